This design comes from an exercise in tuning for small area and a short achievable clock period on the open sky130 flow, not from production work. Where RTL was checked, it was by simulation tests only, not by an equivalence proof against the original. Order is by start time. A run may have started before the one above it ended, and the first run may already hold edits. Some runs may be left out. An edit can pass the tests and still lose a function that they never use. Function not checked in runs 2 to 7: the RTL went through the layout flow alone. The clock cells of runs 11 to 34 come from the design's own scripts or RTL, not from TritonCTS. The clock input has no modelled driver; a real chip could not lean on it and would need a root buffer or a full tree. No activity file was given, so power comes from the tool's default toggle rates.

`design.v`:
```
`timescale 1ns / 1ps
module part3 #(
    parameter SIZE = 16
)(
    input clk,
    input [SIZE-1:0] a,
    input [SIZE-1:0] b,
    input cin,
    output [SIZE-1:0] s,
    output cout
);
    reg [SIZE:0]sum;
    always @(posedge clk) begin
        sum <= a + b + cin;
    end
    assign cout = sum[SIZE];
    assign s = sum[SIZE-1:0];
endmodule
`timescale 1ns / 1ps
module part4(
    input clk,
    input [127:0] a,
    input [127:0] b,
    input cin,
    output [127:0] s,
    output cout
);
    reg [31:0] pipe2_indelay1;
    reg [31:0] pipe3_indelay1;
    reg [31:0] pipe3_indelay2;
    reg [31:0] pipe4_indelay1;
    reg [31:0] pipe4_indelay2;
    reg [31:0] pipe4_indelay3;
    reg [31:0] pipe5_indelay1;
    reg [31:0] pipe5_indelay2;
    reg [31:0] pipe5_indelay3;
    reg [31:0] pipe5_indelay4;
    reg [31:0] pipe6_indelay1;
    reg [31:0] pipe6_indelay2;
    reg [31:0] pipe6_indelay3;
    reg [31:0] pipe6_indelay4;
    reg [31:0] pipe6_indelay5;
    reg [31:0] pipe7_indelay1;
    reg [31:0] pipe7_indelay2;
    reg [31:0] pipe7_indelay3;
    reg [31:0] pipe7_indelay4;
    reg [31:0] pipe7_indelay5;
    reg [31:0] pipe7_indelay6;
    reg [31:0] pipe8_indelay1;
    reg [31:0] pipe8_indelay2;
    reg [31:0] pipe8_indelay3;
    reg [31:0] pipe8_indelay4;
    reg [31:0] pipe8_indelay5;
    reg [31:0] pipe8_indelay6;
    reg [31:0] pipe8_indelay7;
    wire [15:0] sum_out1;
    wire [15:0] sum_out2;
    wire [15:0] sum_out3;
    wire [15:0] sum_out4;
    wire [15:0] sum_out5;
    wire [15:0] sum_out6;
    wire [15:0] sum_out7;
    wire [15:0] sum_out8;  
    reg [15:0] pipe1_outdelay1;
    reg [15:0] pipe1_outdelay2;
    reg [15:0] pipe1_outdelay3;
    reg [15:0] pipe1_outdelay4;
    reg [15:0] pipe1_outdelay5;
    reg [15:0] pipe1_outdelay6;
    reg [15:0] pipe1_outdelay7;
    reg [15:0] pipe2_outdelay1;
    reg [15:0] pipe2_outdelay2;
    reg [15:0] pipe2_outdelay3;
    reg [15:0] pipe2_outdelay4;
    reg [15:0] pipe2_outdelay5;
    reg [15:0] pipe2_outdelay6;
    reg [15:0] pipe3_outdelay1;
    reg [15:0] pipe3_outdelay2;
    reg [15:0] pipe3_outdelay3;
    reg [15:0] pipe3_outdelay4;
    reg [15:0] pipe3_outdelay5;
    reg [15:0] pipe4_outdelay1;
    reg [15:0] pipe4_outdelay2;
    reg [15:0] pipe4_outdelay3;
    reg [15:0] pipe4_outdelay4;
    reg [15:0] pipe5_outdelay1;
    reg [15:0] pipe5_outdelay2;
    reg [15:0] pipe5_outdelay3;
    reg [15:0] pipe6_outdelay1;
    reg [15:0] pipe6_outdelay2;
    reg [15:0] pipe7_outdelay1;
    wire pipe1_carry;
    wire pipe2_carry;
    wire pipe3_carry;
    wire pipe4_carry;
    wire pipe5_carry;
    wire pipe6_carry;
    wire pipe7_carry; 
    wire pipe8_carry;
    part3 #(.SIZE(16)) full_adder_one(.clk(clk), .a(a[15:0]), .b(b[15:0]), .cin(cin), .s(sum_out1), .cout(pipe1_carry));
    part3 #(.SIZE(16)) full_adder_two(.clk(clk), .a(pipe2_indelay1[31:16]), .b(pipe2_indelay1[15:0]), .cin(pipe1_carry), .s(sum_out2), .cout(pipe2_carry));
    part3 #(.SIZE(16)) full_adder_three(.clk(clk), .a(pipe3_indelay2[31:16]), .b(pipe3_indelay2[15:0]), .cin(pipe2_carry), .s(sum_out3), .cout(pipe3_carry));
    part3 #(.SIZE(16)) full_adder_four(.clk(clk), .a(pipe4_indelay3[31:16]), .b(pipe4_indelay3[15:0]), .cin(pipe3_carry), .s(sum_out4), .cout(pipe4_carry));
    part3 #(.SIZE(16)) full_adder_five(.clk(clk), .a(pipe5_indelay4[31:16]), .b(pipe5_indelay4[15:0]), .cin(pipe4_carry), .s(sum_out5), .cout(pipe5_carry));
    part3 #(.SIZE(16)) full_adder_six(.clk(clk), .a(pipe6_indelay5[31:16]), .b(pipe6_indelay5[15:0]), .cin(pipe5_carry), .s(sum_out6), .cout(pipe6_carry));
    part3 #(.SIZE(16)) full_adder_seven(.clk(clk), .a(pipe7_indelay6[31:16]), .b(pipe7_indelay6[15:0]), .cin(pipe6_carry), .s(sum_out7), .cout(pipe7_carry));
    part3 #(.SIZE(16)) full_adder_eight(.clk(clk), .a(pipe8_indelay7[31:16]), .b(pipe8_indelay7[15:0]), .cin(pipe7_carry), .s(sum_out8), .cout(pipe8_carry));
    assign cout = pipe8_carry;
    assign s = {sum_out8, pipe7_outdelay1, pipe6_outdelay2, pipe5_outdelay3, pipe4_outdelay4, pipe3_outdelay5, pipe2_outdelay6, pipe1_outdelay7};
    always @(posedge clk) begin
        pipe2_indelay1 <= {a[31:16], b[31:16]};
        pipe3_indelay1 <= {a[47:32], b[47:32]};
        pipe3_indelay2 <= pipe3_indelay1;
        pipe4_indelay1 <= {a[63:48], b[63:48]};
        pipe4_indelay2 <= pipe4_indelay1;
        pipe4_indelay3 <= pipe4_indelay2;
        pipe5_indelay1 <= {a[79:64], b[79:64]};
        pipe5_indelay2 <= pipe5_indelay1;
        pipe5_indelay3 <= pipe5_indelay2;
        pipe5_indelay4 <= pipe5_indelay3;
        pipe6_indelay1 <= {a[95:80], b[95:80]};
        pipe6_indelay2 <= pipe6_indelay1;
        pipe6_indelay3 <= pipe6_indelay2;
        pipe6_indelay4 <= pipe6_indelay3;
        pipe6_indelay5 <= pipe6_indelay4;
        pipe7_indelay1 <= {a[111:96], b[111:96]};
        pipe7_indelay2 <= pipe7_indelay1;
        pipe7_indelay3 <= pipe7_indelay2;
        pipe7_indelay4 <= pipe7_indelay3;
        pipe7_indelay5 <= pipe7_indelay4;
        pipe7_indelay6 <= pipe7_indelay5;
        pipe8_indelay1 <= {a[127:112], b[127:112]};
        pipe8_indelay2 <= pipe8_indelay1;
        pipe8_indelay3 <= pipe8_indelay2;
        pipe8_indelay4 <= pipe8_indelay3;
        pipe8_indelay5 <= pipe8_indelay4;
        pipe8_indelay6 <= pipe8_indelay5;
        pipe8_indelay7 <= pipe8_indelay6;
        pipe1_outdelay1 <= sum_out1;
        pipe1_outdelay2 <= pipe1_outdelay1;
        pipe1_outdelay3 <= pipe1_outdelay2;
        pipe1_outdelay4 <= pipe1_outdelay3;
        pipe1_outdelay5 <= pipe1_outdelay4;
        pipe1_outdelay6 <= pipe1_outdelay5;
        pipe1_outdelay7 <= pipe1_outdelay6;
        pipe2_outdelay1 <= sum_out2;
        pipe2_outdelay2 <= pipe2_outdelay1;
        pipe2_outdelay3 <= pipe2_outdelay2;
        pipe2_outdelay4 <= pipe2_outdelay3;
        pipe2_outdelay5 <= pipe2_outdelay4;
        pipe2_outdelay6 <= pipe2_outdelay5;
        pipe3_outdelay1 <= sum_out3;
        pipe3_outdelay2 <= pipe3_outdelay1;
        pipe3_outdelay3 <= pipe3_outdelay2;
        pipe3_outdelay4 <= pipe3_outdelay3;
        pipe3_outdelay5 <= pipe3_outdelay4;
        pipe4_outdelay1 <= sum_out4;
        pipe4_outdelay2 <= pipe4_outdelay1;
        pipe4_outdelay3 <= pipe4_outdelay2;
        pipe4_outdelay4 <= pipe4_outdelay3;
        pipe5_outdelay1 <= sum_out5;
        pipe5_outdelay2 <= pipe5_outdelay1;
        pipe5_outdelay3 <= pipe5_outdelay2;
        pipe6_outdelay1 <= sum_out6;
        pipe6_outdelay2 <= pipe6_outdelay1;
        pipe7_outdelay1 <= sum_out7;
    end
endmodule
```
`run.sh`:
```
#!/bin/bash
# synth_recipe.tcl (not shown) runs the flow's synth.tcl, then flattens the netlist and writes it again
# the make line also repeats each setting of config.mk as NAME=value (left out here)
make -C /OpenROAD-flow-scripts/flow DESIGN_CONFIG=/design/flow/config.mk WORK_HOME=/design/flow/orfs CLKGATE_MAP_FILE= SYNTH_SCRIPT=/design/flow/synth_recipe.tcl finish
```
`config.mk`:
```
export PLATFORM = sky130hd
export DESIGN_NAME = part4
export DESIGN_NICKNAME = part4
export VERILOG_FILES = /design/flow/design.v
export SDC_FILE = /design/flow/constraint.sdc
export NUM_CORES = 4
export LEC_CHECK = 0
export CAP_MARGIN = 20
export CORE_MARGIN = 2
export CORE_UTILIZATION = 40
export SLEW_MARGIN = 20
```
`constraint.sdc`:
```
create_clock -name core_clock -period 3.2 [get_ports {clk}]
set_input_delay 0.6400 -clock core_clock [delete_from_list [all_inputs] [get_ports {clk}]]
set_output_delay 0.6400 -clock core_clock [all_outputs]
set_load 0.01 [all_outputs]
```
==> results of run 1 <==
-- per-stage QoR --
stage | hold WS, ns | setup WS (ns)
after floorplan | 0.310 | 0.316
final | 0.301 | 0.228
after CTS | 0.287 | 0.227
after global routing | 0.299 | 0.0715
after global placement | 0.310 | -0.270
after detailed placement | 0.312 | -0.294
-- worst max-delay path: stages (launching register included) --
cell	delay, ns
dfxtp_1	0.32
fa_1	0.47
fa_1	0.48
a21oi_2	0.16
o21bai_2	0.10
a2111oi_2	0.60
o31ai_2	0.17
a21o_1	0.22
a211oi_1	0.24
a21oi_1	0.07
-- final cells by class --
type | instances | area share (%)
Sequential cell | 1480 | 65.6
Multi-Input combinational cell | 667 | 11.9
Clock buffer | 197 | 8.99
Timing Repair Buffer | 389 | 8.60
Tap cell | 1155 | 3.20
Clock inverter | 56 | 1.54
Inverter | 28 | 0.233
Antenna cell | 2 | 0.0111
-- final timing paths --
kind / cells after the start / slack, ns / from / endpoint
max: 9 / 0.23 / full_adder_three.sum[16] / full_adder_four.sum[12]
min: 0 / 0.30 / pipe5_indelay2[2] / pipe5_indelay3[2]
max reg2reg: 9 / 0.23 / full_adder_three.sum[16] / full_adder_four.sum[12]
min reg2reg: 0 / 0.30 / pipe5_indelay2[2] / pipe5_indelay3[2]
-- logic make-up after synthesis --
group                      Yosys count
DFF                               1480
xor gates and xnor gates            94
adders and majority gates          136
and+or+nand+nor                    179
buffers and inverters               30
AOI/OAI and AO/OA                  258
-- power by group through the flow --
stage / logic (mW) / clock network [mW] / registers, mW
after CTS: 2.53 / 17.0 / 21.3
after detailed placement: 2.51 / 0 / 21.7
after floorplan: 0.954 / 0 / 21.6
final: 2.50 / 16.4 / 21.3
after global routing: 2.70 / 17.7 / 21.5
after global placement: 2.48 / 0 / 21.7
-- layout by cell type (no fill, tap or decap), types with 25 or more instances in the layout --
cell	Yosys	final
a21o_1	36	36
ha_1	120	120
xor2_1	36	36
clkbuf_1	2	28
clkdlybuf4s50_1	0	386
dfxtp_1	1480	1480
inv_1	28	28
xnor2_1	58	58
nor3_1	32	32
a21oi_1	68	68
nor2_1	56	56
nand2_1	25	25
o21ai_0	36	36
clkbuf_16	0	145
-- metal layers --
layer | global-route usage, % | up-vias | wire, um
li1 | - | 8286 | -
met1 | 13.4 | 7322 | 22800
met2 | 20.9 | 365 | 27000
met3 | 3.80 | 133 | 2890
met4 | 5.76 | 14 | 1500
met5 | 0 | - | 92
==> impl_metrics.tcl, run 1 <==
set metrics [dict create \
    status "complete, no violations" \
    std_cell_rows 108 \
    fin_worst_skew_ns 0.0232 \
    grt-ovfl-total 0 \
    synth-xor-area-share_pct 2.35 \
    multiInputGateArea_sq_um 5360 \
    hold_class "flip-flop to flip-flop" \
    crit_path_end_kind "flip-flop" \
    grt_pass1_wl_mm 84.7 \
    wl_mm 54.3 \
    dpl-instance-area_sq_um 40400 \
    grt_pass1_vias 16976 \
    gp_congestion 0.798 \
    register_area_sq_um 29600 \
    cts_root_buf "clkbuf_16" \
    async_reset_ff_share_pct 0 \
    fin_setup_tns_ns 0 \
    final_cells 3974 \
    synth_warnings 2 \
    finalHoldViolations 0 \
    leakage_nw 18.9 \
    synth_area_leaders "dfxtp_1, ha_1, xnor2_1, a21oi_1, fa_1" \
    ys_types 65 \
    synthSimpleGateAreaFrac_pct 2.56 \
    tightest_slew_ns 0.558 \
    dr.pass1.iters 5 \
    drt_iter0_markers 543 \
    rsz0062_at_grt "no" \
    syn_inst 2177 \
    synth_top_family_by_area "adder cells" \
    holdBufCountCts 0 \
    worst-path-max-fanout 3 \
    pwr-share-comb_pct 6.2 \
    fp.dieH_um 300 \
    ys_seq_elements 1480 \
    drc_errors 0 \
    port_buffers 386 \
    final_cell_area_sq_um 45200 \
    swShare_pct 20.6 \
    syn_area_sq_um 35100 \
    cts.sinks 1480 \
    finalNetCount 3102 \
    clk_latency_ns 0.72 \
    yosys.area.top_type "dfxtp_1" \
    crit_required_ns 3.79 \
    start_kind "flip-flop" \
    wl_per_cell_um 13.7 \
    fillers 7054 \
    ys_top_cells_by_count "dfxtp_1, ha_1, a21oi_1, xnor2_1, nor2_1" \
    ant_nets 0 \
    synth_nets 2571 \
    ir_drop_mv 0.525 \
    track_usage_pct 12.0 \
    post-route-period-util_pct 92.9 \
    synth_edf_count 0 \
    die_area_sq_um 90100 \
    worstSetupPathType "flip-flop to flip-flop" \
    dp.cells 3719 \
    avgSynthCellArea_sq_um 16.1 \
    drive_gt1_share_pct 9.02 \
    ys.flop_type "dfxtp_1" \
    syn_to_final_growth_pct 28.7 \
    clkTransAtPathRegs_ns 0.06 \
    synth.most_common_cell "dfxtp_1" \
    post_cts_buffers 0 \
    clockBufferDepth 3 \
    antenna_found_initial 9 \
    die_width_um 300 \
    synth_compound_area_share_pct 5.18 \
    pwr_density_cell_nw_per_um2 890 \
    setup_viol 0 \
    fin_crit_ns 2.97 \
    synth-adder-area-share_pct 5.19 \
    power.internal_mw 31.9 \
    cts-resized-gates 0 \
    synth_top_area_share_pct 84.4 \
    hpwl_mm 37.7 \
    p_clk_share_pct 40.9 \
    initial_core_util_pct 40.4 \
    pwr-share-seq_pct 52.9 \
    fmax_mhz 337 \
    p_switching_mw 8.29 \
    muxShareOfSynthArea_pct 0 \
    vias 16120 \
    arrival_ns 3.56 \
    core_sq_um 86900 \
    p_total_mw 40.2 \
    seq_area_frac_synth_pct 84.4 \
    finish.utilization_pct 52.0 \
    vias_per_cell 4.06 \
    cts_buffers 142 \
    drv_slew 0 \
    top_level_ports 387 \
    grt_max_degree 17 \
    max-cap-violations 0 \
    relSlewSlack_pct 62.7 \
    htreeDepth 4 \
    tritoncts "yes" \
]
==> run 2, diff against run 1 <==
==> design.v (replaced) <==
`timescale 1ns / 1ps
module part3 #(
    parameter W = 4
)(
    input  [W-1:0] a,
    input  [W-1:0] b,
    input          cin,
    output [W:0]   s
);
    assign s = a + b + cin;
endmodule
module pmerge #(
    parameter W = 4,
    parameter M = 4
)(
    input  [M*(W+1)-1:0] x,
    output [M*W:0]       y
);
    wire [M:0] c;
    assign c[0] = 1'b0;
    genvar j;
    generate
        for (j = 0; j < M; j = j + 1) begin : sl
            wire [W-1:0] sm = x[j*(W+1) +: W];
            wire         g  = x[j*(W+1) + W];
            assign c[j+1] = g | (&sm & c[j]);
            assign y[j*W +: W] = sm + c[j];
        end
    endgenerate
    assign y[M*W] = c[M];
endmodule
`timescale 1ns / 1ps
module part4(
    input clk,
    input [127:0] a,
    input [127:0] b,
    input cin,
    output [127:0] s,
    output cout
);
    localparam W0 = 4;
    localparam N0 = 128 / W0;
    localparam M1 = 4;
    localparam W1 = W0 * M1;
    localparam N1 = N0 / M1;
    wire [N0*(W0+1)-1:0] d0;
    genvar k;
    generate
        for (k = 0; k < N0; k = k + 1) begin : in_sl
            part3 #(.W(W0)) add (.a(a[k*W0 +: W0]), .b(b[k*W0 +: W0]),
                                 .cin(k == 0 ? cin : 1'b0), .s(d0[k*(W0+1) +: W0+1]));
        end
    endgenerate
    reg [N0*(W0+1)-1:0] r0;
    always @(posedge clk) r0 <= d0;
    wire [N1*(W1+1)-1:0] d1;
    generate
        for (k = 0; k < N1; k = k + 1) begin : m1
            pmerge #(.W(W0), .M(M1)) mg (.x(r0[k*M1*(W0+1) +: M1*(W0+1)]), .y(d1[k*(W1+1) +: W1+1]));
        end
    endgenerate
    reg [N1*(W1+1)-1:0] r1;
    always @(posedge clk) r1 <= d1;
    wire [128:0] d2;
    pmerge #(.W(W1), .M(N1)) m2 (.x(r1), .y(d2));
    reg [128:0] r2, r3, r4, r5, r6, r7;
    always @(posedge clk) begin
        r2 <= d2;
        r3 <= r2;
        r4 <= r3;
        r5 <= r4;
        r6 <= r5;
        r7 <= r6;
    end
    assign {cout, s} = r7;
endmodule
==> run 2 against run 1 <==
Net effect:
- worst hold slack improved by 0.00076 ns
- utilization is 0.21 points higher
- synthesized cell count down 5.5%
- die area shrank 16%
==> impl_metrics.tcl, run 2 <==
set metrics [dict create \
    wl_mm 49.3 \
    status "complete, no violations" \
    ant_nets 0 \
    cpPeakStageDelay_ns 0.38 \
    pwr-share-seq_pct 53.6 \
    largest_reg_flops 160 \
    drv_slew 0 \
    clockBufferDepth 3 \
    fin_setup_tns_ns 0 \
    synth_nets 2537 \
    fin_worst_skew_ns 0.0295 \
    cp_slowest_cell "dfxtp_1" \
    path_delay_family "simple AND/OR/NAND/NOR gates" \
    grt_pass1_vias 15702 \
    crit_chain "nand3_1 > nor4_1 > a21o_4 > a31o_4 > a21o_1 > ha_1 > ha_1 > inv_1 > or2_1 > nor2_1 > nand3_1 > xnor2_1" \
    drive_gt1_share_pct 7.05 \
    core_sq_um 72800 \
    finalNetCount 3020 \
    grt-ovfl-total 0 \
    htreeDepth 3 \
    vias_per_cell 4.19 \
    tritoncts "yes" \
    ys.flop_type "dfxtp_1" \
    post_cts_buffers 0 \
    tightest_slew_ns 0.473 \
    hold_class "flip-flop to flip-flop" \
    final_cells 3587 \
    fillers 6159 \
    ys_top_cells_by_count "dfxtp_1, ha_1, xnor2_1, inv_1, nand3_1" \
    antenna_found_initial 6 \
    cts.sinks 1070 \
    ys_types 45 \
    dpl-instance-area_sq_um 34400 \
    synth_edf_count 0 \
    pwr_density_cell_nw_per_um2 872 \
    holdBufCountCts 0 \
    synth_top_area_share_pct 72.9 \
    seq_area_frac_synth_pct 72.9 \
    syn_to_final_growth_pct 29.4 \
    leakage_nw 16.4 \
    dp.cells 3398 \
    ir_drop_mv 0.500 \
    gp_congestion 0.796 \
    cts_buffers 99 \
    worstSetupPathType "flip-flop to flip-flop" \
    pwr-share-comb_pct 9.0 \
    ys_seq_elements 1070 \
    post-route-period-util_pct 90.3 \
    drt_iter0_markers 424 \
    cts-resized-gates 0 \
    synth_warnings 1 \
    track_usage_pct 12.8 \
    die_area_sq_um 75700 \
    top_level_ports 387 \
    vias 15022 \
    cp.buffers_inverters 1 \
    wl_per_cell_um 13.7 \
    syn_inst 2057 \
    crit_required_ns 3.72 \
    port_buffers 386 \
    synth_area_leaders "dfxtp_1, ha_1, xnor2_1, fa_1, inv_1" \
    fmax_mhz 346 \
    top_register "r0" \
    worst-path-max-fanout 4 \
    yosys.area.top_type "dfxtp_1" \
    die_width_um 275 \
    hpwl_mm 37.3 \
    synth.most_common_cell "dfxtp_1" \
    initial_core_util_pct 40.4 \
    swShare_pct 21.8 \
    clkTransAtPathRegs_ns 0.06 \
    grt_pass1_wl_mm 76.1 \
    fp.dieH_um 275 \
    setup_viol 0 \
    std_cell_rows 99 \
    rsz0062_at_grt "no" \
    avgSynthCellArea_sq_um 14.3 \
    p_clk_share_pct 37.4 \
    drc_errors 0 \
    final_cell_mix "dfxtp_1, clkdlybuf4s50_1, ha_1" \
    syn_area_sq_um 29400 \
    dr.pass1.iters 4 \
    fin_crit_ns 2.89 \
    final_cell_area_sq_um 38000 \
    async_reset_ff_share_pct 0 \
    arrival_ns 3.41 \
    start_kind "flip-flop" \
    reg_top3 "r0 (160), r1 (136)" \
    grt_max_degree 17 \
    final_common_cell "dfxtp_1" \
    clk_latency_ns 0.64 \
    relSlewSlack_pct 68.2 \
    finalHoldViolations 0 \
    power.internal_mw 26.0 \
    max-cap-violations 0 \
    cts_root_buf "clkbuf_16" \
    crit_path_end_kind "flip-flop" \
    p_switching_mw 7.22 \
]
-- run 2: final cells by class --
| cell class | count | area (sq um) | share of cell area (%) |
|---|---|---|---|
| Antenna cell | 4 | 10.0 | 0.0263 |
| Inverter | 136 | 510 | 1.34 |
| Timing Repair Buffer | 386 | 3860 | 10.2 |
| Clock buffer | 127 | 2700 | 7.11 |
| Sequential cell | 1070 | 21400 | 56.3 |
| Tap cell | 959 | 1200 | 3.16 |
| Multi-Input combinational cell | 847 | 7440 | 19.6 |
| Clock inverter | 58 | 887 | 2.33 |
-- run 2: final timing paths --
check | slack, ns | from | end | depth (start not counted)
min | 0.30 | r2[123] | r3[123] | 0
max | 0.31 | r1[21] | r2[76] | 12
max reg2reg | 0.31 | r1[21] | r2[76] | 12
min reg2reg | 0.30 | r2[123] | r3[123] | 0
-- run 2: power by group through the flow --
stage	clock, mW	sequential, mW	combinational, mW
finish	12.4	17.8	3.00
CTS	12.8	17.8	3.08
floorplan	0	17.9	1.15
global placement	0	18.0	3.05
detailed placement	0	18.1	3.05
global route	13.3	18.1	3.30
-- run 2: kinds of logic after synthesis --
kind of cell / count (synthesis) / synth area share, %
flops: 1070 / 72.9
buf+inv: 140 / 1.82
simple gates: 283 / 5.67
compound gates: 131 / 3.05
xor+xnor: 211 / 6.29
fa+ha+maj: 222 / 10.3
-- run 2: per-layer routing --
| metal | vias up | GRT usage, % | wire (um) |
|---|---|---|---|
| li1 | 7678 | - | - |
| met1 | 6907 | 14.1 | 19800 |
| met2 | 336 | 22.8 | 24700 |
| met3 | 99 | 3.52 | 3260 |
| met4 | 2 | 6.23 | 1570 |
| met5 | - | 0 | 16 |
-- run 2: stage by stage --
| step | util (%) | setup slack, ns | total power [mW] | hold slack (ns) |
|---|---|---|---|---|
| 3_5_place_dp | 47.3 | 0.327 | 21.2 | 0.312 |
| 4_1_cts | 52.2 | 0.281 | 33.7 | 0.300 |
| 2_1_floorplan | - | 0.677 | 19.0 | 0.310 |
| 3_3_place_gp | 47.3 | 0.358 | 21.1 | 0.310 |
| 5_1_grt | 52.2 | 0.0564 | 34.8 | 0.305 |
| 6_report | 52.2 | 0.311 | 33.2 | 0.302 |
==> run 3, diff against run 2 <==
==> design.v (replaced) <==
`timescale 1ns / 1ps
module part3 #(
    parameter W = 8
)(
    input  [W-1:0] a,
    input  [W-1:0] b,
    input          cin,
    output [W:0]   s
);
    assign s = a + b + cin;
endmodule
module plook #(
    parameter N = 16
)(
    input  [N-1:0] g,
    input  [N-1:0] p,
    output [N:0]   c
);
    localparam L = $clog2(N);
    wire [N-1:0] gg [0:L];
    wire [N-1:0] pp [0:L];
    assign gg[0] = g;
    assign pp[0] = p;
    genvar l, j;
    generate
        for (l = 0; l < L; l = l + 1) begin : lv
            for (j = 0; j < N; j = j + 1) begin : nd
                if (j >= (1 << l)) begin : mg
                    assign gg[l+1][j] = gg[l][j] | (pp[l][j] & gg[l][j-(1<<l)]);
                    assign pp[l+1][j] = pp[l][j] & pp[l][j-(1<<l)];
                end else begin : cp
                    assign gg[l+1][j] = gg[l][j];
                    assign pp[l+1][j] = pp[l][j];
                end
            end
        end
    endgenerate
    assign c = {gg[L], 1'b0};
endmodule
module pinc #(
    parameter W = 8
)(
    input  [W-1:0] x,
    input          c,
    output [W-1:0] y
);
    genvar i;
    generate
        for (i = 0; i < W; i = i + 1) begin : bt
            if (i == 0) begin : b0
                assign y[i] = x[i] ^ c;
            end else begin : bn
                assign y[i] = x[i] ^ (c & (&x[i-1:0]));
            end
        end
    endgenerate
endmodule
`timescale 1ns / 1ps
module part4(
    input clk,
    input [127:0] a,
    input [127:0] b,
    input cin,
    output [127:0] s,
    output cout
);
    localparam W = 8;
    localparam N = 128 / W;
    wire [127:0] d0s;
    wire [N-1:0] d0g;
    genvar k;
    generate
        for (k = 0; k < N; k = k + 1) begin : in_sl
            part3 #(.W(W)) add (.a(a[k*W +: W]), .b(b[k*W +: W]),
                                .cin(k == 0 ? cin : 1'b0), .s({d0g[k], d0s[k*W +: W]}));
        end
    endgenerate
    reg [127:0] r0s;
    reg [N-1:0] r0g;
    always @(posedge clk) begin
        r0s <= d0s;
        r0g <= d0g;
    end
    wire [N-1:0] p0;
    generate
        for (k = 0; k < N; k = k + 1) begin : pr
            assign p0[k] = &r0s[k*W +: W];
        end
    endgenerate
    wire [N:0] c1;
    plook #(.N(N)) look (.g(r0g), .p(p0), .c(c1));
    reg [127:0] r1s;
    reg [N:1] r1c;
    always @(posedge clk) begin
        r1s <= r0s;
        r1c <= c1[N:1];
    end
    wire [127:0] d2;
    assign d2[W-1:0] = r1s[W-1:0];
    generate
        for (k = 1; k < N; k = k + 1) begin : ic
            pinc #(.W(W)) inc (.x(r1s[k*W +: W]), .c(r1c[k]), .y(d2[k*W +: W]));
        end
    endgenerate
    reg [128:0] r2, r3, r4, r5, r6, r7;
    always @(posedge clk) begin
        r2 <= {r1c[N], d2};
        r3 <= r2;
        r4 <= r3;
        r5 <= r4;
        r6 <= r5;
        r7 <= r6;
    end
    assign {cout, s} = r7;
endmodule
==> run 3 against run 2 <==
Net effect:
- still clean on timing, DRC and antenna
- synthesized cell count fell by 5.8%
- global-route usage fell by 0.19 points
- register-to-register slack improved by 0.55 ns
- first-iteration DRC count fell by 8.5%
- largest power group unchanged
==> impl_metrics.tcl, run 3 <==
set metrics [dict create \
    ys_types 43 \
    synth_top_area_share_pct 76.2 \
    cts_root_buf "clkbuf_16" \
    crit_required_ns 3.66 \
    wl_mm 46.0 \
    leakage_nw 15.2 \
    post-route-period-util_pct 73.2 \
    drt_iter0_markers 388 \
    async_reset_ff_share_pct 0 \
    vias 14408 \
    htreeDepth 3 \
    finalHoldViolations 0 \
    fillers 5717 \
    post_cts_buffers 0 \
    tritoncts "yes" \
    grt_pass1_wl_mm 71.2 \
    syn_inst 1938 \
    setup_viol 0 \
    cts_buffers 99 \
    relSlewSlack_pct 50.6 \
    worst-path-max-fanout 2 \
    clk_latency_ns 0.63 \
    hold_class "flip-flop to flip-flop" \
    hpwl_mm 34.2 \
    syn_to_final_growth_pct 30.6 \
    syn_area_sq_um 27900 \
    fin_worst_skew_ns 0.0180 \
    clkTransAtPathRegs_ns 0.07 \
    fp.dieH_um 268 \
    grt-ovfl-total 0 \
    cts-resized-gates 0 \
    dr.pass1.iters 4 \
    grt_pass1_vias 14457 \
    gp_congestion 0.817 \
    register_area_sq_um 21300 \
    avgSynthCellArea_sq_um 14.4 \
    initial_core_util_pct 40.5 \
    finalNetCount 2844 \
    wl_per_cell_um 13.4 \
    synth_nets 2355 \
    final_common_cell "dfxtp_1" \
    ys.flop_type "dfxtp_1" \
    cts.sinks 1062 \
    drive_gt1_share_pct 7.25 \
    antenna_found_initial 1 \
    fin_crit_ns 2.34 \
    fin_setup_tns_ns 0 \
    fmax_mhz 427 \
    core_sq_um 68800 \
    clockBufferDepth 3 \
    drv_slew 0 \
    grt_max_degree 17 \
    die_area_sq_um 71900 \
    worstSetupPathType "flip-flop to flip-flop" \
    final_cell_mix "dfxtp_1, clkdlybuf4s50_1, xnor2_1" \
    crit_path_end_kind "flip-flop" \
    r2r_slack_ns 0.86 \
    start_kind "flip-flop" \
    tightest_slew_ns 0.738 \
    seq_area_frac_synth_pct 76.2 \
    holdBufCountCts 0 \
    vias_per_cell 4.18 \
    ant_nets 0 \
    final_cell_area_sq_um 36400 \
    max-cap-violations 0 \
    die_width_um 268 \
    ys_top_cells_by_count "dfxtp_1, xnor2_1, ha_1, a21oi_1, nor2_1" \
    synth_warnings 2 \
    ys_seq_elements 1062 \
    rsz0062_at_grt "no" \
    track_usage_pct 12.6 \
    status "complete, no violations" \
    yosys.area.top_type "dfxtp_1" \
    synth.most_common_cell "dfxtp_1" \
    dpl-instance-area_sq_um 32900 \
    top_level_ports 387 \
    port_buffers 386 \
    multiInputGateArea_sq_um 6460 \
    drc_errors 0 \
    ir_drop_mv 0.412 \
    synth_edf_count 0 \
    arrival_ns 2.80 \
    synth_area_leaders "dfxtp_1, ha_1, xnor2_1, xor2_1, a21oi_1" \
    std_cell_rows 96 \
    pwr_density_cell_nw_per_um2 883 \
]
## run 3: path summary, 6_finish.rpt
path | end | cells past startpoint | start
setup / recovery | r1c[15] | 6 | r0g[0]
setup reg to reg | r1c[15] | 6 | r0g[0]
hold reg to reg | r6[15] | 0 | r5[15]
hold / removal | r6[15] | 0 | r5[15]
## run 3: metrics by stage
step                worst slack, ns  std cells  util (%)  total power, mW  hold slack, ns
global route                  0.806       3442      52.9             33.7           0.322
CTS                           0.858       3442      52.9             32.7           0.308
floorplan                      1.07       1938         -             18.7           0.310
detailed placement            0.413       3257      47.9             20.6           0.312
finish                        0.857       3444      52.9             32.2           0.317
global placement              0.484       3257      47.9             20.4           0.310
## run 3: area by class of cell
cell class	count	share of cell area, %
sequential	1062	58.3
clock inverter	40	1.62
timing repair buffer	388	10.6
antenna	2	0.0137
inverter	48	0.494
tap	931	3.20
clock buffer	145	7.96
multi-input combinational	828	17.7
## run 3: report_power, final
group / switching (mW) / total, mW / internal [mW] / leakage, nW
sequential: 0.976 / 17.4 / 16.4 / 8.96
clock: 4.77 / 12.0 / 7.24 / 1.71
combinational: 1.18 / 2.80 / 1.62 / 4.50
## run 3: kinds of logic (layout without fill, tap and decap cells)
family | Yosys count | in the layout | synth area share (%)
and+or+nand+nor | 274 | 274 | 4.80
AOI/OAI and AO/OA | 194 | 194 | 4.46
other | 0 | 2 | 0
adders and majority gates | 159 | 159 | 7.59
xor gates and xnor gates | 201 | 201 | 6.31
buffers and inverters | 48 | 621 | 0.646
DFF | 1062 | 1062 | 76.2
## run 3: worst max-delay path, stage by stage (launching register included)
cell and delay, ns:
dfxtp_1 0.32, nand4_1 0.13, o31ai_1 0.16, a311oi_2 0.63
a211oi_1 0.18, nor3_1 0.57, a31oi_1 0.18
## run 3: per-layer routing
metal  global-route usage, %  share of wire [%]
met3                    3.15                6.3
met4                    5.80                3.1
met1                    14.7                 42
met2                    21.9                 49
met5                       0                  0
==> run 4, diff against run 3 <==
--- a/config.mk
+++ b/config.mk
@@ -5,6 +5,7 @@
 export SDC_FILE = /design/flow/constraint.sdc
 export NUM_CORES = 4
 export LEC_CHECK = 0
+export ABC_AREA = 1
 export CAP_MARGIN = 20
 export CORE_MARGIN = 2
 export CORE_UTILIZATION = 40
==> run 4 against run 3 <==
Net effect:
- still clean on timing, DRC and antenna
- count of clock-buffer cells in the layout down 6
- combinational power increased by 6%
- worst hold slack got worse by 0.00088 ns
- setup slack improved by 0.058 ns
- first-iteration DRC count grew 41%
- final cell count is 9.6% higher
- die area is 4.2% higher
- clock power is essentially flat
- critical path depth decreased by 5
- flip-flop and latch count unchanged
- critical endpoint is now s[86]
==> impl_metrics.tcl, run 4 <==
set metrics [dict create \
    cpPeakStageDelay_ns 0.58 \
    vias_per_cell 4.14 \
    clockBufferDepth 3 \
    holdBufCountCts 0 \
    tightest_slew_ns 0.487 \
    fmax_mhz 438 \
    synth_warnings 2 \
    synth_top_area_share_pct 73.1 \
    power.internal_mw 25.3 \
    die_width_um 274 \
    swShare_pct 21.8 \
    vias 15608 \
    final_cell_mix "dfxtp_1, clkdlybuf4s50_1, nand2_1" \
    die_area_sq_um 74900 \
    cts_buffers 100 \
    synth_area_leaders "dfxtp_1, ha_1, xor2_1, nand2_1, a21oi_1" \
    crit_path_end_kind "output port" \
    seq_area_frac_synth_pct 73.1 \
    pwr_density_cell_nw_per_um2 858 \
    synth-xor-area-share_pct 5.53 \
    initial_core_util_pct 40.6 \
    gp_congestion 0.842 \
    start_kind "flip-flop" \
    worst-path-max-fanout 1 \
    post-route-period-util_pct 71.4 \
    drive_gt1_share_pct 9.77 \
    track_usage_pct 13.1 \
    path_delay_family "buffers and inverters" \
    grt_pass1_vias 15645 \
    grt-ovfl-total 0 \
    avgSynthCellArea_sq_um 12.9 \
    groute.layer.met3.usage_pct 3.63 \
    p_switching_mw 7.04 \
    worstSetupPathType "flip-flop to output port" \
    ys_types 25 \
    tritoncts "yes" \
    clkTransAtPathRegs_ns 0.06 \
    drt_iter0_markers 549 \
    status "complete, no violations" \
    fin_crit_ns 2.29 \
    std_cell_rows 98 \
    hold_class "flip-flop to flip-flop" \
    dr.pass1.iters 5 \
    wl_per_cell_um 13.0 \
    wl_mm 49.2 \
    crit_required_ns 2.56 \
    ant_nets 0 \
    leakage_nw 16.6 \
    cts.sinks 1062 \
    crit_chain "clkdlybuf4s50_1" \
    fin_setup_tns_ns 0 \
    htreeDepth 3 \
    ys_seq_elements 1062 \
    core_sq_um 71700 \
    grt_use_met1_pct 15.5 \
    finalNetCount 3158 \
    final_common_cell "dfxtp_1" \
    fin_hold_ws_ns 0.316 \
    grtUsageMet2_pct 22.0 \
    synth.most_common_cell "dfxtp_1" \
    cp_slowest_cell "clkdlybuf4s50_1" \
    ys.flop_type "dfxtp_1" \
    synthSimpleGateAreaFrac_pct 9.43 \
    grt_max_degree 16 \
    hpwl_mm 37.1 \
    dp.cells 3589 \
    ys_top_cells_by_count "dfxtp_1, nand2_1, inv_1, ha_1, xor2_1" \
    synth-adder-area-share_pct 7.28 \
    cts_root_buf "clkbuf_16" \
    max-cap-violations 0 \
    pwr-share-comb_pct 9.1 \
    antenna_found_initial 3 \
    relSlewSlack_pct 67.4 \
    rsz0062_at_grt "no" \
    syn_to_final_growth_pct 29.5 \
    fin_worst_skew_ns 0.0156 \
    grt_pass1_wl_mm 76.8 \
    synth_top_family_by_area "simple AND/OR/NAND/NOR gates" \
    drc_errors 0 \
    post_cts_buffers 0 \
    drv_slew 0 \
    synth_compound_area_share_pct 2.84 \
    synth_edf_count 0 \
    setup_viol 0 \
    syn_inst 2253 \
    n_antenna_cell 0 \
    muxShareOfSynthArea_pct 0 \
    cp.buffers_inverters 1 \
    syn_area_sq_um 29100 \
    top_usage_layer "met2" \
    fp.dieH_um 274 \
    ir_drop_mv 0.459 \
    final_cells 3774 \
    clk_latency_ns 0.63 \
    synth_nets 2670 \
    port_buffers 386 \
    async_reset_ff_share_pct 0 \
    cts-resized-gates 0 \
    yosys.area.top_type "dfxtp_1" \
    p_clk_share_pct 37.6 \
    finalHoldViolations 0 \
    top_level_ports 387 \
    pwr-share-seq_pct 53.3 \
    arrival_ns 1.65 \
]
run 4: cell types whose count changed after synthesis, moves of 19 or more:
cell | previous run | this run
nor2_4 | 2 | 30
a21o_1 | 34 | 2
nand3_1 | 35 | 94
xor2_1 | 47 | 142
nand2_1 | 67 | 285
a21oi_1 | 74 | 126
nand4_1 | 58 | 15
o21ai_1 | 32 | 1
nand2_2 | 0 | 32
inv_1 | 47 | 143
nor3_1 | 21 | 2
xnor2_1 | 154 | 14
run 4: final cells by class:
| cell class | count | area (sq um) |
|---|---|---|
| clock buffer | 139 | 2880 |
| clock inverter | 46 | 639 |
| fill | 6021 | 34100 |
| inverter | 143 | 537 |
| multi-input combinational | 1048 | 7300 |
| sequential | 1062 | 21300 |
| tap | 950 | 1190 |
| timing repair buffer | 386 | 3860 |
run 4: final timing paths:
check / startpoint / to / slack [ns] / depth (start not counted)
max: r7[86] / s[86] / 0.91 / 1
min: r3[80] / r4[80] / 0.32 / 0
min reg2reg: r3[80] / r4[80] / 0.32 / 0
max reg2reg: r0s[40] / r1c[15] / 1.32 / 9
run 4: cell families after synthesis:
group	after synthesis
compound gates	153
xor+xnor	171
fa+ha+maj	159
buf+inv	143
flops	1062
simple gates	565
run 4: per-stage QoR:
| step | setup WS (ns) | power (mW) | area (sq um) | utilization [%] |
|---|---|---|---|---|
| CTS | 0.880 | 32.8 | 37700 | 52.5 |
| finish | 0.915 | 32.3 | 37700 | 52.5 |
| detailed placement | 0.626 | 20.6 | 34100 | 47.6 |
| floorplan | 1.23 | 18.6 | 29100 | - |
| global route | 0.849 | 33.9 | 37700 | 52.5 |
| global placement | 0.611 | 20.4 | 34100 | 47.6 |
run 4: routing by layer:
| metal | part of all wire [%] | up-vias |
|---|---|---|
| li1 | - | 8175 |
| met2 | 48 | 321 |
| met4 | 2.9 | 4 |
| met3 | 6.1 | 89 |
| met1 | 43 | 7019 |
| met5 | 0.055 | - |
run 4: power by group through the flow:
stage / Sequential (mW) / Clock [mW] / Combinational [mW]
2_1_floorplan: 17.4 / 0 / 1.20
3_3_place_gp: 17.5 / 0 / 2.97
3_5_place_dp: 17.6 / 0 / 2.99
4_1_cts: 17.3 / 12.5 / 3.01
5_1_grt: 17.5 / 13.1 / 3.25
6_report: 17.2 / 12.2 / 2.96
==> run 5, diff against run 4 <==
--- a/config.mk
+++ b/config.mk
@@ -5,8 +5,8 @@
 export SDC_FILE = /design/flow/constraint.sdc
 export NUM_CORES = 4
 export LEC_CHECK = 0
-export ABC_AREA = 1
 export CAP_MARGIN = 20
 export CORE_MARGIN = 2
 export CORE_UTILIZATION = 40
+export SETUP_SLACK_MARGIN = 1.6
 export SLEW_MARGIN = 20
==> run 5 against run 4 <==
Net effect:
- critical path depth increased by 6
- still clean on timing, DRC and antenna
- combinational power increased by 5%
- setup slack improved by 0.49 ns
==> impl_metrics.tcl, run 5 <==
set metrics [dict create \
    arrival_ns 2.32 \
    finish.utilization_pct 55.3 \
    drt_iter0_markers 482 \
    top_level_ports 387 \
    syn_inst 1938 \
    wl_per_cell_um 14.3 \
    std_cell_rows 96 \
    port_buffers 386 \
    tritoncts "yes" \
    status "complete, no violations" \
    post-place-ws_ns 0.546 \
    syn_area_sq_um 27900 \
    dr.pass1.iters 4 \
    tightest_slew_ns 0.511 \
    drc_errors 0 \
    setup_ws_ns 1.41 \
    seq_area_frac_synth_pct 76.2 \
    drv_slew 0 \
    timing.rr.end "r1c[10]" \
    dp.cells 3256 \
    vias_per_cell 4.22 \
    final_cell_mix "dfxtp_1, clkdlybuf4s50_1, xnor2_1" \
    track_usage_pct 13.6 \
    hold_class "primary input to flip-flop" \
    r2r_slack_ns 1.41 \
    crit_required_ns 3.73 \
    grt_pass1_wl_mm 76.1 \
    ir_drop_mv 0.427 \
    cp.depth 7 \
    ys_top_cells_by_count "dfxtp_1, xnor2_1, ha_1, a21oi_1, nor2_1" \
    drive_gt1_share_pct 25.5 \
    grt-ovfl-total 0 \
    synth_nets 2355 \
    synth.most_common_cell "dfxtp_1" \
    max-cap-violations 0 \
    avgSynthCellArea_sq_um 14.4 \
    cp-startpoint "r0s[34]" \
    setup_viol 0 \
    vias 14729 \
    fin_hold_ws_ns 0.246 \
    hold_path.startpoint "b[96]" \
    path_delay_family "compound AO/OA/AOI/OAI gates" \
    fp.dieH_um 268 \
    synth_top_area_share_pct 76.2 \
    fin_setup_tns_ns 0 \
    pwr_density_cell_nw_per_um2 859 \
    finalNetCount 2897 \
    htreeDepth 3 \
    clockBufferDepth 3 \
    hpwl_mm 36.6 \
    rsz0062_at_grt "yes" \
    grt_pass1_vias 15005 \
    core_sq_um 68800 \
    ys.flop_type "dfxtp_1" \
    wl_mm 49.8 \
    worst-path-max-fanout 3 \
    final_common_cell "dfxtp_1" \
    ant_nets 0 \
    yosys.area.top_type "dfxtp_1" \
    finalHoldViolations 0 \
    cts_root_buf "clkbuf_16" \
    syn_to_final_growth_pct 36.4 \
    async_reset_ff_share_pct 0 \
    cp.buffers_inverters 2 \
    regToRegStartpoint "r0s[34]" \
    die_area_sq_um 71900 \
    gp_congestion 0.824 \
    cpPeakStageDelay_ns 0.34 \
    crit_chain "nand4_1 > buf_6 > nor4_4 > a311oi_4 > buf_12 > o221ai_4 > a21o_1" \
    start_kind "flip-flop" \
    initial_core_util_pct 40.5 \
    synth_edf_count 0 \
    grt_max_degree 17 \
    relSlewSlack_pct 65.9 \
    critical_path.endpoint "r1c[10]" \
    leakage_nw 15.9 \
    holdBufCountCts 0 \
    fmax_mhz 557 \
    cp_slowest_cell "nor4_4" \
    ys_seq_elements 1062 \
    die_width_um 268 \
    ys_types 43 \
    fin_worst_skew_ns 0.0179 \
    clk_latency_ns 0.62 \
    cts_buffers 99 \
    crit_path_end_kind "flip-flop" \
    worstSetupPathType "flip-flop to flip-flop" \
    antenna_found_initial 7 \
    cts.sinks 1062 \
    fin_crit_ns 1.79 \
    post-route-period-util_pct 56.1 \
    synth_area_leaders "dfxtp_1, ha_1, xnor2_1, xor2_1, a21oi_1" \
    final_cells 3492 \
    clkTransAtPathRegs_ns 0.06 \
    synth_warnings 2 \
    timing.reg2reg.worst_path_depth 7 \
]
[run 5: cell types whose count changed after synthesis, sizes merged, moves of 44 or more]
cell and change:
nand2 -265, xnor2 +125, inv -95, xor2 -95
nand3 -59, a21oi -52, nand4 +47, nor2 -44
[run 5: worst min-delay path by stage]
stage,slack [ns],end,depth (start not counted)
after detailed placement,0.31,r3[103],0
after global routing,0.22,r0s[96],2
after floorplan,0.31,r1s[0],0
after CTS,0.25,r0s[96],2
final,0.25,r0s[96],2
after global placement,0.31,r4[87],0
[run 5: power breakdown]
| group | switching [mW] | internal [mW] |
|---|---|---|
| Combinational | 1.36 | 1.76 |
| Sequential | 1.04 | 16.5 |
| Clock | 4.72 | 7.33 |
[run 5: repair_timing]
action | CTS | global route
gates resized for setup | 856 | 121
pin swaps | 94 | 116
endpoints found under the setup margin | 203 | 190
buffers inserted | 40 | 14
cloned | 0 | 0
[run 5: logic make-up (layout without fill, tap and decap cells)]
group	Yosys count	after routing	synth area share (%)
xor gates and xnor gates	201	201	6.31
AOI/OAI and AO/OA	194	194	4.46
adders and majority gates	159	159	7.59
and+or+nand+nor	274	274	4.80
buffers and inverters	48	670	0.646
DFF	1062	1062	76.2
other	0	1	0
[run 5: final cells by class]
type                       count  area [sq um]
antenna                        1          2.50
clock buffer                 132          2800
sequential                  1062         21400
multi-input combinational    828          7640
timing repair buffer         441          4160
fill                        5604         30800
clock inverter                49           692
tap                          931          1160
inverter                      48           198
[run 5: stage by stage]
stage / total power [mW] / area (sq um)
finish: 32.7 / 38000
global route: 34.2 / 38000
CTS: 33.0 / 37700
detailed placement: 20.7 / 33700
global placement: 20.6 / 33700
floorplan: 18.8 / 28700
[run 5: layer usage]
metal  vias up  track usage [%]  routed length, um
met1      6740             15.6              20500
met5         -                0                 76
li1       7568                -                  -
met4        12             6.07               1770
met2       299             23.8              24400
met3       110             3.81               3050
[run 5: worst register-to-register path: stages (launching register included)]
cell	delay, ns
dfxtp_2	0.32
nand4_1	0.11
buf_6	0.15
nor4_4	0.34
a311oi_4	0.14
buf_12	0.18
o221ai_4	0.21
a21o_1	0.25
==> run 6, diff against run 5 <==
--- a/design.v
+++ b/design.v
@@ -1,16 +1,25 @@
 `timescale 1ns / 1ps
 module part3 #(
-    parameter W = 8
+    parameter W = 4
 )(
     input  [W-1:0] a,
     input  [W-1:0] b,
     input          cin,
     output [W:0]   s
 );
-    assign s = a + b + cin;
+    wire [W:0] c;
+    assign c[0] = cin;
+    genvar i;
+    generate
+        for (i = 0; i < W; i = i + 1) begin : fa
+            assign s[i] = a[i] ^ b[i] ^ c[i];
+            assign c[i+1] = (a[i] & b[i]) | (a[i] & c[i]) | (b[i] & c[i]);
+        end
+    endgenerate
+    assign s[W] = c[W];
 endmodule
 module plook #(
-    parameter N = 16
+    parameter N = 32
 )(
     input  [N-1:0] g,
     input  [N-1:0] p,
@@ -38,7 +47,7 @@
     assign c = {gg[L], 1'b0};
 endmodule
 module pinc #(
-    parameter W = 8
+    parameter W = 4
 )(
     input  [W-1:0] x,
     input          c,
@@ -64,7 +73,7 @@
     output [127:0] s,
     output cout
 );
-    localparam W = 8;
+    localparam W = 4;
     localparam N = 128 / W;
     wire [127:0] d0s;
     wire [N-1:0] d0g;
@@ -79,7 +88,7 @@
     reg [N-1:0] r0g;
     always @(posedge clk) begin
         r0s <= d0s;
-        r0g <= d0g;
+        r0g <= ~d0g;
     end
     wire [N-1:0] p0;
     generate
@@ -88,7 +97,7 @@
         end
     endgenerate
     wire [N:0] c1;
-    plook #(.N(N)) look (.g(r0g), .p(p0), .c(c1));
+    plook #(.N(N)) look (.g(~r0g), .p(p0), .c(c1));
     reg [127:0] r1s;
     reg [N:1] r1c;
     always @(posedge clk) begin
--- a/config.mk
+++ b/config.mk
@@ -7,6 +7,10 @@
 export LEC_CHECK = 0
 export CAP_MARGIN = 20
 export CORE_MARGIN = 2
-export CORE_UTILIZATION = 40
-export SETUP_SLACK_MARGIN = 1.6
+export CORE_UTILIZATION = 60
+export CTS_BUF_LIST = sky130_fd_sc_hd__clkbuf_8 sky130_fd_sc_hd__clkbuf_16
+export CTS_CLUSTER_DIAMETER = 60
+export CTS_CLUSTER_SIZE = 20
+export PLACE_DENSITY = 0.75
+export SETUP_SLACK_MARGIN = 1.4
 export SLEW_MARGIN = 20
==> run 6 against run 5 <==
Net effect:
- still clean on timing, DRC and antenna
- global-route usage increased by 4.4 points
- first-iteration DRC count decreased by 1.7%
- count of clock-buffer cells in the layout decreased by 69
- via count decreased by 17%
- sequential share of layout area increased by 9.3 points
- largest power group unchanged
- clock power decreased by 38%
- worst hold slack improved by 0.066 ns
- setup slack got worse by 0.44 ns
- die area decreased by 35%
- fmax decreased by 20%
- sequential power about the same
- non-clock buffer count decreased by 37
==> impl_metrics.tcl, run 6 <==
set metrics [dict create \
    fmax_mhz 448 \
    hold_class "flip-flop to flip-flop" \
    crit_path_end_kind "flip-flop" \
    setup_ws_ns 0.970 \
    crit_required_ns 3.74 \
    syn_inst 1607 \
    status "complete, no violations" \
    timing.reg2reg.worst_path_depth 8 \
    wl_per_cell_um 15.7 \
    worstSetupPathType "flip-flop to flip-flop" \
    register_area_sq_um 21900 \
    clk_latency_ns 0.61 \
    die_area_sq_um 46500 \
    relSlewSlack_pct 70.1 \
    cp_slowest_cell "nor4_4" \
    tritoncts "yes" \
    crit_chain "nand4_1 > nor4_4 > o211ai_1 > buf_4 > a41o_4 > a41o_4 > o21a_4 > o31ai_2" \
    syn_to_final_growth_pct 24.4 \
    ys.flop_type "dfxtp_1" \
    whs_path_depth 0 \
    port_buffers 386 \
    timing.rr.end "r1c[32]" \
    fin_hold_ws_ns 0.313 \
    holdBufCountCts 0 \
    synth.most_common_cell "dfxtp_1" \
    worst-path-max-fanout 5 \
    syn_area_sq_um 26900 \
    post-place-ws_ns 0.260 \
    leakage_nw 13.9 \
    vias_per_cell 4.57 \
    antenna_found_initial 3 \
    wl_mm 42.0 \
    start_kind "flip-flop" \
    finalNetCount 2491 \
    synth_warnings 2 \
    fin_setup_tns_ns 0 \
    hold-path-endpoint "r7[51]" \
    hpwl_mm 30.8 \
    final_cells 2672 \
    synth_edf_count 0 \
    setup_viol 0 \
    drc_errors 0 \
    yosys.area.top_type "dfxtp_1" \
    hold_path.startpoint "r6[51]" \
    multiInputGateArea_sq_um 5600 \
    arrival_ns 2.77 \
    cts.sinks 1094 \
    rsz0062_at_grt "yes" \
    drv_slew 0 \
    pwr_density_cell_nw_per_um2 817 \
    clkTransAtPathRegs_ns 0.08 \
    clockBufferDepth 3 \
    std_cell_rows 77 \
    ys_seq_elements 1094 \
    fillers 2684 \
    post-route-period-util_pct 69.7 \
    grt_pass1_vias 12779 \
    synth_area_leaders "dfxtp_1, fa_1, ha_1, xnor2_1, nand4_1" \
    final_common_cell "dfxtp_1" \
    drive_gt1_share_pct 18.8 \
    r2r_slack_ns 0.97 \
    async_reset_ff_share_pct 0 \
    top_level_ports 387 \
    core_sq_um 44200 \
    cpMostUsedCell "a41o_4" \
    fin_worst_skew_ns 0.0178 \
    ir_drop_mv 0.510 \
    ant_nets 0 \
    ys_top_cells_by_count "dfxtp_1, fa_1, ha_1, xnor2_1, nand4_1" \
    grt_max_degree 21 \
    p_total_mw 27.3 \
    die_width_um 216 \
    grt-ovfl-total 0 \
    htreeDepth 2 \
    synth_top_area_share_pct 81.4 \
    avgSynthCellArea_sq_um 16.7 \
    tightest_slew_ns 0.448 \
    fin_crit_ns 2.23 \
    cpPeakStageDelay_ns 0.39 \
    initial_core_util_pct 60.8 \
    fp.dieH_um 216 \
    synth_nets 2024 \
    finalHoldViolations 0 \
    ys_types 41 \
    grt_pass1_wl_mm 64.5 \
    drt_iter0_markers 474 \
    dp.cells 2586 \
    track_usage_pct 18.0 \
    dr.pass1.iters 6 \
    seq_area_frac_synth_pct 81.4 \
    regToRegStartpoint "r0s[14]" \
    cts_buffers 61 \
    vias 12207 \
    max-cap-violations 0 \
    final_cell_mix "dfxtp_1, clkdlybuf4s50_1, buf_2" \
    cts_root_buf "clkbuf_16" \
    gp_congestion 0.820 \
]
[run 6: power breakdown]
| part | switching [mW] | total, mW | internal (mW) | leakage (nW) |
|---|---|---|---|---|
| clock | 3.86 | 7.44 | 3.58 | 0.813 |
| sequential | 0.942 | 17.7 | 16.8 | 9.23 |
| combinational | 1.06 | 2.16 | 1.11 | 3.84 |
[run 6: cell families (layout without fill, tap and decap cells)]
| family | count (synthesis) | after routing | synth area share [%] |
|---|---|---|---|
| flip-flops | 1094 | 1094 | 81.4 |
| AO/OA/AOI/OAI | 69 | 69 | 1.77 |
| adder cells (fa/ha/maj) | 159 | 159 | 10.1 |
| other | 0 | 1 | 0 |
| AND/OR/NAND/NOR | 137 | 137 | 2.92 |
| XOR/XNOR | 93 | 93 | 3.03 |
| buffers and inverters | 55 | 527 | 0.767 |
[run 6: worst max path at each step]
stage | slack, ns | end | startpoint | cells past startpoint
after floorplan | 1.09 | r0s[3] | cin | 6
after global placement | 0.25 | r1c[32] | r0s[23] | 7
after detailed placement | 0.26 | r1c[32] | r0s[20] | 7
after CTS | 0.98 | r1c[32] | r0s[14] | 8
after global routing | 0.88 | r1c[32] | r0s[14] | 8
final | 0.97 | r1c[32] | r0s[14] | 8
[run 6: stage by stage]
step	util (%)	instance area, sq um
floorplan	-	27500
global placement	72.7	32100
detailed placement	72.7	32100
CTS	75.4	33300
global route	75.7	33500
finish	75.7	33500
[run 6: final cells by class]
type / instances / share of cell area (%)
clock buffer: 63 / 4.71
clock inverter: 5 / 0.209
antenna: 1 / 0.00748
multi-input combinational: 458 / 16.7
sequential: 1094 / 65.5
inverter: 55 / 0.624
tap: 592 / 2.21
timing repair buffer: 404 / 9.98
[run 6: worst max-delay path: cells and delay by family (launching register included)]
family,cells,cell delay [ns]
buffers and inverters,1,0.18
AOI/OAI and AO/OA,5,1.04
DFF,1,0.33
and+or+nand+nor,2,0.59
[run 6: what timing repair did]
item | 4_1_cts | 5_1_grt
resized for setup | 636 | 24
pin swaps | 36 | 30
endpoints found under the setup margin | 213 | 54
cloned | 0 | 0
buffers inserted | 12 | 5
[run 6: metal layers]
| layer | track usage (%) | vias to the layer above | wire [um] |
|---|---|---|---|
| li1 | - | 6101 | - |
| met1 | 21.2 | 5761 | 17000 |
| met2 | 31.9 | 270 | 21400 |
| met3 | 4.65 | 71 | 2490 |
| met4 | 6.44 | 4 | 1090 |
| met5 | 0 | - | 20 |
==> run 7, diff against run 6 <==
==> config.mk (replaced) <==
export PLATFORM = sky130hd
export DESIGN_NAME = part4
export DESIGN_NICKNAME = part4
export VERILOG_FILES = /design/flow/design.v
export SDC_FILE = /design/flow/constraint.sdc
export NUM_CORES = 4
export LEC_CHECK = 0
export CAP_MARGIN = 20
export CORE_MARGIN = 2
export CORE_UTILIZATION = 40
export SETUP_SLACK_MARGIN = 1.4
export SLEW_MARGIN = 20
==> run 7 against run 6 <==
Net effect:
- worst hold slack got worse by 0.029 ns
- wire length is 7.9% higher
- final cell count grew 15%
- synthesized cell count unchanged
- critical endpoint unchanged
- count of clock-buffer cells in the layout increased by 68
==> impl_metrics.tcl, run 7 <==
set metrics [dict create \
    final_common_cell "dfxtp_1" \
    hpwl_mm 33.4 \
    antenna_found_initial 0 \
    grt_max_degree 17 \
    wl_per_cell_um 14.7 \
    vias_per_cell 4.08 \
    fp.dieH_um 263 \
    cts_buffers 101 \
    relSlewSlack_pct 63.6 \
    register_area_sq_um 21900 \
    cts.sinks 1094 \
    ys_types 41 \
    worstSetupPathType "flip-flop to flip-flop" \
    track_usage_pct 13.1 \
    ir_drop_mv 0.420 \
    final_cell_mix "dfxtp_1, clkdlybuf4s50_1, buf_2" \
    port_buffers 386 \
    synth_warnings 2 \
    ys.flop_type "dfxtp_1" \
    max-cap-violations 0 \
    crit_path_end_kind "flip-flop" \
    fillers 5447 \
    synth_edf_count 0 \
    die_width_um 263 \
    synth_top_area_share_pct 81.4 \
    fmax_mhz 439 \
    syn_inst 1607 \
    cp.buffers_inverters 0 \
    drt_iter0_markers 320 \
    dr.pass1.iters 4 \
    async_reset_ff_share_pct 0 \
    path_delay_family "simple AND/OR/NAND/NOR gates" \
    dp.cells 2868 \
    fin_setup_tns_ns 0 \
    final_cells 3073 \
    avgSynthCellArea_sq_um 16.7 \
    ys_top_cells_by_count "dfxtp_1, fa_1, ha_1, xnor2_1, nand4_1" \
    arrival_ns 2.83 \
    multiInputGateArea_sq_um 5580 \
    htreeDepth 3 \
    syn_area_sq_um 26900 \
    swShare_pct 21.0 \
    synth.most_common_cell "dfxtp_1" \
    drc_errors 0 \
    clockBufferDepth 3 \
    pwr-share-seq_pct 54.0 \
    core_sq_um 66900 \
    top_level_ports 387 \
    tritoncts "yes" \
    cts_root_buf "clkbuf_16" \
    syn_to_final_growth_pct 33.4 \
    finish.utilization_pct 53.6 \
    initial_core_util_pct 40.2 \
    post-place-ws_ns 0.548 \
    synth_area_leaders "dfxtp_1, fa_1, ha_1, xnor2_1, nand4_1" \
    hold_class "primary input to flip-flop" \
    finalHoldViolations 0 \
    ant_nets 0 \
    crit_chain "nand4_1 > or4_1 > o22ai_2 > nor2_1 > a41o_1 > o21a_1 > o31ai_2" \
    pwr-share-comb_pct 6.6 \
    n_antenna_cell 0 \
    clk_latency_ns 0.63 \
    setup_viol 0 \
    start_kind "flip-flop" \
    pwr_density_cell_nw_per_um2 915 \
    crit_required_ns 3.75 \
    rsz0062_at_grt "yes" \
    fin_worst_skew_ns 0.0189 \
    grt_pass1_vias 13301 \
    seq_area_frac_synth_pct 81.4 \
    vias 12538 \
    fin_crit_ns 2.28 \
    wl_mm 45.3 \
    p_switching_mw 6.88 \
    gp_congestion 0.780 \
    cp_slowest_cell "or4_1" \
    leakage_nw 14.9 \
    post-route-period-util_pct 71.2 \
    drv_slew 0 \
    power.internal_mw 26.0 \
    ys_seq_elements 1094 \
    die_area_sq_um 69300 \
    yosys.area.top_type "dfxtp_1" \
    worst-path-max-fanout 3 \
    grt-ovfl-total 0 \
    clkTransAtPathRegs_ns 0.06 \
    p_total_mw 32.9 \
    std_cell_rows 95 \
    status "complete, no violations" \
    grt_pass1_wl_mm 70.3 \
    drive_gt1_share_pct 23.4 \
    tightest_slew_ns 0.546 \
    p_clk_share_pct 39.4 \
    synth_nets 2024 \
    holdBufCountCts 0 \
    finalNetCount 2534 \
    cpPeakStageDelay_ns 0.63 \
    setup_ws_ns 0.920 \
]
run 7: path summary, 6_finish.rpt:
| check | endpoint | depth (start not counted) | start | slack [ns] |
|---|---|---|---|---|
| hold reg to reg | r7[21] | 0 | r6[21] | 0.31 |
| hold / removal | r0s[72] | 2 | b[72] | 0.28 |
| setup / recovery | r1c[32] | 7 | r0s[51] | 0.92 |
| setup reg to reg | r1c[32] | 7 | r0s[51] | 0.92 |
run 7: timing repair:
| action | 4_1_cts | 5_1_grt |
|---|---|---|
| buffers inserted | 14 | 5 |
| endpoints found under the setup margin | 201 | 45 |
| gates cloned | 0 | 0 |
| resized for setup | 647 | 27 |
| pin swaps | 46 | 30 |
run 7: cells by family (layout without fill, tap and decap cells):
family,after synthesis,after routing,synth area share [%]
AO/OA/AOI/OAI,69,69,1.77
XOR/XNOR,93,93,3.03
adder cells (fa/ha/maj),159,159,10.1
buffers and inverters,55,648,0.767
flip-flops,1094,1094,81.4
AND/OR/NAND/NOR,137,137,2.92
run 7: metal layers:
metal / vias up / wire (um) / global-route usage (%)
met3: 96 / 1970 / 2.84
li1: 6261 / - / -
met5: - / 0 / 0
met2: 289 / 22400 / 22.4
met4: 0 / 1470 / 6.22
met1: 5892 / 19500 / 15.8
run 7: final cells by class:
class,instances,area share [%]
inverters,55,0.582
flip-flops and latches,1094,61.1
repair buffers,407,9.27
well taps,873,3.04
multi-input cells,458,15.6
clock buffers,131,7.89
clock inverters,55,2.57
run 7: power by group through the flow:
stage               sequential, mW  combinational (mW)  clock [mW]
finish                        17.8                2.16        12.9
global route                  18.1                2.39        13.9
global placement              18.0                2.56           0
floorplan                     17.9               0.656           0
CTS                           17.8                2.23        13.3
detailed placement            18.1                2.58           0
run 7: metrics by stage:
step	area, sq um	hold WS (ns)
after CTS	35800	0.317
after global routing	35900	0.245
after detailed placement	32500	0.312
final	35900	0.284
after floorplan	27500	0.310
after global placement	32500	0.310
run 7: worst register-to-register path: stages (launching register included):
cell	delay, ns
dfxtp_1	0.37
nand4_1	0.20
or4_1	0.63
o22ai_2	0.24
nor2_1	0.08
a41o_1	0.27
o21a_1	0.25
o31ai_2	0.17
==> run 8, diff against run 7 <==
==> design.v (replaced) <==
`timescale 1ns / 1ps
module gpo (
    input  gn_hi, pn_hi, gn_lo, pn_lo,
    output g, p
);
    assign g = ~(gn_hi & (pn_hi | gn_lo));
    assign p = ~(pn_hi | pn_lo);
endmodule
module gpa (
    input  g_hi, p_hi, g_lo, p_lo,
    output gn, pn
);
    assign gn = ~(g_hi | (p_hi & g_lo));
    assign pn = ~(p_hi & p_lo);
endmodule
module go (
    input  gn_hi, pn_hi, gn_lo,
    output g
);
    assign g = ~(gn_hi & (pn_hi | gn_lo));
endmodule
module ga (
    input  g_hi, p_hi, g_lo,
    output gn
);
    assign gn = ~(g_hi | (p_hi & g_lo));
endmodule
module ginv (
    input  x,
    output y
);
    assign y = ~x;
endmodule
module part3 #(
    parameter L = 5
)(
    input  [(1<<L)-1:0] gn,
    input  [(1<<L)-1:0] pn,
    output [(1<<L)-1:0] c
);
    localparam N = 1 << L;
    wire [N-1:0] gg [0:L];
    wire [N-1:0] pp [0:L];
    assign gg[0] = gn;
    assign pp[0] = pn;
    genvar l, j;
    generate
        for (l = 0; l < L; l = l + 1) begin : lv
            for (j = 0; j < N; j = j + 1) begin : nd
                if (j < (1 << l)) begin : pass
                    ginv u (.x(gg[l][j]), .y(gg[l+1][j]));
                    assign pp[l+1][j] = 1'b0;
                end else if (j < (2 << l)) begin : fin
                    if (l % 2 == 0) begin : o
                        go u (.gn_hi(gg[l][j]), .pn_hi(pp[l][j]), .gn_lo(gg[l][j-(1<<l)]), .g(gg[l+1][j]));
                    end else begin : a
                        ga u (.g_hi(gg[l][j]), .p_hi(pp[l][j]), .g_lo(gg[l][j-(1<<l)]), .gn(gg[l+1][j]));
                    end
                    assign pp[l+1][j] = 1'b0;
                end else begin : mid
                    if (l % 2 == 0) begin : o
                        gpo u (.gn_hi(gg[l][j]), .pn_hi(pp[l][j]), .gn_lo(gg[l][j-(1<<l)]), .pn_lo(pp[l][j-(1<<l)]),
                               .g(gg[l+1][j]), .p(pp[l+1][j]));
                    end else begin : a
                        gpa u (.g_hi(gg[l][j]), .p_hi(pp[l][j]), .g_lo(gg[l][j-(1<<l)]), .p_lo(pp[l][j-(1<<l)]),
                               .gn(gg[l+1][j]), .pn(pp[l+1][j]));
                    end
                end
            end
        end
    endgenerate
    assign c = gg[L];
endmodule
`timescale 1ns / 1ps
module part4(
    input clk,
    input [127:0] a,
    input [127:0] b,
    input cin,
    output [127:0] s,
    output cout
);
    localparam W = 4;
    localparam N = 128 / W;
    wire [128:0] c0;
    wire [127:0] d0s;
    wire [N-1:0] d0g;
    genvar k, i;
    generate
        for (k = 0; k < N; k = k + 1) begin : in_sl
            for (i = 0; i < W; i = i + 1) begin : fa
                localparam n = k*W + i;
                wire ci = (i == 0) ? ((k == 0) ? cin : 1'b0) : c0[n];
                assign d0s[n] = a[n] ^ b[n] ^ ci;
                assign c0[n+1] = (a[n] & b[n]) | (a[n] & ci) | (b[n] & ci);
            end
            assign d0g[k] = c0[k*W+W];
        end
    endgenerate
    reg [127:0] r0s;
    reg [N-1:0] r0gn;    
    always @(posedge clk) begin
        r0s <= d0s;
        r0gn <= ~d0g;
    end
    wire [N-1:0] pn;
    generate
        for (k = 0; k < N; k = k + 1) begin : pr
            assign pn[k] = ~&r0s[k*W +: W];
        end
    endgenerate
    wire [N-1:0] c1;
    part3 #(.L(5)) look (.gn(r0gn), .pn(pn), .c(c1));
    reg [127:0] r1s;
    reg [N:1] r1c;
    always @(posedge clk) begin
        r1s <= r0s;
        r1c <= c1;
    end
    wire [127:0] d2;
    assign d2[W-1:0] = r1s[W-1:0];
    generate
        for (k = 1; k < N; k = k + 1) begin : ic
            for (i = 0; i < W; i = i + 1) begin : bt
                if (i == 0) begin : b0
                    assign d2[k*W] = r1s[k*W] ^ r1c[k];
                end else begin : bn
                    assign d2[k*W+i] = r1s[k*W+i] ^ (r1c[k] & (&r1s[k*W +: i]));
                end
            end
        end
    endgenerate
    reg [128:0] r2, r3, r4, r5, r6, r7;
    always @(posedge clk) begin
        r2 <= {r1c[N], d2};
        r3 <= r2;
        r4 <= r3;
        r5 <= r4;
        r6 <= r5;
        r7 <= r6;
    end
    assign {cout, s} = r7;
endmodule
--- a/config.mk
+++ b/config.mk
@@ -7,6 +7,12 @@
 export LEC_CHECK = 0
 export CAP_MARGIN = 20
 export CORE_MARGIN = 2
-export CORE_UTILIZATION = 40
+export CORE_UTILIZATION = 60
+export CTS_BUF_LIST = sky130_fd_sc_hd__clkbuf_8 sky130_fd_sc_hd__clkbuf_16
+export CTS_CLUSTER_DIAMETER = 60
+export CTS_CLUSTER_SIZE = 20
+export PLACE_DENSITY = 0.75
 export SETUP_SLACK_MARGIN = 1.4
 export SLEW_MARGIN = 20
+export SYNTH_HIERARCHICAL = 1
+export SYNTH_MINIMUM_KEEP_SIZE = 0
==> run 8 against run 7 <==
Net effect:
- worst hold slack improved by 0.033 ns
- sequential share of layout area rose by 3.5 points
- count of clock-buffer cells in the layout fell by 68
- critical path depth fell by 3
- fmax rose by 26%
- total power fell by 17%
- largest cell class unchanged
- largest power group unchanged
- highest routed layer unchanged
==> impl_metrics.tcl, run 8 <==
set metrics [dict create \
    status "complete, no violations" \
    grt-ovfl-total 0 \
    port_buffers 386 \
    dr.pass1.iters 4 \
    final_common_cell "dfxtp_1" \
    drv_slew 0 \
    gp_congestion 0.824 \
    cts_root_buf "clkbuf_16" \
    timing.reg2reg.worst_path_depth 6 \
    p_total_mw 27.2 \
    wl_mm 46.0 \
    syn_to_final_growth_pct 22.7 \
    final_cell_mix "dfxtp_1, clkdlybuf4s50_1, buf_2" \
    fp.dieH_um 219 \
    final_cell_area_sq_um 33900 \
    post-route-period-util_pct 56.8 \
    relSlewSlack_pct 76.6 \
    drt_iter0_markers 413 \
    top_level_ports 387 \
    std_cell_rows 78 \
    grt_pass1_wl_mm 69.6 \
    ir_drop_mv 0.601 \
    arrival_ns 2.37 \
    die_width_um 219 \
    dpl-instance-area_sq_um 32900 \
    cp.depth 4 \
    die_area_sq_um 47800 \
    path_delay_family "adder cells" \
    clockBufferDepth 3 \
    cpMostUsedCell "fa_2" \
    setup_viol 0 \
    cp.buffers_inverters 1 \
    fin_crit_ns 1.82 \
    vias 13099 \
    hpwl_mm 34.9 \
    max-cap-violations 0 \
    track_usage_pct 19.4 \
    pwr_density_cell_nw_per_um2 802 \
    holdBufCountCts 0 \
    drive_gt1_share_pct 21.9 \
    hold_class "flip-flop to flip-flop" \
    crit_chain "clkdlybuf4s50_1 > fa_2 > fa_2 > fa_2" \
    crit_required_ns 3.75 \
    worstSetupPathType "primary input to flip-flop" \
    post-place-ws_ns 0.548 \
    r2r_slack_ns 1.40 \
    leakage_nw 13.9 \
    drc_errors 0 \
    synth_warnings 8 \
    worst-path-max-fanout 1 \
    setup_ws_ns 1.38 \
    synth_nets 2151 \
    ant_nets 0 \
    fin_worst_skew_ns 0.0260 \
    rsz0062_at_grt "yes" \
    whs_path_depth 0 \
    core_sq_um 45500 \
    avgSynthCellArea_sq_um 15.9 \
    cpPeakStageDelay_ns 0.52 \
    cts.sinks 1094 \
    finalNetCount 2612 \
    antenna_found_initial 0 \
    start_kind "primary input" \
    grt_max_degree 21 \
    tightest_slew_ns 0.350 \
    fmax_mhz 551 \
    clk_latency_ns 0.62 \
    initial_core_util_pct 60.8 \
    tritoncts "yes" \
    syn_inst 1734 \
    cts_buffers 60 \
    crit_path_end_kind "flip-flop" \
    grt_pass1_vias 13725 \
    cp_slowest_cell "fa_2" \
    clkTransAtPathRegs_ns 0.08 \
    htreeDepth 2 \
    n_antenna_cell 0 \
    vias_per_cell 4.68 \
    syn_area_sq_um 27700 \
    finalHoldViolations 0 \
    fin_setup_tns_ns 0 \
    wl_per_cell_um 16.4 \
]
run 8: changes by cell type in the layout (fill, tap and decap cells not counted), sizes merged, moves of 20 or more:
| cell | before | now |
|---|---|---|
| clkbuf | 135 | 63 |
| o21ai | 17 | 75 |
| a21oi | 6 | 54 |
| nor2 | 7 | 54 |
| nand2 | 11 | 44 |
| bufinv | 22 | 0 |
| clkinv | 21 | 1 |
run 8: worst paths after layout:
kind,startpoint,to
max,a[33],r0s[35]
min,r3[91],r4[91]
max reg2reg,r0s[59],r1c[20]
min reg2reg,r3[91],r4[91]
run 8: stage by stage:
stage | hold slack [ns] | std cells | utilization [%]
finish | 0.316 | 2798 | 74.6
global route | 0.322 | 2798 | 74.6
CTS | 0.317 | 2786 | 74.3
detailed placement | 0.312 | 2720 | 72.3
global placement | 0.310 | 2720 | 72.3
floorplan | 0.310 | 1734 | -
run 8: worst reg2reg max path, cell delays in order (launching register included):
cell and delay (ns):
dfxtp_1 0.38, nand4_1 0.29, nor2_2 0.27, nand2_1 0.15
nor2_2 0.21, nand2_1 0.10, o21ai_2 0.28
run 8: area by class of cell:
type,count,area [sq um]
flip-flops and latches,1094,21900
fillers,2914,11500
multi-input cells,572,6190
repair buffers,399,3250
clock buffers,63,1540
well taps,600,751
inverters,68,258
clock inverters,2,25.0
run 8: what timing repair did:
item	in CTS	in global routing
endpoints found under the setup margin	202	35
pin swaps	14	30
setup buffers	1	12
resized for setup	617	14
run 8: power breakdown:
group	switching, mW	total [mW]	internal, mW
clock	3.81	7.21	3.40
combinational	1.15	2.24	1.10
sequential	0.976	17.8	16.8
total	5.93	27.2	21.3
run 8: metal layers:
| layer | wire length (um) | GRT usage [%] | part of all wire (%) | vias to the layer above |
|---|---|---|---|---|
| met3 | 2520 | 4.13 | 5.5 | 80 |
| met2 | 23900 | 35.5 | 52 | 295 |
| li1 | - | - | - | 6469 |
| met5 | 0 | 0 | 0 | - |
| met4 | 1210 | 6.51 | 2.6 | 0 |
| met1 | 18300 | 22.4 | 40 | 6255 |
==> run 9, diff against run 8 <==
==> flow/run.sh (new file) <==
#!/bin/bash
# The standard layout, with the smallest buffer on the ports in place of
# the default port buffer; the resizer still upsizes port buffers that
# limit timing. make's full output goes to make.log in this folder.
set -euo pipefail
export BUFFER_PORTS_ARGS="-buffer_cell sky130_fd_sc_hd__buf_1"
bash standard.sh > make.log 2>&1
==> standard.sh (new file) <==
#!/bin/bash
# synth_recipe.tcl (not shown) runs the flow's synth.tcl, then flattens the netlist and writes it again
# the make line also repeats each setting of config.mk as NAME=value (left out here)
make -C /OpenROAD-flow-scripts/flow DESIGN_CONFIG=/design/flow/config.mk WORK_HOME=/design/flow/orfs CLKGATE_MAP_FILE= SYNTH_SCRIPT=/design/flow/synth_recipe.tcl "${@:-finish}"
removed: run.sh
==> run 9 against run 8 <==
Net effect:
- register-to-register slack better by 0.02 ns
- largest cell class unchanged
- count of clock-buffer cells in the layout up 1
- synthesized area unchanged
- flip-flop and latch count unchanged
- first-iteration DRC count up 24%
- utilization down 3.4 points
==> impl_metrics.tcl, run 9 <==
set metrics [dict create \
    status "complete, no violations" \
    hold_path.startpoint "b[40]" \
    core_sq_um 45500 \
    fillers 2997 \
    synth_warnings 8 \
    power.internal_mw 21.1 \
    cts_root_buf "clkbuf_16" \
    worstSetupPathType "flip-flop to flip-flop" \
    top_layer "met4" \
    p_switching_mw 5.98 \
    fp.dieH_um 219 \
    tightest_slew_ns 0.385 \
    crit_path_end_kind "flip-flop" \
    ant_nets 0 \
    track_usage_pct 18.8 \
    grt_pass1_wl_mm 67.5 \
    drt_iter0_markers 511 \
    syn_area_sq_um 27700 \
    final_cell_mix "dfxtp_1, buf_1, fa_2" \
    top_level_ports 387 \
    post-place-ws_ns 0.917 \
    pwr-share-comb_pct 7.2 \
    final_cells 2804 \
    ir_drop_mv 0.514 \
    antenna_found_initial 0 \
    cts.sinks 1094 \
    holdBufCountCts 0 \
    dpl-instance-area_sq_um 30500 \
    tritoncts "yes" \
    finalNetCount 2614 \
    pwr_density_cell_nw_per_um2 837 \
    setup_ws_ns 1.42 \
    setup_viol 0 \
    wl_met2_mm 23.8 \
    finalHoldViolations 0 \
    wl_per_cell_um 16.1 \
    grt-ovfl-total 0 \
    fmax_mhz 560 \
    relSlewSlack_pct 74.3 \
    fin_crit_ns 1.78 \
    p_clk_share_pct 27.0 \
    syn_to_final_growth_pct 17.1 \
    pwr-share-seq_pct 65.8 \
    clkTransAtPathRegs_ns 0.08 \
    dr.pass1.iters 4 \
    hpwl_mm 34.3 \
    cp-startpoint "r0s[54]" \
    final_cell_area_sq_um 32400 \
    cts_buffers 61 \
    max-cap-violations 0 \
    multiInputGateArea_sq_um 6220 \
    wl_mm 45.3 \
    start_kind "flip-flop" \
    clockBufferDepth 3 \
    crit_required_ns 3.70 \
    std_cell_rows 78 \
    leakage_nw 12.9 \
    avgSynthCellArea_sq_um 15.9 \
    n_antenna_cell 0 \
    vias 13002 \
    worst-path-max-fanout 3 \
    gp_congestion 0.821 \
    port_buffers 386 \
    die_width_um 219 \
    register_area_sq_um 21900 \
    drv_slew 0 \
    htreeDepth 2 \
    rsz0062_at_grt "yes" \
    wl_met3_mm 1.84 \
    fin_setup_tns_ns 0 \
    vias_per_cell 4.64 \
    finish.utilization_pct 71.2 \
    arrival_ns 2.28 \
    swShare_pct 22.1 \
    grt_pass1_vias 13375 \
    synth_nets 2151 \
    post-route-period-util_pct 55.8 \
    syn_inst 1734 \
    dp.cells 2720 \
    clk_latency_ns 0.62 \
    wl_met1_mm 18.5 \
    regToRegStartpoint "r0s[54]" \
    final_common_cell "dfxtp_1" \
    drc_errors 0 \
    drive_gt1_share_pct 18.9 \
    initial_core_util_pct 60.8 \
    hold_class "primary input to flip-flop" \
    fin_worst_skew_ns 0.0192 \
    grt_max_degree 21 \
    die_area_sq_um 47800 \
]
==> run 9: worst paths after layout <==
path	to	slack, ns	depth (start not counted)
worst max-delay path	r1c[20]	1.42	6
worst min-delay path	r0s[40]	0.29	2
worst max register to register	r1c[20]	1.42	6
worst min register to register	r6[24]	0.32	0
==> run 9: metrics by stage <==
stage	hold WS (ns)	total power, mW
after floorplan	0.310	18.7
after global placement	0.310	19.8
after detailed placement	0.312	20.0
after CTS	0.238	27.4
after global routing	0.259	28.3
final	0.287	27.1
==> run 9: what timing repair did <==
item | 4_1_cts | 5_1_grt
endpoints found under the hold margin | 0 | 0
buffers inserted | 2 | 12
gates resized for setup | 74 | 24
pin swaps | 2 | 13
endpoints found under the setup margin | 57 | 23
==> run 9: routing by layer <==
| metal | up-vias | track usage, % |
|---|---|---|
| met5 | - | 0 |
| met4 | 0 | 6.55 |
| met3 | 66 | 2.84 |
| met2 | 289 | 34.4 |
| met1 | 6177 | 22.5 |
| li1 | 6470 | - |
==> run 9: worst max-delay path, cell delays in order (launching register included) <==
cell,delay (ns)
dfxtp_1,0.33
nand4_1,0.29
nor2_2,0.27
nand2_1,0.14
nor2_1,0.24
nand2_1,0.10
o21ai_2,0.29
==> run 9: cell type report <==
class                   instances  area share [%]
repair buffers                400            5.00
flip-flops and latches       1094            67.7
well taps                     600            2.32
clock buffers                  64            4.84
multi-input cells             572            19.2
clock inverters                 6           0.147
inverters                      68           0.796
==> run 9: power groups by stage <==
stage / clock [mW] / combinational, mW / sequential [mW]
after floorplan: 0 / 0.767 / 17.9
after CTS: 7.57 / 1.96 / 17.9
after global placement: 0 / 1.82 / 18.0
after global routing: 8.04 / 2.16 / 18.1
after detailed placement: 0 / 1.89 / 18.2
final: 7.32 / 1.94 / 17.8
==> run 10, diff against run 9 <==
==> flow/run.sh (replaced) <==
#!/bin/bash
# The standard layout with two changes: the smallest buffer on the ports
# (the resizer still upsizes those that limit timing), and a shallow
# two-level clock tree (flow/cts_tree.tcl) in place of TritonCTS's.
# make's full output goes to make.log in this folder.
set -euo pipefail
export BUFFER_PORTS_ARGS="-buffer_cell sky130_fd_sc_hd__buf_1"
export PRE_CTS_TCL="$(pwd)/flow/cts_tree.tcl"
bash standard.sh > make.log 2>&1
==> flow/cts_tree.tcl (new file) <==
# Sourced by ORFS's cts.tcl as PRE_CTS_TCL. Replaces clock_tree_synthesis
# with a two-level tree: the flip-flops are split by recursive bisection of
# their placement into clusters of at most CTS_TREE_CAP sinks, each driven
# by a leaf buffer at its centre; the leaves are split the same way into
# CTS_TREE_ROOTS groups, each driven by a root buffer that the clock port
# drives. Every flip-flop sees the same two buffers, so the tree is
# balanced; it is just shallower than TritonCTS's.

proc cts_tree_bisect { pts cap } {
  # pts: list of {item x y}; returns a list of clusters (lists of pts)
  if { [llength $pts] <= $cap } { return [list $pts] }
  set xs [lsort -real [lmap p $pts { lindex $p 1 }]]
  set ys [lsort -real [lmap p $pts { lindex $p 2 }]]
  set dx [expr { [lindex $xs end] - [lindex $xs 0] }]
  set dy [expr { [lindex $ys end] - [lindex $ys 0] }]
  set idx [expr { $dx >= $dy ? 1 : 2 }]
  set s [lsort -real -index $idx $pts]
  set h [expr { [llength $s] / 2 }]
  return [concat [cts_tree_bisect [lrange $s 0 [expr { $h - 1 }]] $cap] \
                 [cts_tree_bisect [lrange $s $h end] $cap]]
}

proc cts_tree_centre { pts } {
  set sx 0.0; set sy 0.0
  foreach p $pts { set sx [expr { $sx + [lindex $p 1] }]; set sy [expr { $sy + [lindex $p 2] }] }
  set n [llength $pts]
  return [list [expr { int($sx / $n) }] [expr { int($sy / $n) }]]
}

proc cts_tree_buffer { block master name x y innet } {
  set inst [odb::dbInst_create $block $master $name]
  $inst setLocation $x $y
  $inst setPlacementStatus PLACED
  set net [odb::dbNet_create $block "${name}_net"]
  $net setSigType CLOCK
  [$inst findITerm X] connect $net
  if { $innet ne "" } { [$inst findITerm A] connect $innet }
  return [list $inst $net]
}

rename clock_tree_synthesis cts_tree_tritoncts
proc clock_tree_synthesis { args } {
  set cap [expr { [info exists ::env(CTS_TREE_CAP)] ? $::env(CTS_TREE_CAP) : 35 }]
  set nroots [expr { [info exists ::env(CTS_TREE_ROOTS)] ? $::env(CTS_TREE_ROOTS) : 4 }]
  set leafbuf [expr { [info exists ::env(CTS_TREE_LEAF)] ? $::env(CTS_TREE_LEAF) : "sky130_fd_sc_hd__clkbuf_16" }]
  set rootbuf [expr { [info exists ::env(CTS_TREE_ROOT)] ? $::env(CTS_TREE_ROOT) : "sky130_fd_sc_hd__clkbuf_16" }]
  set db [ord::get_db]
  set block [ord::get_db_block]
  set clk [get_ports [get_property [lindex [all_clocks] 0] sources]]
  set clknet [$block findNet [get_name [get_nets -of_objects $clk]]]
  set sinks {}
  foreach it [$clknet getITerms] {
    set bb [[$it getInst] getBBox]
    lappend sinks [list $it [expr { ([$bb xMin] + [$bb xMax]) / 2 }] [expr { ([$bb yMin] + [$bb yMax]) / 2 }]]
  }
  set clusters [cts_tree_bisect $sinks $cap]
  set leaves {}
  set i 0
  foreach c $clusters {
    lassign [cts_tree_centre $c] x y
    lappend leaves [list $i $x $y]
    set leafnet($i) $c
    incr i
  }
  set groups [cts_tree_bisect $leaves [expr { int(ceil([llength $leaves] / double($nroots))) }]]
  set lm [$db findMaster $leafbuf]
  set rm [$db findMaster $rootbuf]
  set r 0
  foreach g $groups {
    lassign [cts_tree_centre $g] x y
    lassign [cts_tree_buffer $block $rm "ctree_root_$r" $x $y $clknet] rinst rnet
    foreach l $g {
      lassign $l li lx ly
      lassign [cts_tree_buffer $block $lm "ctree_leaf_$li" $lx $ly $rnet] linst lnet
      foreach s $leafnet($li) {
        set it [lindex $s 0]
        $it disconnect
        $it connect $lnet
      }
    }
    incr r
  }
  puts "cts_tree: [llength $sinks] sinks, [llength $clusters] leaf buffers, [llength $groups] root buffers"
  set_propagated_clock [all_clocks]
}
==> run 10 against run 9 <==
Net effect:
- the run now fails in clock tree synthesis
- synthesized area is the same
- synthesized cell count is the same
==> impl_metrics.tcl, run 10 <==
set metrics [dict create \
    fp.dieH_um 219 \
    dp.cells 2720 \
    die_width_um 219 \
    avgSynthCellArea_sq_um 15.9 \
    std_cell_rows 78 \
    stop_error "[ERROR STA-0333] object '_f27193de6e7f0000_p_Pin' is not a port." \
    lastStage "clock tree synthesis" \
    hpwl_mm 34.3 \
    status "stopped before the end" \
    initial_core_util_pct 60.8 \
    syn_inst 1734 \
    post-place-ws_ns 0.917 \
    port_buffers 386 \
    dpl-instance-area_sq_um 30500 \
    syn_area_sq_um 27700 \
    top_level_ports 387 \
    gp_congestion 0.821 \
    synth_warnings 8 \
    synth_nets 2151 \
]
==> run 10: how the worst min path moves through the flow <==
stage | endpoint | startpoint | slack [ns]
detailed placement | r6[5] | r5[5] | 0.31
global placement | r6[87] | r5[87] | 0.31
floorplan | r1s[0] | r0s[0] | 0.31
==> run 10: power by group through the flow <==
stage          sequential, mW  combinational, mW  clock, mW
2_1_floorplan            17.9              0.767          0
3_5_place_dp             18.2               1.89          0
3_3_place_gp             18.0               1.82          0
==> run 11, diff against run 10 <==
--- a/flow/cts_tree.tcl
+++ b/flow/cts_tree.tcl
@@ -46,8 +46,8 @@
   set rootbuf [expr { [info exists ::env(CTS_TREE_ROOT)] ? $::env(CTS_TREE_ROOT) : "sky130_fd_sc_hd__clkbuf_16" }]
   set db [ord::get_db]
   set block [ord::get_db_block]
-  set clk [get_ports [get_property [lindex [all_clocks] 0] sources]]
-  set clknet [$block findNet [get_name [get_nets -of_objects $clk]]]
+  set src [lindex [get_property [lindex [all_clocks] 0] sources] 0]
+  set clknet [[$block findBTerm [get_full_name $src]] getNet]
   set sinks {}
   foreach it [$clknet getITerms] {
     set bb [[$it getInst] getBBox]
==> run 11 against run 10 <==
Net effect:
- now clean on timing, DRC and antenna
- synthesized area unchanged
- synthesized cell count unchanged
==> impl_metrics.tcl, run 11 <==
set metrics [dict create \
    critical_path.endpoint "r0s[55]" \
    std_cell_rows 78 \
    max-cap-violations 0 \
    die_area_sq_um 47800 \
    vias 12696 \
    syn_area_sq_um 27700 \
    avgSynthCellArea_sq_um 15.9 \
    status "complete, no violations" \
    timing.rr.end "r1c[20]" \
    worstSetupPathType "primary input to flip-flop" \
    wl_per_cell_um 16.0 \
    pwr_density_cell_nw_per_um2 795 \
    fin_setup_tns_ns 0 \
    post-place-ws_ns 0.917 \
    antenna_found_initial 0 \
    finalNetCount 2589 \
    fin_crit_ns 1.84 \
    grt-ovfl-total 0 \
    final_common_cell "dfxtp_1" \
    grt_pass1_vias 12908 \
    grt_pass1_wl_mm 65.3 \
    drc_errors 0 \
    setup_ws_ns 1.36 \
    finalHoldViolations 0 \
    clk_latency_ns 0.39 \
    vias_per_cell 4.58 \
    hold_class "flip-flop to flip-flop" \
    fin_worst_skew_ns 0.0178 \
    port_buffers 386 \
    clkTransAtPathRegs_ns 0.12 \
    wl_mm 44.2 \
    final_cell_mix "dfxtp_1, buf_1, fa_2" \
    multiInputGateArea_sq_um 6230 \
    gp_congestion 0.821 \
    post-route-period-util_pct 57.5 \
    leakage_nw 12.4 \
    hpwl_mm 34.3 \
    drt_iter0_markers 541 \
    tightest_slew_ns 0.383 \
    initial_core_util_pct 60.8 \
    syn_to_final_growth_pct 14.6 \
    cpPeakStageDelay_ns 0.51 \
    top_level_ports 387 \
    register_area_sq_um 21900 \
    fmax_mhz 544 \
    regToRegStartpoint "r0s[54]" \
    crit_path_end_kind "flip-flop" \
    synth_nets 2151 \
    relSlewSlack_pct 74.4 \
    whs_path_depth 0 \
    syn_inst 1734 \
    timing.reg2reg.worst_path_depth 6 \
    holdBufCountCts 0 \
    r2r_slack_ns 1.43 \
    worst-path-max-fanout 1 \
    grt_max_degree 36 \
    cpMostUsedCell "fa_2" \
    synth_warnings 8 \
    drv_slew 0 \
    crit_required_ns 3.54 \
    fillers 3078 \
    ir_drop_mv 0.520 \
    drive_gt1_share_pct 15.5 \
    die_width_um 219 \
    track_usage_pct 17.8 \
    start_kind "primary input" \
    rsz0062_at_grt "yes" \
    fp.dieH_um 219 \
    dr.pass1.iters 4 \
    cp_slowest_cell "fa_2" \
    ant_nets 0 \
    n_antenna_cell 0 \
    setup_viol 0 \
    arrival_ns 2.18 \
    core_sq_um 45500 \
    crit_chain "buf_1 > ha_4 > fa_2 > fa_2 > fa_2" \
    p_total_mw 25.2 \
    cp-startpoint "a[52]" \
]
-- run 11: cell type report --
type	instances	share of cell area (%)
Tap cell	600	2.37
Sequential cell	1094	69.1
Buffer	36	2.84
Inverter	68	0.813
Multi-Input combinational cell	572	19.7
Timing Repair Buffer	400	5.20
-- run 11: worst min path at each step --
| stage | start | end |
|---|---|---|
| floorplan | r0s[0] | r1s[0] |
| global placement | r5[87] | r6[87] |
| detailed placement | r5[5] | r6[5] |
| CTS | r3[79] | r4[79] |
| global route | r5[94] | r6[94] |
| finish | r4[110] | r5[110] |
-- run 11: power by group --
group | internal, mW | switching [mW] | total [mW]
Sequential | 16.8 | 1.04 | 17.8
Clock | 2.06 | 3.43 | 5.49
Combinational | 0.819 | 1.08 | 1.90
-- run 11: what timing repair did --
item | in CTS | in global routing
setup endpoints to repair | 41 | 35
gates resized for setup | 23 | 50
pin swaps | 41 | 37
setup buffers | 2 | 12
-- run 11: critical path, delay by kind of cell --
kind	cells	cell delay [ns]
adders and majority gates	4	1.43
buffers and inverters	1	0.11
-- run 11: per-layer routing --
| metal | track usage (%) | up-vias | share of wire (%) |
|---|---|---|---|
| met5 | 0 | - | 0 |
| met4 | 3.45 | 0 | 1.9 |
| met3 | 1.56 | 41 | 3.8 |
| met2 | 33.2 | 244 | 52 |
| met1 | 22.5 | 6008 | 42 |
| li1 | - | 6403 | - |
-- run 11: per-stage QoR --
stage	cells	utilization [%]	hold slack (ns)	instance area, sq um
2_1_floorplan	1734	-	0.310	28300
3_3_place_gp	2720	67.0	0.310	30500
3_5_place_dp	2720	67.0	0.312	30500
4_1_cts	2758	69.2	0.333	31500
5_1_grt	2770	69.7	0.332	31700
6_report	2770	69.7	0.324	31700
==> run 12, diff against run 11 <==
==> design.v (replaced) <==
`timescale 1ns / 1ps
module gpo (
    input  gn_hi, pn_hi, gn_lo, pn_lo,
    output g, p
);
    assign g = ~(gn_hi & (pn_hi | gn_lo));
    assign p = ~(pn_hi | pn_lo);
endmodule
module gpa (
    input  g_hi, p_hi, g_lo, p_lo,
    output gn, pn
);
    assign gn = ~(g_hi | (p_hi & g_lo));
    assign pn = ~(p_hi & p_lo);
endmodule
module go (
    input  gn_hi, pn_hi, gn_lo,
    output g
);
    assign g = ~(gn_hi & (pn_hi | gn_lo));
endmodule
module ga (
    input  g_hi, p_hi, g_lo,
    output gn
);
    assign gn = ~(g_hi | (p_hi & g_lo));
endmodule
module ginv (
    input  x,
    output y
);
    assign y = ~x;
endmodule
module part3 #(
    parameter N = 43,
    parameter L = 4
)(
    input  [N-1:0]          gn,
    input  [N-1:0]          pn,
    output [(1<<L)-1:0]     c,
    output [(N-1)/2-1:1<<L] g,
    output [(N-1)/2-1:1<<L] p
);
    localparam M = (N - 1) / 2;
    wire [M-1:0] gg [0:L];
    wire [M-1:0] pp [0:L];
    genvar l, m;
    generate
        for (m = 0; m < M; m = m + 1) begin : pr
            if (m == 0) begin : fin
                go u (.gn_hi(gn[1]), .pn_hi(pn[1]), .gn_lo(gn[0]), .g(gg[0][0]));
                assign pp[0][0] = 1'b0;
            end else begin : mid
                gpo u (.gn_hi(gn[2*m+1]), .pn_hi(pn[2*m+1]), .gn_lo(gn[2*m]), .pn_lo(pn[2*m]),
                       .g(gg[0][m]), .p(pp[0][m]));
            end
        end
        for (l = 0; l < L; l = l + 1) begin : lv
            for (m = 0; m < M; m = m + 1) begin : nd
                if (m < (1 << l)) begin : pass
                    ginv u (.x(gg[l][m]), .y(gg[l+1][m]));
                    assign pp[l+1][m] = 1'b0;
                end else if (m < (2 << l)) begin : fin
                    if (l % 2 == 0) begin : a
                        ga u (.g_hi(gg[l][m]), .p_hi(pp[l][m]), .g_lo(gg[l][m-(1<<l)]), .gn(gg[l+1][m]));
                    end else begin : o
                        go u (.gn_hi(gg[l][m]), .pn_hi(pp[l][m]), .gn_lo(gg[l][m-(1<<l)]), .g(gg[l+1][m]));
                    end
                    assign pp[l+1][m] = 1'b0;
                end else begin : mid
                    if (l % 2 == 0) begin : a
                        gpa u (.g_hi(gg[l][m]), .p_hi(pp[l][m]), .g_lo(gg[l][m-(1<<l)]), .p_lo(pp[l][m-(1<<l)]),
                               .gn(gg[l+1][m]), .pn(pp[l+1][m]));
                    end else begin : o
                        gpo u (.gn_hi(gg[l][m]), .pn_hi(pp[l][m]), .gn_lo(gg[l][m-(1<<l)]), .pn_lo(pp[l][m-(1<<l)]),
                               .g(gg[l+1][m]), .p(pp[l+1][m]));
                    end
                end
            end
        end
    endgenerate
    assign c = gg[L][(1<<L)-1:0];
    assign g = gg[L][M-1:1<<L];
    assign p = pp[L][M-1:1<<L];
endmodule
`timescale 1ns / 1ps
module part4(
    input clk,
    input [127:0] a,
    input [127:0] b,
    input cin,
    output [127:0] s,
    output cout
);
    localparam N = 43;
    localparam M = (N - 1) / 2;    
    localparam L = 4;              
    localparam F = 1 << L;         
    wire [128:0] c0;
    wire [127:0] d0s;
    wire [N-1:0] d0g;
    genvar j, i;
    generate
        for (i = 0; i < 128; i = i + 1) begin : fa
            wire ci = (i == 0) ? cin : (i % 3 == 2) ? 1'b0 : c0[i];
            assign d0s[i] = a[i] ^ b[i] ^ ci;
            assign c0[i+1] = (a[i] & b[i]) | (a[i] & ci) | (b[i] & ci);
        end
        for (j = 0; j < N; j = j + 1) begin : sg
            assign d0g[j] = c0[3*j+2];
        end
    endgenerate
    reg [127:0] r0s;
    reg [N-1:0] r0gn;    
    always @(posedge clk) begin
        r0s <= d0s;
        r0gn <= ~d0g;
    end
    wire [N-1:0] pn0;
    assign pn0[0] = ~&r0s[1:0];
    generate
        for (j = 1; j < N; j = j + 1) begin : p0
            assign pn0[j] = ~&r0s[3*j-1 +: 3];
        end
    endgenerate
    wire [F-1:0] c1;
    wire [M-1:F] g1, p1;
    part3 #(.N(N), .L(L)) look (.gn(r0gn), .pn(pn0), .c(c1), .g(g1), .p(p1));
    reg [127:0] r1s;
    reg [F-1:0] r1c;         
    reg [M-1:F] r1g, r1p;    
    reg [M:0]   r1gn;        
    wire [M:0]  gn_even;
    generate
        for (j = 0; j <= M; j = j + 1) begin : ev
            assign gn_even[j] = r0gn[2*j];
        end
    endgenerate
    always @(posedge clk) begin
        r1s <= r0s;
        r1c <= c1;
        r1g <= g1;
        r1p <= p1;
        r1gn <= gn_even;
    end
    wire [N-1:0] co;         
    generate
        for (j = 0; j < N; j = j + 1) begin : fc
            if (j == 0) begin : s0
                assign co[0] = ~r1gn[0];
            end else if (j % 2 == 1 && (j - 1) / 2 < F) begin : odd_done
                assign co[j] = r1c[(j-1)/2];
            end else if (j % 2 == 1) begin : odd
                assign co[j] = r1g[(j-1)/2] | (r1p[(j-1)/2] & r1c[(j-1)/2 - F]);
            end else begin : even
                assign co[j] = ~r1gn[j/2] | ((&r1s[3*j-1 +: 3]) & co[j-1]);
            end
        end
    endgenerate
    wire [127:0] d2;
    assign d2[1:0] = r1s[1:0];
    generate
        for (j = 1; j < N; j = j + 1) begin : ic
            for (i = 0; i < 3; i = i + 1) begin : bt
                if (i == 0) begin : b0
                    assign d2[3*j-1] = r1s[3*j-1] ^ co[j-1];
                end else begin : bn
                    assign d2[3*j-1+i] = r1s[3*j-1+i] ^ (co[j-1] & (&r1s[3*j-1 +: i]));
                end
            end
        end
    endgenerate
    reg [128:0] r2, r3, r4, r5, r6, r7;
    always @(posedge clk) begin
        r2 <= {co[N-1], d2};
        r3 <= r2;
        r4 <= r3;
        r5 <= r4;
        r6 <= r5;
        r7 <= r6;
    end
    assign {cout, s} = r7;
endmodule
==> config.mk (replaced) <==
export PLATFORM = sky130hd
export DESIGN_NAME = part4
export DESIGN_NICKNAME = part4
export VERILOG_FILES = /design/flow/design.v
export SDC_FILE = /design/flow/constraint.sdc
export NUM_CORES = 4
export LEC_CHECK = 0
export CAP_MARGIN = 20
export CORE_MARGIN = 2
export CORE_UTILIZATION = 60
export PLACE_DENSITY = 0.75
export SETUP_SLACK_MARGIN = 1.5
export SLEW_MARGIN = 20
export SYNTH_HIERARCHICAL = 1
export SYNTH_MINIMUM_KEEP_SIZE = 0
==> run 12 against run 11 <==
Net effect:
- worst hold slack worse by 0.023 ns
- wire length down 4.7%
- first-iteration DRC count down 3.0%
- via count about the same
- synthesized area up 1.5%
- clock skew up 0.020 ns
- die area up 1.5%
- total power up 1.0%
- largest cell class unchanged
- largest power group unchanged
- highest routed layer unchanged
==> impl_metrics.tcl, run 12 <==
set metrics [dict create \
    status "complete, no violations" \
    crit_chain "buf_1" \
    port_buffers 386 \
    post_cts_buffers 0 \
    top_level_ports 387 \
    grt_pass1_wl_mm 62.5 \
    cpPeakStageDelay_ns 0.40 \
    std_cell_rows 79 \
    dp.cells 2762 \
    n_antenna_cell 0 \
    synth_nets 2197 \
    setup_viol 0 \
    post-place-ws_ns 1.26 \
    fin_crit_ns 1.61 \
    syn_area_sq_um 28100 \
    final_cell_area_sq_um 31600 \
    arrival_ns 0.97 \
    fin_hold_ws_ns 0.301 \
    cp_slowest_cell "dfxtp_1" \
    avgSynthCellArea_sq_um 15.9 \
    finalHoldViolations 0 \
    cp-startpoint "r7[6]" \
    core_sq_um 46400 \
    clkTransAtPathRegs_ns 0.12 \
    clk_latency_ns 0.40 \
    antenna_found_initial 0 \
    finish.utilization_pct 68.2 \
    crit_required_ns 2.56 \
    leakage_nw 12.8 \
    fillers 3208 \
    final_cells 2799 \
    ir_drop_mv 0.600 \
    hold_path.startpoint "r6[110]" \
    gp_congestion 0.801 \
    final_cell_mix "dfxtp_1, buf_1, nand2_1" \
    crit_path_end_kind "output port" \
    drc_errors 0 \
    wl_mm 42.1 \
    hpwl_mm 32.8 \
    worst-path-max-fanout 1 \
    grt_pass1_vias 12719 \
    ant_nets 0 \
    vias_per_cell 4.54 \
    grt-ovfl-total 0 \
    drv_slew 0 \
    fmax_mhz 622 \
    grt_max_degree 36 \
    vias 12699 \
    fin_setup_tns_ns 0 \
    wl_per_cell_um 15.1 \
    fin_worst_skew_ns 0.0374 \
    syn_inst 1769 \
    post-route-period-util_pct 50.3 \
    die_width_um 220 \
    final_common_cell "dfxtp_1" \
    synth_warnings 8 \
    worstSetupPathType "flip-flop to output port" \
    p_total_mw 25.5 \
    track_usage_pct 16.6 \
    start_kind "flip-flop" \
    drt_iter0_markers 525 \
    hold_class "flip-flop to flip-flop" \
    rsz0062_at_grt "no" \
    tightest_slew_ns 0.451 \
    max-cap-violations 0 \
    regToRegStartpoint "r0s[74]" \
    dpl-instance-area_sq_um 30600 \
    r2r_slack_ns 1.67 \
    setup_ws_ns 1.59 \
    finalNetCount 2622 \
    drive_gt1_share_pct 10.3 \
    fp.dieH_um 220 \
    pwr_density_cell_nw_per_um2 805 \
    initial_core_util_pct 60.6 \
    cp.buffers_inverters 1 \
    syn_to_final_growth_pct 12.6 \
    die_area_sq_um 48500 \
    relSlewSlack_pct 69.9 \
    dr.pass1.iters 4 \
    path_delay_family "flip-flops" \
]
[run 12: cell count changes in the layout (fill, tap and decap cells not counted), moves of 28 or more]
cell	before	now
fa_1	1	44
fa_2	96	42
nand2_1	44	72
nand3_1	31	62
nand4_1	62	16
xnor2_1	62	17
xor2_1	31	63
[run 12: power by group]
part           switching (mW)  internal (mW)  total, mW
Combinational            1.05          0.728       1.78
Sequential              0.965           17.1       18.0
Clock                    3.53           2.11       5.64
Total                    5.54           19.9       25.5
[run 12: repair_timing]
action                                  in CTS  in global routing
pin swaps                                    0                  0
hold buffers                                 0                  0
endpoints found under the hold margin        0                  0
gates resized for setup                      1                 13
endpoints found under the setup margin       1                 18
[run 12: layer usage]
layer	global-route usage, %	up-vias	part of all wire [%]
met3	1.87	69	4.4
li1	-	6450	-
met4	3.96	0	2.7
met1	21.0	5914	43
met2	30.3	266	50
met5	0	-	0
[run 12: worst paths after layout]
kind         endpoint  cells past startpoint
min           r7[110]                      0
max              s[6]                      1
min reg2reg   r7[110]                      0
max reg2reg   r1c[13]                      6
[run 12: cell type report]
class                   instances  area (sq um)  share of cell area (%)
plain buffers                  37           926                    2.93
flip-flops and latches       1121         22400                    71.0
well taps                     607           759                    2.40
inverters                      69           259                   0.819
multi-input cells             579          5770                    18.3
repair buffers                386          1450                    4.58
==> run 13, diff against run 12 <==
--- a/flow/cts_tree.tcl
+++ b/flow/cts_tree.tcl
@@ -1,23 +1,25 @@
 # Sourced by ORFS's cts.tcl as PRE_CTS_TCL. Replaces clock_tree_synthesis
 # with a two-level tree: the flip-flops are split by recursive bisection of
-# their placement into clusters of at most CTS_TREE_CAP sinks, each driven
+# their placement into equal clusters of at most CTS_TREE_CAP sinks, each driven
 # by a leaf buffer at its centre; the leaves are split the same way into
 # CTS_TREE_ROOTS groups, each driven by a root buffer that the clock port
 # drives. Every flip-flop sees the same two buffers, so the tree is
 # balanced; it is just shallower than TritonCTS's.
 
-proc cts_tree_bisect { pts cap } {
-  # pts: list of {item x y}; returns a list of clusters (lists of pts)
-  if { [llength $pts] <= $cap } { return [list $pts] }
+proc cts_tree_bisect { pts k } {
+  # pts: list of {item x y}; splits them into k clusters of near-equal size
+  # by recursive bisection across the longer side of their bounding box
+  if { $k <= 1 } { return [list $pts] }
   set xs [lsort -real [lmap p $pts { lindex $p 1 }]]
   set ys [lsort -real [lmap p $pts { lindex $p 2 }]]
   set dx [expr { [lindex $xs end] - [lindex $xs 0] }]
   set dy [expr { [lindex $ys end] - [lindex $ys 0] }]
   set idx [expr { $dx >= $dy ? 1 : 2 }]
   set s [lsort -real -index $idx $pts]
-  set h [expr { [llength $s] / 2 }]
-  return [concat [cts_tree_bisect [lrange $s 0 [expr { $h - 1 }]] $cap] \
-                 [cts_tree_bisect [lrange $s $h end] $cap]]
+  set k1 [expr { $k / 2 }]
+  set h [expr { int(round([llength $s] * double($k1) / $k)) }]
+  return [concat [cts_tree_bisect [lrange $s 0 [expr { $h - 1 }]] $k1] \
+                 [cts_tree_bisect [lrange $s $h end] [expr { $k - $k1 }]]]
 }
 
 proc cts_tree_centre { pts } {
@@ -40,7 +42,7 @@
 
 rename clock_tree_synthesis cts_tree_tritoncts
 proc clock_tree_synthesis { args } {
-  set cap [expr { [info exists ::env(CTS_TREE_CAP)] ? $::env(CTS_TREE_CAP) : 35 }]
+  set cap [expr { [info exists ::env(CTS_TREE_CAP)] ? $::env(CTS_TREE_CAP) : 30 }]
   set nroots [expr { [info exists ::env(CTS_TREE_ROOTS)] ? $::env(CTS_TREE_ROOTS) : 4 }]
   set leafbuf [expr { [info exists ::env(CTS_TREE_LEAF)] ? $::env(CTS_TREE_LEAF) : "sky130_fd_sc_hd__clkbuf_16" }]
   set rootbuf [expr { [info exists ::env(CTS_TREE_ROOT)] ? $::env(CTS_TREE_ROOT) : "sky130_fd_sc_hd__clkbuf_16" }]
@@ -53,7 +55,7 @@
     set bb [[$it getInst] getBBox]
     lappend sinks [list $it [expr { ([$bb xMin] + [$bb xMax]) / 2 }] [expr { ([$bb yMin] + [$bb yMax]) / 2 }]]
   }
-  set clusters [cts_tree_bisect $sinks $cap]
+  set clusters [cts_tree_bisect $sinks [expr { int(ceil([llength $sinks] / double($cap))) }]]
   set leaves {}
   set i 0
   foreach c $clusters {
@@ -62,7 +64,7 @@
     set leafnet($i) $c
     incr i
   }
-  set groups [cts_tree_bisect $leaves [expr { int(ceil([llength $leaves] / double($nroots))) }]]
+  set groups [cts_tree_bisect $leaves [expr { min($nroots, [llength $leaves]) }]]
   set lm [$db findMaster $leafbuf]
   set rm [$db findMaster $rootbuf]
   set r 0
==> run 13 against run 12 <==
Net effect:
- sequential share of layout area shrank 0.27 points
- critical path depth did not move
- synthesized area stayed put
- setup slack lost 0.0066 ns
- via count hardly changed
- worst hold slack better by 0.024 ns
- first-iteration DRC count decreased by 12%
- final area up 0.39%
- clock skew down 0.017 ns
==> impl_metrics.tcl, run 13 <==
set metrics [dict create \
    status "complete, no violations" \
    start_kind "flip-flop" \
    fin_setup_tns_ns 0 \
    track_usage_pct 16.6 \
    synth_nets 2197 \
    final_cell_mix "dfxtp_1, buf_1, nand2_1" \
    crit_chain "buf_1" \
    final_common_cell "dfxtp_1" \
    fp.dieH_um 220 \
    n_antenna_cell 0 \
    final_cells 2804 \
    worstSetupPathType "flip-flop to output port" \
    syn_to_final_growth_pct 13.0 \
    clk_latency_ns 0.40 \
    finish.utilization_pct 68.4 \
    grt_pass1_wl_mm 62.5 \
    grt_max_degree 31 \
    port_buffers 386 \
    arrival_ns 0.98 \
    finalNetCount 2627 \
    holdBufCountCts 0 \
    vias_per_cell 4.53 \
    dr.pass1.iters 4 \
    rsz0062_at_grt "no" \
    ir_drop_mv 0.628 \
    fin_hold_ws_ns 0.325 \
    drv_slew 0 \
    cp.buffers_inverters 1 \
    drc_errors 0 \
    antenna_found_initial 0 \
    hold_class "flip-flop to flip-flop" \
    syn_area_sq_um 28100 \
    setup_viol 0 \
    core_sq_um 46400 \
    wl_mm 42.2 \
    cpPeakStageDelay_ns 0.39 \
    avgSynthCellArea_sq_um 15.9 \
    gp_congestion 0.801 \
    synth_warnings 8 \
    syn_inst 1769 \
    fin_crit_ns 1.62 \
    drt_iter0_markers 461 \
    die_area_sq_um 48500 \
    cp_slowest_cell "dfxtp_1" \
    pwr_density_cell_nw_per_um2 812 \
    hpwl_mm 32.8 \
    path_delay_family "flip-flops" \
    max-cap-violations 0 \
    initial_core_util_pct 60.6 \
    crit_required_ns 2.56 \
    clkTransAtPathRegs_ns 0.10 \
    post-route-period-util_pct 50.5 \
    ant_nets 0 \
    grt-ovfl-total 0 \
    finalHoldViolations 0 \
    fmax_mhz 619 \
    worst-path-max-fanout 1 \
    relSlewSlack_pct 71.2 \
    fin_worst_skew_ns 0.0208 \
    leakage_nw 12.9 \
    wl_per_cell_um 15.0 \
    dp.cells 2762 \
    die_width_um 220 \
    vias 12696 \
    drive_gt1_share_pct 10.5 \
    top_level_ports 387 \
    tightest_slew_ns 0.429 \
    std_cell_rows 79 \
    crit_path_end_kind "output port" \
    grt_pass1_vias 12745 \
]
[run 13: per-layer routing]
metal,part of all wire (%),GRT usage [%],vias up
met5,0,0,-
met4,2.7,4.12,0
met3,3.8,1.58,64
met2,50,30.2,256
met1,44,21.2,5917
li1,-,-,6459
[run 13: layout make-up]
type | instances | area, sq um
tap | 607 | 759
buffer | 42 | 1050
fill | 3157 | 14600
timing repair buffer | 386 | 1450
sequential | 1121 | 22400
multi-input combinational | 579 | 5770
inverter | 69 | 259
[run 13: where the power goes]
group	total, mW	switching (mW)	leakage [nW]	internal, mW
sequential	18.0	0.963	9.46	17.1
combinational	1.78	1.05	2.90	0.728
clock	5.96	3.58	0.518	2.38
[run 13: final timing paths]
| check | start | end | slack, ns | cells after the start |
|---|---|---|---|---|
| max | r7[6] | s[6] | 1.58 | 1 |
| min | r5[32] | r6[32] | 0.32 | 0 |
| max reg2reg | r0s[26] | r1c[15] | 1.66 | 6 |
| min reg2reg | r5[32] | r6[32] | 0.32 | 0 |
[run 13: timing repair]
| item | 4_1_cts | 5_1_grt |
|---|---|---|
| resized for setup | 1 | 12 |
| endpoints found under the setup margin | 1 | 18 |
| hold endpoints to repair | 0 | 0 |
| setup buffers | 0 | 0 |
[run 13: through the flow]
step / instance area, sq um / worst slack, ns / power, mW
6_report: 31700 / 1.58 / 25.8
5_1_grt: 31700 / 1.50 / 26.9
4_1_cts: 31700 / 1.51 / 26.0
3_5_place_dp: 30600 / 1.26 / 20.2
3_3_place_gp: 30600 / 1.29 / 20.0
2_1_floorplan: 28400 / 1.50 / 18.9
==> run 14, diff against run 13 <==
--- a/config.mk
+++ b/config.mk
@@ -9,7 +9,7 @@
 export CORE_MARGIN = 2
 export CORE_UTILIZATION = 60
 export PLACE_DENSITY = 0.75
-export SETUP_SLACK_MARGIN = 1.5
+export SETUP_SLACK_MARGIN = 1.75
 export SLEW_MARGIN = 20
 export SYNTH_HIERARCHICAL = 1
 export SYNTH_MINIMUM_KEEP_SIZE = 0
==> run 14 against run 13 <==
Net effect:
- first-iteration DRC count up 3.3%
- sequential share of layout area shrank 3.7 points
- final cell count increased by 0.25%
- flip-flop and latch count unchanged
- worst hold slack worse by 0.00060 ns
- wire length grew 3.8%
- final area rose by 6.2%
- via count is 0.86% higher
- critical endpoint is now s[10]
==> impl_metrics.tcl, run 14 <==
set metrics [dict create \
    status "complete, no violations" \
    syn_inst 1769 \
    crit_path_end_kind "output port" \
    synth_nets 2197 \
    relSlewSlack_pct 77.3 \
    ir_drop_mv 0.747 \
    fin_hold_ws_ns 0.324 \
    regToRegStartpoint "r0s[16]" \
    fmax_mhz 656 \
    drive_gt1_share_pct 27.2 \
    fin_crit_ns 1.52 \
    wl_per_cell_um 15.6 \
    path_delay_family "flip-flops" \
    drt_iter0_markers 476 \
    rsz0062_at_grt "yes" \
    hold-path-endpoint "r7[126]" \
    final_cell_area_sq_um 33700 \
    finalNetCount 2634 \
    cp.buffers_inverters 1 \
    dr.pass1.iters 4 \
    dpl-instance-area_sq_um 31000 \
    r2r_slack_ns 1.71 \
    n_antenna_cell 0 \
    ant_nets 0 \
    track_usage_pct 17.2 \
    fin_setup_tns_ns 0 \
    top_level_ports 387 \
    grtUsageMet2_pct 32.4 \
    grt_pass1_wl_mm 64.8 \
    worstSetupPathType "flip-flop to output port" \
    groute.layer.met3.usage_pct 2.03 \
    fillers 2827 \
    syn_to_final_growth_pct 20.0 \
    grt-ovfl-total 0 \
    die_width_um 220 \
    syn_area_sq_um 28100 \
    crit_chain "buf_6" \
    timing.rr.end "r1c[14]" \
    final_cell_mix "dfxtp_1, buf_1, dfxtp_2" \
    vias_per_cell 4.56 \
    core_sq_um 46400 \
    power.internal_mw 20.8 \
    port_buffers 386 \
    pwr-share-comb_pct 8.9 \
    setup_viol 0 \
    final_common_cell "dfxtp_1" \
    max-cap-violations 0 \
    hold_class "flip-flop to flip-flop" \
    arrival_ns 0.88 \
    grt_use_met1_pct 21.4 \
    die_area_sq_um 48500 \
    p_switching_mw 5.80 \
    p_clk_share_pct 22.5 \
    top_usage_layer "met2" \
    vias 12805 \
    clkTransAtPathRegs_ns 0.10 \
    fp.dieH_um 220 \
    cp_slowest_cell "dfxtp_2" \
    std_cell_rows 79 \
    gp_congestion 0.777 \
    avgSynthCellArea_sq_um 15.9 \
    synth_warnings 8 \
    initial_core_util_pct 60.6 \
    grt_max_degree 31 \
    pwr-share-seq_pct 68.6 \
    drv_slew 0 \
    holdBufCountCts 0 \
    tightest_slew_ns 0.340 \
    start_kind "flip-flop" \
    leakage_nw 13.7 \
    crit_required_ns 2.56 \
    grt_pass1_vias 12922 \
    post-route-period-util_pct 47.6 \
    whs_path_depth 0 \
    timing.reg2reg.worst_path_depth 6 \
    antenna_found_initial 0 \
    swShare_pct 21.8 \
    hold_path.startpoint "r6[126]" \
    cpPeakStageDelay_ns 0.38 \
    pwr_density_cell_nw_per_um2 789 \
    fin_worst_skew_ns 0.0169 \
    p_total_mw 26.6 \
    clk_latency_ns 0.40 \
    wl_mm 43.8 \
    worst-path-max-fanout 1 \
    hpwl_mm 32.3 \
    finalHoldViolations 0 \
    drc_errors 0 \
]
run 14: cell count changes in the layout (fill, tap and decap cells not counted), moves of 14 or more:
cell,before,now
dfxtp_1,1121,1010
ha_4,15,41
nor2_1,38,13
nand3_1,62,47
buf_6,0,110
nor2_4,1,26
buf_2,0,36
ha_2,27,1
fa_1,44,2
dfxtp_2,0,111
o21ai_4,0,14
fa_2,42,84
buf_1,386,236
run 14: metal layers:
layer | vias to the layer above | routed length [um]
met3 | 54 | 1860
li1 | 6465 | -
met5 | - | 0
met1 | 6035 | 18300
met2 | 251 | 22900
met4 | 0 | 796
run 14: power by group through the flow:
stage	Clock (mW)	Sequential [mW]	Combinational, mW
4_1_cts	6.13	18.2	2.27
3_5_place_dp	0	18.4	1.84
2_1_floorplan	0	18.2	0.736
6_report	5.98	18.2	2.38
5_1_grt	6.62	18.5	2.62
3_3_place_gp	0	18.3	1.78
run 14: worst max path at each step:
stage / slack, ns / depth (start not counted) / end / from
4_1_cts: 1.64 / 6 / r1c[14] / r0s[40]
3_3_place_gp: 1.32 / 4 / r0s[76] / a[74]
6_report: 1.68 / 1 / s[10] / r7[10]
2_1_floorplan: 1.50 / 3 / r0s[100] / a[98]
5_1_grt: 1.62 / 1 / s[7] / r7[7]
3_5_place_dp: 1.31 / 4 / r0s[73] / a[71]
run 14: per-stage QoR:
step,std cells,setup WS [ns],util [%]
after global routing,2811,1.62,72.7
after detailed placement,2762,1.31,66.9
after CTS,2804,1.64,71.3
after global placement,2762,1.32,66.9
final,2811,1.68,72.7
after floorplan,1769,1.50,-
run 14: worst reg2reg max path: stages, from the launching register on:
cell and delay, ns:
dfxtp_2 0.37, nand3_4 0.11, nor2_4 0.19, nand2_1 0.14
o21ai_2 0.22, a21oi_2 0.12, o21ai_1 0.24
run 14: what timing repair did:
item / 4_1_cts / 5_1_grt
setup endpoints to repair: 161 / 162
pin swaps: 20 / 53
setup buffers: 0 / 7
resized for setup: 350 / 167
run 14: area by class of cell:
| type | instances | area [sq um] | area share, % |
|---|---|---|---|
| multi-input combinational | 579 | 6670 | 19.8 |
| timing repair buffer | 393 | 2380 | 7.05 |
| buffer | 42 | 1050 | 3.12 |
| sequential | 1121 | 22600 | 67.0 |
| inverter | 69 | 267 | 0.791 |
| tap | 607 | 759 | 2.25 |
==> run 15, diff against run 14 <==
--- a/config.mk
+++ b/config.mk
@@ -7,9 +7,9 @@
 export LEC_CHECK = 0
 export CAP_MARGIN = 20
 export CORE_MARGIN = 2
-export CORE_UTILIZATION = 60
-export PLACE_DENSITY = 0.75
-export SETUP_SLACK_MARGIN = 1.75
+export CORE_UTILIZATION = 70
+export PLACE_DENSITY = 0.85
+export SETUP_SLACK_MARGIN = 1.5
 export SLEW_MARGIN = 20
 export SYNTH_HIERARCHICAL = 1
 export SYNTH_MINIMUM_KEEP_SIZE = 0
==> run 15 against run 14 <==
Net effect:
- still clean
- synthesized area is the same
- global-route usage rose by 5.2 points
- worst hold slack worse by 0.00079 ns
- sequential share of layout area increased by 3.9 points
- wire length is 9.2% higher
- flip-flop and latch count is the same
- via count up 2.3%
- setup slack worse by 0.15 ns
- clock skew rose by 0.010 ns
- die area decreased by 14%
- final area down 6.1%
- largest cell class unchanged
==> impl_metrics.tcl, run 15 <==
set metrics [dict create \
    setup_ws_ns 1.52 \
    avgSynthCellArea_sq_um 15.9 \
    syn_to_final_growth_pct 12.7 \
    tightest_slew_ns 0.412 \
    hold_path.startpoint "r2[43]" \
    hpwl_mm 34.3 \
    cpPeakStageDelay_ns 0.35 \
    core_sq_um 39600 \
    die_area_sq_um 41700 \
    wl_mm 47.8 \
    synth_warnings 8 \
    syn_inst 1769 \
    path_delay_family "simple AND/OR/NAND/NOR gates" \
    arrival_ns 1.96 \
    fin_crit_ns 1.68 \
    final_common_cell "dfxtp_1" \
    vias_per_cell 4.81 \
    crit_chain "nand3_1 > nor2_4 > nand2_1 > nor2_1 > nand2_1 > o21ai_1" \
    grt-ovfl-total 0 \
    grt_pass1_vias 13868 \
    grt_max_degree 31 \
    dr.pass1.iters 4 \
    r2r_slack_ns 1.52 \
    regToRegStartpoint "r0s[38]" \
    cp_slowest_cell "dfxtp_1" \
    ant_nets 0 \
    worstSetupPathType "flip-flop to flip-flop" \
    max-cap-violations 0 \
    drt_iter0_markers 572 \
    final_cells 2722 \
    fmax_mhz 596 \
    post_cts_buffers 0 \
    cp.buffers_inverters 0 \
    drive_gt1_share_pct 10.7 \
    syn_area_sq_um 28100 \
    pwr_density_cell_nw_per_um2 824 \
    vias 13097 \
    gp_congestion 0.800 \
    std_cell_rows 73 \
    finish.utilization_pct 79.8 \
    timing.reg2reg.worst_path_depth 6 \
    relSlewSlack_pct 72.5 \
    p_total_mw 26.1 \
    cts-resized-gates 8 \
    dp.cells 2680 \
    fp.dieH_um 204 \
    hold_class "flip-flop to flip-flop" \
    setup_viol 0 \
    start_kind "flip-flop" \
    cpMostUsedCell "nand2_1" \
    crit_path_end_kind "flip-flop" \
    hold-path-endpoint "r3[43]" \
    leakage_nw 12.9 \
    track_usage_pct 22.4 \
    drc_errors 0 \
    post-route-period-util_pct 52.4 \
    worst-path-max-fanout 3 \
    crit_required_ns 3.48 \
    status "complete, no violations" \
    drv_slew 0 \
    fin_setup_tns_ns 0 \
    final_cell_mix "dfxtp_1, buf_1, nand2_1" \
    holdBufCountCts 0 \
    fin_worst_skew_ns 0.0272 \
    rsz0062_at_grt "yes" \
    whs_path_depth 0 \
    initial_core_util_pct 70.8 \
    n_antenna_cell 0 \
    die_width_um 204 \
    timing.rr.end "r1c[11]" \
    clkTransAtPathRegs_ns 0.11 \
    antenna_found_initial 2 \
    wl_per_cell_um 17.6 \
    clk_latency_ns 0.41 \
    finalHoldViolations 0 \
    grt_pass1_wl_mm 71.0 \
    finalNetCount 2627 \
    post-place-ws_ns 1.27 \
    ir_drop_mv 0.530 \
    synth_nets 2197 \
    top_level_ports 387 \
    cp.depth 6 \
    port_buffers 386 \
]
-- run 15: area by class of cell --
| class | instances | area, sq um |
|---|---|---|
| flip-flops and latches | 1121 | 22400 |
| fillers | 2088 | 8000 |
| multi-input cells | 579 | 5790 |
| repair buffers | 386 | 1450 |
| plain buffers | 42 | 1050 |
| well taps | 525 | 657 |
| inverters | 69 | 259 |
-- run 15: how the worst max path moves through the flow --
stage / from / to / slack (ns)
2_1_floorplan: a[98] / r0s[100] / 1.50
3_3_place_gp: a[74] / r0s[76] / 1.32
3_5_place_dp: a[74] / r0s[76] / 1.27
4_1_cts: r0s[28] / r1c[11] / 1.51
5_1_grt: r0s[16] / r1c[11] / 1.47
6_report: r0s[38] / r1c[11] / 1.52
-- run 15: report_power, final --
| part | internal [mW] | total (mW) | switching (mW) |
|---|---|---|---|
| logic | 0.730 | 1.83 | 1.10 |
| registers | 17.1 | 18.2 | 1.09 |
| clock network | 2.38 | 6.06 | 3.68 |
-- run 15: per-stage QoR --
stage / hold WS (ns) / instance area (sq um)
final: 0.324 / 31600
after global routing: 0.336 / 31600
after CTS: 0.330 / 31600
after detailed placement: 0.312 / 30500
after global placement: 0.310 / 30500
after floorplan: 0.310 / 28400
-- run 15: routing by layer --
metal  vias up  global-route usage (%)  share of wire [%]
li1       6453                       -                  -
met1      6195                    25.6                 39
met2       335                    42.7                 52
met3       110                    2.73                4.3
met4         4                    8.13                4.3
met5         -                       0              0.042
==> run 16, diff against run 15 <==
--- a/flow/cts_tree.tcl
+++ b/flow/cts_tree.tcl
@@ -4,7 +4,9 @@
 # by a leaf buffer at its centre; the leaves are split the same way into
 # CTS_TREE_ROOTS groups, each driven by a root buffer that the clock port
 # drives. Every flip-flop sees the same two buffers, so the tree is
-# balanced; it is just shallower than TritonCTS's.
+# balanced; it is just shallower than TritonCTS's. Leaves and roots are
+# inverters by default (two inversions per path, so the flip-flops see the
+# true clock): an inverter is faster than a buffer.
 
 proc cts_tree_bisect { pts k } {
   # pts: list of {item x y}; splits them into k clusters of near-equal size
@@ -35,17 +37,17 @@
   $inst setPlacementStatus PLACED
   set net [odb::dbNet_create $block "${name}_net"]
   $net setSigType CLOCK
-  [$inst findITerm X] connect $net
+  foreach it [$inst getITerms] { if { [$it isOutputSignal] } { $it connect $net } }
   if { $innet ne "" } { [$inst findITerm A] connect $innet }
   return [list $inst $net]
 }
 
 rename clock_tree_synthesis cts_tree_tritoncts
 proc clock_tree_synthesis { args } {
-  set cap [expr { [info exists ::env(CTS_TREE_CAP)] ? $::env(CTS_TREE_CAP) : 30 }]
+  set cap [expr { [info exists ::env(CTS_TREE_CAP)] ? $::env(CTS_TREE_CAP) : 40 }]
   set nroots [expr { [info exists ::env(CTS_TREE_ROOTS)] ? $::env(CTS_TREE_ROOTS) : 4 }]
-  set leafbuf [expr { [info exists ::env(CTS_TREE_LEAF)] ? $::env(CTS_TREE_LEAF) : "sky130_fd_sc_hd__clkbuf_16" }]
-  set rootbuf [expr { [info exists ::env(CTS_TREE_ROOT)] ? $::env(CTS_TREE_ROOT) : "sky130_fd_sc_hd__clkbuf_16" }]
+  set leafbuf [expr { [info exists ::env(CTS_TREE_LEAF)] ? $::env(CTS_TREE_LEAF) : "sky130_fd_sc_hd__clkinv_16" }]
+  set rootbuf [expr { [info exists ::env(CTS_TREE_ROOT)] ? $::env(CTS_TREE_ROOT) : "sky130_fd_sc_hd__clkinv_16" }]
   set db [ord::get_db]
   set block [ord::get_db_block]
   set src [lindex [get_property [lindex [all_clocks] 0] sources] 0]
--- a/config.mk
+++ b/config.mk
@@ -7,8 +7,8 @@
 export LEC_CHECK = 0
 export CAP_MARGIN = 20
 export CORE_MARGIN = 2
-export CORE_UTILIZATION = 70
-export PLACE_DENSITY = 0.85
+export CORE_UTILIZATION = 60
+export PLACE_DENSITY = 0.75
 export SETUP_SLACK_MARGIN = 1.5
 export SLEW_MARGIN = 20
 export SYNTH_HIERARCHICAL = 1
==> run 16 against run 15 <==
Net effect:
- register-to-register slack better by 0.11 ns
- worst hold slack worse by 0.019 ns
- sequential power about the same
- wire length down 13%
- final cell count up 2.7%
- critical path depth down 2
- flip-flop and latch count unchanged
- via count down 3.7%
- highest routed layer is now met4
- still clean
- final area about the same
- largest power group unchanged
- critical path type is now primary input to flip-flop
- critical endpoint is now r0s[79]
==> impl_metrics.tcl, run 16 <==
set metrics [dict create \
    crit_path_end_kind "flip-flop" \
    top_level_ports 387 \
    dp.cells 2762 \
    drv_slew 0 \
    drt_iter0_markers 396 \
    start_kind "primary input" \
    relSlewSlack_pct 71.4 \
    worstSetupPathType "primary input to flip-flop" \
    hold_class "flip-flop to flip-flop" \
    rsz0062_at_grt "no" \
    final_cells 2795 \
    synth_warnings 8 \
    finalHoldViolations 0 \
    synth_nets 2197 \
    grt_max_degree 40 \
    finish.utilization_pct 68.3 \
    die_area_sq_um 48500 \
    cp_slowest_cell "fa_1" \
    fin_hold_ws_ns 0.304 \
    std_cell_rows 79 \
    post-route-period-util_pct 51.1 \
    fmax_mhz 611 \
    syn_inst 1769 \
    avgSynthCellArea_sq_um 15.9 \
    core_sq_um 46400 \
    post-place-ws_ns 1.26 \
    final_cell_mix "dfxtp_1, buf_1, nand2_1" \
    wl_per_cell_um 15.0 \
    p_clk_share_pct 20.7 \
    setup_ws_ns 1.56 \
    cp-startpoint "a[77]" \
    ir_drop_mv 0.650 \
    grt_pass1_vias 12582 \
    fp.dieH_um 220 \
    clk_latency_ns 0.34 \
    leakage_nw 12.7 \
    vias_per_cell 4.51 \
    fin_worst_skew_ns 0.0458 \
    finalNetCount 2618 \
    gp_congestion 0.801 \
    tightest_slew_ns 0.427 \
    p_total_mw 25.0 \
    ant_nets 0 \
    worst-path-max-fanout 1 \
    final_cell_area_sq_um 31700 \
    pwr-share-seq_pct 72.2 \
    track_usage_pct 16.5 \
    crit_required_ns 3.36 \
    max-cap-violations 0 \
    vias 12610 \
    wl_mm 41.8 \
    dr.pass1.iters 4 \
    status "complete, no violations" \
    die_width_um 220 \
    syn_area_sq_um 28100 \
    clkTransAtPathRegs_ns 0.10 \
    pwr-share-comb_pct 7.1 \
    power.internal_mw 18.6 \
    setup_viol 0 \
    hold_path.startpoint "r4[55]" \
    hpwl_mm 32.8 \
    final_common_cell "dfxtp_1" \
    drc_errors 0 \
    dpl-instance-area_sq_um 30600 \
    post_cts_buffers 0 \
    port_buffers 386 \
    syn_to_final_growth_pct 12.8 \
    arrival_ns 1.80 \
    drive_gt1_share_pct 10.1 \
    holdBufCountCts 0 \
    n_antenna_cell 0 \
    grt-ovfl-total 0 \
    initial_core_util_pct 60.6 \
    antenna_found_initial 0 \
    fin_crit_ns 1.64 \
    p_switching_mw 6.43 \
    regToRegStartpoint "r0s[52]" \
    cpPeakStageDelay_ns 0.53 \
    grt_pass1_wl_mm 62.2 \
    crit_chain "buf_1 > ha_4 > fa_2 > fa_1" \
    fin_setup_tns_ns 0 \
    swShare_pct 25.7 \
    pwr_density_cell_nw_per_um2 789 \
]
run 16: area by class of cell:
cell class,instances,area (sq um)
Fill cell,3198,14700
Inverter,102,1250
Multi-Input combinational cell,579,5770
Sequential cell,1121,22400
Tap cell,607,759
Timing Repair Buffer,386,1450
run 16: timing repair:
action	4_1_cts	5_1_grt
gates resized for setup	1	13
endpoints found under the setup margin	2	18
gates cloned	0	0
run 16: path summary, 6_finish.rpt:
check | end | slack [ns] | depth (start not counted)
max reg2reg | r1c[8] | 1.63 | 6
max | r0s[79] | 1.56 | 4
min reg2reg | r5[55] | 0.30 | 0
min | r5[55] | 0.30 | 0
run 16: worst max-delay path: cells and delay by family:
| family | cells | cell delay, ns |
|---|---|---|
| adder cells (fa/ha/maj) | 3 | 1.05 |
| buffers and inverters | 1 | 0.10 |
run 16: power groups by stage:
stage	registers, mW	clock network, mW	logic, mW
6_report	18.0	5.18	1.78
5_1_grt	18.3	5.86	2.00
4_1_cts	18.1	5.35	1.82
3_5_place_dp	18.4	0	1.81
3_3_place_gp	18.3	0	1.75
2_1_floorplan	18.2	0	0.711
run 16: routing by layer:
metal / GRT usage, % / share of wire, % / up-vias / routed length, um
met5: 0 / 0 / - / 0
met4: 3.71 / 2.5 / 0 / 1030
met3: 1.80 / 3.8 / 57 / 1600
met2: 30.1 / 50 / 248 / 20900
met1: 21.2 / 44 / 5892 / 18300
li1: - / - / 6413 / -
==> run 17, diff against run 16 <==
--- a/design.v
+++ b/design.v
@@ -24,6 +24,32 @@
     output gn
 );
     assign gn = ~(g_hi | (p_hi & g_lo));
+endmodule
+module hadd (
+    input  a, b,
+    output s, c
+);
+    assign s = a ^ b;
+    assign c = a & b;
+endmodule
+module fadd (
+    input  a, b, ci,
+    output s, co
+);
+    assign s = a ^ b ^ ci;
+    assign co = (a & b) | (a & ci) | (b & ci);
+endmodule
+module pxor (
+    input  a, b,
+    output y
+);
+    assign y = a ^ b;
+endmodule
+module cout_n (
+    input  g, p, ci,
+    output con
+);
+    assign con = ~(g | (p & ci));
 endmodule
 module ginv (
     input  x,
@@ -37,9 +63,8 @@
 )(
     input  [N-1:0]          gn,
     input  [N-1:0]          pn,
-    output [(1<<L)-1:0]     c,
-    output [(N-1)/2-1:1<<L] g,
-    output [(N-1)/2-1:1<<L] p
+    output [(N-1)/2-1:0]    g,
+    output [(N-1)/2-1:0]    p
 );
     localparam M = (N - 1) / 2;
     wire [M-1:0] gg [0:L];
@@ -79,9 +104,8 @@
             end
         end
     endgenerate
-    assign c = gg[L][(1<<L)-1:0];
-    assign g = gg[L][M-1:1<<L];
-    assign p = pp[L][M-1:1<<L];
+    assign g = gg[L];
+    assign p = pp[L];
 endmodule
 `timescale 1ns / 1ps
 module part4(
@@ -94,27 +118,32 @@
 );
     localparam N = 43;
     localparam M = (N - 1) / 2;    
-    localparam L = 4;              
-    localparam F = 1 << L;         
-    wire [128:0] c0;
+    localparam L1 = 3;             
     wire [127:0] d0s;
-    wire [N-1:0] d0g;
+    wire [N-1:0] d0gn;
     genvar j, i;
     generate
-        for (i = 0; i < 128; i = i + 1) begin : fa
-            wire ci = (i == 0) ? cin : (i % 3 == 2) ? 1'b0 : c0[i];
-            assign d0s[i] = a[i] ^ b[i] ^ ci;
-            assign c0[i+1] = (a[i] & b[i]) | (a[i] & ci) | (b[i] & ci);
-        end
-        for (j = 0; j < N; j = j + 1) begin : sg
-            assign d0g[j] = c0[3*j+2];
+        for (j = 0; j < N; j = j + 1) begin : sl
+            localparam LO = (j == 0) ? 0 : 3 * j - 1;    
+            localparam HI = 3 * j + 1;                   
+            wire [HI:LO] c;                              
+            if (j == 0) begin : b0
+                fadd u (.a(a[0]), .b(b[0]), .ci(cin), .s(d0s[0]), .co(c[1]));
+            end else begin : bn
+                hadd u0 (.a(a[LO]), .b(b[LO]), .s(d0s[LO]), .c(c[LO+1]));
+                fadd u1 (.a(a[LO+1]), .b(b[LO+1]), .ci(c[LO+1]), .s(d0s[LO+1]), .co(c[LO+2]));
+            end
+            wire p, g;
+            hadd ut (.a(a[HI]), .b(b[HI]), .s(p), .c(g));
+            pxor us (.a(p), .b(c[HI]), .y(d0s[HI]));
+            cout_n uc (.g(g), .p(p), .ci(c[HI]), .con(d0gn[j]));
         end
     endgenerate
     reg [127:0] r0s;
     reg [N-1:0] r0gn;    
     always @(posedge clk) begin
         r0s <= d0s;
-        r0gn <= ~d0g;
+        r0gn <= d0gn;
     end
     wire [N-1:0] pn0;
     assign pn0[0] = ~&r0s[1:0];
@@ -123,13 +152,11 @@
             assign pn0[j] = ~&r0s[3*j-1 +: 3];
         end
     endgenerate
-    wire [F-1:0] c1;
-    wire [M-1:F] g1, p1;
-    part3 #(.N(N), .L(L)) look (.gn(r0gn), .pn(pn0), .c(c1), .g(g1), .p(p1));
+    wire [M-1:0] g1n, p1n;    
+    part3 #(.N(N), .L(L1)) look (.gn(r0gn), .pn(pn0), .g(g1n), .p(p1n));
     reg [127:0] r1s;
-    reg [F-1:0] r1c;         
-    reg [M-1:F] r1g, r1p;    
-    reg [M:0]   r1gn;        
+    reg [M-1:0] r1gn, r1pn;    
+    reg [M:0]   r1en;          
     wire [M:0]  gn_even;
     generate
         for (j = 0; j <= M; j = j + 1) begin : ev
@@ -138,22 +165,41 @@
     endgenerate
     always @(posedge clk) begin
         r1s <= r0s;
-        r1c <= c1;
-        r1g <= g1;
-        r1p <= p1;
-        r1gn <= gn_even;
+        r1gn <= g1n;
+        r1pn <= p1n;
+        r1en <= gn_even;
     end
+    wire [M-1:0] g3, p3, g4n, p4n;
+    generate
+        for (j = 0; j < M; j = j + 1) begin : l3
+            if (j < 8) begin : pass
+                ginv u (.x(r1gn[j]), .y(g3[j]));
+                assign p3[j] = 1'b0;
+            end else if (j < 16) begin : fin
+                go u (.gn_hi(r1gn[j]), .pn_hi(r1pn[j]), .gn_lo(r1gn[j-8]), .g(g3[j]));
+                assign p3[j] = 1'b0;
+            end else begin : mid
+                gpo u (.gn_hi(r1gn[j]), .pn_hi(r1pn[j]), .gn_lo(r1gn[j-8]), .pn_lo(r1pn[j-8]),
+                       .g(g3[j]), .p(p3[j]));
+            end
+        end
+        for (j = 0; j < M; j = j + 1) begin : l4
+            if (j < 16) begin : pass
+                ginv u (.x(g3[j]), .y(g4n[j]));
+            end else begin : fin
+                ga u (.g_hi(g3[j]), .p_hi(p3[j]), .g_lo(g3[j-16]), .gn(g4n[j]));
+            end
+        end
+    endgenerate
     wire [N-1:0] co;         
     generate
         for (j = 0; j < N; j = j + 1) begin : fc
             if (j == 0) begin : s0
-                assign co[0] = ~r1gn[0];
-            end else if (j % 2 == 1 && (j - 1) / 2 < F) begin : odd_done
-                assign co[j] = r1c[(j-1)/2];
+                assign co[0] = ~r1en[0];
             end else if (j % 2 == 1) begin : odd
-                assign co[j] = r1g[(j-1)/2] | (r1p[(j-1)/2] & r1c[(j-1)/2 - F]);
+                assign co[j] = ~g4n[(j-1)/2];
             end else begin : even
-                assign co[j] = ~r1gn[j/2] | ((&r1s[3*j-1 +: 3]) & co[j-1]);
+                assign co[j] = ~r1en[j/2] | ((&r1s[3*j-1 +: 3]) & co[j-1]);
             end
         end
     endgenerate
==> flow/run.sh (replaced) <==
#!/bin/bash
# The standard layout with three changes: the smallest buffer on the ports,
# a shallow two-level clock tree (flow/cts_tree.tcl) in place of
# TritonCTS's, and stronger cells on the paths to the outputs (set when the
# tree is built; the resizer still sizes everything as usual afterwards).
# make's full output goes to make.log in this folder.
set -euo pipefail
export BUFFER_PORTS_ARGS="-buffer_cell sky130_fd_sc_hd__buf_1"
export PRE_CTS_TCL="$(pwd)/flow/cts_tree.tcl"
export CTS_TREE_OUT_BUF=sky130_fd_sc_hd__buf_4
export CTS_TREE_OUT_FF=sky130_fd_sc_hd__dfxtp_2
bash standard.sh > make.log 2>&1
--- a/flow/cts_tree.tcl
+++ b/flow/cts_tree.tcl
@@ -40,6 +40,35 @@
   foreach it [$inst getITerms] { if { [$it isOutputSignal] } { $it connect $net } }
   if { $innet ne "" } { [$inst findITerm A] connect $innet }
   return [list $inst $net]
+}
+
+# Gives each output port's buffer, and the flip-flop that drives it, the
+# drive strengths CTS_TREE_OUT_BUF and CTS_TREE_OUT_FF (when set): the
+# paths to the outputs carry the fixed output delay, so they are the ones
+# that need the drive.
+proc cts_tree_size_outputs { block } {
+  set obuf [expr { [info exists ::env(CTS_TREE_OUT_BUF)] ? $::env(CTS_TREE_OUT_BUF) : "" }]
+  set off [expr { [info exists ::env(CTS_TREE_OUT_FF)] ? $::env(CTS_TREE_OUT_FF) : "" }]
+  set nb 0; set nf 0
+  foreach bt [$block getBTerms] {
+    if { [$bt getIoType] ne "OUTPUT" } { continue }
+    set net [$bt getNet]
+    if { $net eq "NULL" } { continue }
+    foreach it [$net getITerms] {
+      if { ![$it isOutputSignal] } { continue }
+      set buf [$it getInst]
+      if { ![string match "*__buf_*" [[$buf getMaster] getName]] } { continue }
+      set in [$buf findITerm A]
+      if { $in eq "NULL" || [$in getNet] eq "NULL" } { continue }
+      foreach dit [[$in getNet] getITerms] {
+        if { [$dit isOutputSignal] && [string match "*__dfxtp_*" [[[$dit getInst] getMaster] getName]] } {
+          if { $off ne "" } { replace_cell [[$dit getInst] getName] $off; incr nf }
+        }
+      }
+      if { $obuf ne "" } { replace_cell [$buf getName] $obuf; incr nb }
+    }
+  }
+  puts "cts_tree: resized $nb output buffers and $nf flip-flops"
 }
 
 rename clock_tree_synthesis cts_tree_tritoncts
@@ -85,5 +114,6 @@
     incr r
   }
   puts "cts_tree: [llength $sinks] sinks, [llength $clusters] leaf buffers, [llength $groups] root buffers"
+  cts_tree_size_outputs $block
   set_propagated_clock [all_clocks]
 }
--- a/config.mk
+++ b/config.mk
@@ -9,7 +9,7 @@
 export CORE_MARGIN = 2
 export CORE_UTILIZATION = 60
 export PLACE_DENSITY = 0.75
-export SETUP_SLACK_MARGIN = 1.5
+export SETUP_SLACK_MARGIN = 1.6
 export SLEW_MARGIN = 20
 export SYNTH_HIERARCHICAL = 1
 export SYNTH_MINIMUM_KEEP_SIZE = 0
==> run 17 against run 16 <==
Net effect:
- flip-flop and latch count rose by 8
- register-to-register slack better by 0.05 ns
- via count rose by 4.1%
- first-iteration DRC count grew 28%
- die area grew 2.3%
- clock skew down 0.0029 ns
==> impl_metrics.tcl, run 17 <==
set metrics [dict create \
    r2r_slack_ns 1.68 \
    antenna_found_initial 1 \
    die_width_um 223 \
    synth_warnings 8 \
    final_cell_area_sq_um 32600 \
    grt_max_degree 40 \
    drive_gt1_share_pct 20.5 \
    start_kind "flip-flop" \
    fp.dieH_um 223 \
    ant_nets 0 \
    fmax_mhz 660 \
    post-route-period-util_pct 47.4 \
    ir_drop_mv 0.615 \
    dpl-instance-area_sq_um 31000 \
    clk_latency_ns 0.34 \
    std_cell_rows 80 \
    dp.cells 2837 \
    tightest_slew_ns 0.431 \
    clkTransAtPathRegs_ns 0.10 \
    relSlewSlack_pct 71.2 \
    avgSynthCellArea_sq_um 15.7 \
    status "complete, no violations" \
    pwr_density_cell_nw_per_um2 790 \
    finalHoldViolations 0 \
    crit_required_ns 3.42 \
    cts-resized-gates 2 \
    arrival_ns 1.73 \
    drt_iter0_markers 508 \
    cp_slowest_cell "nor2_1" \
    crit_chain "nand3_1 > nor2_1 > nand2_1 > o21ai_1 > a21oi_2" \
    syn_area_sq_um 28700 \
    fin_setup_tns_ns 0 \
    vias_per_cell 4.57 \
    hold_class "flip-flop to flip-flop" \
    hpwl_mm 33.3 \
    fillers 3224 \
    fin_worst_skew_ns 0.0429 \
    rsz0062_at_grt "no" \
    n_antenna_cell 0 \
    grt-ovfl-total 0 \
    final_cell_mix "dfxtp_1, buf_1, buf_4, dfxtp_2, ha_1" \
    wl_mm 43.4 \
    wl_per_cell_um 15.1 \
    worst-path-max-fanout 3 \
    drv_slew 0 \
    vias 13122 \
    crit_path_end_kind "flip-flop" \
    holdBufCountCts 0 \
    grt_pass1_vias 13340 \
    worstSetupPathType "flip-flop to flip-flop" \
    syn_to_final_growth_pct 13.5 \
    dr.pass1.iters 4 \
    gp_congestion 0.864 \
    port_buffers 386 \
    track_usage_pct 17.0 \
    syn_inst 1836 \
    die_area_sq_um 49700 \
    post_cts_buffers 0 \
    leakage_nw 13.7 \
    setup_viol 0 \
    cpPeakStageDelay_ns 0.37 \
    core_sq_um 47500 \
    drc_errors 0 \
    grt_pass1_wl_mm 66.5 \
    fin_crit_ns 1.52 \
    top_level_ports 387 \
    finalNetCount 2685 \
    synth_nets 2264 \
    finish.utilization_pct 68.6 \
    max-cap-violations 0 \
    final_common_cell "dfxtp_1" \
    initial_core_util_pct 60.4 \
    final_cells 2870 \
]
run 17: area by class of cell:
class                      instances  area, sq um  area share (%)
sequential                      1129        22800            69.8
multi-input combinational        653         5960            18.3
inverter                          87         1190            3.66
tap                              615          769            2.36
timing repair buffer             386         1930            5.93
run 17: power by group:
| part | internal, mW | switching, mW | leakage (nW) |
|---|---|---|---|
| Sequential | 17.3 | 1.02 | 9.52 |
| Combinational | 1.11 | 1.13 | 3.82 |
| Clock | 0.760 | 4.45 | 0.377 |
run 17: routing by layer:
metal,vias to the layer above,share of wire [%],track usage (%)
li1,6707,-,-
met3,70,3.9,2.16
met4,2,2.8,4.03
met2,258,50,31.3
met5,-,0.016,0
met1,6085,44,21.1
run 17: path summary, 6_finish.rpt:
check / from / end / cells past startpoint
worst max-delay path: r0s[14] / r1gn[7] / 5
worst min register to register: r6[4] / r7[4] / 0
worst min-delay path: r6[4] / r7[4] / 0
worst max register to register: r0s[14] / r1gn[7] / 5
run 17: critical path: cells and delay by family (launching register included):
family,cells,cell delay (ns)
compound gates,2,0.40
flops,1,0.35
simple gates,3,0.65
run 17: per-stage QoR:
| step | total power [mW] | hold WS, ns | setup slack [ns] |
|---|---|---|---|
| 2_1_floorplan | 19.3 | 0.310 | 1.69 |
| 3_3_place_gp | 20.3 | 0.310 | 1.56 |
| 3_5_place_dp | 20.5 | 0.312 | 1.52 |
| 4_1_cts | 26.1 | 0.298 | 1.62 |
| 5_1_grt | 27.0 | 0.303 | 1.61 |
| 6_report | 25.8 | 0.295 | 1.68 |
==> run 18, diff against run 17 <==
--- a/config.mk
+++ b/config.mk
@@ -9,7 +9,7 @@
 export CORE_MARGIN = 2
 export CORE_UTILIZATION = 60
 export PLACE_DENSITY = 0.75
-export SETUP_SLACK_MARGIN = 1.6
+export SETUP_SLACK_MARGIN = 1.8
 export SLEW_MARGIN = 20
 export SYNTH_HIERARCHICAL = 1
 export SYNTH_MINIMUM_KEEP_SIZE = 0
==> run 18 against run 17 <==
Net effect:
- clock skew increased by 0.0043 ns
- final cell count up 0.17%
- largest power group unchanged
- die area did not move
- utilization grew 3.1 points
- critical endpoint is now s[7]
- sequential power about the same
- final area increased by 4.6%
- first-iteration DRC count is 2.2% higher
- combinational power grew 19%
==> impl_metrics.tcl, run 18 <==
set metrics [dict create \
    whs_path_depth 0 \
    track_usage_pct 17.3 \
    arrival_ns 0.81 \
    std_cell_rows 80 \
    grt_max_degree 40 \
    post-route-period-util_pct 45.5 \
    max-cap-violations 0 \
    timing.reg2reg.worst_path_depth 5 \
    dr.pass1.iters 4 \
    syn_inst 1836 \
    clkTransAtPathRegs_ns 0.10 \
    top_level_ports 387 \
    grt_pass1_wl_mm 68.3 \
    fmax_mhz 687 \
    hpwl_mm 33.2 \
    crit_chain "buf_6" \
    syn_area_sq_um 28700 \
    die_width_um 223 \
    drc_errors 0 \
    clk_latency_ns 0.34 \
    synth_warnings 8 \
    status "complete, no violations" \
    crit_required_ns 2.56 \
    finalNetCount 2690 \
    antenna_found_initial 0 \
    register_area_sq_um 22800 \
    hold_class "flip-flop to flip-flop" \
    port_buffers 386 \
    synth_nets 2264 \
    setup_ws_ns 1.75 \
    cpPeakStageDelay_ns 0.37 \
    cp.buffers_inverters 1 \
    worst-path-max-fanout 1 \
    fillers 3031 \
    finalHoldViolations 0 \
    ir_drop_mv 0.698 \
    grt-ovfl-total 0 \
    drv_slew 0 \
    wl_mm 44.6 \
    die_area_sq_um 49700 \
    setup_viol 0 \
    syn_to_final_growth_pct 18.7 \
    final_common_cell "dfxtp_1" \
    cp_slowest_cell "dfxtp_2" \
    pwr_density_cell_nw_per_um2 771 \
    path_delay_family "flip-flops" \
    vias_per_cell 4.60 \
    crit_path_end_kind "output port" \
    tightest_slew_ns 0.346 \
    vias 13225 \
    cp.depth 1 \
    wl_per_cell_um 15.5 \
    drive_gt1_share_pct 27.1 \
    fin_setup_tns_ns 0 \
    multiInputGateArea_sq_um 6910 \
    final_cell_mix "dfxtp_1, buf_1, dfxtp_2" \
    grt_pass1_vias 13602 \
    drt_iter0_markers 519 \
    fin_crit_ns 1.45 \
    relSlewSlack_pct 77.0 \
    gp_congestion 0.845 \
    leakage_nw 13.9 \
    fp.dieH_um 223 \
    avgSynthCellArea_sq_um 15.7 \
    start_kind "flip-flop" \
    initial_core_util_pct 60.4 \
    rsz0062_at_grt "yes" \
    fin_worst_skew_ns 0.0472 \
    ant_nets 0 \
    n_antenna_cell 0 \
    post-place-ws_ns 1.59 \
    core_sq_um 47500 \
    worstSetupPathType "flip-flop to output port" \
]
-- run 18: power by group --
part           internal [mW]  total (mW)  switching (mW)
logic                   1.45        2.66            1.21
clock network          0.761        5.23            4.47
registers               17.3        18.4            1.11
-- run 18: per-layer routing --
metal  track usage [%]  routed length (um)
met1              21.9               19400
met2              31.8               22600
met4              4.37                1210
met5                 0                   0
met3              1.75                1370
-- run 18: final timing paths --
check / endpoint / from / slack (ns)
min: r7[8] / r6[8] / 0.30
max reg2reg: r1gn[14] / r0s[88] / 1.85
max: s[7] / r7[7] / 1.75
min reg2reg: r7[8] / r6[8] / 0.30
-- run 18: final cells by class --
cell class,instances,area share [%]
inverters,87,3.50
multi-input cells,653,20.3
flip-flops and latches,1129,66.8
well taps,615,2.26
repair buffers,391,7.20
-- run 18: per-stage QoR --
step | std cells | hold slack [ns] | area, sq um | total power [mW] | util [%]
global route | 2875 | 0.304 | 34100 | 27.5 | 71.8
floorplan | 1836 | 0.310 | 29400 | 19.3 | -
CTS | 2873 | 0.305 | 33800 | 26.5 | 71.1
detailed placement | 2837 | 0.312 | 31600 | 20.6 | 66.4
finish | 2875 | 0.300 | 34100 | 26.3 | 71.8
global placement | 2837 | 0.310 | 31600 | 20.4 | 66.4
-- run 18: repair_timing --
item                                    4_1_cts  5_1_grt
hold buffers                                  0        0
endpoints found under the setup margin      168      176
setup buffers                                 3        2
pin swaps                                     4       17
gates cloned                                  0        0
gates resized for setup                     159       76
==> run 19, diff against run 18 <==
==> flow/run.sh (replaced) <==
#!/bin/bash
# The standard layout with four changes: the smallest drive for every
# combinational cell of the synthesised netlist (flow/downsize.tcl; the
# resizer sizes up where timing needs it), the smallest buffer on the
# ports, a shallow two-level clock tree (flow/cts_tree.tcl) in place of
# TritonCTS's, and stronger cells on the paths to the outputs (set when the
# tree is built; the resizer still sizes everything as usual afterwards).
# make's full output goes to make.log in this folder.
set -euo pipefail
export BUFFER_PORTS_ARGS="-buffer_cell sky130_fd_sc_hd__buf_1"
export PRE_FLOORPLAN_TCL="$(pwd)/flow/downsize.tcl"
export PRE_CTS_TCL="$(pwd)/flow/cts_tree.tcl"
export CTS_TREE_OUT_BUF=sky130_fd_sc_hd__buf_4
export CTS_TREE_OUT_FF=sky130_fd_sc_hd__dfxtp_2
bash standard.sh > make.log 2>&1
==> flow/downsize.tcl (new file) <==
# Sourced by ORFS's floorplan.tcl as PRE_FLOORPLAN_TCL, on the synthesised
# netlist. Yosys's ABC maps the small lookahead modules with drive strength
# 2 gates, sized for a load they do not have; this gives every
# combinational cell the smallest drive of its kind. The floorplan's setup
# repair, and the resizer in the later steps, size up again where timing
# needs it.
set cts_ds_n 0
set cts_ds_area 0.0
foreach inst [[ord::get_db_block] getInsts] {
  set m [[$inst getMaster] getName]
  if { ![regexp {^(sky130_fd_sc_hd__[a-z0-9]+)_([0-9]+)$} $m -> base drive] } { continue }
  if { $drive <= 1 || [string match "*df*" $base] || [string match "*buf*" $base] } { continue }
  set small [[ord::get_db] findMaster "${base}_1"]
  if { $small eq "NULL" } { continue }
  set cts_ds_area [expr { $cts_ds_area + [[$inst getMaster] getWidth] - [$small getWidth] }]
  replace_cell [$inst getName] "${base}_1"
  incr cts_ds_n
}
puts "downsize: $cts_ds_n cells to drive 1"
--- a/config.mk
+++ b/config.mk
@@ -9,7 +9,7 @@
 export CORE_MARGIN = 2
 export CORE_UTILIZATION = 60
 export PLACE_DENSITY = 0.75
-export SETUP_SLACK_MARGIN = 1.8
+export SETUP_SLACK_MARGIN = 1.7
 export SLEW_MARGIN = 20
 export SYNTH_HIERARCHICAL = 1
 export SYNTH_MINIMUM_KEEP_SIZE = 0
==> run 19 against run 18 <==
Net effect:
- sequential share of layout area increased by 4.2 points
- utilization fell by 2.6 points
- fmax is 1.9% lower
- combinational power down 21%
- wire length down 5.0%
- via count down 0.97%
- critical path type is now flip-flop to flip-flop
==> impl_metrics.tcl, run 19 <==
set metrics [dict create \
    clk_latency_ns 0.34 \
    ant_nets 0 \
    dr.pass1.iters 5 \
    cpPeakStageDelay_ns 0.38 \
    pwr_density_cell_nw_per_um2 798 \
    tightest_slew_ns 0.376 \
    holdBufCountCts 0 \
    start_kind "flip-flop" \
    worst-path-max-fanout 2 \
    rsz0062_at_grt "yes" \
    synth_warnings 8 \
    register_area_sq_um 22800 \
    fin_setup_tns_ns 0 \
    track_usage_pct 16.5 \
    drc_errors 0 \
    grt-ovfl-total 0 \
    final_cells 2865 \
    max-cap-violations 0 \
    final_cell_mix "dfxtp_1, buf_1, dfxtp_2" \
    grt_max_degree 40 \
    syn_to_final_growth_pct 14.2 \
    dpl-instance-area_sq_um 30300 \
    wl_mm 42.4 \
    port_buffers 386 \
    ir_drop_mv 0.648 \
    cp.buffers_inverters 0 \
    fp.dieH_um 220 \
    dp.cells 2829 \
    final_common_cell "dfxtp_1" \
    syn_area_sq_um 28100 \
    worstSetupPathType "flip-flop to flip-flop" \
    arrival_ns 1.68 \
    power.internal_mw 19.1 \
    hold_class "flip-flop to flip-flop" \
    vias 13097 \
    fin_worst_skew_ns 0.0383 \
    grt_pass1_vias 12520 \
    setup_viol 0 \
    status "complete, no violations" \
    grt_pass1_wl_mm 62.2 \
    finalHoldViolations 0 \
    hpwl_mm 32.0 \
    crit_path_end_kind "flip-flop" \
    p_total_mw 25.6 \
    clkTransAtPathRegs_ns 0.10 \
    relSlewSlack_pct 74.7 \
    crit_chain "nand3_1 > o21ai_1 > a21oi_1 > o21ai_1 > a21oi_1" \
    post-route-period-util_pct 46.3 \
    gp_congestion 0.785 \
    cp_slowest_cell "dfxtp_1" \
    drive_gt1_share_pct 14.3 \
    final_cell_area_sq_um 32100 \
    die_area_sq_um 48500 \
    vias_per_cell 4.57 \
    multiInputGateArea_sq_um 5400 \
    path_delay_family "compound AO/OA/AOI/OAI gates" \
    drv_slew 0 \
    syn_inst 1836 \
    fmax_mhz 675 \
    leakage_nw 13.6 \
    pwr-share-seq_pct 71.4 \
    die_width_um 220 \
    p_switching_mw 6.48 \
    avgSynthCellArea_sq_um 15.3 \
    initial_core_util_pct 60.6 \
    core_sq_um 46400 \
    finalNetCount 2687 \
    top_level_ports 387 \
    std_cell_rows 79 \
    crit_required_ns 3.40 \
    p_clk_share_pct 20.4 \
    wl_per_cell_um 14.8 \
    pwr-share-comb_pct 8.2 \
    fin_crit_ns 1.48 \
    fillers 3133 \
    drt_iter0_markers 591 \
    antenna_found_initial 1 \
    synth_nets 2264 \
    swShare_pct 25.3 \
]
[run 19: power by group through the flow]
stage	Sequential [mW]	Clock, mW	Combinational [mW]
after floorplan	18.4	0	0.730
after global placement	18.4	0	1.70
after detailed placement	18.5	0	1.77
after CTS	18.3	5.36	2.13
after global routing	18.6	5.89	2.34
final	18.3	5.22	2.11
[run 19: final timing paths]
| path | depth (start not counted) | end | slack [ns] | start |
|---|---|---|---|---|
| max | 5 | r1gn[19] | 1.72 | r0s[74] |
| min | 0 | r7[32] | 0.31 | r6[32] |
| max reg2reg | 5 | r1gn[19] | 1.72 | r0s[74] |
| min reg2reg | 0 | r7[32] | 0.31 | r6[32] |
[run 19: per-layer routing]
layer | up-vias | GRT usage, % | wire, um | part of all wire (%)
met5 | - | 0 | 0 | 0
met4 | 0 | 3.76 | 893 | 2.1
met3 | 50 | 1.91 | 1590 | 3.8
met2 | 289 | 29.7 | 20800 | 49
met1 | 6063 | 21.5 | 19100 | 45
li1 | 6695 | - | - | -
[run 19: stage by stage]
| step | utilization (%) | worst slack [ns] | hold slack (ns) |
|---|---|---|---|
| 6_report | 69.2 | 1.72 | 0.306 |
| 5_1_grt | 69.2 | 1.69 | 0.311 |
| 2_1_floorplan | - | 1.71 | 0.310 |
| 4_1_cts | 68.9 | 1.68 | 0.309 |
| 3_3_place_gp | 65.3 | 1.46 | 0.310 |
| 3_5_place_dp | 65.3 | 1.45 | 0.312 |
[run 19: final cells by class]
class	instances	share of cell area, %
tap	607	2.37
timing repair buffer	388	6.10
sequential	1129	71.0
inverter	87	3.72
antenna	1	0.00780
multi-input combinational	653	16.8
[run 19: what timing repair did]
item / in CTS / in global routing
setup endpoints to repair: 13 / 35
pin swaps: 0 / 2
setup buffers: 0 / 2
resized for setup: 7 / 29
==> run 20, diff against run 19 <==
==> flow/run.sh (replaced) <==
#!/bin/bash
# The standard layout with three changes: the smallest buffer on the ports,
# a shallow two-level clock tree (flow/cts_tree.tcl) in place of
# TritonCTS's, and stronger cells on the paths to the outputs (set when the
# tree is built; the resizer still sizes everything as usual afterwards).
# make's full output goes to make.log in this folder.
set -euo pipefail
export BUFFER_PORTS_ARGS="-buffer_cell sky130_fd_sc_hd__buf_1"
export PRE_CTS_TCL="$(pwd)/flow/cts_tree.tcl"
export CTS_TREE_OUT_BUF=sky130_fd_sc_hd__buf_4
export CTS_TREE_OUT_FF=sky130_fd_sc_hd__dfxtp_2
bash standard.sh > make.log 2>&1
removed: flow/downsize.tcl
==> run 20 against run 19 <==
Net effect:
- still clean
- sequential power is essentially flat
- combinational power increased by 9%
- clock skew grew 0.0099 ns
- highest routed layer is now met5
==> impl_metrics.tcl, run 20 <==
set metrics [dict create \
    p_switching_mw 6.60 \
    register_area_sq_um 22800 \
    final_cell_area_sq_um 32800 \
    worstSetupPathType "flip-flop to output port" \
    top_usage_layer "met2" \
    hold-path-endpoint "r3[3]" \
    synth_warnings 8 \
    setup_viol 0 \
    std_cell_rows 80 \
    fmax_mhz 684 \
    grt_pass1_wl_mm 66.7 \
    final_common_cell "dfxtp_1" \
    max-cap-violations 0 \
    clkTransAtPathRegs_ns 0.11 \
    crit_path_end_kind "output port" \
    hold_class "flip-flop to flip-flop" \
    syn_area_sq_um 28700 \
    drv_slew 0 \
    multiInputGateArea_sq_um 6140 \
    grt_use_met1_pct 19.7 \
    vias 13155 \
    wl_per_cell_um 15.1 \
    top_level_ports 387 \
    post-place-ws_ns 1.55 \
    grt_pass1_vias 13471 \
    fin_crit_ns 1.46 \
    regToRegStartpoint "r1gn[0]" \
    avgSynthCellArea_sq_um 15.7 \
    fp.dieH_um 223 \
    gp_congestion 0.796 \
    drt_iter0_markers 379 \
    groute.layer.met3.usage_pct 3.02 \
    rsz0062_at_grt "yes" \
    cp.buffers_inverters 1 \
    p_clk_share_pct 20.2 \
    cp_slowest_cell "dfxtp_2" \
    syn_inst 1836 \
    holdBufCountCts 0 \
    timing.rr.end "r2[105]" \
    finish.utilization_pct 69.0 \
    grt_max_degree 40 \
    crit_chain "buf_4" \
    wl_mm 43.4 \
    final_cells 2874 \
    vias_per_cell 4.58 \
    status "complete, no violations" \
    r2r_slack_ns 1.78 \
    dpl-instance-area_sq_um 31100 \
    hpwl_mm 33.6 \
    fin_worst_skew_ns 0.0482 \
    die_area_sq_um 49700 \
    fin_setup_tns_ns 0 \
    synth_nets 2264 \
    antenna_found_initial 2 \
    clk_latency_ns 0.34 \
    pwr-share-seq_pct 70.9 \
    grt-ovfl-total 0 \
    dr.pass1.iters 4 \
    arrival_ns 0.82 \
    worst-path-max-fanout 1 \
    fin_hold_ws_ns 0.308 \
    setup_ws_ns 1.74 \
    leakage_nw 13.7 \
    cpPeakStageDelay_ns 0.34 \
    drc_errors 0 \
    start_kind "flip-flop" \
    relSlewSlack_pct 76.0 \
    tightest_slew_ns 0.359 \
    path_delay_family "flip-flops" \
    fillers 3216 \
    timing.reg2reg.worst_path_depth 6 \
    syn_to_final_growth_pct 14.2 \
    ant_nets 0 \
    power.internal_mw 19.2 \
    track_usage_pct 17.0 \
    whs_path_depth 0 \
    pwr-share-comb_pct 8.9 \
    finalNetCount 2688 \
    p_total_mw 25.8 \
    grtUsageMet2_pct 32.0 \
    swShare_pct 25.6 \
    pwr_density_cell_nw_per_um2 786 \
    finalHoldViolations 0 \
    port_buffers 386 \
    drive_gt1_share_pct 23.2 \
    die_width_um 223 \
    ir_drop_mv 0.611 \
    final_cell_mix "dfxtp_1, buf_1, buf_4" \
    post-route-period-util_pct 45.7 \
    initial_core_util_pct 60.4 \
    crit_required_ns 2.56 \
    hold_path.startpoint "r2[3]" \
    dp.cells 2837 \
    core_sq_um 47500 \
]
run 20: per-layer routing:
metal / wire length [um] / part of all wire, % / up-vias
met2: 22100 / 51 / 263
met4: 1390 / 3.2 / 4
met1: 17700 / 41 / 6106
met3: 2140 / 4.9 / 76
met5: 22 / 0.051 / -
li1: - / - / 6706
run 20: worst max-delay path by stage:
| stage | end | startpoint | slack (ns) | cells after the start |
|---|---|---|---|---|
| final | s[40] | r7[40] | 1.74 | 1 |
| after global routing | r2[105] | r1gn[0] | 1.67 | 6 |
| after CTS | r1pn[9] | r0s[26] | 1.71 | 5 |
| after detailed placement | r1gn[16] | r0s[100] | 1.55 | 5 |
| after global placement | r1pn[20] | r0s[100] | 1.57 | 5 |
| after floorplan | r0s[100] | a[98] | 1.74 | 3 |
run 20: power by group through the flow:
stage	logic (mW)	registers (mW)	clock network (mW)
2_1_floorplan	0.883	18.4	0
3_3_place_gp	1.91	18.4	0
3_5_place_dp	1.97	18.6	0
4_1_cts	2.33	18.4	5.38
5_1_grt	2.52	18.6	5.91
6_report	2.30	18.3	5.21
run 20: area by class of cell:
cell class	instances	share of cell area (%)
inverters	87	3.64
repair buffers	389	5.96
well taps	615	2.34
diodes	1	0.00762
multi-input cells	653	18.7
flip-flops and latches	1129	69.4
run 20: what timing repair did:
item	in CTS	in global routing
buffers inserted	0	3
gates resized for setup	9	23
pin swaps	1	4
setup endpoints to repair	26	35
==> run 21, diff against run 20 <==
==> flow/run.sh (replaced) <==
#!/bin/bash
# The standard layout with four changes: the smallest drive for every
# combinational cell of the synthesised netlist (flow/downsize.tcl; the
# resizer sizes up where timing needs it), the smallest buffer on the
# ports, a shallow two-level clock tree (flow/cts_tree.tcl) in place of
# TritonCTS's, and stronger cells on the paths to the outputs (set when the
# tree is built; the resizer still sizes everything as usual afterwards).
# make's full output goes to make.log in this folder.
set -euo pipefail
export BUFFER_PORTS_ARGS="-buffer_cell sky130_fd_sc_hd__buf_1"
export PRE_FLOORPLAN_TCL="$(pwd)/flow/downsize.tcl"
export PRE_CTS_TCL="$(pwd)/flow/cts_tree.tcl"
export CTS_TREE_OUT_BUF=sky130_fd_sc_hd__buf_4
export CTS_TREE_OUT_FF=sky130_fd_sc_hd__dfxtp_2
bash standard.sh > make.log 2>&1
==> flow/downsize.tcl (new file) <==
# Sourced by ORFS's floorplan.tcl as PRE_FLOORPLAN_TCL, on the synthesised
# netlist. Yosys's ABC maps the small lookahead modules with drive strength
# 2 gates, sized for a load they do not have; this gives every
# combinational cell the smallest drive of its kind. The floorplan's setup
# repair, and the resizer in the later steps, size up again where timing
# needs it.
set cts_ds_n 0
set cts_ds_area 0.0
foreach inst [[ord::get_db_block] getInsts] {
  set m [[$inst getMaster] getName]
  if { ![regexp {^(sky130_fd_sc_hd__[a-z0-9]+)_([0-9]+)$} $m -> base drive] } { continue }
  if { $drive <= 1 || [string match "*df*" $base] || [string match "*buf*" $base] } { continue }
  set small [[ord::get_db] findMaster "${base}_1"]
  if { $small eq "NULL" } { continue }
  set cts_ds_area [expr { $cts_ds_area + [[$inst getMaster] getWidth] - [$small getWidth] }]
  replace_cell [$inst getName] "${base}_1"
  incr cts_ds_n
}
puts "downsize: $cts_ds_n cells to drive 1"
--- a/config.mk
+++ b/config.mk
@@ -9,7 +9,7 @@
 export CORE_MARGIN = 2
 export CORE_UTILIZATION = 60
 export PLACE_DENSITY = 0.75
-export SETUP_SLACK_MARGIN = 1.7
+export SETUP_SLACK_MARGIN = 1.75
 export SLEW_MARGIN = 20
 export SYNTH_HIERARCHICAL = 1
 export SYNTH_MINIMUM_KEEP_SIZE = 0
==> run 21 against run 20 <==
Net effect:
- still clean on timing, DRC and antenna
- combinational power decreased by 3%
- fmax increased by 0.66%
- flip-flop and latch count unchanged
- worst hold slack got worse by 0.0088 ns
- via count increased by 0.83%
- clock skew decreased by 0.0065 ns
- total power about the same
- clock power about the same
- wire length decreased by 0.30%
- register-to-register slack improved by 0.03 ns
- largest cell class unchanged
==> impl_metrics.tcl, run 21 <==
set metrics [dict create \
    setup_ws_ns 1.75 \
    vias_per_cell 4.63 \
    worstSetupPathType "flip-flop to output port" \
    post-route-period-util_pct 45.4 \
    syn_to_final_growth_pct 15.8 \
    ir_drop_mv 0.725 \
    cp.buffers_inverters 1 \
    crit_required_ns 2.56 \
    top_level_ports 387 \
    critical_path.endpoint "s[9]" \
    fillers 3070 \
    setup_viol 0 \
    max-cap-violations 0 \
    grt_pass1_wl_mm 64.3 \
    final_common_cell "dfxtp_1" \
    fin_setup_tns_ns 0 \
    synth_nets 2264 \
    initial_core_util_pct 60.6 \
    pwr_density_cell_nw_per_um2 794 \
    worst-path-max-fanout 1 \
    fin_hold_ws_ns 0.299 \
    finalHoldViolations 0 \
    crit_chain "buf_6" \
    grt_max_degree 40 \
    cp.depth 1 \
    cp_slowest_cell "dfxtp_2" \
    die_width_um 220 \
    start_kind "flip-flop" \
    fin_crit_ns 1.45 \
    crit_path_end_kind "output port" \
    port_buffers 386 \
    final_cell_mix "dfxtp_1, buf_1, dfxtp_2" \
    die_area_sq_um 48500 \
    cp-startpoint "r7[9]" \
    finalNetCount 2685 \
    relSlewSlack_pct 74.9 \
    timing.rr.end "r2[117]" \
    wl_per_cell_um 15.1 \
    antenna_found_initial 1 \
    post_cts_buffers 0 \
    clk_latency_ns 0.34 \
    syn_area_sq_um 28100 \
    track_usage_pct 17.0 \
    arrival_ns 0.81 \
    std_cell_rows 79 \
    core_sq_um 46400 \
    holdBufCountCts 0 \
    ant_nets 0 \
    r2r_slack_ns 1.81 \
    drv_slew 0 \
    syn_inst 1836 \
    wl_mm 43.3 \
    timing.reg2reg.worst_path_depth 6 \
    vias 13264 \
    tightest_slew_ns 0.374 \
    dr.pass1.iters 7 \
    status "complete, no violations" \
    post-place-ws_ns 1.50 \
    clkTransAtPathRegs_ns 0.10 \
    synth_warnings 8 \
    gp_congestion 0.783 \
    avgSynthCellArea_sq_um 15.3 \
    regToRegStartpoint "r1pn[10]" \
    fin_worst_skew_ns 0.0416 \
    hpwl_mm 32.4 \
    leakage_nw 13.6 \
    p_total_mw 25.8 \
    fp.dieH_um 220 \
    grt-ovfl-total 0 \
    drc_errors 0 \
    rsz0062_at_grt "yes" \
    drt_iter0_markers 537 \
    cpPeakStageDelay_ns 0.37 \
    grt_pass1_vias 13034 \
    fmax_mhz 688 \
    path_delay_family "flip-flops" \
    drive_gt1_share_pct 17.2 \
    hold_class "flip-flop to flip-flop" \
]
run 21: changes by cell type in the layout (fill, tap and decap cells not counted), sizes merged:
cell	change
buf	-3
run 21: stage by stage:
stage / cell area, sq um / cells / utilization (%)
after floorplan: 28200 / 1836 / -
after global placement: 30400 / 2829 / 65.6
after detailed placement: 30400 / 2829 / 65.6
final: 32500 / 2863 / 70.2
after global routing: 32500 / 2863 / 70.2
after CTS: 32200 / 2862 / 69.5
run 21: layer usage:
layer / global-route usage, % / vias to the layer above / share of wire (%)
li1: - / 6703 / -
met1: 21.9 / 6210 / 44
met2: 30.6 / 289 / 50
met3: 1.81 / 62 / 4.0
met4: 4.16 / 0 / 2.6
met5: 0 / - / 0
run 21: cell type report:
cell class | instances | area, sq um | area share [%]
well taps | 607 | 759 | 2.34
inverters | 87 | 1190 | 3.67
flip-flops and latches | 1129 | 22800 | 70.0
multi-input cells | 653 | 5640 | 17.3
diodes | 1 | 2.50 | 0.00769
repair buffers | 386 | 2160 | 6.65
run 21: timing repair:
| action | CTS | global route |
|---|---|---|
| gates resized for setup | 48 | 82 |
| pin swaps | 0 | 8 |
| endpoints found under the setup margin | 57 | 104 |
| endpoints found under the hold margin | 0 | 0 |
run 21: worst min path at each step:
stage	cells past startpoint	slack, ns	from	to
finish	0	0.30	r3[6]	r4[6]
global route	0	0.30	r6[102]	r7[102]
CTS	0	0.30	r6[102]	r7[102]
detailed placement	0	0.31	r2[104]	r3[104]
global placement	0	0.31	r3[82]	r4[82]
floorplan	0	0.31	r0gn[42]	r1en[21]
run 21: report_power, final:
group          total (mW)  internal [mW]  switching, mW
Clock                5.21          0.759           4.45
Sequential           18.4           17.3           1.05
Combinational        2.24           1.19           1.06
Total                25.8           19.3           6.56
==> run 22, diff against run 21 <==
--- a/config.mk
+++ b/config.mk
@@ -9,7 +9,7 @@
 export CORE_MARGIN = 2
 export CORE_UTILIZATION = 60
 export PLACE_DENSITY = 0.75
-export SETUP_SLACK_MARGIN = 1.75
+export SETUP_SLACK_MARGIN = 1.8
 export SLEW_MARGIN = 20
 export SYNTH_HIERARCHICAL = 1
 export SYNTH_MINIMUM_KEEP_SIZE = 0
==> run 22 against run 21 <==
Net effect:
- clock skew up 0.0012 ns
- first-iteration DRC count increased by 2.8%
- synthesized area did not move
- die area is the same
- synthesized cell count stayed put
- combinational power up about 10%
- wire length up 3.1%
- critical path depth unchanged
- sequential power about the same
- largest cell class unchanged
==> impl_metrics.tcl, run 22 <==
set metrics [dict create \
    hold_class "flip-flop to flip-flop" \
    wl_per_cell_um 15.6 \
    wl_met1_mm 20.1 \
    crit_required_ns 2.56 \
    std_cell_rows 79 \
    synth_nets 2264 \
    die_area_sq_um 48500 \
    finalNetCount 2686 \
    p_switching_mw 6.69 \
    leakage_nw 13.6 \
    finish.utilization_pct 71.5 \
    avgSynthCellArea_sq_um 15.3 \
    path_delay_family "flip-flops" \
    p_clk_share_pct 20.0 \
    antenna_found_initial 0 \
    p_total_mw 26.1 \
    cp_slowest_cell "dfxtp_2" \
    grt_pass1_vias 13189 \
    setup_viol 0 \
    drive_gt1_share_pct 20.7 \
    vias_per_cell 4.60 \
    synth_warnings 8 \
    drt_iter0_markers 552 \
    worstSetupPathType "flip-flop to output port" \
    fin_crit_ns 1.46 \
    syn_area_sq_um 28100 \
    fp.dieH_um 220 \
    die_width_um 220 \
    top_level_ports 387 \
    status "complete, no violations" \
    grt_max_degree 40 \
    track_usage_pct 17.6 \
    wl_met3_mm 1.53 \
    port_buffers 386 \
    initial_core_util_pct 60.6 \
    gp_congestion 0.781 \
    tightest_slew_ns 0.338 \
    ir_drop_mv 0.602 \
    arrival_ns 0.82 \
    relSlewSlack_pct 77.3 \
    final_cell_mix "dfxtp_1, buf_1, dfxtp_2" \
    dr.pass1.iters 4 \
    core_sq_um 46400 \
    syn_inst 1836 \
    final_cell_area_sq_um 33200 \
    vias 13174 \
    n_antenna_cell 0 \
    ant_nets 0 \
    cpPeakStageDelay_ns 0.37 \
    clk_latency_ns 0.34 \
    cp.buffers_inverters 1 \
    start_kind "flip-flop" \
    hold_path.startpoint "r2[102]" \
    syn_to_final_growth_pct 18.0 \
    fillers 2940 \
    max-cap-violations 0 \
    swShare_pct 25.6 \
    drc_errors 0 \
    rsz0062_at_grt "yes" \
    pwr-share-comb_pct 9.4 \
    power.internal_mw 19.4 \
    dpl-instance-area_sq_um 30700 \
    finalHoldViolations 0 \
    final_common_cell "dfxtp_1" \
    post-route-period-util_pct 45.5 \
    pwr_density_cell_nw_per_um2 788 \
    regToRegStartpoint "r1gn[2]" \
    worst-path-max-fanout 1 \
    holdBufCountCts 0 \
    clkTransAtPathRegs_ns 0.10 \
    cp-startpoint "r7[102]" \
    crit_chain "buf_6" \
    top_layer "met4" \
    fin_setup_tns_ns 0 \
    wl_met2_mm 22.0 \
    grt-ovfl-total 0 \
    wl_mm 44.6 \
    fin_worst_skew_ns 0.0428 \
    pwr-share-seq_pct 70.5 \
    drv_slew 0 \
    fmax_mhz 687 \
    hpwl_mm 33.0 \
    grt_pass1_wl_mm 66.1 \
    crit_path_end_kind "output port" \
]
## run 22: through the flow
step	setup slack [ns]	cells	hold slack, ns
2_1_floorplan	1.76	1836	0.310
3_3_place_gp	1.41	2829	0.310
3_5_place_dp	1.44	2829	0.312
4_1_cts	1.73	2862	0.295
5_1_grt	1.68	2863	0.301
6_report	1.74	2863	0.293
## run 22: worst paths after layout
check	endpoint	slack, ns	depth (start not counted)
worst min-delay path	r3[102]	0.29	0
worst max register to register	r2[117]	1.81	6
worst max-delay path	s[102]	1.74	1
worst min register to register	r3[102]	0.29	0
## run 22: cell type report
cell class | instances | area (sq um) | area share (%)
Tap cell | 607 | 759 | 2.29
Timing Repair Buffer | 387 | 2420 | 7.31
Sequential cell | 1129 | 22800 | 68.7
Multi-Input combinational cell | 653 | 5990 | 18.1
Inverter | 87 | 1200 | 3.61
## run 22: metal layers
| metal | GRT usage (%) | vias to the layer above |
|---|---|---|
| met5 | 0 | - |
| li1 | - | 6699 |
| met2 | 31.4 | 267 |
| met3 | 1.59 | 55 |
| met1 | 23.4 | 6153 |
| met4 | 3.67 | 0 |
## run 22: timing repair
action,4_1_cts,5_1_grt
pin swaps,3,22
gates resized for setup,161,76
buffers inserted,0,1
setup endpoints to repair,178,181
## run 22: power by group through the flow
stage | combinational (mW) | clock [mW] | sequential [mW]
after floorplan | 0.752 | 0 | 18.4
after global placement | 1.76 | 0 | 18.4
after detailed placement | 1.82 | 0 | 18.6
after CTS | 2.46 | 5.37 | 18.4
after global routing | 2.70 | 5.93 | 18.7
final | 2.47 | 5.24 | 18.4
==> run 23, diff against run 22 <==
==> flow/run.sh (replaced) <==
#!/bin/bash
# The standard layout with four changes: the smallest drive for every
# combinational cell of the synthesised netlist (flow/downsize.tcl; the
# resizer sizes up where timing needs it), the smallest buffer on the
# ports, a shallow two-level clock tree (flow/cts_tree.tcl) in place of
# TritonCTS's, and shorter, stronger paths to the outputs: when the tree is
# built, the flip-flops that drive the output buffers move next to them,
# and they and the buffers get a stronger drive (the resizer still sizes
# everything as usual afterwards).
# make's full output goes to make.log in this folder.
set -euo pipefail
export BUFFER_PORTS_ARGS="-buffer_cell sky130_fd_sc_hd__buf_1"
export PRE_FLOORPLAN_TCL="$(pwd)/flow/downsize.tcl"
export PRE_CTS_TCL="$(pwd)/flow/cts_tree.tcl"
export CTS_TREE_PULL_OUTPUTS=1
export CTS_TREE_OUT_BUF=sky130_fd_sc_hd__buf_4
export CTS_TREE_OUT_FF=sky130_fd_sc_hd__dfxtp_2
bash standard.sh > make.log 2>&1
--- a/flow/cts_tree.tcl
+++ b/flow/cts_tree.tcl
@@ -71,6 +71,47 @@
   puts "cts_tree: resized $nb output buffers and $nf flip-flops"
 }
 
+# Moves the flip-flop that drives each output port's buffer next to that
+# buffer (which sits by the port), on the side towards the core's centre:
+# the path to the output carries the fixed output delay, so its wire
+# should be the short one, and the wire from the flip-flop before it the
+# long one. Detailed placement legalises the moved cells afterwards.
+proc cts_tree_pull_outputs { block } {
+  set core [$block getCoreArea]
+  set cx [expr { ([$core xMin] + [$core xMax]) / 2.0 }]
+  set cy [expr { ([$core yMin] + [$core yMax]) / 2.0 }]
+  set step 4000
+  set n 0
+  foreach bt [$block getBTerms] {
+    if { [$bt getIoType] ne "OUTPUT" } { continue }
+    set net [$bt getNet]
+    if { $net eq "NULL" } { continue }
+    foreach it [$net getITerms] {
+      if { ![$it isOutputSignal] } { continue }
+      set buf [$it getInst]
+      set in [$buf findITerm A]
+      if { $in eq "NULL" || [$in getNet] eq "NULL" } { continue }
+      set bb [$buf getBBox]
+      set bx [expr { ([$bb xMin] + [$bb xMax]) / 2.0 }]
+      set by [expr { ([$bb yMin] + [$bb yMax]) / 2.0 }]
+      foreach dit [[$in getNet] getITerms] {
+        set ff [$dit getInst]
+        if { ![$dit isOutputSignal] || ![string match "*__dfxtp_*" [[$ff getMaster] getName]] } { continue }
+        set dx [expr { $cx - $bx }]; set dy [expr { $cy - $by }]
+        if { abs($dx) >= abs($dy) } {
+          set x [expr { $bx + ($dx > 0 ? $step : -$step) }]; set y $by
+        } else {
+          set x $bx; set y [expr { $by + ($dy > 0 ? $step : -$step) }]
+        }
+        set fb [$ff getBBox]
+        $ff setLocation [expr { int($x - ([$fb xMax] - [$fb xMin]) / 2) }] [expr { int($y - ([$fb yMax] - [$fb yMin]) / 2) }]
+        incr n
+      }
+    }
+  }
+  puts "cts_tree: moved $n output flip-flops next to their buffers"
+}
+
 rename clock_tree_synthesis cts_tree_tritoncts
 proc clock_tree_synthesis { args } {
   set cap [expr { [info exists ::env(CTS_TREE_CAP)] ? $::env(CTS_TREE_CAP) : 40 }]
@@ -79,6 +120,9 @@
   set rootbuf [expr { [info exists ::env(CTS_TREE_ROOT)] ? $::env(CTS_TREE_ROOT) : "sky130_fd_sc_hd__clkinv_16" }]
   set db [ord::get_db]
   set block [ord::get_db_block]
+  if { [info exists ::env(CTS_TREE_PULL_OUTPUTS)] && $::env(CTS_TREE_PULL_OUTPUTS) } {
+    cts_tree_pull_outputs $block
+  }
   set src [lindex [get_property [lindex [all_clocks] 0] sources] 0]
   set clknet [[$block findBTerm [get_full_name $src]] getNet]
   set sinks {}
--- a/config.mk
+++ b/config.mk
@@ -9,7 +9,7 @@
 export CORE_MARGIN = 2
 export CORE_UTILIZATION = 60
 export PLACE_DENSITY = 0.75
-export SETUP_SLACK_MARGIN = 1.8
+export SETUP_SLACK_MARGIN = 1.85
 export SLEW_MARGIN = 20
 export SYNTH_HIERARCHICAL = 1
 export SYNTH_MINIMUM_KEEP_SIZE = 0
==> run 23 against run 22 <==
Net effect:
- still clean on timing, DRC and antenna
- final cell count about the same
- setup slack better by 0.018 ns
- synthesized cell count unchanged
- utilization up 1.2 points
- clock skew up 0.0027 ns
- critical endpoint unchanged
==> impl_metrics.tcl, run 23 <==
set metrics [dict create \
    status "complete, no violations" \
    dpl-instance-area_sq_um 30900 \
    cp_slowest_cell "dfxtp_2" \
    path_delay_family "flip-flops" \
    fin_worst_skew_ns 0.0455 \
    crit_required_ns 2.56 \
    setup_ws_ns 1.76 \
    start_kind "flip-flop" \
    finalNetCount 2687 \
    std_cell_rows 79 \
    ant_nets 0 \
    syn_to_final_growth_pct 20.1 \
    top_level_ports 387 \
    wl_per_cell_um 17.1 \
    post-route-period-util_pct 44.9 \
    synth_warnings 8 \
    hold_class "flip-flop to flip-flop" \
    fin_setup_tns_ns 0 \
    finalHoldViolations 0 \
    vias_per_cell 4.73 \
    final_cell_mix "dfxtp_1, buf_1, dfxtp_2" \
    swShare_pct 26.0 \
    cpPeakStageDelay_ns 0.35 \
    crit_chain "buf_6" \
    power.internal_mw 19.5 \
    grt_max_degree 40 \
    dp.cells 2829 \
    grt-ovfl-total 0 \
    final_cells 2865 \
    die_area_sq_um 48500 \
    ir_drop_mv 0.752 \
    final_cell_area_sq_um 33700 \
    clkTransAtPathRegs_ns 0.10 \
    tightest_slew_ns 0.337 \
    cp.buffers_inverters 1 \
    worstSetupPathType "flip-flop to output port" \
    relSlewSlack_pct 77.4 \
    wl_mm 48.9 \
    fin_hold_ws_ns 0.306 \
    p_total_mw 26.4 \
    die_width_um 220 \
    final_common_cell "dfxtp_1" \
    avgSynthCellArea_sq_um 15.3 \
    gp_congestion 0.803 \
    fp.dieH_um 220 \
    drive_gt1_share_pct 23.0 \
    track_usage_pct 19.4 \
    finish.utilization_pct 72.7 \
    p_switching_mw 6.87 \
    drv_slew 0 \
    pwr-share-comb_pct 9.8 \
    arrival_ns 0.80 \
    leakage_nw 13.7 \
    antenna_found_initial 0 \
    fmax_mhz 696 \
    hpwl_mm 32.5 \
    core_sq_um 46400 \
    max-cap-violations 0 \
    dr.pass1.iters 5 \
    syn_area_sq_um 28100 \
    fin_crit_ns 1.44 \
    fillers 2805 \
    synth_nets 2264 \
    post-place-ws_ns 1.56 \
    grt_pass1_wl_mm 72.7 \
    grt_pass1_vias 14186 \
    p_clk_share_pct 20.0 \
    setup_viol 0 \
    worst-path-max-fanout 1 \
    clk_latency_ns 0.34 \
    drt_iter0_markers 609 \
    drc_errors 0 \
    pwr-share-seq_pct 70.3 \
    rsz0062_at_grt "yes" \
    port_buffers 386 \
    vias 13553 \
    initial_core_util_pct 60.6 \
    pwr_density_cell_nw_per_um2 782 \
    syn_inst 1836 \
    crit_path_end_kind "output port" \
]
[run 23: timing repair]
action	4_1_cts	5_1_grt
buffers inserted	0	2
resized for setup	182	130
hold buffers	0	0
pin swaps	7	45
endpoints found under the setup margin	188	197
[run 23: cell type report]
| class | count | area (sq um) | area share, % |
|---|---|---|---|
| antenna | 1 | 2.50 | 0.00742 |
| inverter | 87 | 1190 | 3.54 |
| multi-input combinational | 653 | 6530 | 19.4 |
| sequential | 1129 | 22800 | 67.6 |
| tap | 607 | 759 | 2.25 |
| timing repair buffer | 388 | 2430 | 7.21 |
[run 23: worst paths after layout]
kind | startpoint | endpoint | slack (ns) | depth (start not counted)
worst min register to register | r4[103] | r5[103] | 0.31 | 0
worst max-delay path | r7[102] | s[102] | 1.76 | 1
worst max register to register | r1gn[2] | r2[117] | 1.80 | 6
worst min-delay path | r4[103] | r5[103] | 0.31 | 0
[run 23: per-layer routing]
| metal | track usage [%] | share of wire [%] |
|---|---|---|
| met1 | 23.4 | 41 |
| met4 | 5.46 | 2.9 |
| met2 | 36.5 | 52 |
| met5 | 0 | 0 |
| met3 | 2.27 | 3.8 |
[run 23: power by group through the flow]
stage               sequential (mW)  combinational, mW  clock, mW
finish                         18.5               2.58       5.26
global route                   18.8               2.81       5.94
global placement               18.4               1.76          0
detailed placement             18.6               1.82          0
CTS                            18.5               2.50       5.42
floorplan                      18.4              0.762          0
[run 23: worst reg2reg max path: cells and delay by family (launching register included)]
family | cells | cell delay, ns
compound gates | 1 | 0.19
xor+xnor | 1 | 0.16
fa+ha+maj | 1 | 0.19
buf+inv | 1 | 0.06
flops | 1 | 0.40
simple gates | 2 | 0.26
==> run 24, diff against run 23 <==
--- a/config.mk
+++ b/config.mk
@@ -9,7 +9,7 @@
 export CORE_MARGIN = 2
 export CORE_UTILIZATION = 60
 export PLACE_DENSITY = 0.75
-export SETUP_SLACK_MARGIN = 1.85
+export SETUP_SLACK_MARGIN = 1.75
 export SLEW_MARGIN = 20
 export SYNTH_HIERARCHICAL = 1
 export SYNTH_MINIMUM_KEEP_SIZE = 0
==> run 24 against run 23 <==
Net effect:
- synthesized cell count did not move
- die area unchanged
- final cell count about the same
- flip-flop and latch count unchanged
- synthesized area stayed put
- register-to-register slack hardly changed
- worst hold slack got worse by 0.0040 ns
- clock skew decreased by 0.0016 ns
- critical path type unchanged
- largest power group unchanged
==> impl_metrics.tcl, run 24 <==
set metrics [dict create \
    status "complete, no violations" \
    setup_ws_ns 1.77 \
    grt_pass1_vias 13558 \
    core_sq_um 46400 \
    post-route-period-util_pct 44.7 \
    post-place-ws_ns 1.50 \
    track_usage_pct 18.3 \
    fp.dieH_um 220 \
    final_common_cell "dfxtp_1" \
    initial_core_util_pct 60.6 \
    dpl-instance-area_sq_um 30400 \
    tightest_slew_ns 0.424 \
    drc_errors 0 \
    ant_nets 0 \
    finalNetCount 2685 \
    gp_congestion 0.783 \
    worst-path-max-fanout 1 \
    dp.cells 2829 \
    syn_area_sq_um 28100 \
    critical_path.endpoint "s[18]" \
    wl_per_cell_um 16.1 \
    crit_required_ns 2.56 \
    std_cell_rows 79 \
    cp.depth 1 \
    syn_inst 1836 \
    arrival_ns 0.79 \
    final_cell_area_sq_um 32500 \
    die_width_um 220 \
    drt_iter0_markers 630 \
    grt_max_degree 40 \
    relSlewSlack_pct 71.6 \
    setup_viol 0 \
    wl_mm 46.2 \
    fin_setup_tns_ns 0 \
    grtUsageMet2_pct 33.4 \
    clk_latency_ns 0.34 \
    grt_use_met1_pct 23.0 \
    post_cts_buffers 0 \
    hold_path.startpoint "r3[6]" \
    final_cells 2863 \
    cp-startpoint "r7[18]" \
    fmax_mhz 698 \
    antenna_found_initial 1 \
    max-cap-violations 0 \
    r2r_slack_ns 1.81 \
    vias 13390 \
    pwr-share-seq_pct 71.1 \
    crit_path_end_kind "output port" \
    p_switching_mw 6.66 \
    rsz0062_at_grt "yes" \
    leakage_nw 13.6 \
    ir_drop_mv 0.624 \
    synth_warnings 8 \
    vias_per_cell 4.68 \
    fin_worst_skew_ns 0.0440 \
    finalHoldViolations 0 \
    grt-ovfl-total 0 \
    cp.buffers_inverters 1 \
    avgSynthCellArea_sq_um 15.3 \
    die_area_sq_um 48500 \
    crit_chain "buf_6" \
    top_level_ports 387 \
    top_usage_layer "met2" \
    timing.rr.end "r2[117]" \
    fin_hold_ws_ns 0.302 \
    final_cell_mix "dfxtp_1, buf_1, dfxtp_2" \
    swShare_pct 25.7 \
    start_kind "flip-flop" \
    dr.pass1.iters 5 \
    p_clk_share_pct 20.3 \
    synth_nets 2264 \
    power.internal_mw 19.2 \
    path_delay_family "flip-flops" \
    pwr_density_cell_nw_per_um2 798 \
    timing.reg2reg.worst_path_depth 6 \
    regToRegStartpoint "r1pn[10]" \
    fin_crit_ns 1.43 \
    drv_slew 0 \
    port_buffers 386 \
    worstSetupPathType "flip-flop to output port" \
    syn_to_final_growth_pct 15.6 \
    drive_gt1_share_pct 17.0 \
    cpPeakStageDelay_ns 0.34 \
    grt_pass1_wl_mm 68.7 \
    groute.layer.met3.usage_pct 1.68 \
    hold_class "flip-flop to flip-flop" \
    pwr-share-comb_pct 8.6 \
    cp_slowest_cell "dfxtp_2" \
    clkTransAtPathRegs_ns 0.10 \
    holdBufCountCts 0 \
    hpwl_mm 32.4 \
]
run 24: metrics by stage:
stage                     util [%]  power, mW
after floorplan                  -       19.1
after global placement        65.6       20.1
after detailed placement      65.6       20.3
after CTS                     69.3       26.0
after global routing          70.0       27.2
final                         70.0       25.9
run 24: cell type report:
class,count,area [sq um]
antenna,1,2.50
fill,3023,13900
inverter,87,1190
multi-input combinational,653,5630
sequential,1129,22800
tap,607,759
timing repair buffer,386,2100
run 24: layer usage:
metal  share of wire [%]  wire (um)  vias up
li1                    -          -     6714
met3                 3.4       1580       83
met2                  51      23600      291
met1                  42      19500     6302
met5                   0          0        -
met4                 3.3       1510        0
run 24: power groups by stage:
stage               clock, mW  combinational (mW)  sequential, mW
global route             5.96                2.47            18.7
finish                   5.25                2.24            18.4
CTS                      5.42                2.17            18.4
floorplan                   0               0.738            18.4
detailed placement          0                1.76            18.6
global placement            0                1.70            18.4
run 24: how the worst min path moves through the flow:
stage | to | slack, ns | cells past startpoint
global placement | r4[82] | 0.31 | 0
floorplan | r1en[21] | 0.31 | 0
CTS | r4[6] | 0.31 | 0
global route | r4[6] | 0.32 | 0
detailed placement | r3[104] | 0.31 | 0
finish | r4[6] | 0.30 | 0
run 24: repair_timing:
item / 4_1_cts / 5_1_grt
pin swaps: 0 / 9
setup endpoints to repair: 39 / 86
resized for setup: 30 / 80
gates cloned: 0 / 0
==> run 25, diff against run 24 <==
--- a/flow/run.sh
+++ b/flow/run.sh
@@ -15,4 +15,5 @@
 export CTS_TREE_PULL_OUTPUTS=1
 export CTS_TREE_OUT_BUF=sky130_fd_sc_hd__buf_4
 export CTS_TREE_OUT_FF=sky130_fd_sc_hd__dfxtp_2
+export CTS_TREE_OUT_FIX=1
 bash standard.sh > make.log 2>&1
--- a/flow/cts_tree.tcl
+++ b/flow/cts_tree.tcl
@@ -45,7 +45,8 @@
 # Gives each output port's buffer, and the flip-flop that drives it, the
 # drive strengths CTS_TREE_OUT_BUF and CTS_TREE_OUT_FF (when set): the
 # paths to the outputs carry the fixed output delay, so they are the ones
-# that need the drive.
+# that need the drive. With CTS_TREE_OUT_FIX set, the resizer may not change
+# the output buffers afterwards: a larger one gains next to nothing there.
 proc cts_tree_size_outputs { block } {
   set obuf [expr { [info exists ::env(CTS_TREE_OUT_BUF)] ? $::env(CTS_TREE_OUT_BUF) : "" }]
   set off [expr { [info exists ::env(CTS_TREE_OUT_FF)] ? $::env(CTS_TREE_OUT_FF) : "" }]
@@ -66,6 +67,7 @@
         }
       }
       if { $obuf ne "" } { replace_cell [$buf getName] $obuf; incr nb }
+      if { [info exists ::env(CTS_TREE_OUT_FIX)] && $::env(CTS_TREE_OUT_FIX) } { $buf setDoNotTouch 1 }
     }
   }
   puts "cts_tree: resized $nb output buffers and $nf flip-flops"
@@ -114,7 +116,7 @@
 
 rename clock_tree_synthesis cts_tree_tritoncts
 proc clock_tree_synthesis { args } {
-  set cap [expr { [info exists ::env(CTS_TREE_CAP)] ? $::env(CTS_TREE_CAP) : 40 }]
+  set cap [expr { [info exists ::env(CTS_TREE_CAP)] ? $::env(CTS_TREE_CAP) : 50 }]
   set nroots [expr { [info exists ::env(CTS_TREE_ROOTS)] ? $::env(CTS_TREE_ROOTS) : 4 }]
   set leafbuf [expr { [info exists ::env(CTS_TREE_LEAF)] ? $::env(CTS_TREE_LEAF) : "sky130_fd_sc_hd__clkinv_16" }]
   set rootbuf [expr { [info exists ::env(CTS_TREE_ROOT)] ? $::env(CTS_TREE_ROOT) : "sky130_fd_sc_hd__clkinv_16" }]
==> run 25 against run 24 <==
Net effect:
- clock power down 7.2%
- fmax up 1.1%
- clock skew down 0.0036 ns
- combinational power down 4%
- worst hold slack better by 0.013 ns
- first-iteration DRC count down 10%
- synthesized area unchanged
- final area down 1.2%
- synthesized cell count unchanged
- total power down 2.0%
- wire length down 1.7%
==> impl_metrics.tcl, run 25 <==
set metrics [dict create \
    avgSynthCellArea_sq_um 15.3 \
    hpwl_mm 32.4 \
    clk_latency_ns 0.30 \
    crit_path_end_kind "output port" \
    dr.pass1.iters 5 \
    arrival_ns 0.78 \
    final_cell_area_sq_um 32100 \
    ant_nets 0 \
    synth_warnings 8 \
    path_delay_family "flip-flops" \
    drive_gt1_share_pct 16.7 \
    drc_errors 0 \
    wl_mm 45.5 \
    timing.reg2reg.worst_path_depth 6 \
    fp.dieH_um 220 \
    r2r_slack_ns 1.81 \
    setup_viol 0 \
    crit_chain "buf_4" \
    gp_congestion 0.783 \
    wl_per_cell_um 15.9 \
    grt_pass1_wl_mm 68.0 \
    fin_worst_skew_ns 0.0404 \
    final_cell_mix "dfxtp_1, buf_1, dfxtp_2" \
    fin_setup_tns_ns 0 \
    port_buffers 386 \
    syn_area_sq_um 28100 \
    worstSetupPathType "flip-flop to output port" \
    die_width_um 220 \
    cpPeakStageDelay_ns 0.34 \
    pwr-share-comb_pct 8.4 \
    rsz0062_at_grt "yes" \
    std_cell_rows 79 \
    fin_hold_ws_ns 0.315 \
    pwr_density_cell_nw_per_um2 791 \
    final_common_cell "dfxtp_1" \
    pwr-share-seq_pct 72.4 \
    timing.rr.end "r2[111]" \
    finalHoldViolations 0 \
    hold_class "flip-flop to flip-flop" \
    cp.buffers_inverters 1 \
    fmax_mhz 706 \
    grt-ovfl-total 0 \
    crit_required_ns 2.56 \
    fin_crit_ns 1.42 \
    cp_slowest_cell "dfxtp_2" \
    p_clk_share_pct 19.2 \
    antenna_found_initial 3 \
    p_switching_mw 6.35 \
    relSlewSlack_pct 73.4 \
    vias 13270 \
    core_sq_um 46400 \
    top_level_ports 387 \
    worst-path-max-fanout 1 \
    swShare_pct 25.0 \
    max-cap-violations 0 \
    drt_iter0_markers 564 \
    grt_pass1_vias 13465 \
    start_kind "flip-flop" \
    status "complete, no violations" \
    initial_core_util_pct 60.6 \
    power.internal_mw 19.0 \
    leakage_nw 13.4 \
    synth_nets 2264 \
    ir_drop_mv 0.618 \
    post-route-period-util_pct 44.3 \
    drv_slew 0 \
    grt_max_degree 51 \
    cp-startpoint "r7[41]" \
    cp.depth 1 \
    syn_inst 1836 \
    finalNetCount 2680 \
    syn_to_final_growth_pct 14.2 \
    dpl-instance-area_sq_um 30400 \
    die_area_sq_um 48500 \
    vias_per_cell 4.64 \
    critical_path.endpoint "s[41]" \
    clkTransAtPathRegs_ns 0.11 \
    tightest_slew_ns 0.396 \
    regToRegStartpoint "r1gn[1]" \
    track_usage_pct 18.0 \
]
run 25: cell count changes in the layout (fill, tap and decap cells not counted), sizes merged:
cell	previous run	this run
buf	386	387
clkinv	33	27
run 25: how the worst min path moves through the flow:
stage          cells after the start       end  slack, ns      from
2_1_floorplan                      0  r1en[21]       0.31  r0gn[42]
3_3_place_gp                       0    r4[82]       0.31    r3[82]
3_5_place_dp                       0   r3[104]       0.31   r2[104]
4_1_cts                            0    r7[65]       0.30    r6[65]
5_1_grt                            0    r7[65]       0.32    r6[65]
6_report                           0    r7[65]       0.31    r6[65]
run 25: power by group through the flow:
stage	Clock (mW)	Sequential (mW)	Combinational (mW)
after global placement	0	18.4	1.70
after CTS	5.01	18.4	2.15
after floorplan	0	18.4	0.738
final	4.87	18.4	2.14
after detailed placement	0	18.6	1.76
after global routing	5.53	18.7	2.38
run 25: metrics by stage:
step                worst slack, ns  std cells  util (%)  power, mW
finish                         1.78       2858      69.2       25.4
global route                   1.72       2858      69.2       26.6
CTS                            1.72       2856      68.8       25.6
detailed placement             1.50       2829      65.6       20.3
global placement               1.53       2829      65.6       20.1
floorplan                      1.76       1836         -       19.1
run 25: timing repair:
action / 4_1_cts / 5_1_grt
pin swaps: 0 / 7
setup buffers: 0 / 1
resized for setup: 15 / 42
setup endpoints to repair: 27 / 42
hold buffers: 0 / 0
endpoints found under the hold margin: 0 / 0
run 25: layer usage:
metal / GRT usage (%) / wire length (um) / vias up
met2: 33.1 / 22900 / 284
met1: 23.0 / 19700 / 6211
li1: - / - / 6699
met4: 4.81 / 1340 / 2
met3: 1.39 / 1510 / 74
met5: 0 / 13 / -
run 25: final cells by class:
cell class	count	area, sq um
sequential	1129	22800
fill	3051	14300
multi-input combinational	653	5590
timing repair buffer	387	1940
inverter	81	1010
tap	607	759
antenna	1	2.50
==> run 26, diff against run 25 <==
==> flow/run.sh (replaced) <==
#!/bin/bash
# The standard layout with five changes: the smallest drive for every
# combinational cell of the synthesised netlist (flow/downsize.tcl; the
# resizer sizes up where timing needs it), the smallest buffer on the
# ports, a shallow two-level clock tree (flow/cts_tree.tcl) in place of
# TritonCTS's, and shorter, stronger paths to the outputs: when the tree is
# built, the flip-flops that drive the output buffers move next to them,
# and they and the buffers get a stronger drive (the resizer still sizes
# everything as usual afterwards), and an area recovery after the repairs
# on global-route parasitics that keeps the worst slack (flow/area_recover.tcl).
# make's full output goes to make.log in this folder.
set -euo pipefail
export BUFFER_PORTS_ARGS="-buffer_cell sky130_fd_sc_hd__buf_1"
export PRE_FLOORPLAN_TCL="$(pwd)/flow/downsize.tcl"
export PRE_CTS_TCL="$(pwd)/flow/cts_tree.tcl"
export PRE_GLOBAL_ROUTE_TCL="$(pwd)/flow/area_recover.tcl"
export CTS_TREE_PULL_OUTPUTS=1
export CTS_TREE_OUT_BUF=sky130_fd_sc_hd__buf_4
export CTS_TREE_OUT_FF=sky130_fd_sc_hd__dfxtp_2
export CTS_TREE_OUT_FIX=1
bash standard.sh > make.log 2>&1
==> flow/area_recover.tcl (new file) <==
# Sourced by ORFS's global_route.tcl as PRE_GLOBAL_ROUTE_TCL. Replaces the
# flow's power recovery step (which runs after the repairs on global-route
# parasitics) with an area recovery that keeps timing: each combinational
# cell above the smallest drive of its kind is tried at smaller drives, and
# a smaller drive is kept only if the worst setup slack stays at least what
# it was before this step, hold slack stays positive, and no max-slew or
# max-capacitance violation appears. A smaller drive of the same cell is
# never wider, so placement stays legal.
proc recover_power_helper { } {
  set db [ord::get_db]
  estimate_parasitics -global_routing
  set target [worst_slack -max]
  set slew0 [sta::max_slew_violation_count]
  set cap0 [sta::max_capacitance_violation_count]
  set area0 [rsz::design_area]
  set n 0
  foreach inst [[ord::get_db_block] getInsts] {
    if { [$inst isDoNotTouch] } { continue }
    set m [[$inst getMaster] getName]
    if { ![regexp {^(sky130_fd_sc_hd__[a-z0-9]+)_([0-9]+)$} $m -> base drive] } { continue }
    if { $drive <= 1 || [regexp {df|dl|clk|tap|fill|decap|diode|conb} $base] } { continue }
    foreach d {1 2 4 6 8} {
      if { $d >= $drive } { break }
      if { [$db findMaster "${base}_$d"] eq "NULL" } { continue }
      replace_cell [$inst getName] "${base}_$d"
      estimate_parasitics -global_routing
      if { [worst_slack -max] >= $target && [worst_slack -min] >= 0
           && [sta::max_slew_violation_count] <= $slew0
           && [sta::max_capacitance_violation_count] <= $cap0 } {
        incr n
        break
      }
      replace_cell [$inst getName] $m
      estimate_parasitics -global_routing
    }
  }
  puts "area_recover: $n cells smaller, area [sta::format_area $area0 0] -> [sta::format_area [rsz::design_area] 0] um2, worst slack [worst_slack -max] (was $target)"
}
==> run 26 against run 25 <==
Net effect:
- total power is 0.15% lower
- clock power hardly changed
- clock skew is 0.00052 ns lower
- die area stayed put
- fmax is 3.7% lower
- wire length hardly changed
- synthesized cell count stayed put
- flip-flop and latch count stayed put
- setup slack worse by 0.054 ns
- final area is 0.53% lower
- worst hold slack worse by 0.0081 ns
==> impl_metrics.tcl, run 26 <==
set metrics [dict create \
    status "complete, no violations" \
    holdBufCountCts 0 \
    port_buffers 386 \
    wl_mm 45.5 \
    grt_max_degree 51 \
    final_cell_mix "dfxtp_1, buf_1, dfxtp_2" \
    crit_chain "buf_1 > ha_1 > fa_1 > xor2_1" \
    synth_warnings 8 \
    dpl-instance-area_sq_um 30400 \
    synth_nets 2264 \
    top_level_ports 387 \
    clkTransAtPathRegs_ns 0.11 \
    max-cap-violations 0 \
    grt-ovfl-total 0 \
    hold_class "flip-flop to flip-flop" \
    cp_slowest_cell "fa_1" \
    cp.buffers_inverters 1 \
    core_sq_um 46400 \
    fillers 3099 \
    wl_per_cell_um 15.9 \
    finish.utilization_pct 68.8 \
    finalNetCount 2680 \
    track_usage_pct 18.0 \
    final_common_cell "dfxtp_1" \
    start_kind "primary input" \
    fin_setup_tns_ns 0 \
    path_delay_family "adder cells" \
    drc_errors 0 \
    post-route-period-util_pct 46.0 \
    vias_per_cell 4.67 \
    worst-path-max-fanout 2 \
    clk_latency_ns 0.30 \
    gp_congestion 0.783 \
    pwr_density_cell_nw_per_um2 794 \
    setup_ws_ns 1.73 \
    crit_required_ns 3.36 \
    fp.dieH_um 220 \
    finalHoldViolations 0 \
    die_width_um 220 \
    syn_inst 1836 \
    vias 13333 \
    antenna_found_initial 3 \
    cpPeakStageDelay_ns 0.41 \
    initial_core_util_pct 60.6 \
    post-place-ws_ns 1.50 \
    dr.pass1.iters 5 \
    avgSynthCellArea_sq_um 15.3 \
    grt_pass1_vias 13465 \
    worstSetupPathType "primary input to flip-flop" \
    drt_iter0_markers 600 \
    syn_to_final_growth_pct 13.6 \
    syn_area_sq_um 28100 \
    leakage_nw 13.5 \
    tightest_slew_ns 0.399 \
    final_cell_area_sq_um 31900 \
    ir_drop_mv 0.621 \
    crit_path_end_kind "flip-flop" \
    hpwl_mm 32.4 \
    fmax_mhz 680 \
    grt_pass1_wl_mm 68.0 \
    fin_worst_skew_ns 0.0399 \
    setup_viol 0 \
    relSlewSlack_pct 73.2 \
    die_area_sq_um 48500 \
    std_cell_rows 79 \
    arrival_ns 1.63 \
    drive_gt1_share_pct 14.2 \
    fin_crit_ns 1.47 \
    drv_slew 0 \
    rsz0062_at_grt "yes" \
    ant_nets 0 \
]
-- run 26: path summary, 6_finish.rpt --
| path | slack (ns) | to | from | cells past startpoint |
|---|---|---|---|---|
| min | 0.31 | r7[65] | r6[65] | 0 |
| min reg2reg | 0.31 | r7[65] | r6[65] | 0 |
| max reg2reg | 1.78 | r1gn[13] | r0s[52] | 5 |
| max | 1.73 | r0s[70] | a[68] | 4 |
-- run 26: final cells by class --
type	instances	area [sq um]	area share [%]
diodes	1	2.50	0.00784
inverters	81	1010	3.18
flip-flops and latches	1129	22800	71.4
repair buffers	387	1940	6.08
well taps	607	759	2.38
multi-input cells	653	5420	17.0
-- run 26: power by group --
part	internal, mW	switching [mW]
combinational	1.05	1.06
sequential	17.3	1.05
clock	0.655	4.22
-- run 26: per-layer routing --
layer	GRT usage, %	vias up	part of all wire [%]
met5	0	-	0.029
met3	1.39	75	3.3
met2	33.1	281	51
li1	-	6694	-
met4	4.81	2	3.0
met1	23.0	6281	43
-- run 26: through the flow --
step	hold slack, ns	std cells	power [mW]
6_report	0.307	2858	25.3
3_5_place_dp	0.312	2829	20.3
3_3_place_gp	0.310	2829	20.1
2_1_floorplan	0.310	1836	19.1
4_1_cts	0.305	2856	25.6
5_1_grt	0.316	2858	26.6
-- run 26: timing repair --
action                                  CTS  global route
setup buffers                             0             1
gates resized for setup                  15            42
cloned                                    0             0
endpoints found under the setup margin   27            42
pin swaps                                 0             7
-- run 26: worst register-to-register path, delay by kind of cell, from the launching register on --
| family | cells | cell delay [ns] |
|---|---|---|
| and+or+nand+nor | 3 | 0.50 |
| DFF | 1 | 0.41 |
| AOI/OAI and AO/OA | 2 | 0.37 |
==> run 27, diff against run 26 <==
==> flow/run.sh (replaced) <==
#!/bin/bash
# The standard layout with four changes: the smallest drive for every
# combinational cell of the synthesised netlist (flow/downsize.tcl; the
# resizer sizes up where timing needs it), the smallest buffer on the
# ports, a shallow two-level clock tree (flow/cts_tree.tcl) in place of
# TritonCTS's, and shorter, stronger paths to the outputs: when the tree is
# built, the flip-flops that drive the output buffers move next to them,
# and they and the buffers get a stronger drive (the resizer still sizes
# everything as usual afterwards).
# make's full output goes to make.log in this folder.
set -euo pipefail
export BUFFER_PORTS_ARGS="-buffer_cell sky130_fd_sc_hd__buf_1"
export PRE_FLOORPLAN_TCL="$(pwd)/flow/downsize.tcl"
export PRE_CTS_TCL="$(pwd)/flow/cts_tree.tcl"
export CTS_TREE_PULL_OUTPUTS=1
export CTS_TREE_OUT_BUF=sky130_fd_sc_hd__buf_4
export CTS_TREE_OUT_FF=sky130_fd_sc_hd__dfxtp_2
bash standard.sh > make.log 2>&1
--- a/flow/cts_tree.tcl
+++ b/flow/cts_tree.tcl
@@ -45,8 +45,7 @@
 # Gives each output port's buffer, and the flip-flop that drives it, the
 # drive strengths CTS_TREE_OUT_BUF and CTS_TREE_OUT_FF (when set): the
 # paths to the outputs carry the fixed output delay, so they are the ones
-# that need the drive. With CTS_TREE_OUT_FIX set, the resizer may not change
-# the output buffers afterwards: a larger one gains next to nothing there.
+# that need the drive.
 proc cts_tree_size_outputs { block } {
   set obuf [expr { [info exists ::env(CTS_TREE_OUT_BUF)] ? $::env(CTS_TREE_OUT_BUF) : "" }]
   set off [expr { [info exists ::env(CTS_TREE_OUT_FF)] ? $::env(CTS_TREE_OUT_FF) : "" }]
@@ -67,7 +66,6 @@
         }
       }
       if { $obuf ne "" } { replace_cell [$buf getName] $obuf; incr nb }
-      if { [info exists ::env(CTS_TREE_OUT_FIX)] && $::env(CTS_TREE_OUT_FIX) } { $buf setDoNotTouch 1 }
     }
   }
   puts "cts_tree: resized $nb output buffers and $nf flip-flops"
removed: flow/area_recover.tcl
==> run 27 against run 26 <==
Net effect:
- via count down 0.30%
- still clean
- sequential power about the same
- total power up 0.12%
- worst hold slack better by 0.0061 ns
- clock skew up 0.00060 ns
- flip-flop and latch count unchanged
==> impl_metrics.tcl, run 27 <==
set metrics [dict create \
    status "complete, no violations" \
    ant_nets 0 \
    finalNetCount 2680 \
    worstSetupPathType "flip-flop to output port" \
    register_area_sq_um 22800 \
    wl_mm 45.4 \
    drt_iter0_markers 567 \
    cp-startpoint "r7[40]" \
    post-route-period-util_pct 44.3 \
    fin_worst_skew_ns 0.0405 \
    top_level_ports 387 \
    p_clk_share_pct 19.2 \
    dr.pass1.iters 5 \
    track_usage_pct 18.0 \
    path_delay_family "flip-flops" \
    vias_per_cell 4.65 \
    pwr-share-comb_pct 8.4 \
    vias 13293 \
    fp.dieH_um 220 \
    fmax_mhz 705 \
    timing.reg2reg.worst_path_depth 6 \
    final_cell_area_sq_um 32100 \
    final_cells 2858 \
    ir_drop_mv 0.665 \
    cp_slowest_cell "dfxtp_2" \
    hpwl_mm 32.4 \
    wl_per_cell_um 15.9 \
    tightest_slew_ns 0.418 \
    arrival_ns 0.78 \
    std_cell_rows 79 \
    rsz0062_at_grt "yes" \
    die_width_um 220 \
    r2r_slack_ns 1.81 \
    worst-path-max-fanout 1 \
    port_buffers 386 \
    clk_latency_ns 0.30 \
    crit_required_ns 2.56 \
    timing.rr.end "r2[111]" \
    setup_ws_ns 1.78 \
    grt_max_degree 51 \
    pwr-share-seq_pct 72.4 \
    final_cell_mix "dfxtp_1, buf_1, dfxtp_2" \
    drv_slew 0 \
    dp.cells 2829 \
    crit_chain "buf_4" \
    antenna_found_initial 3 \
    final_common_cell "dfxtp_1" \
    start_kind "flip-flop" \
    regToRegStartpoint "r1gn[1]" \
    grt_pass1_vias 13465 \
    finalHoldViolations 0 \
    setup_viol 0 \
    grt-ovfl-total 0 \
    drive_gt1_share_pct 16.7 \
    cp.depth 1 \
    core_sq_um 46400 \
    gp_congestion 0.783 \
    synth_nets 2264 \
    power.internal_mw 19.0 \
    cpPeakStageDelay_ns 0.34 \
    leakage_nw 13.4 \
    hold_class "flip-flop to flip-flop" \
    avgSynthCellArea_sq_um 15.3 \
    dpl-instance-area_sq_um 30400 \
    critical_path.endpoint "s[40]" \
    syn_to_final_growth_pct 14.2 \
    synth_warnings 8 \
    holdBufCountCts 0 \
    swShare_pct 25.0 \
    post-place-ws_ns 1.50 \
    fillers 3050 \
    cp.buffers_inverters 1 \
    p_switching_mw 6.34 \
    fin_setup_tns_ns 0 \
    clkTransAtPathRegs_ns 0.11 \
    drc_errors 0 \
    max-cap-violations 0 \
    syn_area_sq_um 28100 \
    multiInputGateArea_sq_um 5590 \
    die_area_sq_um 48500 \
    syn_inst 1836 \
    fin_crit_ns 1.42 \
    pwr_density_cell_nw_per_um2 791 \
    initial_core_util_pct 60.6 \
    relSlewSlack_pct 71.9 \
    grt_pass1_wl_mm 68.0 \
    crit_path_end_kind "output port" \
]
## run 27: power by group through the flow
stage / registers [mW] / clock network [mW] / logic [mW]
after floorplan: 18.4 / 0 / 0.738
final: 18.4 / 4.87 / 2.14
after detailed placement: 18.6 / 0 / 1.76
after CTS: 18.4 / 5.01 / 2.15
after global placement: 18.4 / 0 / 1.70
after global routing: 18.7 / 5.53 / 2.38
## run 27: final cells by class
type / count / share of cell area (%)
antenna: 1 / 0.00780
inverter: 81 / 3.16
multi-input combinational: 653 / 17.4
sequential: 1129 / 71.0
tap: 607 / 2.37
timing repair buffer: 387 / 6.06
## run 27: worst min path at each step
stage,startpoint,endpoint,slack [ns],cells past startpoint
2_1_floorplan,r0gn[42],r1en[21],0.31,0
3_3_place_gp,r3[82],r4[82],0.31,0
3_5_place_dp,r2[104],r3[104],0.31,0
4_1_cts,r6[65],r7[65],0.30,0
5_1_grt,r6[65],r7[65],0.32,0
6_report,r6[65],r7[65],0.31,0
## run 27: metrics by stage
stage / total power [mW] / hold slack [ns] / utilization, %
5_1_grt: 26.6 / 0.316 / 69.2
4_1_cts: 25.6 / 0.305 / 68.8
6_report: 25.4 / 0.313 / 69.2
3_3_place_gp: 20.1 / 0.310 / 65.6
2_1_floorplan: 19.1 / 0.310 / -
3_5_place_dp: 20.3 / 0.312 / 65.6
## run 27: timing repair
action / 4_1_cts / 5_1_grt
setup endpoints to repair: 27 / 42
setup buffers: 0 / 1
gates resized for setup: 15 / 43
pin swaps: 0 / 7
## run 27: per-layer routing
layer  wire [um]  global-route usage, %
met5          13                      0
met4        1340                   4.81
met3        1490                   1.39
met2       23000                   33.1
met1       19600                   23.0
==> run 28, diff against run 27 <==
--- a/config.mk
+++ b/config.mk
@@ -7,7 +7,7 @@
 export LEC_CHECK = 0
 export CAP_MARGIN = 20
 export CORE_MARGIN = 2
-export CORE_UTILIZATION = 60
+export CORE_UTILIZATION = 52
 export PLACE_DENSITY = 0.75
 export SETUP_SLACK_MARGIN = 1.75
 export SLEW_MARGIN = 20
==> run 28 against run 27 <==
Net effect:
- utilization shrank 9.0 points
- die area up 15%
- fmax shrank 3.5%
- critical endpoint is now r2[105]
- first-iteration DRC count grew 3.0%
- largest power group unchanged
- highest routed layer is now met4
- wire length is 2.8% higher
==> impl_metrics.tcl, run 28 <==
set metrics [dict create \
    status "complete, no violations" \
    grt_pass1_vias 13823 \
    critical_path.endpoint "r2[105]" \
    grt_pass1_wl_mm 70.4 \
    fin_worst_skew_ns 0.0501 \
    die_area_sq_um 55900 \
    ant_nets 0 \
    wl_met2_mm 24.3 \
    post-place-ws_ns 1.52 \
    post-route-period-util_pct 45.9 \
    syn_to_final_growth_pct 14.9 \
    antenna_found_initial 0 \
    worst-path-max-fanout 2 \
    hpwl_mm 33.6 \
    p_clk_share_pct 19.3 \
    power.internal_mw 19.1 \
    relSlewSlack_pct 74.2 \
    timing.reg2reg.worst_path_depth 6 \
    std_cell_rows 85 \
    syn_inst 1836 \
    core_sq_um 53600 \
    regToRegStartpoint "r1gn[0]" \
    clkTransAtPathRegs_ns 0.11 \
    p_switching_mw 6.40 \
    leakage_nw 13.5 \
    cp.depth 6 \
    pwr_density_cell_nw_per_um2 790 \
    drive_gt1_share_pct 17.1 \
    drt_iter0_markers 584 \
    path_delay_family "flip-flops" \
    cpPeakStageDelay_ns 0.37 \
    initial_core_util_pct 52.4 \
    setup_ws_ns 1.73 \
    r2r_slack_ns 1.73 \
    top_level_ports 387 \
    wl_per_cell_um 15.8 \
    fp.dieH_um 236 \
    pwr-share-seq_pct 72.0 \
    die_width_um 236 \
    syn_area_sq_um 28100 \
    n_antenna_cell 0 \
    port_buffers 386 \
    wl_mm 46.6 \
    ir_drop_mv 0.625 \
    vias_per_cell 4.51 \
    arrival_ns 1.66 \
    synth_nets 2264 \
    dr.pass1.iters 4 \
    grt_max_degree 51 \
    top_layer "met4" \
    crit_required_ns 3.39 \
    holdBufCountCts 0 \
    fmax_mhz 680 \
    fillers 3942 \
    drv_slew 0 \
    rsz0062_at_grt "yes" \
    drc_errors 0 \
    max-cap-violations 0 \
    finalNetCount 2681 \
    final_common_cell "dfxtp_1" \
    avgSynthCellArea_sq_um 15.3 \
    clk_latency_ns 0.30 \
    track_usage_pct 15.9 \
    fin_setup_tns_ns 0 \
    tightest_slew_ns 0.384 \
    crit_chain "inv_1 > a21oi_4 > nand4b_1 > nand2_1 > ha_1 > xor2_1" \
    cp-startpoint "r1gn[0]" \
    p_total_mw 25.5 \
    crit_path_end_kind "flip-flop" \
    grt-ovfl-total 0 \
    cp.buffers_inverters 1 \
    swShare_pct 25.1 \
    start_kind "flip-flop" \
    vias 13279 \
    synth_warnings 8 \
    cp_slowest_cell "dfxtp_2" \
    fin_crit_ns 1.47 \
    final_cell_mix "dfxtp_1, buf_1, dfxtp_2" \
    gp_congestion 0.827 \
    wl_met1_mm 19.6 \
    timing.rr.end "r2[105]" \
    pwr-share-comb_pct 8.7 \
    finalHoldViolations 0 \
    setup_viol 0 \
    wl_met3_mm 1.36 \
    hold_class "flip-flop to flip-flop" \
    worstSetupPathType "flip-flop to flip-flop" \
]
run 28: cell type report:
class / count / area (sq um) / share of cell area [%]
inverters: 81 / 1010 / 3.14
multi-input cells: 653 / 5610 / 17.4
flip-flops and latches: 1129 / 22800 / 70.6
well taps: 696 / 871 / 2.70
repair buffers: 388 / 1980 / 6.15
run 28: worst min path at each step:
stage               startpoint        to  slack [ns]  cells past startpoint
finish                  r6[96]    r7[96]        0.30                      0
global route            r4[57]    r5[57]        0.32                      0
CTS                     r4[57]    r5[57]        0.31                      0
detailed placement      r1s[1]     r2[1]        0.31                      0
global placement        r5[69]    r6[69]        0.31                      0
floorplan             r0gn[42]  r1en[21]        0.31                      0
run 28: stage by stage:
stage	cells	utilization, %	cell area (sq um)	hold slack (ns)
finish	2947	60.2	32300	0.302
global route	2947	60.2	32300	0.323
CTS	2945	59.8	32000	0.310
detailed placement	2918	56.9	30500	0.312
global placement	2918	56.9	30500	0.310
floorplan	1836	-	28200	0.310
run 28: routing by layer:
layer  vias up  global-route usage, %
li1       6693                      -
met2       259                   30.6
met3        73                   1.52
met1      6254                   19.0
met4         0                   3.89
met5         -                      0
run 28: power by group through the flow:
stage               logic (mW)  registers (mW)  clock network, mW
global route              2.42            18.7               5.55
CTS                       2.21            18.4               5.04
detailed placement        1.81            18.6                  0
finish                    2.21            18.3               4.91
floorplan                0.738            18.4                  0
global placement          1.75            18.4                  0
run 28: timing repair:
action	in CTS	in global routing
setup buffers	0	2
resized for setup	20	57
setup endpoints to repair	40	54
pin swaps	0	8
==> run 29, diff against run 28 <==
--- a/config.mk
+++ b/config.mk
@@ -7,7 +7,7 @@
 export LEC_CHECK = 0
 export CAP_MARGIN = 20
 export CORE_MARGIN = 2
-export CORE_UTILIZATION = 52
+export CORE_UTILIZATION = 68
 export PLACE_DENSITY = 0.75
 export SETUP_SLACK_MARGIN = 1.75
 export SLEW_MARGIN = 20
==> run 29 against run 28 <==
Net effect:
- synthesized area did not move
- synthesized cell count did not move
- die area fell by 23%
- critical path type unchanged
- largest power group unchanged
- clock power barely moved
- combinational power fell by 4%
- sequential share of layout area rose by 0.71 points
- worst hold slack got worse by 0.0085 ns
- largest cell class unchanged
- critical path depth fell by 1
- setup slack improved by 0.041 ns
- utilization rose by 18 points
==> impl_metrics.tcl, run 29 <==
set metrics [dict create \
    die_width_um 207 \
    setup_ws_ns 1.77 \
    std_cell_rows 74 \
    initial_core_util_pct 68.8 \
    drv_slew 0 \
    relSlewSlack_pct 72.9 \
    drive_gt1_share_pct 16.2 \
    crit_chain "nand3_1 > o21ai_2 > a21oi_1 > o21ai_1 > a21oi_1" \
    synth_warnings 8 \
    crit_path_end_kind "flip-flop" \
    core_sq_um 40800 \
    setup_viol 0 \
    leakage_nw 13.4 \
    final_common_cell "dfxtp_1" \
    finalHoldViolations 0 \
    finalNetCount 2679 \
    post-route-period-util_pct 44.6 \
    arrival_ns 1.60 \
    p_total_mw 25.3 \
    cp_slowest_cell "dfxtp_1" \
    post_cts_buffers 0 \
    fin_worst_skew_ns 0.0451 \
    status "complete, no violations" \
    tightest_slew_ns 0.405 \
    gp_congestion 0.780 \
    syn_inst 1836 \
    die_area_sq_um 42900 \
    wl_per_cell_um 15.8 \
    fillers 2394 \
    vias 13290 \
    cp-startpoint "r0s[57]" \
    clkTransAtPathRegs_ns 0.11 \
    fp.dieH_um 207 \
    top_level_ports 387 \
    critical_path.endpoint "r1gn[16]" \
    fin_setup_tns_ns 0 \
    syn_area_sq_um 28100 \
    regToRegStartpoint "r0s[57]" \
    vias_per_cell 4.78 \
    grt_max_degree 51 \
    drt_iter0_markers 588 \
    ir_drop_mv 0.563 \
    port_buffers 386 \
    wl_mm 44.0 \
    syn_to_final_growth_pct 13.7 \
    holdBufCountCts 0 \
    start_kind "flip-flop" \
    rsz0062_at_grt "yes" \
    track_usage_pct 19.9 \
    avgSynthCellArea_sq_um 15.3 \
    max-cap-violations 0 \
    synth_nets 2264 \
    worstSetupPathType "flip-flop to flip-flop" \
    grt-ovfl-total 0 \
    pwr_density_cell_nw_per_um2 794 \
    fmax_mhz 700 \
    clk_latency_ns 0.30 \
    post-place-ws_ns 1.54 \
    grt_pass1_vias 13652 \
    grt_pass1_wl_mm 68.0 \
    hold_class "flip-flop to flip-flop" \
    drc_errors 0 \
    worst-path-max-fanout 2 \
    cpMostUsedCell "a21oi_1" \
    final_cell_mix "dfxtp_1, buf_1, dfxtp_2" \
    finish.utilization_pct 78.2 \
    dr.pass1.iters 4 \
    crit_required_ns 3.37 \
    cpPeakStageDelay_ns 0.43 \
    fin_crit_ns 1.43 \
    hpwl_mm 31.2 \
    timing.reg2reg.worst_path_depth 5 \
    timing.rr.end "r1gn[16]" \
    ant_nets 0 \
    r2r_slack_ns 1.77 \
    antenna_found_initial 1 \
]
-- run 29: where the power goes --
part	leakage, nW	total [mW]	switching, mW	internal (mW)
logic	3.60	2.13	1.06	1.07
registers	9.52	18.3	1.03	17.3
clock network	0.308	4.88	4.22	0.654
total	13.4	25.3	6.31	19.0
-- run 29: critical path, delay by kind of cell (launching register included) --
kind,cells,cell delay (ns)
simple gates,1,0.15
flops,1,0.43
compound gates,4,0.72
-- run 29: through the flow --
stage | area (sq um) | hold WS, ns | cells
after floorplan | 28200 | 0.310 | 1836
after global routing | 31900 | 0.323 | 2782
after CTS | 31800 | 0.310 | 2781
final | 31900 | 0.294 | 2782
after detailed placement | 30300 | 0.312 | 2754
after global placement | 30300 | 0.310 | 2754
-- run 29: what timing repair did --
action | in CTS | in global routing
setup endpoints to repair | 16 | 38
pin swaps | 0 | 6
gates resized for setup | 10 | 37
-- run 29: cell type report --
class / instances / area (sq um) / area share, %
multi-input combinational: 653 / 5530 / 17.3
timing repair buffer: 386 / 1940 / 6.08
tap: 532 / 666 / 2.09
inverter: 81 / 1010 / 3.17
sequential: 1129 / 22800 / 71.3
antenna: 1 / 2.50 / 0.00784
-- run 29: worst min-delay path by stage --
stage                        start  endpoint  depth (start not counted)
after global routing        r6[59]    r7[59]                          0
final                       r4[68]    r5[68]                          0
after floorplan           r0gn[42]  r1en[21]                          0
after global placement      r4[62]    r5[62]                          0
after CTS                   r4[68]    r5[68]                          0
after detailed placement    r2[10]    r3[10]                          0
-- run 29: per-layer routing --
layer	vias up	GRT usage [%]	share of wire, %	routed length, um
li1	6696	-	-	-
met5	-	0	0	0
met3	74	2.42	3.9	1730
met2	313	37.1	51	22400
met1	6207	24.3	42	18400
met4	0	5.76	3.3	1460
==> run 30, diff against run 29 <==
--- a/config.mk
+++ b/config.mk
@@ -7,9 +7,9 @@
 export LEC_CHECK = 0
 export CAP_MARGIN = 20
 export CORE_MARGIN = 2
-export CORE_UTILIZATION = 68
+export CORE_UTILIZATION = 60
 export PLACE_DENSITY = 0.75
-export SETUP_SLACK_MARGIN = 1.75
+export SETUP_SLACK_MARGIN = 1.72
 export SLEW_MARGIN = 20
 export SYNTH_HIERARCHICAL = 1
 export SYNTH_MINIMUM_KEEP_SIZE = 0
==> run 30 against run 29 <==
Net effect:
- still clean on timing, DRC and antenna
- critical path depth stayed put
- clock power hardly changed
- final cell count rose by 2.7%
- largest cell class unchanged
- highest routed layer is now met5
==> impl_metrics.tcl, run 30 <==
set metrics [dict create \
    status "complete, no violations" \
    crit_required_ns 3.35 \
    grt-ovfl-total 0 \
    synth_warnings 8 \
    fmax_mhz 684 \
    drv_slew 0 \
    leakage_nw 13.4 \
    gp_congestion 0.783 \
    synth_nets 2264 \
    fin_worst_skew_ns 0.0412 \
    finalHoldViolations 0 \
    hold_class "flip-flop to flip-flop" \
    finish.utilization_pct 69.0 \
    finalNetCount 2680 \
    syn_to_final_growth_pct 13.9 \
    ir_drop_mv 0.661 \
    start_kind "flip-flop" \
    worstSetupPathType "flip-flop to flip-flop" \
    worst-path-max-fanout 2 \
    track_usage_pct 18.0 \
    tightest_slew_ns 0.396 \
    drive_gt1_share_pct 16.0 \
    avgSynthCellArea_sq_um 15.3 \
    final_cell_mix "dfxtp_1, buf_1, buf_4, dfxtp_2, ha_1" \
    final_common_cell "dfxtp_1" \
    grt_pass1_vias 13460 \
    grt_pass1_wl_mm 68.0 \
    rsz0062_at_grt "yes" \
    ant_nets 0 \
    wl_mm 45.5 \
    clkTransAtPathRegs_ns 0.11 \
    fin_crit_ns 1.46 \
    clk_latency_ns 0.30 \
    syn_area_sq_um 28100 \
    syn_inst 1836 \
    wl_per_cell_um 15.9 \
    crit_path_end_kind "flip-flop" \
    top_level_ports 387 \
    core_sq_um 46400 \
    drt_iter0_markers 591 \
    die_area_sq_um 48500 \
    max-cap-violations 0 \
    pwr_density_cell_nw_per_um2 793 \
    arrival_ns 1.61 \
    grt_max_degree 51 \
    hpwl_mm 32.4 \
    vias 13256 \
    die_width_um 220 \
    fin_hold_ws_ns 0.311 \
    antenna_found_initial 3 \
    drc_errors 0 \
    dr.pass1.iters 4 \
    fin_setup_tns_ns 0 \
    std_cell_rows 79 \
    port_buffers 386 \
    initial_core_util_pct 60.6 \
    setup_viol 0 \
    p_total_mw 25.4 \
    vias_per_cell 4.64 \
    relSlewSlack_pct 73.4 \
    fp.dieH_um 220 \
    post-route-period-util_pct 45.7 \
]
-- run 30: critical path: stages (launching register included) --
cell and delay, ns:
dfxtp_1 0.35, nand3_1 0.13, o21ai_1 0.31, a21oi_1 0.15, o21ai_1 0.26, a21oi_1 0.10
-- run 30: area by class of cell --
type                    instances  area [sq um]
diodes                          1          2.50
fillers                      3072         14400
inverters                      81          1010
multi-input cells             653          5500
flip-flops and latches       1129         22800
well taps                     607           759
repair buffers                387          1940
-- run 30: report_power, final --
group	switching (mW)	total (mW)	internal, mW
sequential	1.05	18.4	17.3
combinational	1.06	2.12	1.06
clock	4.23	4.88	0.655
-- run 30: worst paths after layout --
kind / start / end / slack (ns) / depth (start not counted)
setup / recovery: r0s[40] / r1gn[13] / 1.74 / 5
hold / removal: r6[65] / r7[65] / 0.31 / 0
setup reg to reg: r0s[40] / r1gn[13] / 1.74 / 5
hold reg to reg: r6[65] / r7[65] / 0.31 / 0
-- run 30: routing by layer --
metal / wire (um) / GRT usage [%]
met1: 19800 / 23.0
met2: 22800 / 33.1
met3: 1510 / 1.39
met4: 1360 / 4.81
met5: 13 / 0
-- run 30: timing repair --
item,CTS,global route
endpoints found under the setup margin,20,36
cloned,0,0
pin swaps,0,3
resized for setup,10,25
hold buffers,0,0
buffers inserted,0,1
-- run 30: through the flow --
step | cells | instance area, sq um | worst slack, ns
after CTS | 2856 | 31900 | 1.72
after global placement | 2829 | 30400 | 1.53
after global routing | 2858 | 32000 | 1.69
after detailed placement | 2829 | 30400 | 1.50
after floorplan | 1836 | 28200 | 1.76
final | 2858 | 32000 | 1.74
==> run 31, diff against run 30 <==
==> flow/downsize.tcl (replaced) <==
# Sourced by ORFS's floorplan.tcl as PRE_FLOORPLAN_TCL, on the synthesised
# netlist. Yosys's ABC maps the small lookahead modules with drive strength
# 2 gates, sized for a load they do not have; this gives every
# combinational cell the smallest drive of its kind, except the cells
# that feed the stage-1 registers (r1*), whose lookahead is the deepest
# logic between registers. The floorplan's setup repair, and the resizer
# in the later steps, size up again where timing needs it.
set ds_keep {}
foreach c [get_fanin -to [get_pins -of_objects [get_cells r1*] -filter "direction==input"] -flat -only_cells] {
  dict set ds_keep [get_full_name $c] 1
}
set ds_n 0
foreach inst [[ord::get_db_block] getInsts] {
  set m [[$inst getMaster] getName]
  if { ![regexp {^(sky130_fd_sc_hd__[a-z0-9]+)_([0-9]+)$} $m -> base drive] } { continue }
  if { $drive <= 1 || [string match "*df*" $base] || [string match "*buf*" $base] } { continue }
  if { [dict exists $ds_keep [$inst getName]] } { continue }
  if { [[ord::get_db] findMaster "${base}_1"] eq "NULL" } { continue }
  replace_cell [$inst getName] "${base}_1"
  incr ds_n
}
puts "downsize: $ds_n cells to drive 1, [dict size $ds_keep] cells feeding stage 1 kept"
--- a/config.mk
+++ b/config.mk
@@ -9,7 +9,7 @@
 export CORE_MARGIN = 2
 export CORE_UTILIZATION = 60
 export PLACE_DENSITY = 0.75
-export SETUP_SLACK_MARGIN = 1.72
+export SETUP_SLACK_MARGIN = 1.75
 export SLEW_MARGIN = 20
 export SYNTH_HIERARCHICAL = 1
 export SYNTH_MINIMUM_KEEP_SIZE = 0
==> run 31 against run 30 <==
Net effect:
- sequential share of layout area fell by 0.78 points
- combinational power up 5%
- register-to-register slack improved by 0.04 ns
- via count increased by 0.55%
- flip-flop and latch count did not move
- total power rose by 0.41%
- critical path depth shrank 4
- final area increased by 1.1%
- global-route usage is 0.16 points lower
- critical endpoint is now s[27]
==> impl_metrics.tcl, run 31 <==
set metrics [dict create \
    wl_per_cell_um 15.9 \
    syn_to_final_growth_pct 14.0 \
    dp.cells 2829 \
    grt_max_degree 51 \
    p_clk_share_pct 19.2 \
    dr.pass1.iters 4 \
    n_antenna_cell 0 \
    clkTransAtPathRegs_ns 0.11 \
    finalHoldViolations 0 \
    start_kind "flip-flop" \
    track_usage_pct 17.9 \
    p_switching_mw 6.41 \
    fin_worst_skew_ns 0.0506 \
    antenna_found_initial 0 \
    tightest_slew_ns 0.318 \
    initial_core_util_pct 60.9 \
    cp.depth 1 \
    grt_pass1_vias 13866 \
    gp_congestion 0.807 \
    final_cells 2857 \
    post-route-period-util_pct 44.4 \
    hold_path.startpoint "r6[78]" \
    final_cell_mix "dfxtp_1, buf_1, dfxtp_2" \
    setup_viol 0 \
    vias_per_cell 4.67 \
    pwr-share-seq_pct 72.1 \
    finish.utilization_pct 69.5 \
    arrival_ns 0.78 \
    crit_chain "buf_4" \
    pwr_density_cell_nw_per_um2 788 \
    vias 13329 \
    final_common_cell "dfxtp_1" \
    syn_area_sq_um 28400 \
    synth_warnings 8 \
    drc_errors 0 \
    avgSynthCellArea_sq_um 15.4 \
    fmax_mhz 704 \
    ir_drop_mv 0.734 \
    whs_path_depth 0 \
    cpPeakStageDelay_ns 0.33 \
    path_delay_family "flip-flops" \
    power.internal_mw 19.1 \
    crit_required_ns 2.56 \
    drive_gt1_share_pct 19.7 \
    timing.rr.end "r1gn[15]" \
    regToRegStartpoint "r0s[76]" \
    drv_slew 0 \
    std_cell_rows 79 \
    fin_crit_ns 1.42 \
    hpwl_mm 32.0 \
    leakage_nw 13.5 \
    worstSetupPathType "flip-flop to output port" \
    crit_path_end_kind "output port" \
    core_sq_um 46600 \
    setup_ws_ns 1.78 \
    ant_nets 0 \
    fin_hold_ws_ns 0.293 \
    syn_inst 1836 \
    hold_class "flip-flop to flip-flop" \
    grt-ovfl-total 0 \
    status "complete, no violations" \
    synth_nets 2264 \
    rsz0062_at_grt "yes" \
    swShare_pct 25.2 \
    grt_pass1_wl_mm 69.9 \
    finalNetCount 2680 \
    die_width_um 221 \
    wl_mm 45.4 \
    fin_setup_tns_ns 0 \
    max-cap-violations 0 \
    fp.dieH_um 221 \
    relSlewSlack_pct 78.8 \
    clk_latency_ns 0.31 \
    timing.reg2reg.worst_path_depth 5 \
    top_level_ports 387 \
    hold-path-endpoint "r7[78]" \
    worst-path-max-fanout 1 \
    cp_slowest_cell "dfxtp_2" \
    r2r_slack_ns 1.78 \
    pwr-share-comb_pct 8.7 \
    port_buffers 386 \
    cp.buffers_inverters 1 \
    drt_iter0_markers 495 \
    post-place-ws_ns 1.56 \
    die_area_sq_um 49000 \
]
run 31: cell count changes in the layout (fill, tap and decap cells not counted), sizes merged:
cell	previous run	this run
diode	1	0
run 31: layer usage:
metal	global-route usage, %	share of wire (%)	up-vias	wire [um]
li1	-	-	6701	-
met1	21.4	41	6267	18600
met2	33.7	52	278	23400
met3	1.95	3.8	83	1730
met4	5.15	3.6	0	1620
met5	0	0	-	0
run 31: final cells by class:
type                       instances  area, sq um
fill                            3046        14200
sequential                      1129        22800
multi-input combinational        653         5840
tap                              607          759
timing repair buffer             387         1960
inverter                          81         1010
run 31: how the worst max path moves through the flow:
stage	start	slack, ns	end
after floorplan	a[98]	1.76	r0s[100]
after global placement	r0s[52]	1.56	r1pn[12]
after detailed placement	r0s[52]	1.56	r1pn[8]
after CTS	r1gn[2]	1.75	r2[117]
after global routing	r1pn[19]	1.71	r2[124]
final	r7[27]	1.78	s[27]
run 31: power groups by stage:
stage                     Sequential [mW]  Clock (mW)  Combinational [mW]
after floorplan                      18.4           0               0.803
after global placement               18.4           0                1.77
after detailed placement             18.6           0                1.83
after CTS                            18.4        5.05                2.23
after global routing                 18.7        5.57                2.43
final                                18.4        4.89                2.22
run 31: through the flow:
stage	power, mW	area (sq um)
floorplan	19.2	28500
global placement	20.2	30700
detailed placement	20.4	30700
CTS	25.7	32200
global route	26.7	32300
finish	25.5	32300
run 31: timing repair:
item / in CTS / in global routing
resized for setup: 21 / 37
setup endpoints to repair: 34 / 46
hold buffers: 0 / 0
endpoints found under the hold margin: 0 / 0
buffers inserted: 0 / 1
pin swaps: 1 / 4
==> run 32, diff against run 31 <==
==> flow/downsize.tcl (replaced) <==
# Sourced by ORFS's floorplan.tcl as PRE_FLOORPLAN_TCL, on the synthesised
# netlist. Yosys's ABC maps the small lookahead modules with drive strength
# 2 gates, sized for a load they do not have; this gives every
# combinational cell the smallest drive of its kind. The floorplan's setup
# repair, and the resizer in the later steps, size up again where timing
# needs it.
set cts_ds_n 0
set cts_ds_area 0.0
foreach inst [[ord::get_db_block] getInsts] {
  set m [[$inst getMaster] getName]
  if { ![regexp {^(sky130_fd_sc_hd__[a-z0-9]+)_([0-9]+)$} $m -> base drive] } { continue }
  if { $drive <= 1 || [string match "*df*" $base] || [string match "*buf*" $base] } { continue }
  set small [[ord::get_db] findMaster "${base}_1"]
  if { $small eq "NULL" } { continue }
  set cts_ds_area [expr { $cts_ds_area + [[$inst getMaster] getWidth] - [$small getWidth] }]
  replace_cell [$inst getName] "${base}_1"
  incr cts_ds_n
}
puts "downsize: $cts_ds_n cells to drive 1"
--- a/config.mk
+++ b/config.mk
@@ -9,7 +9,7 @@
 export CORE_MARGIN = 2
 export CORE_UTILIZATION = 60
 export PLACE_DENSITY = 0.75
-export SETUP_SLACK_MARGIN = 1.75
+export SETUP_SLACK_MARGIN = 1.78
 export SLEW_MARGIN = 20
 export SYNTH_HIERARCHICAL = 1
 export SYNTH_MINIMUM_KEEP_SIZE = 0
==> run 32 against run 31 <==
Net effect:
- still clean on timing, DRC and antenna
- sequential share of layout area decreased by 0.82 points
- first-iteration DRC count grew 16%
- sequential power hardly changed
- register-to-register slack gained 0.02 ns
- critical endpoint is now s[4]
- largest power group unchanged
==> impl_metrics.tcl, run 32 <==
set metrics [dict create \
    core_sq_um 46400 \
    fillers 2953 \
    die_area_sq_um 48500 \
    post-route-period-util_pct 44.0 \
    vias 13260 \
    fmax_mhz 710 \
    gp_congestion 0.781 \
    cp_slowest_cell "dfxtp_2" \
    relSlewSlack_pct 71.4 \
    drv_slew 0 \
    die_width_um 220 \
    track_usage_pct 18.1 \
    grt_pass1_wl_mm 67.9 \
    start_kind "flip-flop" \
    fin_worst_skew_ns 0.0444 \
    max-cap-violations 0 \
    crit_required_ns 2.56 \
    std_cell_rows 79 \
    pwr_density_cell_nw_per_um2 785 \
    cpPeakStageDelay_ns 0.36 \
    fin_crit_ns 1.41 \
    drc_errors 0 \
    port_buffers 386 \
    drive_gt1_share_pct 19.2 \
    clkTransAtPathRegs_ns 0.11 \
    antenna_found_initial 1 \
    path_delay_family "flip-flops" \
    grt_max_degree 51 \
    syn_area_sq_um 28100 \
    register_area_sq_um 22800 \
    syn_inst 1836 \
    final_common_cell "dfxtp_1" \
    worstSetupPathType "flip-flop to output port" \
    final_cell_mix "dfxtp_1, buf_1, dfxtp_2" \
    ir_drop_mv 0.689 \
    wl_mm 46.5 \
    setup_viol 0 \
    grt_pass1_vias 13435 \
    setup_ws_ns 1.79 \
    hpwl_mm 33.0 \
    top_level_ports 387 \
    fin_setup_tns_ns 0 \
    rsz0062_at_grt "yes" \
    status "complete, no violations" \
    vias_per_cell 4.64 \
    syn_to_final_growth_pct 16.6 \
    fp.dieH_um 220 \
    holdBufCountCts 0 \
    tightest_slew_ns 0.427 \
    grt-ovfl-total 0 \
    crit_chain "buf_6" \
    synth_nets 2264 \
    cp.buffers_inverters 1 \
    dr.pass1.iters 5 \
    wl_per_cell_um 16.3 \
    ant_nets 0 \
    arrival_ns 0.77 \
    hold_class "flip-flop to flip-flop" \
    multiInputGateArea_sq_um 5890 \
    leakage_nw 13.5 \
    worst-path-max-fanout 1 \
    avgSynthCellArea_sq_um 15.3 \
    finalHoldViolations 0 \
    finalNetCount 2681 \
    synth_warnings 8 \
    clk_latency_ns 0.30 \
    initial_core_util_pct 60.6 \
    post-place-ws_ns 1.44 \
    crit_path_end_kind "output port" \
    drt_iter0_markers 574 \
]
[run 32: changes by cell type in the layout (fill, tap and decap cells not counted), moves of 28 or more]
cell	delta
ha_2	+28
buf_4	-84
a21oi_1	+36
buf_6	+85
ha_1	-43
a21oi_2	-37
[run 32: power breakdown]
group	switching, mW	internal (mW)
Clock	4.23	0.655
Combinational	1.12	1.28
Sequential	1.11	17.3
[run 32: worst paths after layout]
kind | start | endpoint | slack [ns] | cells after the start
worst max-delay path | r7[4] | s[4] | 1.79 | 1
worst min-delay path | r5[63] | r6[63] | 0.31 | 0
worst max register to register | r0s[21] | r1gn[10] | 1.80 | 5
worst min register to register | r5[63] | r6[63] | 0.31 | 0
[run 32: per-stage QoR]
stage               utilization, %  hold slack, ns  cell area [sq um]  power [mW]  cells
detailed placement            66.1           0.312              30700        20.4   2829
global route                  70.6           0.318              32700        26.9   2859
global placement              66.1           0.310              30700        20.2   2829
finish                        70.6           0.311              32700        25.7   2859
CTS                           69.4           0.315              32200        25.6   2856
floorplan                        -           0.310              28400        19.1   1836
[run 32: metal layers]
metal / GRT usage [%] / vias up / wire [um]
met5: 0 / - / 0
met2: 32.9 / 264 / 23600
met3: 2.10 / 52 / 1750
li1: - / 6687 / -
met4: 3.60 / 0 / 1030
met1: 23.3 / 6257 / 20200
[run 32: cell type report]
cell class | instances | share of cell area [%]
repair buffers | 388 | 6.98
flip-flops and latches | 1129 | 69.6
inverters | 81 | 3.10
well taps | 607 | 2.32
diodes | 1 | 0.00764
multi-input cells | 653 | 18.0
[run 32: repair_timing]
action | in CTS | in global routing
setup buffers | 0 | 2
setup endpoints to repair | 40 | 140
pin swaps | 0 | 15
resized for setup | 20 | 148
==> run 33, diff against run 32 <==
--- a/flow/run.sh
+++ b/flow/run.sh
@@ -5,7 +5,7 @@
 # ports, a shallow two-level clock tree (flow/cts_tree.tcl) in place of
 # TritonCTS's, and shorter, stronger paths to the outputs: when the tree is
 # built, the flip-flops that drive the output buffers move next to them,
-# and they and the buffers get a stronger drive (the resizer still sizes
+# and the buffers get a stronger drive (the resizer still sizes
 # everything as usual afterwards).
 # make's full output goes to make.log in this folder.
 set -euo pipefail
@@ -14,5 +14,4 @@
 export PRE_CTS_TCL="$(pwd)/flow/cts_tree.tcl"
 export CTS_TREE_PULL_OUTPUTS=1
 export CTS_TREE_OUT_BUF=sky130_fd_sc_hd__buf_4
-export CTS_TREE_OUT_FF=sky130_fd_sc_hd__dfxtp_2
 bash standard.sh > make.log 2>&1
--- a/config.mk
+++ b/config.mk
@@ -9,7 +9,7 @@
 export CORE_MARGIN = 2
 export CORE_UTILIZATION = 60
 export PLACE_DENSITY = 0.75
-export SETUP_SLACK_MARGIN = 1.78
+export SETUP_SLACK_MARGIN = 1.75
 export SLEW_MARGIN = 20
 export SYNTH_HIERARCHICAL = 1
 export SYNTH_MINIMUM_KEEP_SIZE = 0
==> run 33 against run 32 <==
Net effect:
- still clean
- worst hold slack improved by 0.0081 ns
- final cell count about the same
- clock power about the same
- synthesized area unchanged
- first-iteration DRC count increased by 21%
- via count increased by 0.41%
- critical path type is now primary input to flip-flop
==> impl_metrics.tcl, run 33 <==
set metrics [dict create \
    top_layer "met4" \
    grt_pass1_wl_mm 67.9 \
    worst-path-max-fanout 2 \
    leakage_nw 13.4 \
    track_usage_pct 18.0 \
    post-route-period-util_pct 44.6 \
    grt_pass1_vias 13420 \
    top_level_ports 387 \
    wl_met2_mm 22.5 \
    fp.dieH_um 220 \
    final_cells 2858 \
    hpwl_mm 32.4 \
    wl_mm 45.4 \
    syn_area_sq_um 28100 \
    synth_warnings 8 \
    drv_slew 0 \
    gp_congestion 0.783 \
    drive_gt1_share_pct 10.8 \
    die_area_sq_um 48500 \
    worstSetupPathType "primary input to flip-flop" \
    max-cap-violations 0 \
    crit_path_end_kind "flip-flop" \
    dr.pass1.iters 7 \
    drt_iter0_markers 692 \
    rsz0062_at_grt "yes" \
    fmax_mhz 700 \
    core_sq_um 46400 \
    setup_viol 0 \
    drc_errors 0 \
    ant_nets 0 \
    hold_class "flip-flop to flip-flop" \
    port_buffers 386 \
    tightest_slew_ns 0.409 \
    finalHoldViolations 0 \
    final_cell_area_sq_um 31900 \
    wl_met3_mm 1.57 \
    syn_inst 1836 \
    vias 13315 \
    synth_nets 2264 \
    clkTransAtPathRegs_ns 0.11 \
    finalNetCount 2680 \
    start_kind "primary input" \
    std_cell_rows 79 \
    dpl-instance-area_sq_um 30400 \
    final_common_cell "dfxtp_1" \
    fin_setup_tns_ns 0 \
    grt-ovfl-total 0 \
    crit_required_ns 3.36 \
    fin_hold_ws_ns 0.319 \
    avgSynthCellArea_sq_um 15.3 \
    clk_latency_ns 0.30 \
    dp.cells 2829 \
    fillers 3106 \
    antenna_found_initial 1 \
    final_cell_mix "dfxtp_1, buf_1, buf_4" \
    holdBufCountCts 0 \
    arrival_ns 1.59 \
    die_width_um 220 \
    wl_per_cell_um 15.9 \
    ir_drop_mv 0.722 \
    wl_met1_mm 19.8 \
    syn_to_final_growth_pct 13.6 \
    fin_worst_skew_ns 0.0373 \
    status "complete, no violations" \
    fin_crit_ns 1.43 \
    pwr_density_cell_nw_per_um2 793 \
    vias_per_cell 4.66 \
    relSlewSlack_pct 72.6 \
    initial_core_util_pct 60.6 \
    grt_max_degree 51 \
]
==> run 33: per-stage QoR <==
stage	power (mW)	utilization [%]	worst slack, ns
floorplan	19.1	-	1.76
CTS	25.5	68.5	1.72
global placement	20.1	65.6	1.53
finish	25.3	68.8	1.77
global route	26.5	68.8	1.72
detailed placement	20.3	65.6	1.50
==> run 33: repair_timing <==
item / in CTS / in global routing
setup endpoints to repair: 25 / 46
pin swaps: 1 / 8
buffers inserted: 0 / 1
gates resized for setup: 16 / 39
==> run 33: report_power, final <==
part	total, mW	switching (mW)	internal, mW
combinational	2.13	1.07	1.07
sequential	18.3	1.06	17.2
clock	4.88	4.22	0.654
==> run 33: area by class of cell <==
type | instances | area [sq um] | area share, %
tap | 607 | 759 | 2.38
sequential | 1129 | 22600 | 70.9
antenna | 1 | 2.50 | 0.00785
inverter | 81 | 1010 | 3.18
timing repair buffer | 387 | 1940 | 6.08
multi-input combinational | 653 | 5570 | 17.5
==> run 33: final timing paths <==
kind                            startpoint  cells after the start  slack, ns  endpoint
worst max register to register     r0s[52]                      5       1.79  r1gn[13]
worst min register to register      r2[86]                      0       0.32    r3[86]
worst max-delay path                 a[68]                      4       1.77   r0s[70]
worst min-delay path                r2[86]                      0       0.32    r3[86]
==> run 33: metal layers <==
layer / vias up / GRT usage (%)
met1: 6229 / 23.1
met4: 0 / 5.66
li1: 6702 / -
met5: - / 0
met3: 78 / 1.44
met2: 306 / 32.5
==> run 33: critical path, stage by stage <==
cell,delay [ns]
buf_1,0.07
ha_1,0.22
fa_2,0.36
xor2_1,0.30
==> run 34, diff against run 33 <==
--- a/flow/run.sh
+++ b/flow/run.sh
@@ -13,5 +13,5 @@
 export PRE_FLOORPLAN_TCL="$(pwd)/flow/downsize.tcl"
 export PRE_CTS_TCL="$(pwd)/flow/cts_tree.tcl"
 export CTS_TREE_PULL_OUTPUTS=1
-export CTS_TREE_OUT_BUF=sky130_fd_sc_hd__buf_4
+export CTS_TREE_OUT_BUF=sky130_fd_sc_hd__buf_6
 bash standard.sh > make.log 2>&1
==> run 34 against run 33 <==
Net effect:
- synthesized cell count stayed put
- fmax is 0.17% lower
- clock skew is 0.0029 ns higher
- sequential power hardly changed
- critical path type is now flip-flop to output port
- worst hold slack worse by 0.0068 ns
- synthesized area stayed put
- register-to-register slack worse by 0.02 ns
- final cell count stayed put
- flip-flop and latch count stayed put
==> impl_metrics.tcl, run 34 <==
set metrics [dict create \
    status "complete, no violations" \
    drc_errors 0 \
    crit_path_end_kind "output port" \
    drive_gt1_share_pct 11.3 \
    relSlewSlack_pct 67.6 \
    clkTransAtPathRegs_ns 0.11 \
    leakage_nw 13.6 \
    die_width_um 220 \
    track_usage_pct 18.6 \
    cp.depth 1 \
    hpwl_mm 32.4 \
    timing.reg2reg.worst_path_depth 5 \
    worst-path-max-fanout 1 \
    syn_inst 1836 \
    antenna_found_initial 1 \
    dr.pass1.iters 7 \
    die_area_sq_um 48500 \
    vias 13423 \
    setup_viol 0 \
    final_cell_area_sq_um 32400 \
    fp.dieH_um 220 \
    final_cell_mix "dfxtp_1, buf_1, buf_6" \
    crit_required_ns 2.56 \
    port_buffers 386 \
    syn_area_sq_um 28100 \
    synth_warnings 8 \
    holdBufCountCts 0 \
    hold_class "flip-flop to flip-flop" \
    finalHoldViolations 0 \
    grt_pass1_vias 13599 \
    grt_pass1_wl_mm 69.7 \
    start_kind "flip-flop" \
    pwr_density_cell_nw_per_um2 793 \
    syn_to_final_growth_pct 15.4 \
    fmax_mhz 699 \
    finalNetCount 2680 \
    arrival_ns 0.79 \
    dpl-instance-area_sq_um 30400 \
    gp_congestion 0.783 \
    vias_per_cell 4.70 \
    cpPeakStageDelay_ns 0.37 \
    worstSetupPathType "flip-flop to output port" \
    max-cap-violations 0 \
    initial_core_util_pct 60.6 \
    path_delay_family "flip-flops" \
    wl_per_cell_um 16.4 \
    avgSynthCellArea_sq_um 15.3 \
    core_sq_um 46400 \
    final_common_cell "dfxtp_1" \
    synth_nets 2264 \
    ir_drop_mv 0.749 \
    rsz0062_at_grt "yes" \
    clk_latency_ns 0.30 \
    cp_slowest_cell "dfxtp_1" \
    std_cell_rows 79 \
    grt-ovfl-total 0 \
    whs_path_depth 0 \
    finish.utilization_pct 69.9 \
    final_cells 2858 \
    post-route-period-util_pct 44.7 \
    wl_mm 47.0 \
    cp.buffers_inverters 1 \
    tightest_slew_ns 0.483 \
    grt_max_degree 51 \
    drt_iter0_markers 574 \
    fin_setup_tns_ns 0 \
    fin_worst_skew_ns 0.0403 \
    top_level_ports 387 \
    drv_slew 0 \
    ant_nets 0 \
    dp.cells 2829 \
    crit_chain "buf_6" \
    fin_crit_ns 1.43 \
]
[run 34: report_power, final]
group	switching [mW]	leakage, nW	internal (mW)
registers	1.15	9.52	17.2
logic	1.09	3.77	1.32
clock network	4.23	0.308	0.655
[run 34: through the flow]
stage | hold slack, ns | setup slack (ns) | total power [mW]
after CTS | 0.311 | 1.73 | 25.9
after detailed placement | 0.312 | 1.50 | 20.3
final | 0.312 | 1.77 | 25.7
after floorplan | 0.310 | 1.76 | 19.1
after global routing | 0.315 | 1.72 | 26.9
after global placement | 0.310 | 1.53 | 20.1
[run 34: final cells by class]
cell class                 count  area [sq um]
sequential                  1129         22600
multi-input combinational    653          5580
inverter                      81          1010
fill                        2998         14000
timing repair buffer         387          2420
tap                          607           759
antenna                        1          2.50
[run 34: worst paths after layout]
kind | to | from | slack (ns)
setup / recovery | s[98] | r7[98] | 1.77
hold / removal | r3[86] | r2[86] | 0.31
setup reg to reg | r1gn[20] | r0s[94] | 1.77
hold reg to reg | r3[86] | r2[86] | 0.31
[run 34: routing by layer]
metal	up-vias	wire length, um	track usage [%]
li1	6693	-	-
met3	82	1700	1.57
met4	0	1550	5.84
met1	6324	19900	23.2
met5	-	0	0
met2	324	23900	34.2
[run 34: timing repair]
action	in CTS	in global routing
buffers inserted	0	1
setup endpoints to repair	25	48
resized for setup	17	48
pin swaps	1	4

## static timing again, ports no longer ideal
The results above use ideal ports. As a check the final layouts listed here were re-extracted and re-timed, cells and wires unchanged.
Step 1 (the two cells are an assumption about what drives the block):
set clk [get_ports {clk}]
set_driving_cell -lib_cell sky130_fd_sc_hd__clkbuf_16 $clk
set_driving_cell -lib_cell sky130_fd_sc_hd__buf_2 [delete_from_list [all_inputs] $clk]
Step 2 moves the port delays by t, midway between the first and last clock arrival at a register: inputs arrive t later, outputs are due t later. That takes back most of the time a late clock gives input paths.
a / b / c = ideal ports / drivers / drivers and shift; a / b = the first two.
run	t, ns	setup WS [ns]	pins driven straight from the clock port
run 1	0.764	0.228 / 0.228 / -0.347	1
run 2	0.692	0.311 / 0.311 / 0.311	1
run 3	0.675	0.857 / 0.857 / 0.460	1
run 4	0.675	0.915 / 0.858 / 0.614	1
run 5	0.667	1.406 / 1.406 / 0.969	1
run 6	0.660	0.970 / 0.970 / 0.756	1
run 7	0.681	0.920 / 0.920 / 0.737	1
run 8	0.666	1.384 / 1.400 / 0.748	1
run 9	0.673	1.415 / 1.383 / 0.913	1
run 11	0.493	1.361 / 1.429 / 0.949	4
run 12	0.497	1.592 / 1.476 / 1.278	4
run 13	0.503	1.585 / 1.471 / 1.245	4
run 14	0.500	1.675 / 1.565 / 1.317	4
run 15	0.514	1.523 / 1.453 / 1.246	4
run 16	0.556	1.564 / 1.419 / 1.233	4
run 17	0.563	1.684 / 1.477 / 1.513	4
run 18	0.557	1.745 / 1.502 / 1.530	4
run 19	0.556	1.717 / 1.496 / 1.407	4
run 20	0.561	1.737 / 1.494 / 1.566	4
run 21	0.555	1.747 / 1.507 / 1.500	4
run 22	0.557	1.745 / 1.502 / 1.523	4
run 23	0.565	1.763 / 1.512 / 1.541	4
run 24	0.553	1.768 / 1.529 / 1.476	4
run 25	0.522	1.783 / 1.539 / 1.515	4
run 26	0.522	1.729 / 1.538 / 1.435	4
run 27	0.523	1.782 / 1.537 / 1.513	4
run 28	0.531	1.730 / 1.530 / 1.531	4
run 29	0.526	1.771 / 1.539 / 1.541	4
run 30	0.524	1.738 / 1.534 / 1.515	4
run 31	0.532	1.779 / 1.531 / 1.533	4
run 32	0.528	1.792 / 1.542 / 1.537	4
run 33	0.520	1.772 / 1.543 / 1.470	4
run 34	0.522	1.770 / 1.523 / 1.476	4
With both steps, setup timing fails in run 1, where it was met with ideal ports. The setup slack of run 8, which loses most, moves by +0.016 ns with the drivers and by -0.636 ns with both steps.
